Context: an optimization exercise on an open-source flow, tuned for small area, a short achievable clock period and few clock cycles. The choices shown serve that exercise and are no tape-out recipe. RTL that was checked went through simulation tests only; none was proved equivalent to the original. Order is by start time. A run may have started before the one above it ended, and the first run may already hold edits. Not every run is shown, and edits may drop behaviour that the tests do not exercise. For runs 3, 4, 6 to 10, 12 to 16 and 20, only the layout was checked, not whether the RTL still works. No activity file was given, so power comes from the tool's default toggle rates.

`flow/design.v`:
```
module GCD #(parameter WIDTH = 16) (clk,a,b,start,gcd,done);
	input clk;
    input [WIDTH-1:0] a;        
    input [WIDTH-1:0] b;                 
    input start;          
    output reg [WIDTH-1:0] gcd;  
    output reg done;        
    reg [WIDTH-1:0] x, y;
    reg calculating;
    always @(posedge clk)
	begin
        if(start)
		begin
            x <= a;
            y <= b;
            calculating <= 1;
            done <= 0;
        end 
		else if(calculating)
		begin
            if (x == y)
			begin
                gcd <= x;
                done <= 1;
                calculating <= 0;
            end
			else if (x > y)
			begin
                x <= x - y;
            end
			else
			begin
                y <= y - x;
            end
        end
    end
endmodule
```
`flow/run.sh`:
```
#!/bin/bash
# synth_recipe.tcl (not shown) runs the flow's synth.tcl, then flattens the netlist and writes it again
# the make line also repeats each setting of config.mk as NAME=value (left out here)
make -C /OpenROAD-flow-scripts/flow DESIGN_CONFIG=/design/flow/config.mk WORK_HOME=/design/flow/orfs CLKGATE_MAP_FILE= SYNTH_SCRIPT=/design/flow/synth_recipe.tcl finish
```
`flow/config.mk`:
```
export PLATFORM = sky130hd
export DESIGN_NAME = GCD
export DESIGN_NICKNAME = GCD
export VERILOG_FILES = /design/flow/design.v
export SDC_FILE = /design/flow/constraint.sdc
export NUM_CORES = 4
export LEC_CHECK = 0
export CAP_MARGIN = 20
export CORE_MARGIN = 2
export CORE_UTILIZATION = 40
export SLEW_MARGIN = 20
```
`flow/constraint.sdc`:
```
create_clock -name core_clock -period 3.0 [get_ports {clk}]
set_input_delay 0.6000 -clock core_clock [delete_from_list [all_inputs] [get_ports {clk}]]
set_output_delay 0.6000 -clock core_clock [all_outputs]
set_load 0.01 [all_outputs]
```
==> results of run 1 <==
==> synthesized netlist by cell type (all sizes together) <==
| cell | instances |
|---|---|
| nand2b | 2 |
| o221ai | 3 |
| and3 | 3 |
| edfxtp | 48 |
| dlymetal6s2s | 1 |
| nor2 | 13 |
| buf | 5 |
| o21a | 6 |
| dfxtp | 2 |
| clkinv | 1 |
| a221oi | 1 |
| nor2b | 4 |
| a221o | 2 |
| inv | 39 |
| fa | 2 |
| xor2 | 14 |
| nand4 | 4 |
| o31a | 1 |
| mux2i | 3 |
| o31ai | 3 |
| o21ai | 42 |
| clkbuf | 12 |
| o21bai | 4 |
| nor4 | 1 |
| and2 | 4 |
| a31oi | 2 |
| nand2 | 41 |
| o22ai | 3 |
| a211oi | 1 |
| a21oi | 31 |
| xnor2 | 10 |
| nand3 | 5 |
| mux2 | 2 |
| nor3 | 4 |
| ha | 31 |
| a21o | 10 |
==> stage by stage <==
stage | cell area (sq um) | setup slack, ns | util, %
after CTS | 4180 | 0.263 | 48.6
after detailed placement | 4090 | 0.287 | 47.6
after global routing | 4180 | 0.0730 | 48.6
after global placement | 4090 | 0.386 | 47.6
after floorplan | 3490 | 0.291 | -
final | 4180 | 0.249 | 48.6
==> cell families after synthesis <==
kind of cell	synth area share (%)
xor+xnor	6.02
mux	1.61
buf+inv	7.56
simple gates	10.8
fa+ha+maj	12.2
compound gates	19.4
flops	42.4
==> layout make-up <==
cell class,instances,area (sq um)
inverter,40,150
tap,108,135
multi-input combinational,252,1750
clock buffer,5,68.8
clock inverter,3,16.3
fill,825,4420
timing repair buffer,61,578
sequential,50,1480
==> critical path, cell delays in order, from the launching register on <==
cell      delay [ns]
edfxtp_1        0.43
ha_1            0.57
nand4_4         0.17
o221ai_2        0.27
a31oi_1         0.16
o31a_1          0.30
o21ai_1         0.19
o21a_1          0.16
buf_4           0.20
==> final timing paths <==
path	start	to	slack (ns)	depth (start not counted)
worst max-delay path	x[3]$_DFFE_PP_	x[3]$_DFFE_PP_	0.25	8
worst min-delay path	done$_SDFFE_PP0P_	done$_SDFFE_PP0P_	0.48	2
worst max register to register	x[3]$_DFFE_PP_	x[3]$_DFFE_PP_	0.25	8
worst min register to register	done$_SDFFE_PP0P_	done$_SDFFE_PP0P_	0.48	2
==> routing by layer <==
| metal | vias to the layer above | GRT usage (%) |
|---|---|---|
| li1 | 1353 | - |
| met1 | 1276 | 24.6 |
| met3 | 7 | 2.88 |
| met5 | - | 0 |
| met4 | 0 | 3.95 |
| met2 | 83 | 30.6 |
==> registers in the layout, indices dropped and copies added (netlist names) <==
signal	cells
gcd	16
done	1
y	16
calculating	1
x	16
==> results_dict.tcl, run 1 <==
set metrics [dict create \
    outcome "no timing/DRC/antenna violations" \
    timing.critical_path.from_type "flip-flop" \
    finClkSkew_ns 0.00664 \
    die_area_sq_um 9500 \
    fin_crit_ns 2.75 \
    m1WireLength_mm 3.90 \
    mostFrequentLayoutCell "clkdlybuf4s50_1" \
    port_buffers 50 \
    routed-wl-met2_mm 3.96 \
    routed_wirelength_mm 8.34 \
    synthCells 360 \
    fp.coreArea_sq_um 8590 \
    site_rows 34 \
    cts-resized-gates 0 \
    rsz0062_at_grt "no" \
    synth_area_leader_cell "edfxtp_1" \
    setup.worst_path.end_class "flip-flop" \
    relSlewSlack_pct 65.9 \
    timing.final.max_slew_violations 0 \
    worst_hold_slack_ns 0.479 \
    routed.top_layer "met4" \
    ys_top_cells_by_area "edfxtp_1 41%, ha_1 11%, o21ai_0 4.6%" \
    cts_root_buffer "clkbuf_8" \
    hold_class "reg -> reg" \
    tritoncts "yes" \
    cts.sinks 50 \
    timing.critical_path.arrival_ns 2.77 \
    die_span_y_microns 97.5 \
    dpl.cell_count 511 \
    ys_seq_area_share_pct 42.4 \
    total_clock_buffers_created_by_cts 5 \
    synth_area_sq_um 3490 \
    setup_tns_ns 0 \
    hpwl_mm 6.28 \
    report.final.hold_viol_count 0 \
    fmax_mhz 364 \
    synth.yosys.warnings 1 \
    global_route.usage.total_pct 18.1 \
    setup_buffers_after_cts 0 \
    crit_path_max_fanout 10 \
    synth.net_count 427 \
    drc 0 \
    synthDominantCellAreaShare_pct 41.3 \
    first_global_vias 2674 \
    syn_avg_cell_area_sq_um 9.70 \
    globalRoute.totalOverflow 0 \
    max_slew.worst_pin.slew_ns 0.512 \
    layout-area-overhead-vs-synth_pct 19.6 \
    timing.setup.critical_path_class "reg -> reg" \
    chipWidth_microns 97.5 \
    total_via_count_in_the_routed_design 2719 \
    vias_per_cell 5.24 \
    clock_latency_ns 0.31 \
    gp_congestion 0.981 \
    antenna_found_initial 0 \
    finish.net_count 477 \
    clk_transition_reported_paths_ns 0.09 \
    layout_cell_share_with_drive_strength_beyond_1_pct 7.54 \
    cts-root-to-sink-buffers 2 \
    yosys_register_bits 50 \
    stdcell_count 519 \
    finalSetupViolCount 0 \
    routed-wl-met3_microns 404 \
    cts-htree-levels 2 \
    routed_wire_length_per_instance_microns 16.1 \
    timing.max_cap.violations 0 \
    tcrit_tclk_final_pct 91.7 \
    largest_net_degree_at_the_start_of_global_routing 59 \
    count_of_boundary_i_o_pins 51 \
    antenna_left 0 \
    diodes 0 \
    crit_required_ns 3.02 \
    drt-pass1-iter-count 5 \
    final_cell_mix "49 x clkdlybuf4s50_1, 48 x edfxtp_1, 41 x nand2_1" \
    initial_utilization_pct 40.7 \
    synthDistinctLibCells 45 \
    wire_length_of_the_first_global_routing_pass_mm 13.6 \
    hold_buffer_count_at_cts 0 \
    drt_first_iter_violations 212 \
]
Testbench counts, summed over its fixed seeds: cycles 166,785.
Power of run 1 is not shown: the default activity estimate is doubtful for this run.
==> run 2, diff against run 1 <==
==> flow/design.v (replaced) <==
module GCD #(parameter WIDTH = 16) (clk,a,b,start,gcd,done);
    input clk;
    input [WIDTH-1:0] a;
    input [WIDTH-1:0] b;
    input start;
    output [WIDTH-1:0] gcd;
    output done;
    localparam KW = 4;    
    reg [WIDTH-1:0] x, y;
    reg [KW-1:0] k;
    function [KW-1:0] ctz;
        input [WIDTH-1:0] v;
        integer i;
        begin
            ctz = 0;
            for (i = WIDTH-1; i >= 0; i = i - 1)
                if (v[i]) ctz = i;
        end
    endfunction
    wire [WIDTH-1:0] e = x ^ y;
    wire [KW-1:0] k_ld = ctz(a | b);
    wire [KW-1:0] t_e = ctz(e) - k;       
    wire [KW-1:0] t_y = ctz(y) - k;
    wire [KW-1:0] t_a = ctz(a) - k_ld;
    wire norm_y = (t_e == 0);
    wire [WIDTH:0] d = {1'b0, x} - {1'b0, y};
    wire neg = d[WIDTH];
    wire signed [WIDTH:0] sin = start ? {1'b0, a} : norm_y ? {1'b0, y} : d;
    wire [KW-1:0] amt = start ? t_a : norm_y ? t_y : t_e;
    wire [WIDTH:0] sh = sin >>> amt;
    wire [WIDTH-1:0] above = {WIDTH{1'b1}} << k << 1;
    wire sneg = !start && !norm_y && neg;
    wire [WIDTH-1:0] r = sh[WIDTH-1:0] ^ (above & {WIDTH{sneg}});
    wire busy = (e != 0);
    always @(posedge clk) begin
        if (start) begin
            x <= r;
            y <= b;
            k <= k_ld;
        end else if (busy) begin
            if (norm_y || neg)
                y <= r;
            else
                x <= r;
        end
    end
    assign gcd = x;
    assign done = !busy;
endmodule
==> results_dict.tcl, run 2 <==
set metrics [dict create \
    outcome "complete, but fails checks" \
    checkFailReasons "setup timing" \
    async_set_reset_flop_share_out_of_synthesis_pct 0 \
    synth_most_common_cell "nand2_1" \
    setup_tns_ns -87.36 \
    hpwl_mm 20.0 \
    global_route.usage.total_pct 36.1 \
    synthDominantCellAreaShare_pct 20.6 \
    initial_utilization_pct 41.3 \
    nFillCells 1027 \
    vias_per_cell 6.12 \
    synth_adder_area_share_pct 7.49 \
    timing.critical_path.arrival_ns 5.06 \
    diodes 0 \
    tcrit_tclk_final_pct 164 \
    first_global_vias 7216 \
    total_clock_buffers_created_by_cts 5 \
    synthDistinctLibCells 83 \
    setup.worst_path.end_class "flip-flop" \
    clock_latency_ns 0.29 \
    yosys_register_bits 36 \
    fp.coreArea_sq_um 12700 \
    clk_transition_reported_paths_ns 0.06 \
    synth_enable_flop_cells 36 \
    post_synth_and_or_nand_nor_area_fraction_pct 24.5 \
    layout-area-overhead-vs-synth_pct 75.4 \
    site_rows 41 \
    dpl.cell_count 1139 \
    min_to "y[14]$_DFFE_PP_" \
    rsz0062_at_grt "yes" \
    min_delay_path_depth 3 \
    max_slew.worst_pin.slew_ns 0.528 \
    routed_wirelength_mm 26.0 \
    layout_cell_share_with_drive_strength_beyond_1_pct 45.2 \
    finalSetupViolCount 64 \
    routed_wire_length_per_instance_microns 21.8 \
    largest_net_degree_at_the_start_of_global_routing 16 \
    timing.final.max_slew_violations 0 \
    finClkSkew_ns 0.00783 \
    endpoint_of_the_worst_slack_reg_to_reg_timing_path "y[7]$_DFFE_PP_" \
    timing.setup.critical_path_class "reg -> reg" \
    reg2reg_setup_slack_ns -1.93 \
    holdCritStartpoint "b[14]" \
    syn_avg_cell_area_sq_um 7.67 \
    synth_area_leader_cell "edfxtp_1" \
    wire_length_of_the_first_global_routing_pass_mm 39.2 \
    mostFrequentLayoutCell "buf_4" \
    cts-htree-levels 2 \
    proportion_of_synthesized_area_in_mux_cells_pct 4.74 \
    cts_root_buffer "clkbuf_16" \
    antenna_left 0 \
    synth.yosys.warnings 1 \
    final_cell_mix "288 x buf_4, 69 x nand2_1, 68 x nor2_1" \
    synthCells 684 \
    crit_path_max_fanout 7 \
    timing.max_cap.violations 0 \
    timing.critical_path.from_type "flip-flop" \
    tritoncts "yes" \
    regToRegStartpoint "x[14]$_DFFE_PP_" \
    synth_top_family_by_area "compound AO/OA/AOI/OAI gates" \
    setup_slack_ns -1.93 \
    synth_top_cells_by_count "78 x nand2_1, 77 x nor2_1, 40 x a21oi_1, 36 x edfxtp_1, 35 x inv_1" \
    synth_compound_area_share_pct 32.2 \
    fmax_mhz 203 \
    drt_first_iter_violations 767 \
    timing.reg2reg.worst_path_depth 23 \
    total_via_count_in_the_routed_design 7298 \
    cts.sinks 36 \
    crit_required_ns 3.13 \
    globalRoute.totalOverflow 0 \
    synth_area_sq_um 5250 \
    fin_crit_ns 4.93 \
    yosys_most_used_dff "edfxtp_1" \
    reg.largest.list "x x16, y x16, k x4" \
    ys_seq_area_share_pct 20.6 \
    yosys.area_share.xor_xnor_pct 4.20 \
    chipWidth_microns 119 \
    report.final.hold_viol_count 0 \
    cts-root-to-sink-buffers 2 \
    port_buffers 50 \
    synth.net_count 747 \
    ys_top_cells_by_area "edfxtp_1 21%, ha_1 6.0%, nand2_1 5.6%" \
    stdcell_count 1193 \
    drt-pass1-iter-count 5 \
    finish.utilization_pct 72.4 \
    antenna_found_initial 0 \
    finish.net_count 1083 \
    hold_class "in -> reg" \
    die_area_sq_um 14100 \
    count_of_boundary_i_o_pins 51 \
    relSlewSlack_pct 64.6 \
    drc 0 \
    die_span_y_microns 119 \
    gp_congestion 0.965 \
    post-place-ws_ns -2.26 \
]
-- run 2: cell types whose count changed in the layout (fill, tap and decap cells not counted), sizes merged, moves of 9 or more --
cell | previous run | this run
o21ai | 42 | 29
a211oi | 1 | 22
nor3 | 4 | 16
o31ai | 3 | 18
a21oi | 31 | 41
a31oi | 2 | 14
nor2 | 13 | 80
buf | 12 | 320
edfxtp | 48 | 36
nand2 | 41 | 79
nand3 | 5 | 27
o211ai | 0 | 19
mux2i | 3 | 12
-- run 2: metrics by stage --
step	hold slack, ns	instance area, sq um
5_1_grt	0.854	9210
4_1_cts	0.964	8850
3_5_place_dp	0.995	7970
3_3_place_gp	1.01	7970
6_report	0.831	9210
2_1_floorplan	0.712	5390
-- run 2: cell families (layout without fill, tap and decap cells) --
family | Yosys count | count (layout)
xor gates and xnor gates | 20 | 20
AOI/OAI and AO/OA | 229 | 229
buffers and inverters | 77 | 413
muxes | 22 | 22
and+or+nand+nor | 271 | 272
adders and majority gates | 29 | 29
DFF | 36 | 36
-- run 2: how the worst max path moves through the flow --
stage / startpoint / endpoint / cells after the start / slack (ns)
global placement: x[14]$_DFFE_PP_ / y[4]$_DFFE_PP_ / 23 / -2.18
detailed placement: b[15] / y[8]$_DFFE_PP_ / 21 / -2.26
CTS: x[14]$_DFFE_PP_ / y[8]$_DFFE_PP_ / 25 / -1.86
finish: x[14]$_DFFE_PP_ / y[7]$_DFFE_PP_ / 23 / -1.93
global route: x[14]$_DFFE_PP_ / y[5]$_DFFE_PP_ / 24 / -2.11
floorplan: x[14]$_DFFE_PP_ / y[8]$_DFFE_PP_ / 24 / -1.63
-- run 2: cell type report --
| type | instances | area [sq um] | area share, % |
|---|---|---|---|
| Clock buffer | 7 | 133 | 1.44 |
| Inverter | 36 | 135 | 1.47 |
| Timing Repair Buffer | 369 | 3080 | 33.5 |
| Clock inverter | 1 | 3.75 | 0.0408 |
| Tap cell | 172 | 215 | 2.34 |
| Multi-Input combinational cell | 572 | 4550 | 49.5 |
| Sequential cell | 36 | 1080 | 11.7 |
-- run 2: repair_timing --
| item | 4_1_cts | 5_1_grt |
|---|---|---|
| gates resized for setup | 95 | 72 |
| buffers inserted | 37 | 13 |
| cloned | 4 | 0 |
| hold buffers | 0 | 0 |
| setup endpoints to repair | 65 | 65 |
| pin swaps | 58 | 50 |
-- run 2: critical path, cell delays in order (launching register included) --
cell	delay, ns
edfxtp_1	0.45
ha_4	0.30
inv_2	0.03
o21ai_2	0.13
a21boi_2	0.07
o21ai_1	0.17
a21boi_1	0.11
o21ai_1	0.14
a21boi_1	0.08
o21ai_1	0.14
nand2_1	0.08
ha_2	0.18
fa_2	0.57
nand2_4	0.06
or2_4	0.30
buf_12	0.16
o31ai_4	0.25
buf_6	0.19
nand2_8	0.09
mux2i_1	0.33
o22ai_4	0.15
mux2_4	0.31
o211a_1	0.25
o31ai_2	0.20
-- run 2: layer usage --
layer	track usage, %	part of all wire (%)
met5	0	0
met3	3.81	7.5
met2	63.3	49
met4	16.1	4.5
met1	44.3	39
Testbench counts for the RTL of run 2, summed over its fixed seeds: cycles 28,429.
Power of run 2 is not shown: default switching activity piles up to over one toggle a cycle in this logic, so the estimate is an artifact.
==> run 3, diff against run 2 <==
==> flow/design.v (replaced) <==
module GCD #(parameter WIDTH = 16) (clk,a,b,start,gcd,done);
    input clk;
    input [WIDTH-1:0] a;
    input [WIDTH-1:0] b;
    input start;
    output [WIDTH-1:0] gcd;
    output done;
    localparam KW = 4;    
    reg [WIDTH-1:0] x, y;
    reg [KW-1:0] k;
    reg xo, yo;
    function [KW-1:0] ctz;
        input [WIDTH-1:0] v;
        integer i;
        begin
            ctz = 0;
            for (i = WIDTH-1; i >= 0; i = i - 1)
                if (v[i]) ctz = i;
        end
    endfunction
    wire [WIDTH-1:0] X = yo ? {WIDTH{1'b0}} : x;
    wire [WIDTH-1:0] Y = xo ? {WIDTH{1'b0}} : y;
    wire [WIDTH-1:0] e = X ^ Y;
    wire neg;
    wire [WIDTH-1:0] dl;
    gcd_sub #(WIDTH) u_sub (.x(X), .y(Y), .d(dl), .neg(neg));
    wire signed [WIDTH:0] d = {neg, dl};
    wire [KW-1:0] t = ctz(e) - k;
    wire [WIDTH:0] sh = d >>> t;
    wire [WIDTH-1:0] above = {WIDTH{1'b1}} << k << 1;
    wire [WIDTH-1:0] r = sh[WIDTH-1:0] ^ (above & {WIDTH{neg}});
    wire busy = (e != 0);
    wire [KW-1:0] ka = ctz(a);
    wire [KW-1:0] kb = ctz(b);
    always @(posedge clk) begin
        if (start) begin
            x <= a;
            y <= b;
            k <= (ka < kb) ? ka : kb;
            xo <= (ka > kb);
            yo <= (kb > ka);
        end else if (busy) begin
            if (neg)
                y <= r;
            else
                x <= r;
            xo <= 1'b0;
            yo <= 1'b0;
        end
    end
    assign gcd = x;
    assign done = !busy;
endmodule
module gcd_sub #(parameter WIDTH = 16) (x, y, d, neg);
    input [WIDTH-1:0] x, y;
    output [WIDTH-1:0] d;
    output neg;
    localparam L = 4;    
    wire [WIDTH-1:0] p0 = ~(x ^ y);
    wire [WIDTH-1:0] g0 = x & ~y;
    wire [WIDTH-1:0] G [0:L];
    wire [WIDTH-1:0] P [0:L];
    assign G[0] = {g0[WIDTH-1:1], g0[0] | p0[0]};
    assign P[0] = p0;
    genvar l, i;
    generate
        for (l = 0; l < L; l = l + 1) begin : lv
            for (i = 0; i < WIDTH; i = i + 1) begin : bt
                if (((i >> l) & 1) == 1) begin : op
                    gcd_pg u (.gh(G[l][i]), .ph(P[l][i]),
                              .gl(G[l][((i >> l) << l) - 1]), .pl(P[l][((i >> l) << l) - 1]),
                              .g(G[l+1][i]), .p(P[l+1][i]));
                end else begin : pass
                    assign G[l+1][i] = G[l][i];
                    assign P[l+1][i] = P[l][i];
                end
            end
        end
    endgenerate
    assign neg = ~G[L][WIDTH-1];
    assign d = p0 ^ {G[L][WIDTH-2:0], 1'b1};
endmodule
module gcd_pg (gh, ph, gl, pl, g, p);
    input gh, ph, gl, pl;
    output g, p;
    assign g = gh | (ph & gl);
    assign p = ph & pl;
endmodule
--- a/flow/config.mk
+++ b/flow/config.mk
@@ -10,2 +10,3 @@
 export CORE_UTILIZATION = 40
 export SLEW_MARGIN = 20
+export SYNTH_HIERARCHICAL = 1
==> results_dict.tcl, run 3 <==
set metrics [dict create \
    reg.largest.list "x x16, y x16, k x4" \
    checkFailReasons "setup timing" \
    crit_required_ns 3.01 \
    finish.net_count 940 \
    vias_per_cell 5.63 \
    rsz0062_at_grt "yes" \
    drt_first_iter_violations 493 \
    cts-htree-levels 2 \
    outcome "complete, but fails checks" \
    dpl.cell_count 983 \
    timing.max_cap.violations 0 \
    worst_hold_slack_ns 0.746 \
    timing.final.max_slew_violations 0 \
    timing.critical_path.cells "buf_6 > and4bb_2 > a32oi_2 > nand2_1 > a32o_1 > a32oi_2 > o21ai_2 > fa_2 > buf_6 > mux4_2 > nand2_2 > o21ai_4 > a211oi_2 > mux2_4 > nor3_4 > mux2i_1" \
    critical_path.n_buffers_inverters 2 \
    first_global_vias 5663 \
    timing.critical_path.from_type "flip-flop" \
    clk_transition_reported_paths_ns 0.06 \
    finalSetupViolCount 66 \
    cts_root_buffer "clkbuf_16" \
    routed_wire_length_per_instance_microns 19.6 \
    max_slew.worst_pin.slew_ns 0.586 \
    tritoncts "yes" \
    die_area_sq_um 13700 \
    nFillCells 997 \
    total_clock_buffers_created_by_cts 5 \
    synthCells 592 \
    antenna_found_initial 0 \
    synth.yosys.warnings 8 \
    timing.critical_path.arrival_ns 4.19 \
    port_buffers 50 \
    final_cell_mix "221 x buf_4, 40 x nor2_1, 39 x inv_1" \
    crit_path_max_fanout 10 \
    finish.utilization_pct 69.1 \
    cts-root-to-sink-buffers 2 \
    antenna_left 0 \
    clock_latency_ns 0.28 \
    finClkSkew_ns 0.00613 \
    critical-path-slowest-cell "fa_2" \
    total_via_count_in_the_routed_design 5939 \
    hpwl_mm 14.9 \
    largest_net_degree_at_the_start_of_global_routing 47 \
    layout-area-overhead-vs-synth_pct 69.5 \
    drc 0 \
    wire_length_of_the_first_global_routing_pass_mm 29.5 \
    hold_buffer_count_at_cts 0 \
    die_span_y_microns 117 \
    syn_avg_cell_area_sq_um 8.62 \
    fin_crit_ns 4.17 \
    cts.sinks 38 \
    layout_cell_share_with_drive_strength_beyond_1_pct 48.0 \
    tcrit_tclk_final_pct 139 \
    hold_class "in -> reg" \
    diodes 0 \
    mostFrequentLayoutCell "buf_4" \
    critical-path-max-stage-delay_ns 0.74 \
    chipWidth_microns 117 \
    timing.setup.critical_path_class "reg -> reg" \
    gp_congestion 0.959 \
    global_route.usage.total_pct 28.4 \
    stdcell_count 1055 \
    relSlewSlack_pct 60.8 \
    fmax_mhz 240 \
    setup_slack_ns -1.17 \
    count_of_boundary_i_o_pins 51 \
    drt-pass1-iter-count 5 \
    routed_wirelength_mm 20.6 \
    synth.net_count 650 \
    fp.coreArea_sq_um 12500 \
    cp_top_family "compound AO/OA/AOI/OAI gates" \
    globalRoute.totalOverflow 0 \
    report.final.hold_viol_count 0 \
    setup.worst_path.end_class "flip-flop" \
    initial_utilization_pct 40.8 \
    synth_area_sq_um 5100 \
    site_rows 41 \
]
[run 3: cell type report]
cell class | instances | area (sq um) | share of cell area, %
clock inverters | 3 | 16.3 | 0.188
multi-input cells | 485 | 4340 | 50.2
inverters | 44 | 170 | 1.97
well taps | 172 | 215 | 2.49
flip-flops and latches | 38 | 1140 | 13.2
clock buffers | 5 | 125 | 1.45
repair buffers | 308 | 2650 | 30.6
[run 3: path summary, 6_finish.rpt]
check / startpoint / end / slack (ns) / cells past startpoint
worst min register to register: k[3]$_DFFE_PP_ / x[8]$_DFFE_PP_ / 1.14 / 3
worst max register to register: yo$_SDFFCE_PN0P_ / y[10]$_DFFE_PP_ / -1.17 / 16
worst max-delay path: yo$_SDFFCE_PN0P_ / y[10]$_DFFE_PP_ / -1.17 / 16
worst min-delay path: b[12] / y[12]$_DFFE_PP_ / 0.75 / 4
[run 3: through the flow]
| stage | cell area, sq um | worst slack [ns] | TNS (ns) |
|---|---|---|---|
| after floorplan | 5270 | -0.760 | -28.11 |
| after global placement | 7300 | -1.23 | -53.10 |
| after detailed placement | 7300 | -1.24 | -54.40 |
| after CTS | 8020 | -1.06 | -46.89 |
| after global routing | 8650 | -1.29 | -50.23 |
| final | 8650 | -1.17 | -42.97 |
[run 3: routing by layer]
| metal | GRT usage, % | part of all wire (%) | vias to the layer above |
|---|---|---|---|
| met5 | 0 | 0 | - |
| met4 | 11.5 | 4.5 | 0 |
| li1 | - | - | 2763 |
| met1 | 35.6 | 39 | 2864 |
| met3 | 3.14 | 6.6 | 51 |
| met2 | 49.8 | 50 | 261 |
[run 3: worst min-delay path, stage by stage]
cell and delay (ns):
clkbuf_2 0.10, buf_4 0.11, nand2_1 0.06, nand2_1 0.06
[run 3: repair_timing]
item / 4_1_cts / 5_1_grt
pin swaps: 33 / 34
resized for setup: 85 / 109
gates cloned: 1 / 4
setup buffers: 36 / 26
endpoints found under the setup margin: 70 / 70
endpoints found under the hold margin: 0 / 0
Power of run 3 is left out for the same reason.
==> run 4, diff against run 3 <==
--- a/flow/design.v
+++ b/flow/design.v
@@ -26,5 +26,7 @@
     gcd_sub #(WIDTH) u_sub (.x(X), .y(Y), .d(dl), .neg(neg));
     wire signed [WIDTH:0] d = {neg, dl};
-    wire [KW-1:0] t = ctz(e) - k;
+    wire [KW-1:0] c, t;
+    gcd_ctz u_ctz (.v(e), .c(c));
+    gcd_sub #(KW) u_t (.x(c), .y(k), .d(t), .neg());
     wire [WIDTH:0] sh = d >>> t;
     wire [WIDTH-1:0] above = {WIDTH{1'b1}} << k << 1;
@@ -87,2 +89,19 @@
     assign p = ph & pl;
 endmodule
+module gcd_ctz (v, c);
+    input [15:0] v;
+    output [3:0] c;
+    wire [15:0] z;    
+    genvar i;
+    assign z[0] = ~v[0];
+    generate
+        for (i = 1; i < 16; i = i + 1) begin : zp
+            assign z[i] = ~|v[i:0];
+        end
+    endgenerate
+    assign c[3] = z[7];
+    assign c[2] = (z[3] & ~z[7]) | (z[11] & ~z[15]);
+    assign c[1] = (z[1] & ~z[3]) | (z[5] & ~z[7]) | (z[9] & ~z[11]) | (z[13] & ~z[15]);
+    assign c[0] = (z[0] & v[1]) | (z[2] & v[3]) | (z[4] & v[5]) | (z[6] & v[7]) |
+                  (z[8] & v[9]) | (z[10] & v[11]) | (z[12] & v[13]) | (z[14] & v[15]);
+endmodule
==> results_dict.tcl, run 4 <==
set metrics [dict create \
    synth_area_sq_um 4850 \
    critical-path-slowest-cell "or4b_2" \
    port_buffers 50 \
    rsz0062_at_grt "yes" \
    area_taken_by_flip_flops_and_latches_sq_um 1140 \
    synthCells 572 \
    post-place-ws_ns -1.34 \
    clock_latency_ns 0.28 \
    fp.coreArea_sq_um 11900 \
    routed-wl-met2_mm 8.57 \
    global_route.usage.total_pct 26.4 \
    die_area_sq_um 13000 \
    checkFailReasons "setup timing" \
    timing.max_cap.violations 0 \
    finish.net_count 870 \
    clk_transition_reported_paths_ns 0.05 \
    cp_top_family "simple AND/OR/NAND/NOR gates" \
    setup_slack_ns -1.26 \
    setup.worst_path.end_class "flip-flop" \
    fmax_mhz 235 \
    site_rows 40 \
    gp_congestion 0.947 \
    final_design_area_no_fill_sq_um 7760 \
    cts.sinks 38 \
    count_of_boundary_i_o_pins 51 \
    finClkSkew_ns 0.00284 \
    synth.yosys.warnings 9 \
    max_slew.worst_pin.slew_ns 0.575 \
    cts_root_buffer "clkbuf_16" \
    vias_per_cell 5.52 \
    tritoncts "yes" \
    cts-root-to-sink-buffers 2 \
    finish.utilization_pct 65.2 \
    timing.final.max_slew_violations 0 \
    fin_crit_ns 4.26 \
    relSlewSlack_pct 61.5 \
    hold_class "in -> reg" \
    routed.top_layer "met4" \
    outcome "complete, but fails checks" \
    antenna_found_initial 0 \
    timing.setup.critical_path_class "reg -> reg" \
    crit_path_max_fanout 17 \
    timing.critical_path.arrival_ns 4.25 \
    total_clock_buffers_created_by_cts 5 \
    diodes 0 \
    timing.critical_path.from_type "flip-flop" \
    routed_wirelength_mm 17.3 \
    drc 0 \
    crit_required_ns 3.00 \
    m1WireLength_mm 7.34 \
    synth.net_count 630 \
    die_span_y_microns 114 \
    layout-area-overhead-vs-synth_pct 60.2 \
    reg.largest.list "x x16, y x16, k x4" \
    placed_area_sq_um 7060 \
    routed_wire_length_per_instance_microns 18.0 \
    wire_length_of_the_first_global_routing_pass_mm 26.6 \
    hpwl_mm 14.0 \
    timing.critical_path.cells "buf_12 > nor2b_1 > xor2_1 > or4b_2 > o211ai_2 > inv_1 > ha_4 > xnor2_4 > buf_4 > clkbuf_16 > mux4_2 > o22ai_1 > a311oi_1 > xnor2_1 > nand2_1 > a21boi_0" \
    cts-htree-levels 2 \
    report.final.hold_viol_count 0 \
    drt-pass1-iter-count 5 \
    largest_net_degree_at_the_start_of_global_routing 41 \
    first_global_vias 5207 \
    nFillCells 995 \
    initial_utilization_pct 40.7 \
    antenna_left 0 \
    globalRoute.totalOverflow 0 \
    layout_cell_share_with_drive_strength_beyond_1_pct 41.1 \
    finalSetupViolCount 64 \
    critical-path-max-stage-delay_ns 0.64 \
    hold_buffer_count_at_cts 0 \
    routed-wl-met3_microns 812 \
    multi_input_gate_area_in_the_final_layout_sq_um 3910 \
    tcrit_tclk_final_pct 142 \
    syn_avg_cell_area_sq_um 8.47 \
    mostFrequentLayoutCell "buf_4" \
    chipWidth_microns 114 \
    total_via_count_in_the_routed_design 5301 \
    drt_first_iter_violations 311 \
    final_cell_mix "194 x buf_4, 48 x inv_1, 43 x nor2_1" \
    critical_path.n_buffers_inverters 4 \
]
## run 4: final timing paths
| kind | from | endpoint | slack [ns] | cells after the start |
|---|---|---|---|---|
| setup / recovery | yo$_SDFFCE_PN0P_ | x[2]$_DFFE_PP_ | -1.26 | 16 |
| hold / removal | a[15] | x[15]$_DFFE_PP_ | 0.76 | 3 |
| setup reg to reg | yo$_SDFFCE_PN0P_ | x[2]$_DFFE_PP_ | -1.26 | 16 |
| hold reg to reg | k[3]$_DFFE_PP_ | y[8]$_DFFE_PP_ | 0.96 | 3 |
## run 4: worst min-delay path, stage by stage
cell            delay, ns
dlymetal6s2s_1       0.11
buf_4                0.13
o21a_1               0.10
## run 4: timing repair
| action | in CTS | in global routing |
|---|---|---|
| gates cloned | 1 | 2 |
| resized for setup | 48 | 76 |
| setup endpoints to repair | 71 | 70 |
| setup buffers | 4 | 4 |
| pin swaps | 10 | 25 |
## run 4: per-layer routing
metal,GRT usage (%),vias up
met3,2.81,33
met1,34.1,2541
li1,-,2558
met5,0,-
met4,8.05,0
met2,46.4,169
## run 4: cell type report
class	instances	share of cell area [%]
Timing Repair Buffer	254	28.1
Clock buffer	6	1.66
Multi-Input combinational cell	459	50.3
Inverter	54	2.72
Sequential cell	38	14.7
Tap cell	147	2.37
Clock inverter	2	0.113
## run 4: metrics by stage
| stage | instances | setup TNS [ns] | hold WS (ns) |
|---|---|---|---|
| floorplan | 572 | -25.31 | 0.712 |
| global placement | 941 | -47.91 | 0.948 |
| detailed placement | 941 | -50.84 | 0.984 |
| CTS | 954 | -39.92 | 0.994 |
| global route | 960 | -51.06 | 0.783 |
| finish | 960 | -42.49 | 0.763 |
Power of run 4 is left out for the same reason.
==> run 5, diff against run 4 <==
==> flow/design.v (replaced) <==
module GCD #(parameter WIDTH = 16) (clk,a,b,start,gcd,done);
    input clk;
    input [WIDTH-1:0] a;
    input [WIDTH-1:0] b;
    input start;
    output [WIDTH-1:0] gcd;
    output done;
    localparam KW = 4;    
    reg [WIDTH-1:0] x, y;
    reg [KW-1:0] k;
    function [KW-1:0] ctz;
        input [WIDTH-1:0] v;
        integer i;
        begin
            ctz = 0;
            for (i = WIDTH-1; i >= 0; i = i - 1)
                if (v[i]) ctz = i;
        end
    endfunction
    wire [WIDTH-1:0] kh = {{(WIDTH-1){1'b0}}, 1'b1} << k;
    wire xo = ~|(x & kh);
    wire yo = ~|(y & kh);
    wire [WIDTH:0] d = {1'b0, x} - {1'b0, y};
    wire neg = d[WIDTH];
    wire [WIDTH-1:0] e = x ^ y;
    reg [WIDTH-1:0] m;
    integer i;
    always @* begin
        m[0] = 1'b0;
        for (i = 1; i < WIDTH; i = i + 1)
            m[i] = m[i-1] | e[i-1];
    end
    wire [WIDTH-1:0] ad = d[WIDTH-1:0] ^ (m & {WIDTH{neg}});
    wire [WIDTH-1:0] h = {1'b0, ad[WIDTH-1:1]};
    wire busy = (e != 0);
    wire sub = busy & ~xo & ~yo;
    always @(posedge clk) begin
        if (start) begin
            x <= a;
            y <= b;
            k <= ctz(a | b);
        end else begin
            if (xo)
                x <= {1'b0, x[WIDTH-1:1]};
            else if (sub & ~neg)
                x <= h;
            if (yo)
                y <= {1'b0, y[WIDTH-1:1]};
            else if (sub & neg)
                y <= h;
        end
    end
    assign gcd = x;
    assign done = ~busy;
endmodule
--- a/flow/config.mk
+++ b/flow/config.mk
@@ -10,3 +10,2 @@
 export CORE_UTILIZATION = 40
 export SLEW_MARGIN = 20
-export SYNTH_HIERARCHICAL = 1
==> results_dict.tcl, run 5 <==
set metrics [dict create \
    synth_top_cells_by_count "44 x nand2_1, 36 x edfxtp_1, 32 x nor2_1, 29 x inv_1, 17 x a21oi_1" \
    yosys_most_used_dff "edfxtp_1" \
    die_span_y_microns 97.7 \
    nFillCells 816 \
    cts-root-to-sink-buffers 2 \
    finish.net_count 518 \
    finClkSkew_ns 0.00446 \
    endpoint_of_the_worst_slack_reg_to_reg_timing_path "x[13]$_DFFE_PP_" \
    timing.critical_path.arrival_ns 2.98 \
    cts_root_buffer "clkbuf_8" \
    finalSetupViolCount 0 \
    relSlewSlack_pct 49.3 \
    count_of_boundary_i_o_pins 51 \
    setup.worst_path.end_class "flip-flop" \
    synthCells 396 \
    crit_path_max_fanout 8 \
    clk_transition_reported_paths_ns 0.07 \
    timing.final.max_slew_violations 0 \
    final_design_area_no_fill_sq_um 4370 \
    final_cell_mix "49 x clkdlybuf4s50_1, 43 x nand2_1, 36 x edfxtp_1" \
    ys_top_cells_by_area "edfxtp_1 31%, ha_1 5.7%, nand2_1 4.7%" \
    drt_first_iter_violations 241 \
    die_area_sq_um 9540 \
    async_set_reset_flop_share_out_of_synthesis_pct 0 \
    fin_crit_ns 2.84 \
    timing.critical_path.from_type "flip-flop" \
    drc 0 \
    routed_wire_length_per_instance_microns 19.9 \
    cts-htree-levels 2 \
    timing.max_cap.violations 0 \
    site_rows 34 \
    wire_length_of_the_first_global_routing_pass_mm 18.2 \
    setup_tns_ns 0 \
    routed_wirelength_mm 11.5 \
    hold_class "reg -> reg" \
    timing.setup.critical_path_class "reg -> reg" \
    report.final.hold_viol_count 0 \
    total_clock_buffers_created_by_cts 5 \
    regToRegStartpoint "y[0]$_DFFE_PP_" \
    cts.sinks 36 \
    ys_seq_area_share_pct 30.8 \
    max_slew.worst_pin.slew_ns 0.754 \
    synthDominantCellAreaShare_pct 30.8 \
    worst_setup_path_endpoint "x[13]$_DFFE_PP_" \
    syn_avg_cell_area_sq_um 8.86 \
    reg2reg_setup_slack_ns 0.16 \
    fmax_mhz 352 \
    diodes 0 \
    outcome "no timing/DRC/antenna violations" \
    synth_area_sq_um 3510 \
    hold_buffer_count_at_cts 0 \
    crit_required_ns 3.14 \
    largest_net_degree_at_the_start_of_global_routing 41 \
    port_buffers 50 \
    mostFrequentLayoutCell "clkdlybuf4s50_1" \
    yosys_register_bits 36 \
    placed_area_sq_um 4260 \
    layout-area-overhead-vs-synth_pct 24.6 \
    first_global_vias 3399 \
    antenna_found_initial 0 \
    drt-pass1-iter-count 5 \
    total_via_count_in_the_routed_design 3395 \
    tcrit_tclk_final_pct 94.7 \
    fp.coreArea_sq_um 8590 \
    synth_area_leader_cell "edfxtp_1" \
    hpwl_mm 9.05 \
    startpoint "y[0]$_DFFE_PP_" \
    initial_utilization_pct 40.8 \
    finish.utilization_pct 50.9 \
    tritoncts "yes" \
    vias_per_cell 5.89 \
    synth.net_count 447 \
    synth_enable_flop_cells 36 \
    rsz0062_at_grt "no" \
    global_route.usage.total_pct 24.3 \
    worst_hold_slack_ns 0.631 \
    synthDistinctLibCells 69 \
    chipWidth_microns 97.7 \
    synth.yosys.warnings 1 \
    antenna_left 0 \
    timing.reg2reg.worst_path_depth 9 \
    clock_latency_ns 0.30 \
    globalRoute.totalOverflow 0 \
    synth_most_common_cell "nand2_1" \
    reg.largest.list "x x16, y x16, k x4" \
    layout_cell_share_with_drive_strength_beyond_1_pct 13.7 \
    gp_congestion 0.910 \
]
## run 5: cells by family after synthesis
logic type,Yosys count,share of synthesized area (%)
DFF,36,30.8
adders and majority gates,17,6.28
AOI/OAI and AO/OA,119,25.9
xor gates and xnor gates,22,6.70
and+or+nand+nor,142,20.3
muxes,13,3.78
buffers and inverters,47,6.28
## run 5: metrics by stage
step / instances / setup WS (ns)
after detailed placement: 565 / 0.144
after global routing: 576 / 0.0267
after CTS: 576 / 0.150
after global placement: 565 / 0.0976
after floorplan: 396 / 0.239
final: 576 / 0.158
## run 5: cell type report
cell class	count	area, sq um	area share (%)
Multi-Input combinational cell	313	2210	50.7
Sequential cell	36	1080	24.7
Timing Repair Buffer	82	752	17.2
Tap cell	108	135	3.09
Inverter	29	109	2.49
Clock buffer	7	76.3	1.75
Clock inverter	1	3.75	0.0859
## run 5: per-layer routing
layer,part of all wire [%],vias up,routed length [microns],track usage (%)
li1,-,1641,-,-
met1,44,1593,5050,31.9
met2,47,138,5370,40.1
met3,6.7,23,769,5.11
met4,2.4,0,279,7.69
met5,0,-,0,0
## run 5: worst min path at each step
stage	start	to	slack, ns	cells after the start
4_1_cts	y[10]$_DFFE_PP_	y[9]$_DFFE_PP_	0.63	2
3_5_place_dp	y[10]$_DFFE_PP_	y[9]$_DFFE_PP_	0.61	2
5_1_grt	y[10]$_DFFE_PP_	y[9]$_DFFE_PP_	0.70	2
6_report	y[10]$_DFFE_PP_	y[9]$_DFFE_PP_	0.63	2
2_1_floorplan	y[12]$_DFFE_PP_	y[11]$_DFFE_PP_	0.57	2
3_3_place_gp	y[10]$_DFFE_PP_	y[9]$_DFFE_PP_	0.61	2
## run 5: worst max-delay path, cell delays in order, from the launching register on
cell,delay [ns]
edfxtp_1,0.41
ha_1,0.25
fa_1,0.41
nand2b_1,0.19
a211oi_2,0.30
o31ai_2,0.16
o21a_4,0.25
o41a_1,0.13
xor3_1,0.38
o221ai_1,0.19
## run 5: timing repair
action,4_1_cts,5_1_grt
gates resized for setup,4,0
setup buffers,3,0
setup endpoints to repair,1,0
Testbench counts for the RTL of run 5, summed over its fixed seeds: cycles 52,054.
Power of run 5 is not shown: the default activity estimate is doubtful for this run.
==> run 6, diff against run 5 <==
--- a/flow/design.v
+++ b/flow/design.v
@@ -19,9 +19,13 @@
     endfunction
     wire [WIDTH-1:0] kh = {{(WIDTH-1){1'b0}}, 1'b1} << k;
-    wire xo = ~|(x & kh);
-    wire yo = ~|(y & kh);
+    wire [WIDTH-1:0] kh1 = {kh[WIDTH-2:0], 1'b0};
+    wire [WIDTH-1:0] e = x ^ y;
+    wire nx = ~|(x & kh);
+    wire ny = ~|(y & kh);
+    wire x1 = |(x & kh1);
+    wire y1 = |(y & kh1);
+    wire e1 = |(e & kh1);
     wire [WIDTH:0] d = {1'b0, x} - {1'b0, y};
     wire neg = d[WIDTH];
-    wire [WIDTH-1:0] e = x ^ y;
     reg [WIDTH-1:0] m;
     integer i;
@@ -32,7 +36,9 @@
     end
     wire [WIDTH-1:0] ad = d[WIDTH-1:0] ^ (m & {WIDTH{neg}});
-    wire [WIDTH-1:0] h = {1'b0, ad[WIDTH-1:1]};
     wire busy = (e != 0);
-    wire sub = busy & ~xo & ~yo;
+    wire sub = busy & ~nx & ~ny;
+    wire [WIDTH-1:0] v = nx ? x : ny ? y : ad;
+    wire s1 = nx ? x1 : ny ? y1 : e1;
+    wire [WIDTH-1:0] r = s1 ? {1'b0, v[WIDTH-1:1]} : {2'b00, v[WIDTH-1:2]};
     always @(posedge clk) begin
         if (start) begin
@@ -41,12 +47,8 @@
             k <= ctz(a | b);
         end else begin
-            if (xo)
-                x <= {1'b0, x[WIDTH-1:1]};
-            else if (sub & ~neg)
-                x <= h;
-            if (yo)
-                y <= {1'b0, y[WIDTH-1:1]};
-            else if (sub & neg)
-                y <= h;
+            if (nx | (sub & ~neg))
+                x <= r;
+            if (ny | (sub & neg))
+                y <= r;
         end
     end
==> results_dict.tcl, run 6 <==
set metrics [dict create \
    outcome "complete, but fails checks" \
    checkFailReasons "setup timing" \
    cts.sinks 36 \
    crit_path_max_fanout 2 \
    timing.reg2reg.worst_path_depth 12 \
    setup.worst_path.end_class "flip-flop" \
    synth_adder_area_share_pct 5.36 \
    cp_top_family "compound AO/OA/AOI/OAI gates" \
    site_rows 36 \
    total_via_count_in_the_routed_design 4942 \
    routed-wl-met3_microns 925 \
    finalSetupViolCount 24 \
    vias_per_cell 5.79 \
    largest_net_degree_at_the_start_of_global_routing 22 \
    critical_path.n_buffers_inverters 1 \
    cts_root_buffer "clkbuf_8" \
    tcrit_tclk_final_pct 106 \
    critical-path-max-stage-delay_ns 0.42 \
    layout-area-overhead-vs-synth_pct 63.5 \
    m1WireLength_mm 7.43 \
    async_set_reset_flop_share_out_of_synthesis_pct 0 \
    timing.critical_path.cells "ha_2 > fa_2 > nand2b_4 > a21o_1 > a21o_1 > o31a_1 > a211o_1 > o211ai_1 > mux2i_2 > buf_4 > o32ai_2 > a21o_1" \
    drt-pass1-iter-count 6 \
    clk_transition_reported_paths_ns 0.07 \
    finClkSkew_ns 0.00534 \
    fmax_mhz 314 \
    synth_top_cells_by_count "54 x nand2_1, 40 x a21oi_1, 36 x edfxtp_1, 33 x nor2_1, 28 x inv_1" \
    setup_slack_ns -0.183 \
    synth_compound_area_share_pct 29.2 \
    synth_area_leader_cell "edfxtp_1" \
    total_clock_buffers_created_by_cts 5 \
    relSlewSlack_pct 54.6 \
    ys_top_cells_by_area "edfxtp_1 26%, nand2_1 4.9%, a21oi_1 4.9%" \
    routed-wl-met2_mm 7.94 \
    antenna_found_initial 0 \
    reg.largest.list "x x16, y x16, k x4" \
    ys_seq_area_share_pct 26.3 \
    routed_wire_length_per_instance_microns 20.0 \
    reg2reg_setup_slack_ns -0.18 \
    critical-path-slowest-cell "edfxtp_1" \
    wire_length_of_the_first_global_routing_pass_mm 25.3 \
    critical_path_depth 12 \
    hold_class "reg -> reg" \
    hpwl_mm 13.1 \
    rsz0062_at_grt "yes" \
    globalRoute.totalOverflow 0 \
    synth.yosys.warnings 1 \
    tritoncts "yes" \
    global_route.usage.total_pct 29.1 \
    routed_wirelength_mm 17.0 \
    drc 0 \
    holdCritStartpoint "x[8]$_DFFE_PP_" \
    port_buffers 50 \
    syn_avg_cell_area_sq_um 8.04 \
    finish.net_count 771 \
    layout_cell_share_with_drive_strength_beyond_1_pct 40.1 \
    critical-path-top-cell-by-count "a21o_1" \
    timing.max_cap.violations 0 \
    min_delay_path_depth 4 \
    timing.setup.critical_path_class "reg -> reg" \
    proportion_of_synthesized_area_in_mux_cells_pct 5.85 \
    endpoint_of_the_worst_slack_reg_to_reg_timing_path "y[2]$_DFFE_PP_" \
    die_area_sq_um 11100 \
    regToRegStartpoint "y[0]$_DFFE_PP_" \
    timing.critical_path.from_type "flip-flop" \
    yosys_most_used_dff "edfxtp_1" \
    max_slew.worst_pin.slew_ns 0.673 \
    synth.net_count 562 \
    final_cell_mix "167 x buf_4, 53 x nand2_1, 49 x clkdlybuf4s50_1" \
    timing.critical_path.arrival_ns 3.22 \
    drt_first_iter_violations 349 \
    clock_latency_ns 0.28 \
    post_synth_and_or_nand_nor_area_fraction_pct 24.5 \
    min_to "x[7]$_DFFE_PP_" \
    cts-htree-levels 2 \
    fin_crit_ns 3.18 \
    diodes 0 \
    final_design_area_no_fill_sq_um 6720 \
    cts-root-to-sink-buffers 2 \
    synth_area_sq_um 4110 \
    routed.top_layer "met4" \
    crit_required_ns 3.04 \
    placed_area_sq_um 5790 \
    chipWidth_microns 105 \
    synthDominantCellAreaShare_pct 26.3 \
    timing.final.max_slew_violations 0 \
    yosys_register_bits 36 \
    area_taken_by_flip_flops_and_latches_sq_um 1080 \
    mostFrequentLayoutCell "buf_4" \
    first_global_vias 4793 \
    count_of_boundary_i_o_pins 51 \
    gp_congestion 0.986 \
    hold_buffer_count_at_cts 0 \
    synth_top_family_by_area "compound AO/OA/AOI/OAI gates" \
    die_span_y_microns 105 \
    multi_input_gate_area_in_the_final_layout_sq_um 3320 \
    synthDistinctLibCells 71 \
    report.final.hold_viol_count 0 \
    initial_utilization_pct 41.6 \
    synthCells 511 \
    post-place-ws_ns -0.230 \
    synth_most_common_cell "nand2_1" \
    yosys.area_share.xor_xnor_pct 1.71 \
    nFillCells 817 \
    fp.coreArea_sq_um 9860 \
    synth_enable_flop_cells 36 \
    antenna_left 0 \
]
==> run 6: through the flow <==
stage | utilization [%] | hold slack, ns | instances | setup TNS [ns]
after floorplan | - | 0.712 | 511 | 0
after global placement | 58.7 | 0.917 | 815 | -2.64
after detailed placement | 58.7 | 0.922 | 815 | -4.74
after CTS | 63.4 | 0.966 | 834 | -0.988
after global routing | 68.1 | 1.01 | 853 | -4.16
final | 68.1 | 0.980 | 853 | -1.89
==> run 6: how the worst max path moves through the flow <==
stage	startpoint	endpoint	slack [ns]
6_report	y[0]$_DFFE_PP_	y[2]$_DFFE_PP_	-0.18
5_1_grt	x[0]$_DFFE_PP_	x[1]$_DFFE_PP_	-0.26
4_1_cts	y[0]$_DFFE_PP_	y[1]$_DFFE_PP_	-0.14
3_5_place_dp	y[0]$_DFFE_PP_	y[3]$_DFFE_PP_	-0.23
3_3_place_gp	y[0]$_DFFE_PP_	y[5]$_DFFE_PP_	-0.17
2_1_floorplan	x[0]$_DFFE_PP_	x[1]$_DFFE_PP_	0.01
==> run 6: repair_timing <==
action,in CTS,in global routing
pin swaps,25,36
cloned,1,0
buffers inserted,11,20
resized for setup,66,58
setup endpoints to repair,31,31
==> run 6: worst min-delay path, cell delays in order (launching register included) <==
cell and delay (ns):
edfxtp_1 0.39, buf_4 0.17, a21oi_4 0.08, o22ai_2 0.13
a21o_1 0.11
==> run 6: kinds of logic (layout without fill, tap and decap cells) <==
logic type	Yosys count	in the layout
fa+ha+maj	17	17
compound gates	175	175
buf+inv	60	268
mux	21	21
xor+xnor	8	8
flops	36	36
simple gates	194	195
==> run 6: cell type report <==
| cell class | count | share of cell area [%] |
|---|---|---|
| multi-input combinational | 416 | 49.4 |
| timing repair buffer | 233 | 29.3 |
| sequential | 36 | 16.1 |
| tap | 133 | 2.48 |
| inverter | 28 | 1.57 |
| clock buffer | 6 | 1.08 |
| clock inverter | 1 | 0.0745 |
==> run 6: per-layer routing <==
metal,GRT usage [%],vias to the layer above
met5,0,-
li1,-,2352
met2,48.8,192
met3,2.16,53
met4,11.2,0
met1,39.0,2345
Power of run 6 is not shown: the default activity estimate is doubtful for this run.
==> run 7, diff against run 6 <==
--- a/flow/config.mk
+++ b/flow/config.mk
@@ -9,3 +9,4 @@
 export CORE_MARGIN = 2
 export CORE_UTILIZATION = 40
+export GPL_TIMING_DRIVEN = 0
 export SLEW_MARGIN = 20
==> results_dict.tcl, run 7 <==
set metrics [dict create \
    synthDominantCellAreaShare_pct 26.3 \
    synth_most_common_cell "nand2_1" \
    syn_avg_cell_area_sq_um 8.04 \
    timing.critical_path.arrival_ns 3.29 \
    synth_enable_flop_cells 36 \
    proportion_of_synthesized_area_in_mux_cells_pct 5.85 \
    drt_first_iter_violations 389 \
    global_route.usage.total_pct 29.8 \
    tcrit_tclk_final_pct 108 \
    routed_wirelength_mm 16.9 \
    ys_top_cells_by_area "edfxtp_1 26%, nand2_1 4.9%, a21oi_1 4.9%" \
    layout-area-overhead-vs-synth_pct 41.9 \
    multi_input_gate_area_in_the_final_layout_sq_um 3270 \
    routed_wire_length_per_instance_microns 22.6 \
    globalRoute.totalOverflow 0 \
    rsz0062_at_grt "yes" \
    yosys_register_bits 36 \
    clock_latency_ns 0.28 \
    drt-pass1-iter-count 5 \
    total_clock_buffers_created_by_cts 5 \
    chipWidth_microns 105 \
    cts.sinks 36 \
    diodes 0 \
    finish.net_count 663 \
    hpwl_mm 12.2 \
    final_cell_mix "54 x nand2_1, 50 x buf_4, 50 x clkdlybuf4s50_1" \
    setup_tns_ns -3.99 \
    mostFrequentLayoutCell "nand2_1" \
    fp.coreArea_sq_um 9860 \
    synthDistinctLibCells 71 \
    synth_adder_area_share_pct 5.36 \
    hold_class "reg -> reg" \
    area_taken_by_flip_flops_and_latches_sq_um 1080 \
    setup_slack_ns -0.251 \
    cts_root_buffer "clkbuf_8" \
    wire_length_of_the_first_global_routing_pass_mm 25.3 \
    layout_cell_share_with_drive_strength_beyond_1_pct 28.9 \
    timing.critical_path.from_type "flip-flop" \
    site_rows 36 \
    synth_top_family_by_area "compound AO/OA/AOI/OAI gates" \
    total_via_count_in_the_routed_design 4686 \
    antenna_found_initial 0 \
    max_slew.worst_pin.slew_ns 0.573 \
    fin_crit_ns 3.25 \
    timing.final.max_slew_violations 0 \
    drc 0 \
    yosys_most_used_dff "edfxtp_1" \
    checkFailReasons "setup timing" \
    finClkSkew_ns 0.00518 \
    synth.net_count 562 \
    hold_buffer_count_at_cts 0 \
    finalSetupViolCount 31 \
    port_buffers 50 \
    synth_compound_area_share_pct 29.2 \
    relSlewSlack_pct 61.8 \
    timing.setup.critical_path_class "reg -> reg" \
    largest_net_degree_at_the_start_of_global_routing 17 \
    async_set_reset_flop_share_out_of_synthesis_pct 0 \
    timing.max_cap.violations 0 \
    initial_utilization_pct 41.6 \
    reg.largest.list "x x16, y x16, k x4" \
    outcome "complete, but fails checks" \
    post_synth_and_or_nand_nor_area_fraction_pct 24.5 \
    nFillCells 890 \
    yosys.area_share.xor_xnor_pct 1.71 \
    ys_seq_area_share_pct 26.3 \
    synth_area_sq_um 4110 \
    die_span_y_microns 105 \
    antenna_left 0 \
    tritoncts "yes" \
    gp_congestion 1.00 \
    cts-root-to-sink-buffers 2 \
    first_global_vias 4465 \
    clk_transition_reported_paths_ns 0.07 \
    vias_per_cell 6.29 \
    cts-htree-levels 2 \
    count_of_boundary_i_o_pins 51 \
    report.final.hold_viol_count 0 \
    synth.yosys.warnings 1 \
    synth_area_leader_cell "edfxtp_1" \
    crit_required_ns 3.04 \
    setup.worst_path.end_class "flip-flop" \
    synthCells 511 \
    fmax_mhz 308 \
    synth_top_cells_by_count "54 x nand2_1, 40 x a21oi_1, 36 x edfxtp_1, 33 x nor2_1, 28 x inv_1" \
    crit_path_max_fanout 4 \
    die_area_sq_um 11100 \
]
## run 7: cell counts after synthesis
Identical to the previous run, type by type.
## run 7: critical path, stage by stage (launching register included)
cell	delay [ns]
edfxtp_1	0.42
ha_2	0.21
fa_2	0.37
nand2b_4	0.16
a21o_1	0.20
a21o_1	0.20
o31a_1	0.30
a211o_1	0.28
o211ai_1	0.11
mux2i_1	0.32
nor2_1	0.10
a221o_1	0.33
## run 7: logic make-up (layout without fill, tap and decap cells)
family	count (synthesis)	count (layout)
compound gates	175	175
mux	21	21
flops	36	36
fa+ha+maj	17	17
simple gates	194	194
xor+xnor	8	8
buf+inv	60	161
## run 7: area by class of cell
cell class | instances | share of cell area, %
well taps | 133 | 2.86
multi-input cells | 415 | 56.1
clock inverters | 2 | 0.129
flip-flops and latches | 36 | 18.6
inverters | 28 | 1.80
repair buffers | 100 | 15.8
plain buffers | 26 | 3.59
clock buffers | 5 | 1.18
## run 7: repair_timing
action | 4_1_cts | 5_1_grt
setup endpoints to repair | 63 | 47
setup buffers | 46 | 4
pin swaps | 31 | 17
gates resized for setup | 91 | 44
## run 7: metrics by stage
stage	cell area (sq um)	worst slack, ns	cells	util [%]	hold slack, ns
final	5830	-0.251	745	59.1	0.925
after global routing	5830	-0.359	745	59.1	0.984
after CTS	5590	-0.247	741	56.7	0.885
after detailed placement	4800	-0.732	694	48.7	0.871
after global placement	4800	-0.748	694	48.7	0.886
after floorplan	4140	0.0142	511	-	0.712
## run 7: final timing paths
kind / from / endpoint / slack [ns] / depth (start not counted)
setup / recovery: y[0]$_DFFE_PP_ / x[1]$_DFFE_PP_ / -0.25 / 11
hold / removal: x[10]$_DFFE_PP_ / y[8]$_DFFE_PP_ / 0.93 / 4
setup reg to reg: y[0]$_DFFE_PP_ / x[1]$_DFFE_PP_ / -0.25 / 11
hold reg to reg: x[10]$_DFFE_PP_ / y[8]$_DFFE_PP_ / 0.93 / 4
## run 7: per-layer routing
metal  wire length, microns  track usage (%)  vias to the layer above
met5                      0                0                        -
met4                    915             14.6                        0
met1                   7030             39.4                     2238
met3                   1240             2.78                       52
met2                   7680             48.8                      251
li1                       -                -                     2145
Power of run 7 is not shown: the default activity estimate is doubtful for this run.
==> run 8, diff against run 7 <==
--- a/flow/design.v
+++ b/flow/design.v
@@ -26,15 +26,13 @@
     wire y1 = |(y & kh1);
     wire e1 = |(e & kh1);
-    wire [WIDTH:0] d = {1'b0, x} - {1'b0, y};
-    wire neg = d[WIDTH];
-    reg [WIDTH-1:0] m;
-    integer i;
-    always @* begin
-        m[0] = 1'b0;
-        for (i = 1; i < WIDTH; i = i + 1)
-            m[i] = m[i-1] | e[i-1];
-    end
-    wire [WIDTH-1:0] ad = d[WIDTH-1:0] ^ (m & {WIDTH{neg}});
-    wire busy = (e != 0);
+    wire [WIDTH-1:0] p = ~e;
+    wire [WIDTH-1:0] g = x & ~y;
+    wire [WIDTH-1:0] G, P;        
+    gcd_prefix #(WIDTH) u_pfx (.g(g), .p(p), .G(G), .P(P));
+    wire neg = ~(G[WIDTH-1] | P[WIDTH-1]);    
+    wire [WIDTH-1:0] Gb = {G[WIDTH-2:0], 1'b0};
+    wire [WIDTH-1:0] Pb = {P[WIDTH-2:0], 1'b1};
+    wire [WIDTH-1:0] ad = p ^ (neg ? ~Gb : (Gb | Pb));
+    wire busy = ~P[WIDTH-1];
     wire sub = busy & ~nx & ~ny;
     wire [WIDTH-1:0] v = nx ? x : ny ? y : ad;
@@ -56,2 +54,34 @@
     assign done = ~busy;
 endmodule
+module gcd_prefix #(parameter WIDTH = 16) (g, p, G, P);
+    input [WIDTH-1:0] g, p;
+    output [WIDTH-1:0] G, P;
+    localparam L = 4;    
+    wire [WIDTH-1:0] gl [0:L];
+    wire [WIDTH-1:0] pl [0:L];
+    assign gl[0] = g;
+    assign pl[0] = p;
+    genvar l, i;
+    generate
+        for (l = 0; l < L; l = l + 1) begin : lv
+            for (i = 0; i < WIDTH; i = i + 1) begin : bt
+                if (((i >> l) & 1) == 1) begin : op
+                    gcd_pg u (.gh(gl[l][i]), .ph(pl[l][i]),
+                              .gl(gl[l][((i >> l) << l) - 1]), .pl(pl[l][((i >> l) << l) - 1]),
+                              .g(gl[l+1][i]), .p(pl[l+1][i]));
+                end else begin : pass
+                    assign gl[l+1][i] = gl[l][i];
+                    assign pl[l+1][i] = pl[l][i];
+                end
+            end
+        end
+    endgenerate
+    assign G = gl[L];
+    assign P = pl[L];
+endmodule
+module gcd_pg (gh, ph, gl, pl, g, p);
+    input gh, ph, gl, pl;
+    output g, p;
+    assign g = gh | (ph & gl);
+    assign p = ph & pl;
+endmodule
--- a/flow/config.mk
+++ b/flow/config.mk
@@ -9,4 +9,4 @@
 export CORE_MARGIN = 2
 export CORE_UTILIZATION = 40
-export GPL_TIMING_DRIVEN = 0
 export SLEW_MARGIN = 20
+export SYNTH_HIERARCHICAL = 1
==> results_dict.tcl, run 8 <==
set metrics [dict create \
    outcome "complete, but fails checks" \
    checkFailReasons "setup timing" \
    synthDistinctLibCells 60 \
    critical-path-slowest-cell "edfxtp_1" \
    count_of_boundary_i_o_pins 51 \
    synth_area_sq_um 4160 \
    fp.coreArea_sq_um 10200 \
    rsz0062_at_grt "yes" \
    largest_net_degree_at_the_start_of_global_routing 38 \
    synth_top_cells_by_count "87 x nand2_1, 36 x edfxtp_1, 35 x a21o_1, 35 x and2_1, 29 x mux2i_1" \
    max_slew.worst_pin.slew_ns 0.624 \
    routed_wirelength_mm 14.0 \
    cts-root-to-sink-buffers 2 \
    initial_utilization_pct 40.7 \
    report.final.hold_viol_count 0 \
    synth.yosys.warnings 8 \
    global_route.usage.total_pct 23.3 \
    hold_buffer_count_at_cts 0 \
    critical_path_depth 15 \
    mostFrequentLayoutCell "buf_4" \
    critical-path-top-cell-by-count "a21o_1" \
    timing.final.max_slew_violations 0 \
    hold_class "reg -> reg" \
    nFillCells 909 \
    yosys_register_bits 36 \
    antenna_left 0 \
    finish.net_count 666 \
    synth_area_leader_cell "edfxtp_1" \
    timing.reg2reg.worst_path_depth 15 \
    die_area_sq_um 11200 \
    cts.sinks 36 \
    timing.critical_path.cells "inv_2 > ha_4 > and2_4 > a21o_1 > a21o_1 > a21o_1 > nor2_4 > clkbuf_16 > nor3_1 > a21oi_1 > xor2_1 > mux2i_1 > o21ai_2 > a22oi_2 > nand2_1" \
    chipWidth_microns 106 \
    yosys_most_used_dff "edfxtp_1" \
    crit_path_max_fanout 6 \
    gp_congestion 0.954 \
    total_via_count_in_the_routed_design 4236 \
    timing.critical_path.arrival_ns 3.06 \
    async_set_reset_flop_share_out_of_synthesis_pct 0 \
    antenna_found_initial 0 \
    drt_first_iter_violations 302 \
    fin_crit_ns 3.02 \
    globalRoute.totalOverflow 0 \
    setup.worst_path.end_class "flip-flop" \
    critical-path-max-stage-delay_ns 0.43 \
    clk_transition_reported_paths_ns 0.08 \
    drt-pass1-iter-count 5 \
    site_rows 37 \
    worst_hold_slack_ns 0.870 \
    synthCells 500 \
    synth_enable_flop_cells 36 \
    total_clock_buffers_created_by_cts 5 \
    clock_latency_ns 0.29 \
    layout-area-overhead-vs-synth_pct 38.8 \
    ys_top_cells_by_area "edfxtp_1 26%, nand2_1 7.8%, mux2i_1 7.0%" \
    relSlewSlack_pct 58.3 \
    fmax_mhz 331 \
    layout_cell_share_with_drive_strength_beyond_1_pct 30.2 \
    syn_avg_cell_area_sq_um 8.33 \
    drc 0 \
    min_delay_path_depth 5 \
    crit_required_ns 3.04 \
    critical_path.n_buffers_inverters 2 \
    port_buffers 50 \
    hpwl_mm 10.7 \
    synth.net_count 550 \
    diodes 0 \
    cts_root_buffer "clkbuf_8" \
    cts-htree-levels 2 \
    synth_most_common_cell "nand2_1" \
    die_span_y_microns 106 \
    synthDominantCellAreaShare_pct 26.0 \
    vias_per_cell 5.63 \
    setup_slack_ns -0.0191 \
    first_global_vias 3980 \
    timing.critical_path.from_type "flip-flop" \
    wire_length_of_the_first_global_routing_pass_mm 20.5 \
    tritoncts "yes" \
    timing.max_cap.violations 0 \
    finClkSkew_ns 0.00779 \
    final_cell_mix "94 x buf_4, 87 x nand2_1, 49 x clkdlybuf4s50_1" \
    reg.largest.list "x x16, y x16, k x4" \
    timing.setup.critical_path_class "reg -> reg" \
    tcrit_tclk_final_pct 101 \
    routed_wire_length_per_instance_microns 18.6 \
    cp_top_family "compound AO/OA/AOI/OAI gates" \
    ys_seq_area_share_pct 26.0 \
    finalSetupViolCount 3 \
]
-- run 8: changes by cell type in the layout (fill, tap and decap cells not counted), moves of 12 or more --
| cell | previous run | this run |
|---|---|---|
| inv_1 | 24 | 11 |
| a21oi_1 | 33 | 13 |
| nand2_1 | 54 | 87 |
| a22oi_2 | 1 | 13 |
| buf_4 | 50 | 94 |
| nor2_1 | 29 | 15 |
| mux2i_1 | 12 | 29 |
| and2_1 | 10 | 29 |
-- run 8: area by class of cell --
class	count	area, sq um	area share (%)
multi-input combinational	399	2980	51.5
timing repair buffer	153	1390	24.1
sequential	36	1080	18.7
tap	136	170	2.94
inverter	21	78.8	1.36
clock buffer	5	68.8	1.19
clock inverter	2	12.5	0.216
-- run 8: routing by layer --
layer	GRT usage (%)	part of all wire, %	vias to the layer above
met5	0	0	-
met4	6.77	2.2	0
met3	2.02	5.2	25
met2	38.3	47	176
met1	32.6	46	1997
li1	-	-	2038
-- run 8: final timing paths --
check        slack [ns]           start        endpoint
max               -0.02  y[7]$_DFFE_PP_  x[3]$_DFFE_PP_
max reg2reg       -0.02  y[7]$_DFFE_PP_  x[3]$_DFFE_PP_
min reg2reg        0.87  x[2]$_DFFE_PP_  y[1]$_DFFE_PP_
min                0.87  x[2]$_DFFE_PP_  y[1]$_DFFE_PP_
-- run 8: worst reg2reg max path: stages, from the launching register on --
cell and delay, ns:
edfxtp_1 0.43, inv_2 0.12, ha_4 0.21, and2_4 0.16, a21o_1 0.18, a21o_1 0.19, a21o_1 0.20, nor2_4 0.22
clkbuf_16 0.21, nor3_1 0.04, a21oi_1 0.15, xor2_1 0.09, mux2i_1 0.18, o21ai_2 0.10, a22oi_2 0.17, nand2_1 0.10
-- run 8: stage by stage --
stage               setup TNS (ns)  setup WS, ns  utilization, %  area, sq um  instances
floorplan                        0       0.00479               -         4170        500
global placement                 0        0.0131            51.5         5270        730
detailed placement          -0.233       -0.0546            51.5         5270        730
CTS                              0       0.00258            52.4         5370        738
global route                 -2.75        -0.144            56.5         5780        752
finish                     -0.0333       -0.0191            56.5         5780        752
-- run 8: logic make-up after synthesis --
logic type / Yosys count / synth area share, %
buffers and inverters: 65 / 9.34
and+or+nand+nor: 199 / 23.9
xor gates and xnor gates: 15 / 3.16
muxes: 32 / 8.05
adders and majority gates: 16 / 4.81
DFF: 36 / 26.0
AOI/OAI and AO/OA: 137 / 24.8
-- run 8: Yosys stat by module, one instance, submodules excluded, excerpt --
module,cells inside,flops+latches
gcd_pg,2,0
GCD,420,36
-- run 8: what timing repair did --
item / 4_1_cts / 5_1_grt
gates resized for setup: 3 / 61
pin swaps: 1 / 40
setup buffers: 1 / 12
gates cloned: 0 / 2
endpoints found under the setup margin: 12 / 31
Power of run 8 is not shown: the default activity estimate is doubtful for this run.
==> run 9, diff against run 8 <==
--- a/flow/config.mk
+++ b/flow/config.mk
@@ -9,4 +9,5 @@
 export CORE_MARGIN = 2
 export CORE_UTILIZATION = 40
+export GPL_TIMING_DRIVEN = 0
 export SLEW_MARGIN = 20
 export SYNTH_HIERARCHICAL = 1
==> results_dict.tcl, run 9 <==
set metrics [dict create \
    layout_cell_share_with_drive_strength_beyond_1_pct 31.5 \
    synth_area_leader_cell "edfxtp_1" \
    cp_top_family "compound AO/OA/AOI/OAI gates" \
    multi_input_gate_area_in_the_final_layout_sq_um 3110 \
    drc 0 \
    synth_enable_flop_cells 36 \
    synth.net_count 550 \
    port_buffers 50 \
    max_slew.worst_pin.slew_ns 0.597 \
    timing.critical_path.cells "ha_4 > a21o_1 > a21o_1 > a21o_1 > a21o_1 > nor2_4 > buf_12 > clkbuf_16 > nor3_4 > a21oi_2 > xor2_1 > mux2i_1 > o21ai_2 > a22oi_2 > nand2_1" \
    hold_class "reg -> reg" \
    clk_transition_reported_paths_ns 0.06 \
    timing.final.max_slew_violations 0 \
    timing.reg2reg.worst_path_depth 15 \
    drt_first_iter_violations 280 \
    routed_wirelength_mm 14.8 \
    synth_most_common_cell "nand2_1" \
    die_area_sq_um 11200 \
    yosys_register_bits 36 \
    critical-path-max-stage-delay_ns 0.50 \
    critical-path-slowest-cell "edfxtp_1" \
    count_of_boundary_i_o_pins 51 \
    async_set_reset_flop_share_out_of_synthesis_pct 0 \
    die_span_y_microns 106 \
    final_cell_mix "85 x nand2_1, 64 x buf_4, 50 x clkdlybuf4s50_1" \
    placed_area_sq_um 4860 \
    relSlewSlack_pct 59.9 \
    clock_latency_ns 0.29 \
    dpl.cell_count 687 \
    timing.critical_path.arrival_ns 3.16 \
    finalSetupViolCount 30 \
    hpwl_mm 10.8 \
    cts-htree-levels 2 \
    fin_crit_ns 3.11 \
    outcome "complete, but fails checks" \
    routed_wire_length_per_instance_microns 20.0 \
    yosys_most_used_dff "edfxtp_1" \
    hold_buffer_count_at_cts 0 \
    mostFrequentLayoutCell "nand2_1" \
    gp_congestion 0.987 \
    critical_path.n_buffers_inverters 2 \
    synth_top_cells_by_count "87 x nand2_1, 36 x edfxtp_1, 35 x a21o_1, 35 x and2_1, 29 x mux2i_1" \
    drt-pass1-iter-count 5 \
    synthDistinctLibCells 60 \
    tritoncts "yes" \
    antenna_found_initial 0 \
    largest_net_degree_at_the_start_of_global_routing 17 \
    cts_root_buffer "clkbuf_8" \
    site_rows 37 \
    report.final.hold_viol_count 0 \
    nFillCells 994 \
    finClkSkew_ns 0.00944 \
    regToRegStartpoint "x[9]$_DFFE_PP_" \
    chipWidth_microns 106 \
    min_delay_path_depth 5 \
    holdCritStartpoint "x[14]$_DFFE_PP_" \
    ys_top_cells_by_area "edfxtp_1 26%, nand2_1 7.8%, mux2i_1 7.0%" \
    timing.critical_path.from_type "flip-flop" \
    critical-path-top-cell-by-count "a21o_1" \
    endpoint_of_the_worst_slack_reg_to_reg_timing_path "y[12]$_DFFE_PP_" \
    synth_area_sq_um 4160 \
    total_via_count_in_the_routed_design 4215 \
    reg2reg_setup_slack_ns -0.11 \
    tcrit_tclk_final_pct 104 \
    cts.sinks 36 \
    stdcell_count 742 \
    timing.max_cap.violations 0 \
    finish.utilization_pct 56.6 \
    setup.worst_path.end_class "flip-flop" \
    reg.largest.list "x x16, y x16, k x4" \
    setup_slack_ns -0.114 \
    cts-root-to-sink-buffers 2 \
    layout-area-overhead-vs-synth_pct 39.1 \
    finish.net_count 656 \
    synthDominantCellAreaShare_pct 26.0 \
    rsz0062_at_grt "yes" \
    first_global_vias 4224 \
    area_taken_by_flip_flops_and_latches_sq_um 1080 \
    initial_utilization_pct 40.7 \
    total_clock_buffers_created_by_cts 5 \
    crit_required_ns 3.05 \
    diodes 0 \
    fmax_mhz 321 \
    checkFailReasons "setup timing" \
    wire_length_of_the_first_global_routing_pass_mm 22.6 \
    global_route.usage.total_pct 26.2 \
    antenna_left 0 \
    fp.coreArea_sq_um 10200 \
    crit_path_max_fanout 5 \
    synthCells 500 \
    globalRoute.totalOverflow 0 \
    timing.setup.critical_path_class "reg -> reg" \
    synth.yosys.warnings 8 \
    vias_per_cell 5.68 \
    final_design_area_no_fill_sq_um 5790 \
    min_to "x[13]$_DFFE_PP_" \
    ys_seq_area_share_pct 26.0 \
    syn_avg_cell_area_sq_um 8.33 \
]
[run 9: cell counts after synthesis]
Identical to the previous run, type by type.
[run 9: timing repair]
item,in CTS,in global routing
gates resized for setup,73,30
endpoints found under the setup margin,47,47
pin swaps,41,33
setup buffers,45,2
cloned,2,0
[run 9: layout make-up]
cell class,instances,share of cell area (%)
multi-input combinational,399,53.7
sequential,36,18.7
timing repair buffer,100,16.2
buffer,43,5.83
tap,136,2.94
inverter,21,1.36
clock buffer,5,1.19
clock inverter,2,0.130
[run 9: layer usage]
layer / share of wire (%) / GRT usage (%) / vias to the layer above / wire [microns]
met4: 2.3 / 9.02 / 0 / 341
met5: 0 / 0 / - / 0
li1: - / - / 2018 / -
met3: 6.2 / 2.58 / 26 / 912
met2: 47 / 43.5 / 156 / 6930
met1: 45 / 35.6 / 2015 / 6630
[run 9: cell families (layout without fill, tap and decap cells)]
logic type	count (synthesis)	in the layout	share of synthesized area, %
AND/OR/NAND/NOR	199	199	23.9
AO/OA/AOI/OAI	137	137	24.8
buffers and inverters	65	171	9.34
flip-flops	36	36	26.0
multiplexers	32	32	8.05
adder cells (fa/ha/maj)	16	16	4.81
XOR/XNOR	15	15	3.16
[run 9: worst reg2reg max path: cells and delay by family (launching register included)]
| kind | cells | cell delay [ns] |
|---|---|---|
| buf+inv | 2 | 0.30 |
| flops | 1 | 0.50 |
| compound gates | 7 | 1.22 |
| simple gates | 3 | 0.25 |
| fa+ha+maj | 1 | 0.30 |
| mux | 1 | 0.22 |
| xor+xnor | 1 | 0.09 |
[run 9: stage by stage]
stage / setup TNS, ns / hold slack (ns) / setup slack (ns)
final: -2.07 / 0.887 / -0.114
after global routing: -6.00 / 0.979 / -0.249
after CTS: -0.926 / 0.889 / -0.0654
after detailed placement: -23.32 / 0.852 / -0.596
after global placement: -32.23 / 0.842 / -0.594
after floorplan: 0 / 0.712 / 0.00479
[run 9: worst max path at each step]
stage | start | cells past startpoint | slack, ns | endpoint
2_1_floorplan | x[1]$_DFFE_PP_ | 14 | 0.005 | x[6]$_DFFE_PP_
3_3_place_gp | x[1]$_DFFE_PP_ | 13 | -0.59 | y[1]$_DFFE_PP_
3_5_place_dp | x[1]$_DFFE_PP_ | 14 | -0.60 | y[7]$_DFFE_PP_
4_1_cts | x[2]$_DFFE_PP_ | 15 | -0.07 | y[7]$_DFFE_PP_
5_1_grt | x[9]$_DFFE_PP_ | 15 | -0.25 | y[6]$_DFFE_PP_
6_report | x[9]$_DFFE_PP_ | 15 | -0.11 | y[12]$_DFFE_PP_
[run 9: Yosys stat by module (local to each module, per instance), excerpt]
module | flops+latches | cells | area (sq um) | times used
gcd_pg | 0 | 2 | 13.8 | 32
GCD | 36 | 420 | 3600 | 1
Power of run 9 is not shown: the default activity estimate is doubtful for this run.
==> run 10, diff against run 9 <==
--- a/flow/design.v
+++ b/flow/design.v
@@ -25,5 +25,5 @@
     wire x1 = |(x & kh1);
     wire y1 = |(y & kh1);
-    wire e1 = |(e & kh1);
+    wire e1 = x1 ^ y1;                  
     wire [WIDTH-1:0] p = ~e;
     wire [WIDTH-1:0] g = x & ~y;
@@ -31,12 +31,14 @@
     gcd_prefix #(WIDTH) u_pfx (.g(g), .p(p), .G(G), .P(P));
     wire neg = ~(G[WIDTH-1] | P[WIDTH-1]);    
+    wire busy = ~P[WIDTH-1];                  
     wire [WIDTH-1:0] Gb = {G[WIDTH-2:0], 1'b0};
     wire [WIDTH-1:0] Pb = {P[WIDTH-2:0], 1'b1};
-    wire [WIDTH-1:0] ad = p ^ (neg ? ~Gb : (Gb | Pb));
-    wire busy = ~P[WIDTH-1];
+    wire [WIDTH-1:0] dxy = p ^ (Gb | Pb);
+    wire [WIDTH-1:0] dyx = ~(p ^ Gb);
     wire sub = busy & ~nx & ~ny;
-    wire [WIDTH-1:0] v = nx ? x : ny ? y : ad;
-    wire s1 = nx ? x1 : ny ? y1 : e1;
-    wire [WIDTH-1:0] r = s1 ? {1'b0, v[WIDTH-1:1]} : {2'b00, v[WIDTH-1:2]};
+    wire [WIDTH-1:0] rx = e1 ? {1'b0, dxy[WIDTH-1:1]} : {2'b00, dxy[WIDTH-1:2]};
+    wire [WIDTH-1:0] ry = e1 ? {1'b0, dyx[WIDTH-1:1]} : {2'b00, dyx[WIDTH-1:2]};
+    wire [WIDTH-1:0] xn = x1 ? {1'b0, x[WIDTH-1:1]} : {2'b00, x[WIDTH-1:2]};
+    wire [WIDTH-1:0] yn = y1 ? {1'b0, y[WIDTH-1:1]} : {2'b00, y[WIDTH-1:2]};
     always @(posedge clk) begin
         if (start) begin
@@ -45,8 +47,12 @@
             k <= ctz(a | b);
         end else begin
-            if (nx | (sub & ~neg))
-                x <= r;
-            if (ny | (sub & neg))
-                y <= r;
+            if (nx)
+                x <= xn;
+            else if (sub & ~neg)
+                x <= rx;
+            if (ny)
+                y <= yn;
+            else if (sub & neg)
+                y <= ry;
         end
     end
--- a/flow/config.mk
+++ b/flow/config.mk
@@ -9,5 +9,4 @@
 export CORE_MARGIN = 2
 export CORE_UTILIZATION = 40
-export GPL_TIMING_DRIVEN = 0
 export SLEW_MARGIN = 20
 export SYNTH_HIERARCHICAL = 1
==> results_dict.tcl, run 10 <==
set metrics [dict create \
    outcome "no timing/DRC/antenna violations" \
    fmax_mhz 357 \
    timing.critical_path.arrival_ns 2.82 \
    total_clock_buffers_created_by_cts 5 \
    timing.max_cap.violations 0 \
    m1WireLength_mm 5.77 \
    endpoint_of_the_worst_slack_reg_to_reg_timing_path "y[7]$_DFFE_PP_" \
    synth.net_count 530 \
    global_route.usage.total_pct 23.9 \
    site_rows 37 \
    synth_top_cells_by_count "50 x mux2i_1, 46 x nor2_1, 36 x edfxtp_1, 34 x and2_1, 32 x a21o_1" \
    setup.worst_path.end_class "flip-flop" \
    timing.final.max_slew_violations 0 \
    multi_input_gate_area_in_the_final_layout_sq_um 2950 \
    synth_enable_flop_cells 36 \
    drc 0 \
    synth_area_leader_cell "edfxtp_1" \
    diodes 0 \
    timing.reg2reg.worst_path_depth 9 \
    clock_latency_ns 0.30 \
    timing.setup.critical_path_class "reg -> reg" \
    total_via_count_in_the_routed_design 3994 \
    wire_length_of_the_first_global_routing_pass_mm 21.0 \
    routed-wl-met2_mm 6.72 \
    tritoncts "yes" \
    ys_seq_area_share_pct 25.3 \
    hold_class "reg -> reg" \
    chipWidth_microns 107 \
    fp.coreArea_sq_um 10400 \
    gp_congestion 0.949 \
    fin_crit_ns 2.80 \
    syn_avg_cell_area_sq_um 8.91 \
    first_global_vias 3939 \
    mostFrequentLayoutCell "buf_4" \
    globalRoute.totalOverflow 0 \
    synth_most_common_cell "mux2i_1" \
    area_taken_by_flip_flops_and_latches_sq_um 1080 \
    antenna_found_initial 0 \
    synth.yosys.warnings 8 \
    cts-htree-levels 2 \
    vias_per_cell 5.76 \
    finClkSkew_ns 0.0107 \
    finalSetupViolCount 0 \
    async_set_reset_flop_share_out_of_synthesis_pct 0 \
    report.final.hold_viol_count 0 \
    drt_first_iter_violations 269 \
    relSlewSlack_pct 49.8 \
    initial_utilization_pct 41.3 \
    finish.net_count 607 \
    worst_setup_path_endpoint "y[7]$_DFFE_PP_" \
    tcrit_tclk_final_pct 93.4 \
    synthCells 480 \
    hpwl_mm 10.5 \
    synth_area_sq_um 4280 \
    cts_root_buffer "clkbuf_8" \
    layout_cell_share_with_drive_strength_beyond_1_pct 18.1 \
    reg2reg_setup_slack_ns 0.20 \
    rsz0062_at_grt "no" \
    antenna_left 0 \
    max_slew.worst_pin.slew_ns 0.746 \
    reg.largest.list "x x16, y x16, k x4" \
    crit_path_max_fanout 10 \
    synthDominantCellAreaShare_pct 25.3 \
    port_buffers 50 \
    die_span_y_microns 107 \
    drt-pass1-iter-count 4 \
    routed.top_layer "met4" \
    clk_transition_reported_paths_ns 0.09 \
    synthDistinctLibCells 55 \
    cts-root-to-sink-buffers 2 \
    timing.critical_path.from_type "flip-flop" \
    startpoint "x[5]$_DFFE_PP_" \
    crit_required_ns 3.02 \
    die_area_sq_um 11500 \
    cts.sinks 36 \
    nFillCells 1000 \
    largest_net_degree_at_the_start_of_global_routing 27 \
    layout-area-overhead-vs-synth_pct 26.6 \
    regToRegStartpoint "x[5]$_DFFE_PP_" \
    yosys_register_bits 36 \
    routed_wirelength_mm 13.7 \
    setup_tns_ns 0 \
    yosys_most_used_dff "edfxtp_1" \
    ys_top_cells_by_area "edfxtp_1 25%, mux2i_1 12%, xnor2_1 6.1%" \
    count_of_boundary_i_o_pins 51 \
    routed_wire_length_per_instance_microns 19.8 \
    routed-wl-met3_microns 704 \
    final_cell_mix "56 x buf_4, 50 x mux2i_1, 49 x clkdlybuf4s50_1" \
]
==> run 10: changes by cell type in the layout (fill, tap and decap cells not counted), sizes merged, moves of 11 or more <==
cell,before,now
o21ai,24,11
buf,83,62
a221oi,0,11
xor2,15,0
xnor2,0,31
mux2i,30,50
a22oi,16,4
nor2,16,47
nand2,87,25
nor3,20,6
==> run 10: timing repair <==
item / CTS / global route
setup endpoints to repair: 1 / 4
resized for setup: 9 / 5
endpoints found under the hold margin: 0 / 0
hold buffers: 0 / 0
setup buffers: 10 / 10
==> run 10: cell families (layout without fill, tap and decap cells) <==
logic type	Yosys count	count (layout)	share of synthesized area, %
and+or+nand+nor	157	157	19.9
AOI/OAI and AO/OA	117	117	19.8
buffers and inverters	63	141	8.45
muxes	60	60	15.4
DFF	36	36	25.3
xor gates and xnor gates	31	31	6.52
adders and majority gates	16	16	4.68
==> run 10: how the worst min path moves through the flow <==
stage,from,end,slack [ns],depth (start not counted)
after global placement,y[8]$_DFFE_PP_,y[7]$_DFFE_PP_,0.69,2
final,y[6]$_DFFE_PP_,y[5]$_DFFE_PP_,0.70,2
after floorplan,y[6]$_DFFE_PP_,y[5]$_DFFE_PP_,0.66,2
after global routing,y[6]$_DFFE_PP_,y[5]$_DFFE_PP_,0.76,2
after CTS,y[6]$_DFFE_PP_,y[5]$_DFFE_PP_,0.70,2
after detailed placement,y[6]$_DFFE_PP_,y[5]$_DFFE_PP_,0.68,2
==> run 10: worst max-delay path: stages, from the launching register on <==
cell,delay (ns)
edfxtp_1,0.44
buf_4,0.18
mux4_2,0.46
a221oi_1,0.26
o211a_1,0.31
xnor2_4,0.15
buf_12,0.15
buf_4,0.11
mux2i_1,0.29
o221ai_1,0.17
==> run 10: layer usage <==
metal  track usage (%)  vias to the layer above
met5                 0                        -
met3              3.21                       31
met4              9.80                        0
li1                  -                     1908
met1              31.0                     1915
met2              40.0                      140
==> run 10: final cells by class <==
cell class                      instances  area share (%)
Clock buffer                            6            1.34
Clock inverter                          2           0.647
Inverter                               21            1.45
Multi-Input combinational cell        381            54.4
Sequential cell                        36            20.0
Tap cell                              136            3.14
Timing Repair Buffer                  112            19.1
==> run 10: per-stage QoR <==
step	setup WS (ns)	area (sq um)	util (%)	hold WS, ns	std cells
2_1_floorplan	0.144	4280	-	0.658	480
3_3_place_gp	0.137	5040	48.6	0.685	666
3_5_place_dp	0.102	5040	48.6	0.681	666
4_1_cts	0.00252	5310	51.2	0.701	684
5_1_grt	0.0303	5420	52.2	0.761	694
6_report	0.199	5420	52.2	0.701	694
==> run 10: Yosys stat by module (local to each module, per instance), excerpt <==
module | cells inside | flip-flops and latches
GCD | 400 | 36
gcd_pg | 2 | 0
Power of run 10 is not shown: the default activity estimate is doubtful for this run.
==> run 11, diff against run 10 <==
--- a/flow/design.v
+++ b/flow/design.v
@@ -41,19 +41,19 @@
     wire [WIDTH-1:0] xn = x1 ? {1'b0, x[WIDTH-1:1]} : {2'b00, x[WIDTH-1:2]};
     wire [WIDTH-1:0] yn = y1 ? {1'b0, y[WIDTH-1:1]} : {2'b00, y[WIDTH-1:2]};
+    wire wx = sub & ~neg;
+    wire wy = sub & neg;
+    wire [WIDTH-1:0] nxt_x = ({WIDTH{start}} & a) |
+                             ({WIDTH{~start & nx}} & xn) |
+                             ({WIDTH{~start & ~nx & wx}} & rx) |
+                             ({WIDTH{~start & ~nx & ~wx}} & x);
+    wire [WIDTH-1:0] nxt_y = ({WIDTH{start}} & b) |
+                             ({WIDTH{~start & ny}} & yn) |
+                             ({WIDTH{~start & ~ny & wy}} & ry) |
+                             ({WIDTH{~start & ~ny & ~wy}} & y);
     always @(posedge clk) begin
-        if (start) begin
-            x <= a;
-            y <= b;
+        x <= nxt_x;
+        y <= nxt_y;
+        if (start)
             k <= ctz(a | b);
-        end else begin
-            if (nx)
-                x <= xn;
-            else if (sub & ~neg)
-                x <= rx;
-            if (ny)
-                y <= yn;
-            else if (sub & neg)
-                y <= ry;
-        end
     end
     assign gcd = x;
==> results_dict.tcl, run 11 <==
set metrics [dict create \
    clock_latency_ns 0.29 \
    synth_area_sq_um 4250 \
    synth_top_family_by_area "compound AO/OA/AOI/OAI gates" \
    max_slew.worst_pin.slew_ns 0.569 \
    synth_most_common_cell "mux2i_1" \
    port_buffers 50 \
    drc 0 \
    reg.largest.list "x x16, y x16, k x4" \
    antenna_left 0 \
    synth.net_count 567 \
    synth_adder_area_share_pct 4.71 \
    synth_enable_flop_cells 4 \
    globalRoute.totalOverflow 0 \
    min_delay_path_depth 2 \
    timing.max_cap.violations 0 \
    clk_transition_reported_paths_ns 0.08 \
    ys_seq_area_share_pct 17.9 \
    layout-area-overhead-vs-synth_pct 22.1 \
    syn_avg_cell_area_sq_um 8.23 \
    timing.critical_path.arrival_ns 3.06 \
    count_of_boundary_i_o_pins 51 \
    site_rows 37 \
    timing.final.max_slew_violations 0 \
    global_route.usage.total_pct 25.4 \
    fmax_mhz 351 \
    fp.coreArea_sq_um 10300 \
    setup_slack_ns 0.153 \
    holdCritStartpoint "y[8]$_DFF_P_" \
    vdd_ir_drop_max_v 0.000479 \
    cts-htree-levels 2 \
    final_cell_mix "49 x clkdlybuf4s50_1, 38 x mux2i_1, 38 x buf_4" \
    timing.critical_path.from_type "flip-flop" \
    initial_utilization_pct 41.2 \
    routed_wire_length_per_instance_microns 20.2 \
    setup_tns_ns 0 \
    tritoncts "yes" \
    proportion_of_synthesized_area_in_mux_cells_pct 13.8 \
    cts.sinks 36 \
    endpoint_of_the_worst_slack_reg_to_reg_timing_path "y[5]$_DFF_P_" \
    final_design_area_no_fill_sq_um 5200 \
    timing.reg2reg.worst_path_depth 10 \
    synthDominantCellAreaShare_pct 15.1 \
    placed_area_sq_um 5060 \
    synth_top_cells_by_count "38 x mux2i_1, 32 x a21o_1, 32 x and2_1, 32 x dfxtp_1, 32 x nor2_1" \
    chipWidth_microns 107 \
    vias_per_cell 5.95 \
    total_clock_buffers_created_by_cts 5 \
    die_span_y_microns 107 \
    wire_length_of_the_first_global_routing_pass_mm 22.7 \
    crit_path_max_fanout 11 \
    crit_required_ns 3.21 \
    drt_first_iter_violations 271 \
    finish.net_count 622 \
    cts_root_buffer "clkbuf_8" \
    static-leakage-power_nw 2.20 \
    async_set_reset_flop_share_out_of_synthesis_pct 0 \
    min_to "y[8]$_DFF_P_" \
    rsz0062_at_grt "no" \
    yosys_register_bits 36 \
    setup.worst_path.end_class "flip-flop" \
    timing.setup.critical_path_class "reg -> reg" \
    synth_compound_area_share_pct 24.2 \
    report.power.total_mw 4.85 \
    synthCells 517 \
    largest_net_degree_at_the_start_of_global_routing 38 \
    regToRegStartpoint "y[1]$_DFF_P_" \
    finClkSkew_ns 0.00762 \
    hold_class "reg -> reg" \
    yosys_most_used_dff "dfxtp_1" \
    total_via_count_in_the_routed_design 4224 \
    mostFrequentLayoutCell "clkdlybuf4s50_1" \
    hold_buffer_count_at_cts 0 \
    layout_cell_share_with_drive_strength_beyond_1_pct 14.1 \
    yosys.area_share.xor_xnor_pct 6.76 \
    outcome "no timing/DRC/antenna violations" \
    first_global_vias 4140 \
    tcrit_tclk_final_pct 94.9 \
    finalSetupViolCount 0 \
    fin_crit_ns 2.85 \
    hpwl_mm 11.3 \
    gp_congestion 0.918 \
    antenna_found_initial 1 \
    synth_area_leader_cell "dfxtp_1" \
    die_area_sq_um 11500 \
    ys_top_cells_by_area "dfxtp_1 15%, mux2i_1 8.9%, xnor2_1 6.4%" \
    reg2reg_setup_slack_ns 0.15 \
    post_synth_and_or_nand_nor_area_fraction_pct 23.1 \
    drt-pass1-iter-count 6 \
    cts-root-to-sink-buffers 2 \
    synthDistinctLibCells 63 \
    cellPowerDensity_nw_per_um2 932 \
    report.final.hold_viol_count 0 \
    routed_wirelength_mm 14.4 \
    post-place-ws_ns 0.0614 \
    synth.yosys.warnings 8 \
    relSlewSlack_pct 61.7 \
]
run 11: changes by cell type in the layout (fill, tap and decap cells not counted), moves of 12 or more:
cell	before	now
nor2_1	46	32
mux2i_1	50	38
dfxtp_1	0	32
nand2b_1	4	18
nand3_1	5	29
a22oi_1	4	23
buf_4	56	38
edfxtp_1	36	4
o211ai_1	1	17
run 11: metal layers:
layer / global-route usage [%] / vias to the layer above / part of all wire [%]
met1: 34.4 / 2041 / 45
met3: 4.92 / 21 / 6.3
met2: 40.9 / 125 / 46
met4: 7.42 / 0 / 2.2
met5: 0 / - / 0
li1: - / 2037 / -
run 11: per-stage QoR:
stage | cells | utilization [%] | hold WS [ns]
2_1_floorplan | 517 | - | 0.486
3_3_place_gp | 701 | 49.0 | 0.514
3_5_place_dp | 701 | 49.0 | 0.526
4_1_cts | 709 | 50.3 | 0.550
5_1_grt | 709 | 50.3 | 0.582
6_report | 710 | 50.3 | 0.556
run 11: worst max path at each step:
stage                            start             to  slack (ns)  cells past startpoint
floorplan           k[1]$_SDFFCE_PP0P_  x[13]$_DFF_P_        0.46                      9
global placement          y[2]$_DFF_P_           done        0.14                      7
detailed placement        y[2]$_DFF_P_           done        0.06                      7
CTS                       y[1]$_DFF_P_   y[5]$_DFF_P_        0.19                     10
global route              y[1]$_DFF_P_   y[5]$_DFF_P_        0.02                     10
finish                    y[1]$_DFF_P_   y[5]$_DFF_P_        0.15                     10
run 11: where the power goes:
part | internal [mW] | switching [mW] | leakage [nW] | total [mW]
registers | 0.633 | 0.137 | 0.307 | 0.770
logic | 1.77 | 1.94 | 1.85 | 3.72
clock network | 0.163 | 0.197 | 0.0399 | 0.360
total | 2.57 | 2.28 | 2.20 | 4.85
run 11: what timing repair did:
item / CTS / global route
setup buffers: 0 / 0
setup endpoints to repair: 1 / 0
resized for setup: 9 / 0
run 11: layout make-up:
class / count / area (sq um)
Inverter: 20 / 75.1
Clock inverter: 1 / 3.75
Multi-Input combinational cell: 413 / 3160
Timing Repair Buffer: 96 / 945
Antenna cell: 1 / 2.50
Sequential cell: 36 / 761
Clock buffer: 7 / 76.3
Fill cell: 1024 / 5130
Tap cell: 136 / 170
run 11: kinds of logic (layout without fill, tap and decap cells):
kind of cell               Yosys count  count (layout)
other                                0               1
adders and majority gates           16              16
AOI/OAI and AO/OA                  137             137
xor gates and xnor gates            32              32
DFF                                 36              36
muxes                               56              56
buffers and inverters               68             124
and+or+nand+nor                    172             172
run 11: per-module statistics from Yosys (local to each module, per instance), excerpt:
module | flops+latches | copies in the design | cell area, sq um | cells
GCD | 36 | 1 | 3690 | 437
gcd_pg | 0 | 32 | 13.8 | 2
run 11: worst max-delay path: stages (launching register included):
cell	delay, ns
dfxtp_1	0.37
inv_1	0.08
ha_1	0.36
a21o_1	0.23
a21o_1	0.29
a21o_1	0.25
a21o_1	0.19
nor2_1	0.24
nand3_1	0.32
buf_12	0.25
o211ai_1	0.18
Testbench counts for the RTL of run 11, summed over its fixed seeds: cycles 36,528.
==> run 12, diff against run 11 <==
--- a/flow/design.v
+++ b/flow/design.v
@@ -66,6 +66,6 @@
     wire [WIDTH-1:0] gl [0:L];
     wire [WIDTH-1:0] pl [0:L];
-    assign gl[0] = g;
-    assign pl[0] = p;
+    assign gl[0] = ~g;
+    assign pl[0] = ~p;
     genvar l, i;
     generate
@@ -73,21 +73,33 @@
             for (i = 0; i < WIDTH; i = i + 1) begin : bt
                 if (((i >> l) & 1) == 1) begin : op
-                    gcd_pg u (.gh(gl[l][i]), .ph(pl[l][i]),
-                              .gl(gl[l][((i >> l) << l) - 1]), .pl(pl[l][((i >> l) << l) - 1]),
-                              .g(gl[l+1][i]), .p(pl[l+1][i]));
+                    if (l % 2 == 0) begin : pos
+                        gcd_pgo u (.ghn(gl[l][i]), .phn(pl[l][i]),
+                                   .gln(gl[l][((i >> l) << l) - 1]), .pln(pl[l][((i >> l) << l) - 1]),
+                                   .g(gl[l+1][i]), .p(pl[l+1][i]));
+                    end else begin : ngt
+                        gcd_pga u (.gh(gl[l][i]), .ph(pl[l][i]),
+                                   .gl(gl[l][((i >> l) << l) - 1]), .pl(pl[l][((i >> l) << l) - 1]),
+                                   .gn(gl[l+1][i]), .pn(pl[l+1][i]));
+                    end
                 end else begin : pass
-                    assign gl[l+1][i] = gl[l][i];
-                    assign pl[l+1][i] = pl[l][i];
+                    assign gl[l+1][i] = ~gl[l][i];
+                    assign pl[l+1][i] = ~pl[l][i];
                 end
             end
         end
     endgenerate
-    assign G = gl[L];
-    assign P = pl[L];
+    assign G = ~gl[L];
+    assign P = ~pl[L];
 endmodule
-module gcd_pg (gh, ph, gl, pl, g, p);
+module gcd_pga (gh, ph, gl, pl, gn, pn);
     input gh, ph, gl, pl;
+    output gn, pn;
+    assign gn = ~(gh | (ph & gl));
+    assign pn = ~(ph & pl);
+endmodule
+module gcd_pgo (ghn, phn, gln, pln, g, p);
+    input ghn, phn, gln, pln;
     output g, p;
-    assign g = gh | (ph & gl);
-    assign p = ph & pl;
+    assign g = ~(ghn & (phn | gln));
+    assign p = ~(phn | pln);
 endmodule
==> results_dict.tcl, run 12 <==
set metrics [dict create \
    rsz0062_at_grt "no" \
    global_route.usage.total_pct 24.5 \
    crit_required_ns 3.23 \
    clk_transition_reported_paths_ns 0.09 \
    cts-resized-gates 24 \
    synthCells 573 \
    cts-root-to-sink-buffers 2 \
    syn_avg_cell_area_sq_um 7.69 \
    power_frac_comb_pct 77.0 \
    count_of_boundary_i_o_pins 51 \
    chipWidth_microns 109 \
    drc 0 \
    fmax_mhz 356 \
    holdCritStartpoint "y[15]$_DFF_P_" \
    port_buffers 50 \
    yosys_most_used_dff "dfxtp_1" \
    placed_area_sq_um 5190 \
    regToRegStartpoint "k[0]$_SDFFCE_PP0P_" \
    diodes 0 \
    routed_wire_length_per_instance_microns 18.7 \
    setup_buffers_after_cts 0 \
    wire_length_of_the_first_global_routing_pass_mm 22.5 \
    timing.max_cap.violations 0 \
    startpoint "k[0]$_SDFFCE_PP0P_" \
    die_area_sq_um 11900 \
    report.final.hold_viol_count 0 \
    antenna_found_initial 0 \
    drt-pass1-iter-count 8 \
    cellPowerDensity_nw_per_um2 961 \
    synthDistinctLibCells 63 \
    outcome "no timing/DRC/antenna violations" \
    stdcell_count 772 \
    setup_tns_ns 0 \
    cp_top_family "compound AO/OA/AOI/OAI gates" \
    max_slew.worst_pin.slew_ns 0.801 \
    gp_congestion 0.930 \
    synthDominantCellAreaShare_pct 14.5 \
    cts_root_buffer "clkbuf_8" \
    synth.yosys.warnings 8 \
    power_report.internal_total_mw 2.60 \
    mostFrequentLayoutCell "inv_1" \
    final_design_area_no_fill_sq_um 5400 \
    total_via_count_in_the_routed_design 4489 \
    async_set_reset_flop_share_out_of_synthesis_pct 0 \
    vdd_ir_drop_max_v 0.000405 \
    critical-path-max-stage-delay_ns 0.66 \
    finClkSkew_ns 0.0151 \
    tritoncts "yes" \
    finalSetupViolCount 0 \
    hold_class "reg -> reg" \
    p_seq_share_pct 15.2 \
    critical-path-slowest-cell "a21boi_2" \
    ys_top_cells_by_area "dfxtp_1 15%, mux2i_1 8.6%, inv_1 6.8%" \
    cts-htree-levels 2 \
    synth_most_common_cell "inv_1" \
    site_rows 38 \
    switching_fraction_of_total_power_pct 49.9 \
    timing.setup.critical_path_class "reg -> reg" \
    ys_seq_area_share_pct 17.3 \
    relSlewSlack_pct 46.3 \
    vias_per_cell 5.81 \
    worst_hold_slack_ns 0.520 \
    layout_cell_share_with_drive_strength_beyond_1_pct 21.5 \
    hpwl_mm 11.2 \
    static-leakage-power_nw 2.29 \
    synth_top_cells_by_count "80 x inv_1, 48 x nor2_1, 38 x mux2i_1, 34 x nand2_1, 32 x dfxtp_1" \
    reg.largest.list "x x16, y x16, k x4" \
    timing.critical_path.from_type "flip-flop" \
    first_global_vias 4255 \
    largest_net_degree_at_the_start_of_global_routing 39 \
    timing.critical_path.arrival_ns 3.04 \
    fp.coreArea_sq_um 10800 \
    initial_utilization_pct 40.9 \
    hold_buffer_count_at_cts 0 \
    timing.final.max_slew_violations 0 \
    cts.sinks 36 \
    synth_area_leader_cell "dfxtp_1" \
    synth.net_count 623 \
    dpl.cell_count 764 \
    tcrit_tclk_final_pct 93.7 \
    fin_crit_ns 2.81 \
    total_clock_buffers_created_by_cts 5 \
    finish.net_count 681 \
    synth_area_sq_um 4410 \
    layout-area-overhead-vs-synth_pct 22.4 \
    drt_first_iter_violations 355 \
    timing.critical_path.cells "buf_4 > and4b_1 > a31oi_1 > a32oi_1 > or2_2 > a21boi_2 > a22oi_1 > o211ai_1" \
    yosys_register_bits 36 \
    setup.worst_path.end_class "flip-flop" \
    final_cell_mix "80 x inv_1, 49 x clkdlybuf4s50_1, 41 x buf_4" \
    synth_enable_flop_cells 4 \
    crit_path_max_fanout 16 \
    clock_latency_ns 0.31 \
    routed_wirelength_mm 14.4 \
    critical_path.n_buffers_inverters 1 \
    globalRoute.totalOverflow 0 \
    p_clk_share_pct 7.8 \
    p_switching_mw 2.59 \
    antenna_left 0 \
    die_span_y_microns 109 \
]
-- run 12: cell count changes in the layout (fill, tap and decap cells not counted), moves of 4 or more --
cell	change
inv_1	+60
a21o_1	-32
and2_1	-29
a21oi_2	+16
o21ai_2	+16
nand2_1	+15
dfxtp_1	-11
dfxtp_2	+11
nor2_2	+8
nor2_1	+6
buf_12	-4
-- run 12: per-module statistics from Yosys, one instance, submodules excluded, excerpt --
module	area [sq um]	times used	cells	flops+latches
GCD	3690	1	437	36
gcd_pga	12.5	16	2	0
gcd_pgo	12.5	16	2	0
-- run 12: cell type report --
class | count | area [sq um]
Clock buffer | 7 | 86.3
Fill cell | 1053 | 5400
Timing Repair Buffer | 95 | 891
Inverter | 80 | 300
Multi-Input combinational cell | 413 | 3160
Sequential cell | 36 | 774
Clock inverter | 1 | 7.51
Tap cell | 140 | 175
-- run 12: power groups by stage --
stage / Combinational (mW) / Sequential, mW / Clock (mW)
floorplan: 2.81 / 0.804 / 0
global placement: 3.77 / 0.775 / 0
detailed placement: 3.81 / 0.779 / 0
CTS: 3.91 / 0.781 / 0.403
global route: 4.35 / 0.807 / 0.417
finish: 3.99 / 0.790 / 0.404
-- run 12: path summary, 6_finish.rpt --
check | to | slack, ns | cells after the start
worst max-delay path | y[1]$_DFF_P_ | 0.19 | 8
worst min-delay path | y[15]$_DFF_P_ | 0.52 | 1
worst max register to register | y[1]$_DFF_P_ | 0.19 | 8
worst min register to register | y[15]$_DFF_P_ | 0.52 | 1
-- run 12: kinds of logic (layout without fill, tap and decap cells) --
group	Yosys count	count (layout)	share of synthesized area, %
buf+inv	124	183	13.6
flops	36	36	17.3
xor+xnor	32	32	6.53
compound gates	137	137	24.3
fa+ha+maj	16	16	4.54
mux	56	56	13.3
simple gates	172	172	20.5
-- run 12: routing by layer --
layer  routed length, microns  GRT usage (%)  share of wire, %
met1                     6740           34.8                47
met3                      872           2.81               6.1
met2                     6510           39.4                45
met5                        0              0                 0
met4                      278           6.14               1.9
-- run 12: through the flow --
step | power [mW] | worst slack, ns | utilization [%]
6_report | 5.19 | 0.190 | 50.0
4_1_cts | 5.10 | 0.00000200 | 49.7
2_1_floorplan | 3.62 | 0.405 | -
3_3_place_gp | 4.54 | 0.184 | 48.1
3_5_place_dp | 4.59 | 0.175 | 48.1
5_1_grt | 5.57 | 0.0442 | 50.0
-- run 12: worst register-to-register path, stage by stage, from the launching register on --
cell,delay [ns]
edfxtp_1,0.64
buf_4,0.29
and4b_1,0.21
a31oi_1,0.13
a32oi_1,0.14
or2_2,0.36
a21boi_2,0.66
a22oi_1,0.16
o211ai_1,0.15
==> run 13, diff against run 12 <==
--- a/flow/design.v
+++ b/flow/design.v
@@ -26,8 +26,15 @@
     wire y1 = |(y & kh1);
     wire e1 = x1 ^ y1;                  
-    wire [WIDTH-1:0] p = ~e;
-    wire [WIDTH-1:0] g = x & ~y;
+    wire [WIDTH-1:0] pn, gn;      
+    genvar j;
+    generate
+        for (j = 0; j < WIDTH; j = j + 1) begin : bp
+            gcd_xor2 u_p (.a(x[j]), .b(y[j]), .z(pn[j]));
+            gcd_orn2 u_g (.a(y[j]), .b(x[j]), .z(gn[j]));
+        end
+    endgenerate
+    wire [WIDTH-1:0] p = ~pn;
     wire [WIDTH-1:0] G, P;        
-    gcd_prefix #(WIDTH) u_pfx (.g(g), .p(p), .G(G), .P(P));
+    gcd_prefix #(WIDTH) u_pfx (.gn(gn), .pn(pn), .G(G), .P(P));
     wire neg = ~(G[WIDTH-1] | P[WIDTH-1]);    
     wire busy = ~P[WIDTH-1];                  
@@ -60,12 +67,12 @@
     assign done = ~busy;
 endmodule
-module gcd_prefix #(parameter WIDTH = 16) (g, p, G, P);
-    input [WIDTH-1:0] g, p;
+module gcd_prefix #(parameter WIDTH = 16) (gn, pn, G, P);
+    input [WIDTH-1:0] gn, pn;     
     output [WIDTH-1:0] G, P;
     localparam L = 4;    
     wire [WIDTH-1:0] gl [0:L];
     wire [WIDTH-1:0] pl [0:L];
-    assign gl[0] = ~g;
-    assign pl[0] = ~p;
+    assign gl[0] = gn;
+    assign pl[0] = pn;
     genvar l, i;
     generate
@@ -104,2 +111,12 @@
     assign p = ~(phn | pln);
 endmodule
+module gcd_xor2 (a, b, z);
+    input a, b;
+    output z;
+    assign z = a ^ b;
+endmodule
+module gcd_orn2 (a, b, z);
+    input a, b;
+    output z;
+    assign z = a | ~b;
+endmodule
==> results_dict.tcl, run 13 <==
set metrics [dict create \
    outcome "no timing/DRC/antenna violations" \
    clk_transition_reported_paths_ns 0.08 \
    total_via_count_in_the_routed_design 4183 \
    max_slew.worst_pin.slew_ns 0.658 \
    regToRegStartpoint "k[2]$_SDFFCE_PP0P_" \
    chipWidth_microns 106 \
    die_span_y_microns 106 \
    final_cell_mix "62 x buf_4, 50 x clkdlybuf4s50_1, 49 x mux2_2" \
    finish.net_count 628 \
    largest_net_degree_at_the_start_of_global_routing 31 \
    synthDominantCellAreaShare_pct 15.5 \
    async_set_reset_flop_share_out_of_synthesis_pct 0 \
    startpoint "k[2]$_SDFFCE_PP0P_" \
    finish.utilization_pct 51.5 \
    finalSetupViolCount 0 \
    first_global_vias 4143 \
    synthDistinctLibCells 58 \
    fin_crit_ns 2.87 \
    timing.reg2reg.worst_path_depth 10 \
    synth.net_count 543 \
    routed_wire_length_per_instance_microns 18.7 \
    post-place-ws_ns 0.123 \
    ys_top_cells_by_area "dfxtp_1 15%, mux2_2 13%, a222oi_1 6.8%" \
    synth_top_family_by_area "compound AO/OA/AOI/OAI gates" \
    finClkSkew_ns 0.0113 \
    yosys_register_bits 36 \
    timing.critical_path.arrival_ns 3.09 \
    routed_wirelength_mm 13.6 \
    synth_adder_area_share_pct 0 \
    static-leakage-power_nw 2.21 \
    count_of_boundary_i_o_pins 51 \
    fp.coreArea_sq_um 10200 \
    reg.largest.list "x x16, y x16, k x4" \
    global_route.usage.total_pct 24.6 \
    initial_utilization_pct 40.6 \
    proportion_of_synthesized_area_in_mux_cells_pct 19.5 \
    synthCells 509 \
    setup_slack_ns 0.134 \
    drc 0 \
    hold_buffer_count_at_cts 0 \
    layout_cell_share_with_drive_strength_beyond_1_pct 27.6 \
    site_rows 37 \
    post_synth_and_or_nand_nor_area_fraction_pct 16.3 \
    reg2reg_setup_slack_ns 0.13 \
    wire_length_of_the_first_global_routing_pass_mm 22.0 \
    worst_setup_path_endpoint "y[8]$_DFF_P_" \
    gp_congestion 0.898 \
    layout-area-overhead-vs-synth_pct 26.8 \
    die_area_sq_um 11200 \
    grtUsageMet1_pct 33.9 \
    setup.worst_path.end_class "flip-flop" \
    endpoint_of_the_worst_slack_reg_to_reg_timing_path "y[8]$_DFF_P_" \
    gr-usage-met2_pct 41.0 \
    drt-pass1-iter-count 6 \
    synth.yosys.warnings 8 \
    grt-busiest-layer "met2" \
    synth_compound_area_share_pct 26.1 \
    cts.sinks 36 \
    hpwl_mm 10.7 \
    yosys.area_share.xor_xnor_pct 9.96 \
    nFillCells 1008 \
    crit_path_max_fanout 16 \
    vias_per_cell 5.72 \
    met3_usage_pct 2.66 \
    synth_top_cells_by_count "49 x mux2_2, 49 x nor2_1, 44 x inv_1, 32 x dfxtp_1, 32 x xor2_1" \
    timing.setup.critical_path_class "reg -> reg" \
    fmax_mhz 349 \
    vdd_ir_drop_max_v 0.000595 \
    hold_class "reg -> reg" \
    timing.final.max_slew_violations 0 \
    globalRoute.totalOverflow 0 \
    mostFrequentLayoutCell "buf_4" \
    port_buffers 50 \
    crit_required_ns 3.22 \
    worst_hold_slack_ns 0.577 \
    synth_area_sq_um 4130 \
    ys_seq_area_share_pct 18.4 \
    report.final.hold_viol_count 0 \
    synth_area_leader_cell "dfxtp_1" \
    diodes 0 \
    tritoncts "yes" \
    antenna_found_initial 0 \
    synth_enable_flop_cells 4 \
    antenna_left 0 \
    clock_latency_ns 0.30 \
    timing.critical_path.from_type "flip-flop" \
    drt_first_iter_violations 418 \
    timing.max_cap.violations 0 \
    relSlewSlack_pct 56.1 \
    yosys_most_used_dff "dfxtp_1" \
    cts-root-to-sink-buffers 2 \
    total_clock_buffers_created_by_cts 5 \
    cts_root_buffer "clkbuf_8" \
    cts-htree-levels 2 \
    cellPowerDensity_nw_per_um2 1110 \
    syn_avg_cell_area_sq_um 8.12 \
    tcrit_tclk_final_pct 95.5 \
]
[run 13: where the power goes]
group	switching, mW	leakage [nW]	internal (mW)	total, mW
clock network	0.192	0.0422	0.164	0.355
logic	2.37	1.86	2.19	4.57
registers	0.225	0.307	0.649	0.874
[run 13: Yosys stat by module (local to each module, per instance), excerpt]
| module | times used | cells inside | flip-flops and latches |
|---|---|---|---|
| gcd_xor2 | 16 | 1 | 0 |
| gcd_pga | 16 | 2 | 0 |
| gcd_orn2 | 16 | 1 | 0 |
| GCD | 1 | 363 | 36 |
| gcd_pgo | 16 | 2 | 0 |
[run 13: worst min-delay path by stage]
stage                                to  slack [ns]  cells past startpoint           from
after floorplan           y[15]$_DFF_P_        0.51                      2  y[15]$_DFF_P_
after global placement     y[0]$_DFF_P_        0.56                      2   y[0]$_DFF_P_
after detailed placement   y[0]$_DFF_P_        0.57                      2   y[0]$_DFF_P_
after CTS                  y[0]$_DFF_P_        0.59                      2   y[0]$_DFF_P_
after global routing       y[1]$_DFF_P_        0.62                      2   y[1]$_DFF_P_
final                      y[1]$_DFF_P_        0.58                      2   y[1]$_DFF_P_
[run 13: final cells by class]
class                   instances  area, sq um  area share (%)
clock inverters                 1         5.00          0.0955
multi-input cells             391         3010            57.5
well taps                     136          170            3.25
flip-flops and latches         36          762            14.5
clock buffers                   7         76.3            1.46
inverters                      44          165            3.15
repair buffers                116         1050            20.1
[run 13: cell families after synthesis]
| group | after synthesis |
|---|---|
| xor+xnor | 47 |
| mux | 73 |
| compound gates | 136 |
| buf+inv | 82 |
| flops | 36 |
| simple gates | 135 |
[run 13: what timing repair did]
item	4_1_cts	5_1_grt
buffers inserted	0	1
endpoints found under the setup margin	0	25
gates resized for setup	0	6
[run 13: routing by layer]
metal  wire, microns  up-vias
met5               0        -
met4             236        0
met3             812       19
met2            6410      154
met1            6180     1979
li1                -     2031
[run 13: stage by stage]
stage | instance area (sq um) | cells | TNS [ns] | total power, mW
2_1_floorplan | 4130 | 509 | 0 | 3.98
3_3_place_gp | 5110 | 721 | 0 | 5.31
3_5_place_dp | 5110 | 721 | 0 | 5.34
4_1_cts | 5190 | 729 | 0 | 5.72
5_1_grt | 5240 | 731 | -0.0117 | 6.27
6_report | 5240 | 731 | 0 | 5.79
[run 13: critical path, cell delays in order (launching register included)]
cell	delay, ns
edfxtp_1	0.46
buf_4	0.23
or3b_2	0.49
a21oi_1	0.14
a2bb2oi_1	0.29
a311oi_4	0.07
buf_12	0.18
xor2_4	0.24
buf_12	0.19
mux2_2	0.35
o21ai_1	0.13
==> run 14, diff against run 13 <==
--- a/flow/design.v
+++ b/flow/design.v
@@ -9,4 +9,5 @@
     reg [WIDTH-1:0] x, y;
     reg [KW-1:0] k;
+    reg nx, ny;         
     function [KW-1:0] ctz;
         input [WIDTH-1:0] v;
@@ -20,10 +21,12 @@
     wire [WIDTH-1:0] kh = {{(WIDTH-1){1'b0}}, 1'b1} << k;
     wire [WIDTH-1:0] kh1 = {kh[WIDTH-2:0], 1'b0};
+    wire [WIDTH-1:0] kh2 = {kh[WIDTH-3:0], 2'b00};
     wire [WIDTH-1:0] e = x ^ y;
-    wire nx = ~|(x & kh);
-    wire ny = ~|(y & kh);
     wire x1 = |(x & kh1);
     wire y1 = |(y & kh1);
+    wire x2 = |(x & kh2);
+    wire y2 = |(y & kh2);
     wire e1 = x1 ^ y1;                  
+    wire e2 = x2 ^ y2;                  
     wire [WIDTH-1:0] pn, gn;      
     genvar j;
@@ -48,4 +51,20 @@
     wire [WIDTH-1:0] xn = x1 ? {1'b0, x[WIDTH-1:1]} : {2'b00, x[WIDTH-1:2]};
     wire [WIDTH-1:0] yn = y1 ? {1'b0, y[WIDTH-1:1]} : {2'b00, y[WIDTH-1:2]};
+    wire ox = x1 ? 1'b0 : ~x2;
+    wire oy = y1 ? 1'b0 : ~y2;
+    wire od = ~e1 & ~e2;
+    wire [WIDTH-1:0] ab = a | b;
+    reg [WIDTH-1:0] lb;
+    reg seen;
+    integer i;
+    always @* begin
+        seen = 1'b0;
+        for (i = 0; i < WIDTH; i = i + 1) begin
+            lb[i] = ab[i] & ~seen;
+            seen = seen | ab[i];
+        end
+    end
+    wire nx0 = ~|(a & lb);
+    wire ny0 = ~|(b & lb);
     wire wx = sub & ~neg;
     wire wy = sub & neg;
@@ -58,12 +77,16 @@
                              ({WIDTH{~start & ~ny & wy}} & ry) |
                              ({WIDTH{~start & ~ny & ~wy}} & y);
+    wire nxt_nx = (start & nx0) | (~start & nx & ox) | (~start & ~nx & wx & od);
+    wire nxt_ny = (start & ny0) | (~start & ny & oy) | (~start & ~ny & wy & od);
+    wire [KW-1:0] nxt_k = ({KW{start}} & ctz(ab)) | ({KW{~start}} & k);
     always @(posedge clk) begin
         x <= nxt_x;
         y <= nxt_y;
-        if (start)
-            k <= ctz(a | b);
+        nx <= nxt_nx;
+        ny <= nxt_ny;
+        k <= nxt_k;
     end
     assign gcd = x;
-    assign done = ~busy;
+    assign done = ~|e;
 endmodule
 module gcd_prefix #(parameter WIDTH = 16) (gn, pn, G, P);
--- a/flow/config.mk
+++ b/flow/config.mk
@@ -9,4 +9,5 @@
 export CORE_MARGIN = 2
 export CORE_UTILIZATION = 40
+export SETUP_SLACK_MARGIN = 0.4
 export SLEW_MARGIN = 20
 export SYNTH_HIERARCHICAL = 1
==> results_dict.tcl, run 14 <==
set metrics [dict create \
    hold_buffer_count_at_cts 0 \
    total_via_count_in_the_routed_design 5293 \
    synth_area_sq_um 4680 \
    syn_avg_cell_area_sq_um 7.66 \
    tritoncts "yes" \
    endpoint_of_the_worst_slack_reg_to_reg_timing_path "y[12]$_DFF_P_" \
    cts_root_buffer "clkbuf_16" \
    ys_seq_area_share_pct 17.1 \
    diodes 0 \
    fmax_mhz 370 \
    initial_utilization_pct 41.0 \
    synth_enable_flop_cells 4 \
    total_clock_buffers_created_by_cts 5 \
    hpwl_mm 13.0 \
    die_area_sq_um 12600 \
    clock_latency_ns 0.28 \
    cts.sinks 38 \
    synth_area_leader_cell "dfxtp_1" \
    antenna_found_initial 0 \
    nFillCells 1095 \
    synth_top_cells_by_count "77 x nor2_1, 53 x nand2_1, 50 x inv_1, 45 x xnor2_1, 34 x dfxtp_1" \
    crit_required_ns 3.15 \
    outcome "no timing/DRC/antenna violations" \
    fp.coreArea_sq_um 11400 \
    async_set_reset_flop_share_out_of_synthesis_pct 0 \
    timing.critical_path.from_type "flip-flop" \
    reg2reg_setup_slack_ns 0.30 \
    antenna_left 0 \
    hold_class "reg -> reg" \
    vias_per_cell 6.03 \
    placed_area_sq_um 5860 \
    chipWidth_microns 112 \
    layout_cell_share_with_drive_strength_beyond_1_pct 29.3 \
    yosys_most_used_dff "dfxtp_1" \
    synth.net_count 645 \
    synthDistinctLibCells 68 \
    gp_congestion 0.919 \
    die_span_y_microns 112 \
    cts-htree-levels 2 \
    dpl.cell_count 844 \
    min_delay_path_depth 2 \
    fin_crit_ns 2.70 \
    max_slew.worst_pin.slew_ns 0.781 \
    synth.yosys.warnings 8 \
    count_of_boundary_i_o_pins 51 \
    timing.reg2reg.worst_path_depth 8 \
    worst_setup_path_endpoint "y[12]$_DFF_P_" \
    globalRoute.totalOverflow 0 \
    timing.critical_path.arrival_ns 2.85 \
    relSlewSlack_pct 47.8 \
    finalSetupViolCount 0 \
    layout-area-overhead-vs-synth_pct 36.8 \
    routed_wirelength_mm 17.9 \
    port_buffers 50 \
    synthCells 611 \
    mostFrequentLayoutCell "buf_4" \
    first_global_vias 5089 \
    finish.utilization_pct 56.1 \
    largest_net_degree_at_the_start_of_global_routing 43 \
    global_route.usage.total_pct 27.3 \
    cts-root-to-sink-buffers 2 \
    tcrit_tclk_final_pct 90.1 \
    clk_transition_reported_paths_ns 0.06 \
    synthDominantCellAreaShare_pct 14.5 \
    wire_length_of_the_first_global_routing_pass_mm 27.5 \
    ys_top_cells_by_area "dfxtp_1 15%, xnor2_1 8.4%, nor2_1 6.2%" \
    drc 0 \
    final_cell_mix "93 x buf_4, 74 x nor2_1, 52 x nand2_1" \
    timing.max_cap.violations 0 \
    yosys_register_bits 38 \
    drt-pass1-iter-count 6 \
    finClkSkew_ns 0.00425 \
    timing.setup.critical_path_class "reg -> reg" \
    timing.final.max_slew_violations 0 \
    crit_path_max_fanout 8 \
    setup_tns_ns 0 \
    report.final.hold_viol_count 0 \
    setup.worst_path.end_class "flip-flop" \
    drt_first_iter_violations 667 \
    final_design_area_no_fill_sq_um 6400 \
    synth_most_common_cell "nor2_1" \
    routed_wire_length_per_instance_microns 20.4 \
    stdcell_count 878 \
    site_rows 39 \
    finish.net_count 768 \
    rsz0062_at_grt "yes" \
]
-- run 14: changes by cell type after synthesis, sizes merged, moves of 6 or more --
cell	delta
a21oi	+12
mux2i	-12
nand2	+25
a22oi	+15
xnor2	+31
mux2	-21
a31oi	+6
or3	+8
nor2	+28
o21ai	-26
o311ai	+13
xor2	-13
inv	+6
-- run 14: worst min-delay path by stage --
stage	startpoint	end	slack, ns
6_report	x[1]$_DFF_P_	x[1]$_DFF_P_	0.60
3_5_place_dp	y[0]$_DFF_P_	y[0]$_DFF_P_	0.59
5_1_grt	x[1]$_DFF_P_	x[1]$_DFF_P_	0.64
4_1_cts	y[0]$_DFF_P_	y[0]$_DFF_P_	0.61
2_1_floorplan	y[0]$_DFF_P_	y[0]$_DFF_P_	0.55
3_3_place_gp	y[0]$_DFF_P_	y[0]$_DFF_P_	0.59
-- run 14: cell families after synthesis --
logic type,count (synthesis),synth area share (%)
xor+xnor,65,12.6
simple gates,210,21.4
flops,38,17.1
buf+inv,92,9.73
compound gates,166,29.1
mux,40,10.1
-- run 14: final cells by class --
type                            count  area (sq um)  area share (%)
Timing Repair Buffer              156          1420            22.2
Sequential cell                    38           813            12.7
Tap cell                          143           179            2.79
Clock buffer                        8           136            2.13
Multi-Input combinational cell    483          3670            57.3
Inverter                           50           188            2.93
-- run 14: critical path, stage by stage, from the launching register on --
cell	delay, ns
edfxtp_1	0.55
nor2b_4	0.20
a22o_1	0.26
a221oi_4	0.38
and2_4	0.32
buf_6	0.12
mux2_4	0.28
a222oi_1	0.29
o311ai_1	0.16
-- run 14: timing repair --
action	CTS	global route
gates cloned	1	2
pin swaps	3	32
endpoints found under the setup margin	32	31
gates resized for setup	4	34
buffers inserted	7	16
-- run 14: stage by stage --
step / hold WS [ns] / worst slack [ns]
floorplan: 0.546 / 0.484
CTS: 0.609 / 0.344
global placement: 0.586 / 0.0922
global route: 0.639 / 0.217
detailed placement: 0.594 / 0.118
finish: 0.603 / 0.296
-- run 14: routing by layer --
| layer | routed length [microns] | GRT usage, % |
|---|---|---|
| met1 | 7660 | 37.5 |
| met2 | 8510 | 43.9 |
| met3 | 1360 | 3.56 |
| met4 | 386 | 9.92 |
| met5 | 0 | 0 |
-- run 14: modules after synthesis (local to each module, per instance), a selection --
| module | cell area (sq um) | flops+latches |
|---|---|---|
| gcd_pgo | 12.5 | 0 |
| gcd_pga | 12.5 | 0 |
| GCD | 3810 | 38 |
| gcd_xor2 | 8.76 | 0 |
| gcd_orn2 | 6.26 | 0 |
Power of run 14 is not shown: the default activity estimate is doubtful for this run.
==> run 15, diff against run 14 <==
--- a/flow/config.mk
+++ b/flow/config.mk
@@ -9,5 +9,4 @@
 export CORE_MARGIN = 2
 export CORE_UTILIZATION = 40
-export SETUP_SLACK_MARGIN = 0.4
 export SLEW_MARGIN = 20
 export SYNTH_HIERARCHICAL = 1
==> results_dict.tcl, run 15 <==
set metrics [dict create \
    setup.worst_path.end_class "output pin" \
    setup_tns_ns 0 \
    clock_latency_ns 0.29 \
    crit_path_max_fanout 7 \
    finish.utilization_pct 51.2 \
    die_area_sq_um 12600 \
    async_set_reset_flop_share_out_of_synthesis_pct 0 \
    startpoint "x[2]$_DFF_P_" \
    relSlewSlack_pct 36.8 \
    drc 0 \
    timing.setup.critical_path_class "reg -> out" \
    diodes 0 \
    timing.final.max_slew_violations 0 \
    synth.net_count 645 \
    reg2reg_setup_slack_ns 0.17 \
    cts-htree-levels 2 \
    timing.max_cap.violations 0 \
    wire_length_of_the_first_global_routing_pass_mm 26.4 \
    largest_net_degree_at_the_start_of_global_routing 29 \
    tritoncts "yes" \
    synth_most_common_cell "nor2_1" \
    finalSetupViolCount 0 \
    synth_enable_flop_cells 4 \
    finish.net_count 724 \
    yosys_register_bits 38 \
    grtUsageMet1_pct 35.5 \
    site_rows 39 \
    cts_root_buffer "clkbuf_16" \
    post-place-ws_ns 0.223 \
    layout-area-overhead-vs-synth_pct 24.9 \
    hpwl_mm 12.9 \
    count_of_boundary_i_o_pins 51 \
    layout_cell_share_with_drive_strength_beyond_1_pct 20.7 \
    timing.critical_path.arrival_ns 2.33 \
    grt-busiest-layer "met2" \
    final_cell_mix "77 x nor2_1, 59 x buf_4, 53 x nand2_1" \
    gr-usage-met2_pct 41.5 \
    routed_wirelength_mm 16.8 \
    timing.reg2reg.worst_path_depth 8 \
    fin_crit_ns 2.93 \
    synthCells 611 \
    first_global_vias 5065 \
    outcome "no timing/DRC/antenna violations" \
    fp.coreArea_sq_um 11400 \
    mostFrequentLayoutCell "nor2_1" \
    setup_slack_ns 0.0740 \
    initial_utilization_pct 41.0 \
    nFillCells 1157 \
    antenna_left 0 \
    synthDominantCellAreaShare_pct 14.5 \
    fmax_mhz 342 \
    synth_area_leader_cell "dfxtp_1" \
    ys_seq_area_share_pct 17.1 \
    worst_setup_path_endpoint "done" \
    total_via_count_in_the_routed_design 5154 \
    ys_top_cells_by_area "dfxtp_1 15%, xnor2_1 8.4%, nor2_1 6.2%" \
    setup_buffers_after_cts 0 \
    yosys_most_used_dff "dfxtp_1" \
    cts.sinks 38 \
    crit_required_ns 2.40 \
    rsz0062_at_grt "no" \
    vias_per_cell 6.18 \
    timing.critical_path.from_type "flip-flop" \
    synth_top_cells_by_count "77 x nor2_1, 53 x nand2_1, 50 x inv_1, 45 x xnor2_1, 34 x dfxtp_1" \
    antenna_found_initial 0 \
    chipWidth_microns 112 \
    globalRoute.totalOverflow 0 \
    gp_congestion 0.974 \
    synthDistinctLibCells 68 \
    met3_usage_pct 3.83 \
    max_slew.worst_pin.slew_ns 0.943 \
    global_route.usage.total_pct 25.8 \
    tcrit_tclk_final_pct 97.5 \
    syn_avg_cell_area_sq_um 7.66 \
    synth.yosys.warnings 8 \
    die_span_y_microns 112 \
    cts-root-to-sink-buffers 2 \
    synth_area_sq_um 4680 \
    hold_buffer_count_at_cts 0 \
    routed_wire_length_per_instance_microns 20.1 \
    hold_class "reg -> reg" \
    report.final.hold_viol_count 0 \
    total_clock_buffers_created_by_cts 5 \
    port_buffers 50 \
    endpoint_of_the_worst_slack_reg_to_reg_timing_path "y[10]$_DFF_P_" \
    drt-pass1-iter-count 9 \
    clk_transition_reported_paths_ns 0.06 \
    drt_first_iter_violations 682 \
    finClkSkew_ns 0.00721 \
]
run 15: cell count changes in the layout (fill, tap and decap cells not counted), sizes merged:
cell and delta:
clkdlybuf4s50 +1, buf -42, and2 -1, bufinv +2, clkbuf -4, clkinv +1
dlygate4sd2 -1
run 15: area by class of cell:
class                      count  area [sq um]  share of cell area [%]
sequential                    38           802                    13.7
clock inverter                 3          63.8                    1.09
clock buffer                   5           125                    2.14
timing repair buffer         113          1020                    17.5
inverter                      50           188                    3.21
multi-input combinational    482          3470                    59.3
tap                          143           179                    3.06
run 15: how the worst min path moves through the flow:
stage / slack [ns] / to / startpoint / cells after the start
after floorplan: 0.55 / y[0]$_DFF_P_ / y[0]$_DFF_P_ / 2
after detailed placement: 0.53 / x[5]$_DFF_P_ / x[5]$_DFF_P_ / 2
after CTS: 0.55 / x[5]$_DFF_P_ / x[5]$_DFF_P_ / 2
final: 0.55 / x[5]$_DFF_P_ / x[5]$_DFF_P_ / 2
after global routing: 0.57 / x[5]$_DFF_P_ / x[5]$_DFF_P_ / 2
after global placement: 0.52 / x[5]$_DFF_P_ / x[5]$_DFF_P_ / 2
run 15: cell families after synthesis:
| kind of cell | share of synthesized area [%] |
|---|---|
| flip-flops | 17.1 |
| AND/OR/NAND/NOR | 21.4 |
| buffers and inverters | 9.73 |
| XOR/XNOR | 12.6 |
| AO/OA/AOI/OAI | 29.1 |
| multiplexers | 10.1 |
run 15: repair_timing:
item,in CTS,in global routing
resized for setup,0,2
setup endpoints to repair,0,4
hold endpoints to repair,0,0
run 15: stage by stage:
stage	cells	hold slack [ns]	instance area [sq um]
6_report	834	0.547	5850
5_1_grt	834	0.568	5850
4_1_cts	833	0.546	5820
3_5_place_dp	825	0.530	5630
3_3_place_gp	825	0.522	5630
2_1_floorplan	611	0.546	4680
run 15: per-module statistics from Yosys (local to each module, per instance), a selection:
module    area (sq um)  flops+latches  times used  cells inside
gcd_pgo           12.5              0          16             2
GCD               3810             38           1           465
gcd_xor2          8.76              0          16             1
gcd_orn2          6.26              0          16             1
gcd_pga           12.5              0          16             2
run 15: worst max-delay path: stages, from the launching register on:
cell,delay (ns)
dfxtp_1,0.50
buf_4,0.20
xnor2_1,0.12
nand4_1,0.10
nor4_1,0.48
clkdlybuf4s50_1,0.63
run 15: metal layers:
| metal | part of all wire [%] | vias to the layer above |
|---|---|---|
| met2 | 45 | 280 |
| met3 | 9.6 | 46 |
| li1 | - | 2373 |
| met1 | 42 | 2455 |
| met4 | 3.1 | 0 |
| met5 | 0 | - |
Power of run 15 is not shown: the default activity estimate is doubtful for this run.
==> run 16, diff against run 15 <==
--- a/flow/design.v
+++ b/flow/design.v
@@ -9,5 +9,4 @@
     reg [WIDTH-1:0] x, y;
     reg [KW-1:0] k;
-    reg nx, ny;         
     function [KW-1:0] ctz;
         input [WIDTH-1:0] v;
@@ -21,12 +20,10 @@
     wire [WIDTH-1:0] kh = {{(WIDTH-1){1'b0}}, 1'b1} << k;
     wire [WIDTH-1:0] kh1 = {kh[WIDTH-2:0], 1'b0};
-    wire [WIDTH-1:0] kh2 = {kh[WIDTH-3:0], 2'b00};
     wire [WIDTH-1:0] e = x ^ y;
+    wire nx = ~|(x & kh);
+    wire ny = ~|(y & kh);
     wire x1 = |(x & kh1);
     wire y1 = |(y & kh1);
-    wire x2 = |(x & kh2);
-    wire y2 = |(y & kh2);
     wire e1 = x1 ^ y1;                  
-    wire e2 = x2 ^ y2;                  
     wire [WIDTH-1:0] pn, gn;      
     genvar j;
@@ -51,20 +48,4 @@
     wire [WIDTH-1:0] xn = x1 ? {1'b0, x[WIDTH-1:1]} : {2'b00, x[WIDTH-1:2]};
     wire [WIDTH-1:0] yn = y1 ? {1'b0, y[WIDTH-1:1]} : {2'b00, y[WIDTH-1:2]};
-    wire ox = x1 ? 1'b0 : ~x2;
-    wire oy = y1 ? 1'b0 : ~y2;
-    wire od = ~e1 & ~e2;
-    wire [WIDTH-1:0] ab = a | b;
-    reg [WIDTH-1:0] lb;
-    reg seen;
-    integer i;
-    always @* begin
-        seen = 1'b0;
-        for (i = 0; i < WIDTH; i = i + 1) begin
-            lb[i] = ab[i] & ~seen;
-            seen = seen | ab[i];
-        end
-    end
-    wire nx0 = ~|(a & lb);
-    wire ny0 = ~|(b & lb);
     wire wx = sub & ~neg;
     wire wy = sub & neg;
@@ -77,13 +58,8 @@
                              ({WIDTH{~start & ~ny & wy}} & ry) |
                              ({WIDTH{~start & ~ny & ~wy}} & y);
-    wire nxt_nx = (start & nx0) | (~start & nx & ox) | (~start & ~nx & wx & od);
-    wire nxt_ny = (start & ny0) | (~start & ny & oy) | (~start & ~ny & wy & od);
-    wire [KW-1:0] nxt_k = ({KW{start}} & ctz(ab)) | ({KW{~start}} & k);
     always @(posedge clk) begin
         x <= nxt_x;
         y <= nxt_y;
-        nx <= nxt_nx;
-        ny <= nxt_ny;
-        k <= nxt_k;
+        k <= ({KW{start}} & ctz(a | b)) | ({KW{~start}} & k);
     end
     assign gcd = x;
==> results_dict.tcl, run 16 <==
set metrics [dict create \
    outcome "no timing/DRC/antenna violations" \
    finish.utilization_pct 54.1 \
    synth.net_count 577 \
    ys_top_cells_by_area "dfxtp_1 15%, xor2_1 9.4%, mux2_2 8.1%" \
    switching_fraction_of_total_power_pct 49.9 \
    crit_path_max_fanout 5 \
    count_of_boundary_i_o_pins 51 \
    final_cell_mix "87 x buf_4, 50 x clkdlybuf4s50_1, 47 x nor2_1" \
    multi_input_gate_area_in_the_final_layout_sq_um 3160 \
    timing.critical_path.from_type "flip-flop" \
    fp.coreArea_sq_um 10400 \
    static-leakage-power_nw 2.41 \
    critical_path.n_buffers_inverters 2 \
    reg2reg_setup_slack_ns 0.14 \
    drc 0 \
    cts-htree-levels 2 \
    tcrit_tclk_final_pct 96.8 \
    synthDistinctLibCells 60 \
    vdd_ir_drop_max_v 0.000499 \
    antenna_found_initial 0 \
    report.power.total_mw 5.62 \
    die_span_y_microns 108 \
    wire_length_of_the_first_global_routing_pass_mm 24.5 \
    p_clk_share_pct 6.8 \
    first_global_vias 4794 \
    power_frac_comb_pct 79.2 \
    timing.final.max_slew_violations 0 \
    power_report.internal_total_mw 2.81 \
    post-place-ws_ns 0.0194 \
    relSlewSlack_pct 49.6 \
    vias_per_cell 5.86 \
    grt-busiest-layer "met2" \
    rsz0062_at_grt "no" \
    diodes 0 \
    timing.max_cap.violations 0 \
    yosys_register_bits 36 \
    layout-area-overhead-vs-synth_pct 30.9 \
    yosys_most_used_dff "dfxtp_1" \
    site_rows 37 \
    critical-path-max-stage-delay_ns 0.63 \
    synth.yosys.warnings 8 \
    ys_seq_area_share_pct 17.7 \
    antenna_left 0 \
    p_switching_mw 2.81 \
    met3_usage_pct 3.93 \
    hpwl_mm 11.7 \
    synth_area_sq_um 4290 \
    syn_avg_cell_area_sq_um 7.90 \
    synthDominantCellAreaShare_pct 14.9 \
    finClkSkew_ns 0.00886 \
    gp_congestion 0.963 \
    setup.worst_path.end_class "output pin" \
    fmax_mhz 344 \
    routed_wire_length_per_instance_microns 19.2 \
    async_set_reset_flop_share_out_of_synthesis_pct 0 \
    cts-root-to-sink-buffers 2 \
    setup_tns_ns 0 \
    grtUsageMet1_pct 35.0 \
    timing.setup.critical_path_class "reg -> out" \
    routed_wirelength_mm 15.2 \
    worst_hold_slack_ns 0.634 \
    setup_slack_ns 0.0953 \
    crit_required_ns 2.40 \
    cellPowerDensity_nw_per_um2 1000 \
    globalRoute.totalOverflow 0 \
    max_slew.worst_pin.slew_ns 0.753 \
    mostFrequentLayoutCell "buf_4" \
    die_area_sq_um 11600 \
    total_via_count_in_the_routed_design 4632 \
    drt_first_iter_violations 566 \
    timing.critical_path.arrival_ns 2.30 \
    cts.sinks 36 \
    cp_top_family "buffers and inverters" \
    synth_enable_flop_cells 4 \
    fin_crit_ns 2.90 \
    synth_most_common_cell "nor2_1" \
    global_route.usage.total_pct 26.8 \
    cts_root_buffer "clkbuf_8" \
    report.final.hold_viol_count 0 \
    synth_top_cells_by_count "47 x nor2_1, 46 x inv_1, 46 x xor2_1, 35 x nand2_1, 32 x dfxtp_1" \
    gr-usage-met2_pct 45.2 \
    clock_latency_ns 0.30 \
    synthCells 543 \
    clk_transition_reported_paths_ns 0.08 \
    tritoncts "yes" \
    nFillCells 1018 \
    synth_area_leader_cell "dfxtp_1" \
    layout_cell_share_with_drive_strength_beyond_1_pct 26.3 \
    area_taken_by_flip_flops_and_latches_sq_um 761 \
    total_clock_buffers_created_by_cts 5 \
    drt-pass1-iter-count 5 \
    p_seq_share_pct 14.0 \
    finish.net_count 688 \
    initial_utilization_pct 41.3 \
    largest_net_degree_at_the_start_of_global_routing 41 \
    timing.critical_path.cells "buf_4 > xnor2_1 > nand4_1 > nor4_1 > clkdlybuf4s50_1" \
    finalSetupViolCount 0 \
    chipWidth_microns 108 \
    critical-path-slowest-cell "clkdlybuf4s50_1" \
    hold_class "reg -> reg" \
    port_buffers 50 \
]
-- run 16: cell types whose count changed in the layout (fill, tap and decap cells not counted), sizes merged, moves of 8 or more --
cell	before	now
a21oi	33	23
a222oi	28	20
a22oi	16	8
buf	63	92
mux2i	9	29
nand2	53	35
nand3	9	28
nor2	77	47
o21ai	29	40
o311ai	13	0
or3	9	0
xnor2	47	17
xor2	19	47
-- run 16: cell type report --
class / instances / share of cell area [%]
Clock buffer: 7 / 1.54
Clock inverter: 1 / 0.134
Inverter: 46 / 3.08
Multi-Input combinational cell: 423 / 56.3
Sequential cell: 36 / 13.6
Tap cell: 136 / 3.03
Timing Repair Buffer: 142 / 22.3
-- run 16: path summary, 6_finish.rpt --
| kind | startpoint | endpoint | cells past startpoint |
|---|---|---|---|
| setup / recovery | y[5]$_DFF_P_ | done | 5 |
| hold / removal | y[6]$_DFF_P_ | y[6]$_DFF_P_ | 2 |
| setup reg to reg | flip-flop | x[2]$_DFF_P_ | 9 |
| hold reg to reg | y[6]$_DFF_P_ | y[6]$_DFF_P_ | 2 |
-- run 16: metal layers --
metal  wire, microns  share of wire (%)  up-vias
met3            1170                7.7       26
li1                -                  -     2197
met4             293                1.9        0
met2            7090                 47      217
met1            6640                 44     2192
met5               0                  0        -
-- run 16: Yosys stat by module (local to each module, per instance), a selection --
module    copies in the design  cells inside
gcd_pga                     16             2
gcd_orn2                    16             1
gcd_xor2                    16             1
GCD                          1           397
gcd_pgo                     16             2
-- run 16: kinds of logic (layout without fill, tap and decap cells) --
kind of cell	Yosys count	count (layout)	synth area share [%]
flip-flops	36	36	17.7
AND/OR/NAND/NOR	168	168	19.7
buffers and inverters	84	196	9.16
XOR/XNOR	64	64	13.2
multiplexers	64	64	16.7
AO/OA/AOI/OAI	127	127	23.4
-- run 16: tightest hold or removal path: cells and delay by family (launching register included) --
family	cells	cell delay, ns
flops	1	0.43
compound gates	2	0.17
-- run 16: per-stage QoR --
| stage | cell area [sq um] | instances |
|---|---|---|
| global placement | 5490 | 780 |
| CTS | 5590 | 788 |
| floorplan | 4290 | 543 |
| finish | 5610 | 791 |
| global route | 5610 | 791 |
| detailed placement | 5490 | 780 |
-- run 16: repair_timing --
action	4_1_cts	5_1_grt
buffers inserted	0	3
pin swaps	0	0
endpoints found under the setup margin	1	8
hold buffers	0	0
cloned	0	0
resized for setup	1	1
endpoints found under the hold margin	0	0
-- run 16: power by group through the flow --
stage | Combinational (mW) | Clock [mW] | Sequential [mW]
after floorplan | 2.72 | 0 | 0.935
final | 4.45 | 0.381 | 0.786
after detailed placement | 4.38 | 0 | 0.796
after CTS | 4.41 | 0.386 | 0.785
after global placement | 4.31 | 0 | 0.792
after global routing | 4.80 | 0.408 | 0.809
==> run 17, diff against run 16 <==
==> flow/design.v: back to that of run 11 <==
--- a/flow/config.mk
+++ b/flow/config.mk
@@ -10,3 +10,2 @@
 export CORE_UTILIZATION = 40
 export SLEW_MARGIN = 20
-export SYNTH_HIERARCHICAL = 1
==> results_dict.tcl, run 17 <==
set metrics [dict create \
    outcome "no timing/DRC/antenna violations" \
    synth.net_count 580 \
    tcrit_tclk_final_pct 97.5 \
    crit_required_ns 3.13 \
    timing.setup.critical_path_class "reg -> reg" \
    reg2reg_setup_slack_ns 0.08 \
    synth_most_common_cell "nand2_1" \
    initial_utilization_pct 40.8 \
    cts-root-to-sink-buffers 2 \
    clk_transition_reported_paths_ns 0.08 \
    post-place-ws_ns 0.0224 \
    synth_area_sq_um 4160 \
    die_span_y_microns 106 \
    stdcell_count 777 \
    finalSetupViolCount 0 \
    site_rows 37 \
    critical_path.n_buffers_inverters 6 \
    min_to "y[11]$_DFF_P_" \
    synth_area_leader_cell "dfxtp_1" \
    cellPowerDensity_nw_per_um2 1090 \
    p_seq_share_pct 13.2 \
    port_buffers 50 \
    dpl.cell_count 769 \
    report.power.total_mw 5.93 \
    timing.critical_path.from_type "flip-flop" \
    finClkSkew_ns 0.00616 \
    ys_top_cells_by_area "dfxtp_1 15%, mux2i_1 7.0%, nand2_1 6.1%" \
    startpoint "y[6]$_DFF_P_" \
    placed_area_sq_um 5320 \
    endpoint_of_the_worst_slack_reg_to_reg_timing_path "x[0]$_DFF_P_" \
    holdCritStartpoint "y[11]$_DFF_P_" \
    largest_net_degree_at_the_start_of_global_routing 23 \
    drc 0 \
    timing.critical_path.cells "inv_1 > ha_1 > buf_4 > a221o_1 > a221oi_4 > o221ai_2 > inv_1 > buf_4 > nor4_4 > buf_4 > buf_4 > a22oi_2 > o211ai_1" \
    die_area_sq_um 11200 \
    fmax_mhz 342 \
    synth_enable_flop_cells 4 \
    synth_top_cells_by_count "67 x nand2_1, 42 x o21ai_0, 34 x inv_1, 34 x nor2_1, 32 x dfxtp_1" \
    count_of_boundary_i_o_pins 51 \
    yosys_register_bits 36 \
    mostFrequentLayoutCell "buf_4" \
    power_report.internal_total_mw 2.98 \
    yosys_most_used_dff "dfxtp_1" \
    fin_crit_ns 2.92 \
    globalRoute.totalOverflow 0 \
    critical-path-max-stage-delay_ns 0.42 \
    routed_wire_length_per_instance_microns 19.9 \
    cts.sinks 36 \
    fp.coreArea_sq_um 10200 \
    layout-area-overhead-vs-synth_pct 31.5 \
    hold_class "reg -> reg" \
    setup.worst_path.end_class "flip-flop" \
    synthDominantCellAreaShare_pct 15.4 \
    critical-path-slowest-cell "a221o_1" \
    setup_slack_ns 0.0756 \
    max_slew.worst_pin.slew_ns 0.529 \
    p_clk_share_pct 6.6 \
    relSlewSlack_pct 64.6 \
    antenna_left 0 \
    switching_fraction_of_total_power_pct 49.8 \
    ys_seq_area_share_pct 18.3 \
    total_clock_buffers_created_by_cts 5 \
    regToRegStartpoint "y[6]$_DFF_P_" \
    clock_latency_ns 0.29 \
    min_delay_path_depth 2 \
    layout_cell_share_with_drive_strength_beyond_1_pct 21.1 \
    wire_length_of_the_first_global_routing_pass_mm 24.5 \
    vias_per_cell 6.00 \
    cp_top_family "compound AO/OA/AOI/OAI gates" \
    routed_wirelength_mm 15.5 \
    drt_first_iter_violations 422 \
    reg.largest.list "x x16, y x16, k x4" \
    cts_root_buffer "clkbuf_8" \
    timing.reg2reg.worst_path_depth 13 \
    async_set_reset_flop_share_out_of_synthesis_pct 0 \
    crit_path_max_fanout 5 \
    p_switching_mw 2.95 \
    final_cell_mix "89 x buf_4, 67 x nand2_1, 49 x clkdlybuf4s50_1" \
    global_route.usage.total_pct 27.9 \
    total_via_count_in_the_routed_design 4659 \
    report.final.hold_viol_count 0 \
    antenna_found_initial 0 \
    finish.net_count 696 \
    syn_avg_cell_area_sq_um 7.91 \
    drt-pass1-iter-count 6 \
    timing.final.max_slew_violations 0 \
    synthDistinctLibCells 76 \
    static-leakage-power_nw 2.28 \
    diodes 0 \
    timing.critical_path.arrival_ns 3.05 \
    timing.max_cap.violations 0 \
    chipWidth_microns 106 \
    tritoncts "yes" \
    cts-htree-levels 2 \
    first_global_vias 4522 \
    hpwl_mm 13.0 \
    synth.yosys.warnings 2 \
    gp_congestion 1.03 \
    critical-path-top-cell-by-count "buf_4" \
    synthCells 525 \
    power_frac_comb_pct 80.2 \
    final_design_area_no_fill_sq_um 5460 \
    vdd_ir_drop_max_v 0.000473 \
]
[run 17: cell types whose count changed after synthesis, moves of 13 or more]
cell	change
xor2_1	-37
a21oi_1	+14
nand2_1	+32
ha_1	+17
o21ai_0	+33
a21oi_2	-15
nor2_1	-13
o21ai_2	-16
mux2_2	-23
[run 17: worst register-to-register path, stage by stage, from the launching register on]
cell      delay (ns)
dfxtp_2         0.33
inv_1           0.06
ha_1            0.31
buf_4           0.16
a221o_1         0.42
a221oi_4        0.35
o221ai_2        0.18
inv_1           0.12
buf_4           0.13
nor4_4          0.04
buf_4           0.17
buf_4           0.16
a22oi_2         0.13
o211ai_1        0.19
[run 17: metrics by stage]
stage	util (%)	TNS (ns)	hold WS, ns
floorplan	-	0	0.491
global placement	52.2	0	0.547
detailed placement	52.2	0	0.552
CTS	53.3	0	0.571
global route	53.6	-0.0228	0.594
finish	53.6	0	0.575
[run 17: how the worst max path moves through the flow]
stage,slack (ns),depth (start not counted),endpoint
CTS,0.05,14,x[0]$_DFF_P_
detailed placement,0.02,6,done
finish,0.08,13,x[0]$_DFF_P_
global placement,0.007,6,done
global route,-0.02,13,x[0]$_DFF_P_
floorplan,0.08,11,x[12]$_DFF_P_
[run 17: metal layers]
layer	global-route usage (%)	share of wire [%]
met2	43.5	45
met3	3.99	6.8
met1	39.3	45
met4	9.68	3.1
met5	0	0
[run 17: timing repair]
action	4_1_cts	5_1_grt
setup endpoints to repair	1	16
gates resized for setup	5	8
hold buffers	0	0
pin swaps	1	6
buffers inserted	0	1
[run 17: final cells by class]
class,count,area [sq um]
Sequential cell,36,764
Timing Repair Buffer,142,1220
Inverter,34,128
Tap cell,136,170
Clock buffer,7,96.3
Fill cell,987,4720
Multi-Input combinational cell,422,3090
[run 17: cell families after synthesis]
group,Yosys count,synth area share [%]
XOR/XNOR,26,5.84
buffers and inverters,67,8.28
AO/OA/AOI/OAI,173,31.5
AND/OR/NAND/NOR,164,19.3
adder cells (fa/ha/maj),21,7.05
multiplexers,38,9.70
flip-flops,36,18.3
[run 17: power groups by stage]
stage | registers, mW | logic (mW) | clock network, mW
after floorplan | 0.874 | 2.91 | 0
after global placement | 0.778 | 4.55 | 0
after detailed placement | 0.782 | 4.62 | 0
after CTS | 0.772 | 4.65 | 0.394
after global routing | 0.799 | 5.19 | 0.411
final | 0.781 | 4.76 | 0.394
Testbench counts for the RTL of run 17, summed over its fixed seeds: cycles 36,528.
==> run 18, diff against run 17 <==
--- a/flow/config.mk
+++ b/flow/config.mk
@@ -9,3 +9,5 @@
 export CORE_MARGIN = 2
 export CORE_UTILIZATION = 40
+export GPL_TIMING_DRIVEN = 0
 export SLEW_MARGIN = 20
+export SYNTH_HIERARCHICAL = 1
==> results_dict.tcl, run 18 <==
set metrics [dict create \
    routed_wire_length_per_instance_microns 21.4 \
    timing.critical_path.from_type "flip-flop" \
    critical-path-top-cell-by-count "a21o_1" \
    drc 0 \
    reg2reg_setup_slack_ns 0.13 \
    report.final.hold_viol_count 0 \
    final_cell_mix "49 x clkdlybuf4s50_1, 38 x mux2i_1, 32 x nor2_1" \
    synth.yosys.warnings 8 \
    cts.sinks 36 \
    report.power.total_mw 5.20 \
    cts-root-to-sink-buffers 2 \
    setup.worst_path.end_class "flip-flop" \
    layout-area-overhead-vs-synth_pct 26.1 \
    regToRegStartpoint "x[3]$_DFF_P_" \
    power_frac_comb_pct 73.7 \
    layout_cell_share_with_drive_strength_beyond_1_pct 21.8 \
    relSlewSlack_pct 50.7 \
    reg.largest.list "x x16, y x16, k x4" \
    outcome "no timing/DRC/antenna violations" \
    total_via_count_in_the_routed_design 4375 \
    crit_path_max_fanout 10 \
    p_seq_share_pct 18.5 \
    die_span_y_microns 107 \
    clock_latency_ns 0.30 \
    timing.setup.critical_path_class "reg -> reg" \
    synth_enable_flop_cells 4 \
    cts-htree-levels 2 \
    timing.critical_path.arrival_ns 3.08 \
    fp.coreArea_sq_um 10300 \
    synth_area_leader_cell "dfxtp_1" \
    mostFrequentLayoutCell "clkdlybuf4s50_1" \
    syn_avg_cell_area_sq_um 8.23 \
    timing.final.max_slew_violations 0 \
    count_of_boundary_i_o_pins 51 \
    yosys_register_bits 36 \
    tritoncts "yes" \
    endpoint_of_the_worst_slack_reg_to_reg_timing_path "y[13]$_DFF_P_" \
    critical-path-slowest-cell "dfxtp_1" \
    initial_utilization_pct 41.2 \
    post-place-ws_ns -0.237 \
    stdcell_count 718 \
    cellPowerDensity_nw_per_um2 970 \
    ys_seq_area_share_pct 17.9 \
    crit_required_ns 3.20 \
    p_clk_share_pct 7.9 \
    largest_net_degree_at_the_start_of_global_routing 12 \
    synth_area_sq_um 4250 \
    synth_top_cells_by_count "38 x mux2i_1, 32 x a21o_1, 32 x and2_1, 32 x dfxtp_1, 32 x nor2_1" \
    hpwl_mm 11.6 \
    diodes 0 \
    wire_length_of_the_first_global_routing_pass_mm 23.6 \
    critical_path.n_buffers_inverters 1 \
    p_switching_mw 2.42 \
    static-leakage-power_nw 2.23 \
    vias_per_cell 6.09 \
    global_route.usage.total_pct 26.6 \
    hold_class "reg -> reg" \
    globalRoute.totalOverflow 0 \
    synth.net_count 567 \
    chipWidth_microns 107 \
    dpl.cell_count 703 \
    cts_root_buffer "clkbuf_8" \
    synthCells 517 \
    gp_congestion 0.908 \
    setup_slack_ns 0.126 \
    rsz0062_at_grt "no" \
    hold_buffer_count_at_cts 0 \
    finish.utilization_pct 52.0 \
    tcrit_tclk_final_pct 95.8 \
    finish.net_count 631 \
    synth_most_common_cell "mux2i_1" \
    critical_path_depth 9 \
    first_global_vias 4260 \
    critical-path-max-stage-delay_ns 0.52 \
    finClkSkew_ns 0.00883 \
    die_area_sq_um 11500 \
    switching_fraction_of_total_power_pct 46.6 \
    min_delay_path_depth 1 \
    site_rows 37 \
    antenna_left 0 \
    port_buffers 50 \
    max_slew.worst_pin.slew_ns 0.739 \
    antenna_found_initial 0 \
    clk_transition_reported_paths_ns 0.09 \
    routed_wirelength_mm 15.4 \
    fmax_mhz 348 \
    cp_top_family "compound AO/OA/AOI/OAI gates" \
    timing.critical_path.cells "ha_4 > and2_1 > a21o_1 > a21o_2 > a21o_1 > nor2_1 > nand3_1 > clkbuf_2 > o211ai_1" \
    yosys_most_used_dff "dfxtp_1" \
    async_set_reset_flop_share_out_of_synthesis_pct 0 \
    fin_crit_ns 2.87 \
    synthDistinctLibCells 63 \
    power_report.internal_total_mw 2.78 \
    setup_tns_ns 0 \
    drt-pass1-iter-count 5 \
    drt_first_iter_violations 314 \
    total_clock_buffers_created_by_cts 5 \
    vdd_ir_drop_max_v 0.000429 \
    min_to "y[15]$_DFF_P_" \
    holdCritStartpoint "y[15]$_DFF_P_" \
    finalSetupViolCount 0 \
    timing.reg2reg.worst_path_depth 9 \
    timing.max_cap.violations 0 \
    ys_top_cells_by_area "dfxtp_1 15%, mux2i_1 8.9%, xnor2_1 6.4%" \
    synthDominantCellAreaShare_pct 15.1 \
]
[run 18: cell count changes in the layout (fill, tap and decap cells not counted), moves of 16 or more]
cell     previous run  this run
o21ai_0            42         3
inv_1              34        17
dfxtp_1            29        13
a21o_1              3        31
a22oi_1             3        22
buf_4              89        26
nand2_1            67        18
and2_1              3        25
[run 18: Yosys stat by module (local to each module, per instance), a selection]
| module | cell area (sq um) | flip-flops and latches | cells |
|---|---|---|---|
| GCD | 3690 | 36 | 437 |
| gcd_pg | 13.8 | 0 | 2 |
[run 18: metal layers]
| layer | up-vias | wire length, microns | GRT usage, % |
|---|---|---|---|
| met5 | - | 0 | 0 |
| met4 | 0 | 399 | 7.24 |
| met3 | 36 | 1340 | 3.71 |
| met2 | 202 | 7140 | 44.3 |
| met1 | 2086 | 6500 | 35.9 |
| li1 | 2051 | - | - |
[run 18: worst max path at each step]
| stage | startpoint | endpoint | slack, ns |
|---|---|---|---|
| 3_5_place_dp | y[3]$_DFF_P_ | x[11]$_DFF_P_ | -0.24 |
| 3_3_place_gp | y[3]$_DFF_P_ | x[11]$_DFF_P_ | -0.20 |
| 4_1_cts | y[1]$_DFF_P_ | done | -0.01 |
| 2_1_floorplan | k[1]$_SDFFCE_PP0P_ | x[13]$_DFF_P_ | 0.46 |
| 5_1_grt | y[1]$_DFF_P_ | x[12]$_DFF_P_ | 0.0008 |
| 6_report | x[3]$_DFF_P_ | y[13]$_DFF_P_ | 0.13 |
[run 18: stage by stage]
| stage | hold WS, ns | area, sq um |
|---|---|---|
| 2_1_floorplan | 0.486 | 4250 |
| 3_3_place_gp | 0.526 | 4920 |
| 3_5_place_dp | 0.528 | 4920 |
| 4_1_cts | 0.552 | 5150 |
| 5_1_grt | 0.533 | 5370 |
| 6_report | 0.521 | 5370 |
[run 18: logic make-up after synthesis]
logic type	after synthesis	synth area share, %
flip-flops	36	17.9
adder cells (fa/ha/maj)	16	4.71
multiplexers	56	13.8
AO/OA/AOI/OAI	137	24.2
buffers and inverters	68	9.47
AND/OR/NAND/NOR	172	23.1
XOR/XNOR	32	6.76
[run 18: final cells by class]
cell class	instances	area, sq um
fillers	998	4960
well taps	136	170
clock buffers	8	100
inverters	20	75.1
plain buffers	48	340
multi-input cells	414	3330
flip-flops and latches	36	787
repair buffers	56	561
[run 18: power by group through the flow]
| stage | sequential, mW | combinational (mW) | clock [mW] |
|---|---|---|---|
| 2_1_floorplan | 0.804 | 2.64 | 0 |
| 3_3_place_gp | 0.909 | 3.41 | 0 |
| 3_5_place_dp | 0.907 | 3.44 | 0 |
| 4_1_cts | 0.918 | 3.61 | 0.411 |
| 5_1_grt | 0.971 | 4.17 | 0.427 |
| 6_report | 0.960 | 3.83 | 0.410 |
[run 18: what timing repair did]
action / 4_1_cts / 5_1_grt
setup buffers: 1 / 5
resized for setup: 27 / 40
endpoints found under the setup margin: 23 / 30
cloned: 0 / 1
pin swaps: 1 / 4
==> run 19, diff against run 18 <==
--- a/flow/config.mk
+++ b/flow/config.mk
@@ -6,8 +6,7 @@
 export NUM_CORES = 4
 export LEC_CHECK = 0
-export CAP_MARGIN = 20
+export CAP_MARGIN = 0
 export CORE_MARGIN = 2
 export CORE_UTILIZATION = 40
-export GPL_TIMING_DRIVEN = 0
-export SLEW_MARGIN = 20
+export SLEW_MARGIN = 0
 export SYNTH_HIERARCHICAL = 1
==> results_dict.tcl, run 19 <==
set metrics [dict create \
    synthCells 517 \
    critical-path-top-cell-by-count "a21o_1" \
    wire_length_of_the_first_global_routing_pass_mm 22.7 \
    global_route.usage.total_pct 25.4 \
    timing.final.max_slew_violations 0 \
    report.final.hold_viol_count 0 \
    fmax_mhz 351 \
    synth_most_common_cell "mux2i_1" \
    site_rows 37 \
    antenna_found_initial 1 \
    placed_area_sq_um 5060 \
    total_clock_buffers_created_by_cts 5 \
    cts-htree-levels 2 \
    antenna_left 0 \
    report.power.total_mw 4.85 \
    cts_root_buffer "clkbuf_8" \
    count_of_boundary_i_o_pins 51 \
    finish.net_count 622 \
    static-leakage-power_nw 2.20 \
    timing.critical_path.cells "inv_1 > ha_1 > a21o_1 > a21o_1 > a21o_1 > a21o_1 > nor2_1 > nand3_1 > buf_12 > o211ai_1" \
    setup.worst_path.end_class "flip-flop" \
    drt_first_iter_violations 271 \
    startpoint "y[1]$_DFF_P_" \
    routed_wirelength_mm 14.4 \
    fp.coreArea_sq_um 10300 \
    hold_class "reg -> reg" \
    tritoncts "yes" \
    synthDistinctLibCells 63 \
    crit_required_ns 3.21 \
    yosys_register_bits 36 \
    die_span_y_microns 107 \
    critical-path-slowest-cell "dfxtp_1" \
    clk_transition_reported_paths_ns 0.08 \
    finalSetupViolCount 0 \
    outcome "no timing/DRC/antenna violations" \
    cts.sinks 36 \
    synth_top_cells_by_count "38 x mux2i_1, 32 x a21o_1, 32 x and2_1, 32 x dfxtp_1, 32 x nor2_1" \
    ys_top_cells_by_area "dfxtp_1 15%, mux2i_1 8.9%, xnor2_1 6.4%" \
    hpwl_mm 11.3 \
    total_via_count_in_the_routed_design 4224 \
    post-place-ws_ns 0.0614 \
    layout_cell_share_with_drive_strength_beyond_1_pct 14.1 \
    critical_path.n_buffers_inverters 2 \
    port_buffers 50 \
    syn_avg_cell_area_sq_um 8.23 \
    relSlewSlack_pct 61.7 \
    synth_enable_flop_cells 4 \
    vias_per_cell 5.95 \
    synth_area_sq_um 4250 \
    synthDominantCellAreaShare_pct 15.1 \
    finClkSkew_ns 0.00762 \
    globalRoute.totalOverflow 0 \
    reg.largest.list "x x16, y x16, k x4" \
    clock_latency_ns 0.29 \
    crit_path_max_fanout 11 \
    drt-pass1-iter-count 6 \
    vdd_ir_drop_max_v 0.000479 \
    setup_tns_ns 0 \
    timing.critical_path.arrival_ns 3.06 \
    mostFrequentLayoutCell "clkdlybuf4s50_1" \
    timing.critical_path.from_type "flip-flop" \
    nFillCells 1024 \
    holdCritStartpoint "y[8]$_DFF_P_" \
    rsz0062_at_grt "no" \
    layout-area-overhead-vs-synth_pct 22.1 \
    critical-path-max-stage-delay_ns 0.37 \
    die_area_sq_um 11500 \
    fin_crit_ns 2.85 \
    final_design_area_no_fill_sq_um 5200 \
    regToRegStartpoint "y[1]$_DFF_P_" \
    timing.setup.critical_path_class "reg -> reg" \
    setup_buffers_after_cts 0 \
    final_cell_mix "49 x clkdlybuf4s50_1, 38 x mux2i_1, 38 x buf_4" \
    tcrit_tclk_final_pct 94.9 \
    setup_slack_ns 0.153 \
    gp_congestion 0.918 \
    yosys_most_used_dff "dfxtp_1" \
    largest_net_degree_at_the_start_of_global_routing 38 \
    synth.net_count 567 \
    cts-root-to-sink-buffers 2 \
    drc 0 \
    async_set_reset_flop_share_out_of_synthesis_pct 0 \
    ys_seq_area_share_pct 17.9 \
    routed_wire_length_per_instance_microns 20.2 \
    chipWidth_microns 107 \
    timing.max_cap.violations 0 \
    cellPowerDensity_nw_per_um2 932 \
    cp_top_family "compound AO/OA/AOI/OAI gates" \
    first_global_vias 4140 \
    max_slew.worst_pin.slew_ns 0.569 \
    finish.utilization_pct 50.3 \
    initial_utilization_pct 41.2 \
    synth_area_leader_cell "dfxtp_1" \
    synth.yosys.warnings 8 \
]
-- run 19: worst min-delay path, delay by kind of cell, from the launching register on --
family	cells	cell delay [ns]
flops	1	0.36
compound gates	2	0.17
-- run 19: per-stage QoR --
| stage | cells | hold slack [ns] |
|---|---|---|
| 2_1_floorplan | 517 | 0.486 |
| 3_3_place_gp | 701 | 0.514 |
| 3_5_place_dp | 701 | 0.526 |
| 4_1_cts | 709 | 0.550 |
| 5_1_grt | 709 | 0.582 |
| 6_report | 710 | 0.556 |
-- run 19: logic make-up (layout without fill, tap and decap cells) --
| family | count (synthesis) | count (layout) | share of synthesized area (%) |
|---|---|---|---|
| XOR/XNOR | 32 | 32 | 6.76 |
| other | 0 | 1 | 0 |
| buffers and inverters | 68 | 124 | 9.47 |
| flip-flops | 36 | 36 | 17.9 |
| adder cells (fa/ha/maj) | 16 | 16 | 4.71 |
| AO/OA/AOI/OAI | 137 | 137 | 24.2 |
| AND/OR/NAND/NOR | 172 | 172 | 23.1 |
| multiplexers | 56 | 56 | 13.8 |
-- run 19: cell type report --
cell class / instances / area (sq um) / share of cell area [%]
timing repair buffer: 96 / 945 / 18.2
antenna: 1 / 2.50 / 0.0482
sequential: 36 / 761 / 14.6
inverter: 20 / 75.1 / 1.44
multi-input combinational: 413 / 3160 / 60.9
tap: 136 / 170 / 3.27
clock inverter: 1 / 3.75 / 0.0722
clock buffer: 7 / 76.3 / 1.47
-- run 19: final timing paths --
check	end	slack [ns]	cells past startpoint
worst max-delay path	y[5]$_DFF_P_	0.15	10
worst min-delay path	y[8]$_DFF_P_	0.56	2
worst max register to register	y[5]$_DFF_P_	0.15	10
worst min register to register	y[8]$_DFF_P_	0.56	2
-- run 19: metal layers --
layer / vias to the layer above / track usage, % / share of wire, %
li1: 2037 / - / -
met5: - / 0 / 0
met1: 2041 / 34.4 / 45
met3: 21 / 4.92 / 6.3
met2: 125 / 40.9 / 46
met4: 0 / 7.42 / 2.2
-- run 19: repair_timing --
item	4_1_cts	5_1_grt
hold buffers	0	0
endpoints found under the setup margin	1	0
endpoints found under the hold margin	0	0
gates resized for setup	9	0
-- run 19: Yosys stat by module, one instance, submodules excluded, a selection --
module	times used	cells	flops+latches	cell area, sq um
gcd_pg	32	2	0	13.8
GCD	1	437	36	3690
-- run 19: power by group --
group / total, mW / internal, mW / switching (mW)
logic: 3.72 / 1.77 / 1.94
registers: 0.770 / 0.633 / 0.137
clock network: 0.360 / 0.163 / 0.197
==> run 20, diff against run 19 <==
--- a/flow/design.v
+++ b/flow/design.v
@@ -6,21 +6,24 @@
     output [WIDTH-1:0] gcd;
     output done;
-    localparam KW = 4;    
     reg [WIDTH-1:0] x, y;
-    reg [KW-1:0] k;
-    function [KW-1:0] ctz;
-        input [WIDTH-1:0] v;
-        integer i;
-        begin
-            ctz = 0;
-            for (i = WIDTH-1; i >= 0; i = i - 1)
-                if (v[i]) ctz = i;
+    wire [WIDTH-1:0] e = x ^ y;
+    wire [WIDTH-1:0] o = x | y;
+    reg [WIDTH-1:0] kh, zx, zy;    
+    reg sx, sy, so;
+    integer i;
+    always @* begin
+        sx = 1'b0; sy = 1'b0; so = 1'b0;
+        for (i = 0; i < WIDTH; i = i + 1) begin
+            kh[i] = o[i] & ~so;
+            so = so | o[i];
+            sx = sx | x[i];
+            sy = sy | y[i];
+            zx[i] = ~sx;
+            zy[i] = ~sy;
         end
-    endfunction
-    wire [WIDTH-1:0] kh = {{(WIDTH-1){1'b0}}, 1'b1} << k;
+    end
     wire [WIDTH-1:0] kh1 = {kh[WIDTH-2:0], 1'b0};
-    wire [WIDTH-1:0] e = x ^ y;
-    wire nx = ~|(x & kh);
-    wire ny = ~|(y & kh);
+    wire nx = |(y & zx);
+    wire ny = |(x & zy);
     wire x1 = |(x & kh1);
     wire y1 = |(y & kh1);
@@ -54,6 +57,4 @@
         x <= nxt_x;
         y <= nxt_y;
-        if (start)
-            k <= ctz(a | b);
     end
     assign gcd = x;
--- a/flow/config.mk
+++ b/flow/config.mk
@@ -6,7 +6,7 @@
 export NUM_CORES = 4
 export LEC_CHECK = 0
-export CAP_MARGIN = 0
+export CAP_MARGIN = 20
 export CORE_MARGIN = 2
 export CORE_UTILIZATION = 40
-export SLEW_MARGIN = 0
+export SLEW_MARGIN = 20
 export SYNTH_HIERARCHICAL = 1
==> results_dict.tcl, run 20 <==
set metrics [dict create \
    endpoint_of_the_worst_slack_reg_to_reg_timing_path "y[14]$_DFF_P_" \
    total_clock_buffers_created_by_cts 5 \
    finClkSkew_ns 0.0101 \
    min_to "x[7]$_DFF_P_" \
    first_global_vias 4053 \
    initial_utilization_pct 41.0 \
    cp_top_family "compound AO/OA/AOI/OAI gates" \
    globalRoute.totalOverflow 0 \
    mostFrequentLayoutCell "buf_4" \
    layout-area-overhead-vs-synth_pct 23.6 \
    synth_area_leader_cell "dfxtp_1" \
    finish.net_count 681 \
    rsz0062_at_grt "yes" \
    regToRegStartpoint "y[1]$_DFF_P_" \
    synth_area_sq_um 4210 \
    min_delay_path_depth 3 \
    reg.largest.list "x x16, y x16" \
    crit_path_max_fanout 15 \
    finalSetupViolCount 0 \
    finish.utilization_pct 50.7 \
    drt_first_iter_violations 342 \
    routed_wire_length_per_instance_microns 18.0 \
    drt-pass1-iter-count 6 \
    die_area_sq_um 11400 \
    timing.critical_path.cells "inv_1 > ha_1 > inv_1 > a21o_1 > a21o_1 > a21o_1 > a21o_1 > nor4_4 > and2b_2 > a221oi_1 > o21ai_0" \
    critical-path-max-stage-delay_ns 0.36 \
    vias_per_cell 5.59 \
    gp_congestion 0.933 \
    synth_enable_flop_cells 0 \
    fp.coreArea_sq_um 10300 \
    fin_crit_ns 2.88 \
    yosys_most_used_dff "dfxtp_1" \
    total_via_count_in_the_routed_design 4207 \
    antenna_left 0 \
    critical_path.n_buffers_inverters 2 \
    setup_buffers_after_cts 0 \
    timing.final.max_slew_violations 0 \
    relSlewSlack_pct 41.6 \
    cts.sinks 32 \
    die_span_y_microns 107 \
    timing.max_cap.violations 0 \
    drc 0 \
    crit_required_ns 3.18 \
    timing.setup.critical_path_class "reg -> reg" \
    wire_length_of_the_first_global_routing_pass_mm 21.7 \
    yosys_register_bits 32 \
    global_route.usage.total_pct 24.1 \
    cts-htree-levels 2 \
    critical-path-top-cell-by-count "a21o_1" \
    clk_transition_reported_paths_ns 0.08 \
    final_cell_mix "59 x buf_4, 52 x mux2i_1, 49 x clkdlybuf4s50_1" \
    timing.critical_path.arrival_ns 3.05 \
    synthCells 534 \
    synth.yosys.warnings 8 \
    largest_net_degree_at_the_start_of_global_routing 26 \
    site_rows 37 \
    fmax_mhz 347 \
    count_of_boundary_i_o_pins 51 \
    ys_top_cells_by_area "dfxtp_1 15%, mux2i_1 12%, ha_1 9.5%" \
    holdCritStartpoint "x[7]$_DFF_P_" \
    port_buffers 50 \
    startpoint "y[1]$_DFF_P_" \
    synth.net_count 600 \
    diodes 0 \
    async_set_reset_flop_share_out_of_synthesis_pct 0 \
    syn_avg_cell_area_sq_um 7.89 \
    layout_cell_share_with_drive_strength_beyond_1_pct 14.1 \
    timing.reg2reg.worst_path_depth 11 \
    ys_seq_area_share_pct 15.2 \
    clock_latency_ns 0.30 \
    timing.critical_path.from_type "flip-flop" \
    report.final.hold_viol_count 0 \
    chipWidth_microns 107 \
    critical-path-slowest-cell "and2b_2" \
    synthDistinctLibCells 55 \
    hold_class "reg -> reg" \
    antenna_found_initial 0 \
    synth_most_common_cell "mux2i_1" \
    max_slew.worst_pin.slew_ns 0.871 \
    tritoncts "yes" \
    outcome "no timing/DRC/antenna violations" \
    hpwl_mm 10.8 \
    tcrit_tclk_final_pct 95.9 \
    setup.worst_path.end_class "flip-flop" \
    synth_top_cells_by_count "52 x mux2i_1, 47 x inv_1, 35 x nand2_1, 34 x a21o_1, 33 x and2_1" \
    cts_root_buffer "clkbuf_8" \
    routed_wirelength_mm 13.6 \
    cts-root-to-sink-buffers 2 \
    synthDominantCellAreaShare_pct 15.2 \
    reg2reg_setup_slack_ns 0.12 \
]
[run 20: cell types whose count changed in the layout (fill, tap and decap cells not counted), sizes merged, moves of 15 or more]
cell   change
o21ai     +25
ha        +16
mux2      -17
inv       +29
nand2     +17
xnor2     -15
[run 20: tightest hold or removal path, delay by kind of cell, from the launching register on]
family / cells / cell delay, ns
DFF: 1 / 0.33
buffers and inverters: 1 / 0.13
and+or+nand+nor: 1 / 0.06
AOI/OAI and AO/OA: 1 / 0.06
[run 20: layer usage]
metal | vias up | share of wire (%) | wire length, microns | track usage [%]
li1 | 2061 | - | - | -
met1 | 1949 | 51 | 6880 | 36.5
met2 | 174 | 41 | 5560 | 35.2
met3 | 23 | 6.1 | 822 | 3.40
met5 | - | 0 | 0 | 0
met4 | 0 | 2.2 | 295 | 6.40
[run 20: cells by family (layout without fill, tap and decap cells)]
kind of cell,count (synthesis),count (layout),synth area share [%]
AO/OA/AOI/OAI,149,149,25.6
XOR/XNOR,31,31,6.89
adder cells (fa/ha/maj),32,32,9.51
buffers and inverters,85,167,10.5
flip-flops,32,32,15.2
multiplexers,53,53,12.6
AND/OR/NAND/NOR,152,152,19.7
[run 20: area by class of cell]
type	instances	area [sq um]
inverter	49	184
timing repair buffer	110	962
tap	136	170
clock inverter	2	35.0
clock buffer	6	72.6
fill	1027	5070
multi-input combinational	417	3140
sequential	32	641
[run 20: worst max-delay path by stage]
| stage | endpoint | slack, ns | cells after the start |
|---|---|---|---|
| after CTS | y[14]$_DFF_P_ | 0.04 | 11 |
| after global routing | y[14]$_DFF_P_ | -0.03 | 11 |
| after floorplan | y[5]$_DFF_P_ | 0.03 | 11 |
| after detailed placement | done | 0.03 | 8 |
| after global placement | done | 0.06 | 8 |
| final | y[14]$_DFF_P_ | 0.12 | 11 |
[run 20: per-module statistics from Yosys, one instance, submodules excluded, excerpt]
module  copies in the design  cell area (sq um)  cells  flops+latches
GCD                        1               3650    454             32
gcd_pg                    32               13.8      2              0
[run 20: timing repair]
item | 4_1_cts | 5_1_grt
hold endpoints to repair | 0 | 0
endpoints found under the setup margin | 1 | 15
hold buffers | 0 | 0
gates cloned | 0 | 0
gates resized for setup | 5 | 3
[run 20: per-stage QoR]
step / cells / hold WS [ns] / cell area, sq um / TNS (ns) / worst slack, ns
after floorplan: 534 / 0.504 / 4210 / 0 / 0.0251
after global routing: 752 / 0.644 / 5210 / -0.0462 / -0.0284
after detailed placement: 744 / 0.586 / 5090 / 0 / 0.0322
after global placement: 744 / 0.577 / 5090 / 0 / 0.0635
final: 752 / 0.605 / 5210 / 0 / 0.122
after CTS: 752 / 0.608 / 5200 / 0 / 0.0416
Power of run 20 is left out: the tool's default activity adds up to more than one toggle a clock period on the data nets, which glitch-free logic cannot reach.

-- afterwards: timing with drivers on the ports --
How much do the figures lean on ideal ports? The routed layouts below were timed once more, with nothing changed but the port constraints. Step 1 sets driving cells, clkbuf_16 on the clock port and buf_2 on the other inputs (assumed; they add their load-dependent delay and slew). Step 2 moves the port delays by t, midway between the first and last clock arrival at a register: inputs arrive t later, outputs are due t later. That takes back most of the time a late clock gives input paths. Slacks: ideal ports / drivers / drivers and shift; pairs: ideal ports / drivers.
run | t, ns | setup WS [ns] | worst hold slack (ns) | worst register clock-pin slew, ns
run 1 | 0.338 | 0.249 / 0.249 / 0.249 | 0.479 / 0.479 / 0.479 | 0.10 / 0.10
run 2 | 0.325 | -1.927 / -1.927 / -2.013 | 0.831 / 0.845 / 1.034 | 0.06 / 0.06
run 3 | 0.312 | -1.171 / -1.171 / -1.171 | 0.746 / 0.743 / 1.055 | 0.06 / 0.06
run 4 | 0.306 | -1.255 / -1.255 / -1.255 | 0.763 / 0.762 / 0.964 | 0.05 / 0.05
run 5 | 0.325 | 0.158 / 0.158 / 0.158 | 0.631 / 0.631 / 0.631 | 0.08 / 0.08
run 6 | 0.306 | -0.183 / -0.183 / -0.183 | 0.980 / 0.980 / 0.980 | 0.07 / 0.07
run 7 | 0.308 | -0.251 / -0.251 / -0.251 | 0.925 / 0.925 / 0.925 | 0.07 / 0.07
run 8 | 0.316 | -0.019 / -0.019 / -0.019 | 0.870 / 0.870 / 0.870 | 0.08 / 0.08
run 9 | 0.319 | -0.114 / -0.114 / -0.114 | 0.887 / 0.887 / 0.887 | 0.07 / 0.07
run 10 | 0.329 | 0.199 / 0.199 / 0.199 | 0.701 / 0.701 / 0.701 | 0.09 / 0.09
run 11 | 0.322 | 0.153 / 0.153 / 0.153 | 0.556 / 0.556 / 0.556 | 0.08 / 0.08
run 12 | 0.334 | 0.190 / 0.190 / 0.184 | 0.520 / 0.520 / 0.520 | 0.10 / 0.10
run 13 | 0.323 | 0.134 / 0.106 / 0.134 | 0.577 / 0.577 / 0.577 | 0.08 / 0.08
run 14 | 0.319 | 0.296 / 0.296 / 0.296 | 0.603 / 0.603 / 0.603 | 0.06 / 0.06
run 15 | 0.322 | 0.074 / 0.035 / 0.163 | 0.547 / 0.547 / 0.547 | 0.06 / 0.06
run 16 | 0.325 | 0.095 / 0.063 / 0.138 | 0.634 / 0.634 / 0.634 | 0.08 / 0.08
run 17 | 0.322 | 0.076 / 0.076 / 0.076 | 0.575 / 0.575 / 0.575 | 0.08 / 0.08
run 18 | 0.325 | 0.126 / 0.126 / 0.092 | 0.521 / 0.521 / 0.521 | 0.09 / 0.09
run 19 | 0.322 | 0.153 / 0.153 / 0.153 | 0.556 / 0.556 / 0.556 | 0.08 / 0.08
run 20 | 0.327 | 0.122 / 0.120 / 0.122 | 0.605 / 0.605 / 0.605 | 0.08 / 0.08
The setup slack of run 2, which loses most, moves by 0.000 ns with the drivers and by -0.086 ns with both steps.
